What follows belongs to an exercise in optimizing a design on an open flow for small area, a short achievable clock period and few clock cycles; a production flow would make more cautious choices.
The RTL was checked by simulation tests, not by an equivalence proof against the original design.
The runs stand in the order in which they began. Some may have run side by side, so a run need not build on the results above it, and the first need not be the original design.
The series may have gaps, and a smaller design here may also do less where the tests do not look.

**run.sh**
```bash
#!/bin/bash
# synth_recipe.tcl (not shown) runs the flow's synth.tcl, then flattens the netlist and writes it again
# the make line also repeats each setting of config.mk as NAME=value (left out here)
make -C /OpenROAD-flow-scripts/flow DESIGN_CONFIG=/design/flow/config.mk WORK_HOME=/design/flow/orfs CLKGATE_MAP_FILE= SYNTH_SCRIPT=/design/flow/synth_recipe.tcl finish
```
**config.mk**
```make
export PLATFORM = sky130hd
export DESIGN_NAME = EC_TOP
export DESIGN_NICKNAME = EC_TOP
export VERILOG_FILES = /design/flow/design.v
export SDC_FILE = /design/flow/constraint.sdc
export NUM_CORES = 4
export LEC_CHECK = 0
export CAP_MARGIN = 20
export CORE_MARGIN = 2
export CORE_UTILIZATION = 30
export SLEW_MARGIN = 20
```
**constraint.sdc**
```tcl
create_clock -name core_clock -period 160.0 [get_ports {clk}]
set_input_delay 32.0000 -clock core_clock [delete_from_list [all_inputs] [get_ports {clk}]]
set_output_delay 32.0000 -clock core_clock [all_outputs]
set_load 0.01 [all_outputs]
```
**design.v**
```verilog
module INV_IP #(parameter IP_WIDTH = 6) (
    IN_1, IN_2,
    OUT_INV
);
input  [IP_WIDTH-1:0] IN_1, IN_2;
output signed [IP_WIDTH-1:0] OUT_INV;
reg [IP_WIDTH-1:0] a[IP_WIDTH+2:0];
reg [IP_WIDTH-1:0] b[IP_WIDTH+2:0];
reg [IP_WIDTH-1:0] q[IP_WIDTH+2:0];
reg [IP_WIDTH-1:0] mo[IP_WIDTH+2:0];
reg signed [IP_WIDTH-1:0] d[IP_WIDTH+2:0];
reg signed [IP_WIDTH-1:0] s[IP_WIDTH+2:0];
reg signed [IP_WIDTH-1:0] t[IP_WIDTH+2:0];
genvar i;
generate
    for(i=0;i<IP_WIDTH+3;i=i+1)begin:loop_mo
        always@(*)begin
          if(i==0)begin
            if(IN_1>IN_2)begin
                a[0] = IN_1;
                b[0] = IN_2;
            end
            else begin
                a[0] = IN_2;
                b[0] = IN_1;
            end
            q[0] = a[0]/b[0];
            mo[0] = a[0]%b[0];
          end
          else if(mo[i-1]!=0) begin
            a[i] = b[i-1];
            b[i] = mo[i-1];
            q[i] = a[i]/b[i];
            mo[i] = a[i]%b[i];
          end
          else begin
            a[i] = 1;
            b[i] = 0;
            q[i] = 0;
            mo[i] = 0;
          end
        end
    end
endgenerate
genvar j;
generate
    for(j=0;j<IP_WIDTH+3;j=j+1)begin:cal
        always@(*)begin
            if(b[IP_WIDTH+2-j]==0)begin
                d[j] = 1;
                s[j] = 1;
                t[j] = 0;
            end
            else if(j==0)begin
                d[j] = 1;
                s[j] = 1;
                t[j] = 0;
            end
            else  begin
                d[j] = d[(j==0)?0:j-1];
                s[j] = t[(j==0)?0:j-1];
                t[j] = s[(j==0)?0:j-1]-q[IP_WIDTH+2-j]*t[(j==0)?0:j-1];
            end
        end
    end
endgenerate
assign OUT_INV =(t[IP_WIDTH+2]>0)? t[IP_WIDTH+2]:t[IP_WIDTH+2]+a[0];
endmodule
module EC_TOP(
    clk, rst_n, in_valid,
    in_Px, in_Py, in_Qx, in_Qy, in_prime, in_a,
    out_valid, out_Rx, out_Ry
);
input clk, rst_n, in_valid;
input [6-1:0] in_Px, in_Py, in_Qx, in_Qy, in_prime, in_a;
output reg out_valid;
output reg [6-1:0] out_Rx, out_Ry;
parameter IDLE = 3'b0;
parameter IN_DATA = 3'b1;
parameter CAL1 = 3'b010;
parameter CAL2 = 3'b011;
parameter CAL3 = 3'b100;
parameter CAL4 = 3'b101;
parameter OUT = 3'b110;
reg [2:0] current_state,next_state;
reg [5:0] Px,Py,Qx,Qy;
reg [5:0] npx,npy,nqx,nqy,nrx;
reg [5:0] pr,a;
reg [5:0] in1,in2;
wire [5:0] wout;
reg [20:0] fup;
reg [20:0] s;
reg  [7:0] Rx,Ry;
reg [10:0] bin1;
always@(posedge clk or negedge rst_n)begin
    if(!rst_n) current_state<=IDLE;
    else current_state<=next_state;
end
always@(*)begin
    case(current_state)
    IDLE:begin
        if(in_valid) next_state = IN_DATA;
        else next_state = IDLE;
    end
    IN_DATA:begin
      if(!in_valid)  next_state = CAL1;
      else next_state = IN_DATA;
    end
    CAL1:begin
        next_state = CAL2;
    end
    CAL2:begin
        next_state = CAL3;
    end
    CAL3:begin
        next_state = CAL4;
    end
    CAL4:begin
        next_state = OUT;
    end
    OUT:begin
        next_state = IDLE;
    end
    default:next_state = IDLE;
    endcase
end
always@(posedge clk or negedge rst_n)begin
    if(!rst_n)begin
        Px<=0;
        Py<=0;
        Qx<=0;
        Qy<=0;
        pr<=0;
        a<=0;
    end
    else if(in_valid)begin
        Px<=in_Px;
        Py<=in_Py;
        Qx<=in_Qx;
        Qy<=in_Qy;
        pr<=in_prime;
        a<=in_a;
    end
end
always@(*)begin
    npx = pr-Px;
    npy = pr-Py;
    nqx = pr-Qx;
    nqy = pr-Qy;
    nrx = pr-Rx;
end
always@(*)begin
    if((Px==Qx)&&(Py==Qy)) begin
        bin1 = (2*Py)%pr;
        in1=bin1;
        in2=pr;
    end
    else begin
        bin1 = (Qx+npx)%pr;
        in1=bin1;
        in2 = pr;
    end
end
INV_IP #(.IP_WIDTH(6)) I_INV_IP ( .IN_1(in1), .IN_2(in2), .OUT_INV(wout));
always @(posedge clk or negedge rst_n) begin
    if(!rst_n)begin
        fup<=0;
    end
    else if(current_state==CAL1)begin
        if((Px==Qx)&&(Py==Qy)) begin
            fup<=(3*Px*Px+a)%pr;
        end
        else begin
            fup<=(Qy+npy)%pr;
        end
    end
end
always @(posedge clk or negedge rst_n) begin
    if(!rst_n)begin
        s<=0;
    end
    else if(current_state==CAL2)begin
            s<=(fup*wout)%pr;
    end
end
always @(posedge clk or negedge rst_n) begin
    if(!rst_n)begin
        Rx<=0;
    end
    else if(current_state==CAL3)begin
            Rx<=((s*s)+npx+nqx)%pr;
    end
end
always @(posedge clk or negedge rst_n) begin
    if(!rst_n)begin
        Ry<=0;
    end
    else if(current_state==CAL4)begin
        Ry<=(s*(Px+nrx)+npy)%pr;
    end
end
always@(posedge clk or negedge rst_n)begin
    if(!rst_n)begin
        out_valid<=0;
        out_Rx<=0;
        out_Ry<=0;
    end
    else if(current_state==OUT)begin
        out_valid<=1;
        out_Rx<=Rx;
        out_Ry<=Ry;
    end
    else begin
        out_valid<=0;
        out_Rx<=0;
        out_Ry<=0;
    end
end
endmodule
```
==> impl_results.md, run 1 <==
* Outcome: no timing/DRC/antenna violations
* EDFF count, synth at 0
* Sum of overflow across all layers after global routing at 0
* Crit-path slowest cell: or4b_1
* Average via count per standard cell at between 5 and 6
* GRT Util Overall at about 17%
* Number of buffers added by the clock tree synthesis step at 9
* Final setup viols at 0
* Category of the worst setup path launch point: flip-flop
* Largest fanout of any net on the critical path at 26
* Final hold viol count at 0
* Path type of the worst min-delay path: reg -> reg
* Proportion of synthesized flip-flops having asynchronous set or reset at between 90% and 100%
* Ys flop type: dfrtp_1
* Arrival time of data at the critical path endpoint at 148.88 ns
* Family with the most delay on the worst path: compound AO/OA/AOI/OAI gates
* Max Freq at 0.00673 GHz
* Routability Congestion at a little over 0.9
* Detail Placement HPWL at 188 mm
* Wirelength, routed at 229 mm
* Final standard cell utilization of the core at 32.2%
* # diodes at 0
* # fillers at 27600
* Max-cap violations at 0
* Placement Rows at 186
* Critical Path Sink Type: flip-flop
* Most frequent cell after synthesis: ha_1
* Number of global-route vias before repair at just over 70000
* Leading post-synthesis cells by cell area: ha_1 (17%), fa_1 (9.6%), xnor2_1 (5.3%)
* Clock slew at the register clock pins of the worst setup and hold paths at 0.09 ns
* Worst path bufs/invs at between 40 and 50
* Top post-synthesis cells by count: ha_1 (1068), nand2_1 (916), nor2_1 (819)
* Area growth from synthesis to layout at 6.80%
* Max-slew headroom at 6.38%
* Hold path start: Ry[5]
* Levels on crit path at 706
* Critical path start-end classification: reg -> reg
* CP required at between 150 and 200 ns
* Fin nets at 11800
* Final period util at 92.8%
* Post-CTS Hold Fix Bufs at 0
* Capturing element of the worst setup path: s[0]
* Part of the Yosys area used for sequential elements at 3.43%
* Max H-tree Level at 3
* Final sum of negative setup slack at 0 ns
* Clock insertion delay at the later pin of the skew report at a little over 0.4 ns
* CTS Sinks at 106
* Routed WL per cell at ~17 um
* Initial Utilization at 30.1%
* WHS Path Cells at 2
* Clock period minus worst slack at approximately 150 ns
* Library cell appearing most often on the critical path: ha_1
* Iteration count of the initial detailed-routing pass at 6
* Clk root buf: clkbuf_16
* Antenna violations before repair at 4
* Yosys warning count at 9
* Count of different cell masters after synthesis at around 170
* Worst path max stage delay at ~0.7 ns
* DRC Markers at 0
* First-pass GRT wire length at 374 mm
* Die height at 512 um
* Max Buffers Root-to-Sink at 2
* Startpoint of the most critical setup path: pr[0]
* Biggest registers after layout: fup x21, s x21
* Final number of max-transition violations at 0
* Minimum setup slack among reg-to-reg paths at between 10 and 15 ns
* Slew at the pin with the worst max-slew slack at 1.39 ns
* Mapped Area at 0.0773 sq mm
* Post-synth top area share at between 10% and 20%
* Number of top-level design ports at 52
* Total area of sequential cells at ~0.0027 sq mm
* Routed Antenna Nets at 0
* CTS tree: yes
* Synth Register Bits at 106
* Worst r2r path cells at 706
* Number of I/O port buffers at 51
* Crit Reg-Reg Endpoint: s[0]
* Core box area at 0.257 sq mm
* Maximum number of pins on one net before global-route repair at 60
* Die Wd at 512 um
* WHS Endpoint: Ry[5]
* Reg2Reg Launch Point: pr[0]
* Cell taking the most area after synthesis: ha_1
* First-iteration detailed-routing DRC count at 4889
* Multi-input gate area in the final layout at 0.0710 sq mm
* Synth Area per Inst at 7.47 sq um
* Post-route clock skew at around 0.020 ns
* Vias after detailed routing at 74800
* Fraction of final layout cells with drive strength greater than 1 at 7.66%
* Overall die area at 0.262 sq mm
* Synthesized netlist cell count at ~10000
routing by layer:
layer,routed length (um),up-vias,GRT usage (%)
met5,18,-,0
met4,4520,2,3.20
li1,-,37600,-
met1,110000,35300,23.6
met2,105000,1677,28.5
met3,9000,245,0.965
per-stage QoR:
| step | hold slack [ns] | area [sq um] | std cells | setup slack [ns] |
|---|---|---|---|---|
| 6_report | 0.485 | 82600 | 13700 | 11.45 |
| 5_1_grt | 0.506 | 82600 | 13700 | -0.454 |
| 4_1_cts | 0.492 | 81800 | 13600 | 1.64 |
| 3_5_place_dp | 0.470 | 81500 | 13600 | 2.17 |
| 3_3_place_gp | 0.462 | 81500 | 13600 | 5.18 |
| 2_1_floorplan | 0.442 | 77400 | 10400 | 20.60 |
layout by cell type (no fill, tap or decap), types with 30 or more instances in the layout:
cell type / synthesis / final
o21a_1: 434 / 433
o21ai_1: 110 / 116
nand2_1: 916 / 910
nand2b_1: 146 / 143
nor4_1: 69 / 64
a211o_1: 31 / 30
xor2_1: 226 / 225
nand3_1: 198 / 197
nor2_1: 819 / 815
mux2i_1: 119 / 116
nor3_1: 551 / 546
o21bai_1: 83 / 83
xnor2_1: 464 / 463
a21oi_1: 605 / 587
dfrtp_1: 106 / 104
a21o_1: 210 / 206
or4_1: 33 / 33
or2_2: 88 / 88
mux2_2: 150 / 150
ha_1: 1068 / 1068
and4_1: 32 / 32
a31oi_1: 104 / 100
a211oi_1: 91 / 87
fa_1: 372 / 372
o31ai_1: 191 / 190
inv_1: 766 / 759
o21ai_0: 427 / 415
nor2b_1: 129 / 121
a21boi_0: 32 / 32
or3_1: 107 / 105
nand4_1: 113 / 113
o211ai_1: 59 / 59
and3_1: 110 / 109
and2_1: 305 / 303
clkdlybuf4s50_1: 0 / 49
buf_4: 47 / 114
cell type report:
class,count,share of cell area (%)
Multi-Input combinational cell,9216,86.0
Sequential cell,106,3.22
Clock inverter,5,0.0560
Timing Repair Buffer,166,1.68
Inverter,786,3.61
Tap cell,3384,5.13
Clock buffer,11,0.306
what timing repair did:
item	CTS	global route
gates resized for setup	0	137
endpoints found under the setup margin	0	21
hold endpoints to repair	0	0
setup buffers	0	27
logic make-up after synthesis:
logic type | Yosys count | synth area share [%]
AND/OR/NAND/NOR | 3887 | 26.1
AO/OA/AOI/OAI | 2870 | 25.6
adder cells (fa/ha/maj) | 1452 | 27.1
buffers and inverters | 1050 | 5.65
XOR/XNOR | 698 | 8.02
multiplexers | 287 | 4.05
flip-flops | 106 | 3.43
other | 1 | 0.00485
Testbench counts, summed over its fixed seeds: cycles 11,208.
Power of run 1 is not shown: the default activity estimate is doubtful for this run.
==> run 2, diff against run 1 <==
==> design.v (replaced) <==
module EC_TOP(
    clk, rst_n, in_valid,
    in_Px, in_Py, in_Qx, in_Qy, in_prime, in_a,
    out_valid, out_Rx, out_Ry
);
input clk, rst_n, in_valid;
input [5:0] in_Px, in_Py, in_Qx, in_Qy, in_prime, in_a;
output reg out_valid;
output reg [5:0] out_Rx, out_Ry;
wire [5:0] p = in_prime;
wire [5:0] Px = in_Px, Py = in_Py, Qx = in_Qx, Qy = in_Qy, a = in_a;
function [5:0] modred;
    input [13:0] x;
    input [5:0]  p;
    input integer rows;
    reg [14:0] r;
    integer k;
    begin
        r = {1'b0, x};
        for (k = 7; k >= 0; k = k - 1)
            if (k < rows && r[k +: 7] >= {1'b0, p})
                r[k +: 7] = r[k +: 7] - {1'b0, p};
        modred = r[5:0];
    end
endfunction
function [5:0] modsub;
    input [5:0] x, y, p;
    reg [6:0] d;
    begin
        d = {1'b0, x} - {1'b0, y};
        if (d[6]) d = d + {1'b0, p};
        modsub = d[5:0];
    end
endfunction
function [5:0] half;
    input [5:0] x, p;
    reg [6:0] t;
    begin
        t = x[0] ? {1'b0, x} + {1'b0, p} : {1'b0, x};
        half = t[6:1];
    end
endfunction
wire dbl = (Px == Qx);
wire [11:0] px2  = Px * Px;
wire [5:0]  px2m = modred({2'b0, px2}, p, 6);
wire [7:0]  n3   = {2'b0, px2m} + {1'b0, px2m, 1'b0} + {2'b0, a};
wire [5:0]  numd = modred({6'b0, n3}, p, 2);
wire [5:0]  numa = modsub(Qy, Py, p);
wire [6:0]  py2  = {Py, 1'b0};
wire [5:0]  dend = (py2 >= {1'b0, p}) ? py2 - {1'b0, p} : py2[5:0];
wire [5:0]  dena = modsub(Qx, Px, p);
wire [5:0]  num  = dbl ? numd : numa;
wire [5:0]  den  = dbl ? dend : dena;
function [5:0] bound;
    input [5:0] x;
    input integer m;
    integer b;
    begin
        for (b = 0; b < 6; b = b + 1)
            bound[b] = (m >= (1 << b)) ? x[b] : 1'b0;
    end
endfunction
function [5:0] halfsub;
    input [5:0] xa, xb, p;
    reg [6:0] d;
    reg [7:0] t;
    begin
        d = {1'b0, xa} - {1'b0, xb};
        t = {d[6], d} + (d[0] ? {2'b0, p} : d[6] ? {1'b0, p, 1'b0} : 8'd0);
        halfsub = t[6:1];
    end
endfunction
reg [5:0] u, v, x1, x2, xa, xb;
reg [6:0] du;
reg swap;
integer i;
always @(*) begin
    u = den; v = p; x1 = num; x2 = 6'd0;
    for (i = 0; i < 10; i = i + 1) begin
        u = bound(u, (i == 0) ? 60 : (i < 7) ? 30 : (i == 7) ? 15 : (i == 8) ? 7 : 3);
        v = bound(v, (i < 6) ? 61 : (i == 6) ? 29 : (i == 7) ? 9 : (i == 8) ? 5 : 3);
        du = {1'b0, u} - {1'b0, v};
        swap = u[0] & du[6];
        xa = swap ? x2 : x1;
        xb = u[0] ? (swap ? x1 : x2) : 6'd0;
        if (swap) begin
            x2 = x1;
            v = u;
        end
        x1 = halfsub(xa, xb, p);
        u = !u[0] ? u >> 1 : swap ? (~du[5:0] + 6'd1) >> 1 : du[6:1];
    end
end
wire [5:0] s = x2;
wire [11:0] s2  = s * s;
wire [6:0]  cx  = {p, 1'b0} - {1'b0, Px} - {1'b0, Qx};
wire [5:0]  Rx  = modred({2'b0, s2} + {7'b0, cx}, p, 6);
wire [6:0]  e   = {1'b0, Px} + {1'b0, p} - {1'b0, Rx};
wire [12:0] se  = s * e;
wire [5:0]  Ry  = modred({1'b0, se} + {8'b0, p} - {8'b0, Py}, p, 7);
always @(posedge clk or negedge rst_n) begin
    if (!rst_n) begin
        out_valid <= 1'b0;
        out_Rx <= 6'd0;
        out_Ry <= 6'd0;
    end else begin
        out_valid <= in_valid;
        out_Rx <= in_valid ? Rx : 6'd0;
        out_Ry <= in_valid ? Ry : 6'd0;
    end
end
endmodule
==> run 2 against run 1 <==
Die area shrank 71%. Global-route usage is 1.2 points lower. Largest cell class unchanged. Worst setup slack better by 34 ns. Still clean on timing, DRC and antenna. Clock-buffer cell count decreased by 7. Critical path depth down 312. Hold slack improved by 32 ns. Core utilization increased by 0.36 points. Synthesized cell count is 72% lower.
==> impl_results.md, run 2 <==
* Outcome: no timing/DRC/antenna violations
* Maximum number of pins on one net before global-route repair at 40
* Post-CTS Setup Repair Bufs at 0
* Fraction of final layout cells with drive strength greater than 1 at between 6 and 7%
* Final period util at 71.5%
* Number of top-level design ports at 52
* Number of global-route vias before repair at slightly below 20000
* Critical Path Sink Type: flip-flop
* Average via count per standard cell at around 5
* Most frequent cells in the layout: ha_1 (409), inv_1 (326), a21oi_1 (233)
* Number of buffers added by the clock tree synthesis step at 3
* CTS tree: yes
* Slew at the pin with the worst max-slew slack at 0.934 ns
* Max Buffers Root-to-Sink at 2
* Iteration count of the initial detailed-routing pass at 7
* Quantity of gates resized following cts at 0
* Max-cap violations at 0
* CP required at 160.10 ns
* Clk root buf: clkbuf_16
* Wirelength, routed at 59.8 mm
* Post-CTS Hold Fix Bufs at 0
* Arrival time of data at the critical path endpoint at between 100 and 150 ns
* First-pass GRT wire length at 98.2 mm
* Initial Utilization at 30.2%
* Mapped Area at 0.0220 sq mm
* Count of different cell masters after synthesis at ~110
* Routed WL per cell at 15.6 um
* Proportion of synthesized flip-flops having asynchronous set or reset at 100%
* Synthesized netlist cell count at 2861
* Library cell appearing most often on the critical path: a21o_1
* Leading post-synthesis cells by cell area: ha_1 (23%), fa_1 (10%), xnor2_1 (6.8%)
* Area growth from synthesis to layout at 7.60%
* GRT Util Overall at 15.6%
* Synth Register Bits at 13
* Crit-path slowest cell: nor3_1
* Path type of the worst min-delay path: in -> async
* Overall die area at 0.0756 sq mm
* Biggest registers after layout: out_Rx x6, out_Ry x6, out_valid x1
* EDFF count, synth at 0
* DRC Markers at 0
* Category of the worst setup path launch point: input pin
* CTS Sinks at 13
* Ys flop type: dfrtp_1
* Antenna violations before repair at 2
* Die height at 275 um
* Fin nets at 3440
* Part of the Yosys area used for sequential elements at 1.48%
* Yosys warning count at 1
* Final sum of negative setup slack at 0 ns
* Max-slew headroom at 37.7%
* Placement Rows at 99
* Critical path start-end classification: in -> reg
* Vias after detailed routing at 19600
* Worst path max stage delay at between 0.6 and 0.7 ns
* Post-synth top area share at 23.2%
* Setup repair after global routing missed its margin: false
* Most common library cell in the layout ignoring fill and taps: ha_1
* Die Wd at 275 um
* Most frequent cell after synthesis: ha_1
* Max Freq at 0.00874 GHz
* Cell taking the most area after synthesis: ha_1
* Routability Congestion at 0.884
* Synth Area per Inst at 7.70 sq um
* Final setup viols at 0
* Clock slew at the register clock pins of the worst setup and hold paths at approximately 0.040 ns
* Largest fanout of any net on the critical path at 14
* Final number of max-transition violations at 0
* Final hold viol count at 0
* Clock period minus worst slack at 114.38 ns
* Core box area at 0.0728 sq mm
* # diodes at 0
* Routed Antenna Nets at 0
* Top post-synthesis cells by count: ha_1 (409), inv_1 (330), a21oi_1 (233)
* # fillers at about 7800
* Sum of overflow across all layers after global routing at 0
* Number of I/O port buffers at between 50 and 60
* Max H-tree Level at 1
* Detail Placement HPWL at 49.0 mm
* First-iteration detailed-routing DRC count at 1051
## run 2: cell type report
| class | count | area (sq um) | share of cell area [%] |
|---|---|---|---|
| Sequential cell | 13 | 325 | 1.37 |
| Inverter | 338 | 1270 | 5.36 |
| Timing Repair Buffer | 71 | 651 | 2.75 |
| Tap cell | 959 | 1200 | 5.06 |
| Clock buffer | 4 | 78.8 | 0.333 |
| Multi-Input combinational cell | 2451 | 20200 | 85.1 |
## run 2: path summary, 6_finish.rpt
kind	from	endpoint	depth (start not counted)
setup / recovery	in_Px[4]	out_Ry[5]	394
hold / removal	rst_n	out_Rx[3]	1
max in group asynchronous	rst_n	out_Ry[1]	1
min in group core_clock	in_valid	out_valid	1
## run 2: through the flow
| stage | hold WS [ns] | worst slack [ns] | instances | area (sq um) | utilization, % |
|---|---|---|---|---|---|
| floorplan | 31.70 | 53.79 | 2861 | 22000 | - |
| global placement | 32.40 | 46.73 | 3832 | 23600 | 32.4 |
| detailed placement | 32.41 | 45.73 | 3832 | 23600 | 32.4 |
| CTS | 32.15 | 45.68 | 3836 | 23700 | 32.5 |
| global route | 32.19 | 38.46 | 3836 | 23700 | 32.5 |
| finish | 32.13 | 45.62 | 3836 | 23700 | 32.5 |
## run 2: cell families (layout without fill, tap and decap cells)
| kind of cell | count (synthesis) | count (layout) | share of synthesized area (%) |
|---|---|---|---|
| AOI/OAI and AO/OA | 786 | 786 | 23.4 |
| xor gates and xnor gates | 270 | 270 | 10.7 |
| adders and majority gates | 524 | 524 | 33.6 |
| buffers and inverters | 397 | 413 | 6.96 |
| DFF | 13 | 13 | 1.48 |
| muxes | 174 | 174 | 8.40 |
| and+or+nand+nor | 697 | 697 | 15.4 |
## run 2: metal layers
layer | global-route usage, % | routed length [um]
met5 | 0 | 32
met4 | 2.23 | 813
met3 | 0.820 | 1760
met2 | 27.8 | 28000
met1 | 21.2 | 29200
## run 2: critical path: cells and delay by family
family / cells / cell delay, ns
AND/OR/NAND/NOR: 74 / 13.29
XOR/XNOR: 16 / 2.85
AO/OA/AOI/OAI: 188 / 36.02
buffers and inverters: 38 / 3.79
multiplexers: 21 / 7.29
adder cells (fa/ha/maj): 57 / 19.11
Testbench counts for the RTL of run 2, summed over its fixed seeds: cycles 1,608.
Power of run 2 is left out: the tool's default activity adds up to more than one toggle a clock period on the data nets, which glitch-free logic cannot reach.
==> run 3, diff against run 2 <==
==> flow/run.sh (new file) <==
#!/bin/bash
# Own layout flow: the standard ORFS flow, with a different synthesis mapping:
#  - ripple-carry adders (no Kogge-Stone extra map, no full-adder cell extraction),
#  - abc technology mapping with flow/abc.script (area-oriented map with a delay target).
# Registers, their names and everything after synthesis are as in the standard flow.
set -euo pipefail
W=$(pwd)
mkdir -p "$W/mysynth"
python3 - "$FLOW_HOME/scripts/synth.tcl" "$W/mysynth/synth.tcl" "$W/flow/abc.script" <<'PY'
import sys
src, dst, abc = sys.argv[1:]
s = open(src).read()
old = "  log_cmd abc {*}$abc_args\n"
assert s.count(old) == 1
s = s.replace(old, "  set abc_args [lreplace $abc_args 1 1 %s]\n%s" % (abc, old))
open(dst, "w").write(s)
PY
bash standard.sh SYNTH_SCRIPT="$W/flow/my_synth.tcl" MY_SYNTH_TCL="$W/mysynth/synth.tcl" \
    SYNTH_OPERATIONS_ARGS=-nofsm ADDER_MAP_FILE= finish > "$W/flow_make.log" 2>&1
==> flow/abc.script (new file) <==
strash
dch
map -D 70000 -B 0.9
topo
stime -c
buffer -c
upsize -c -D 70000
dnsize -c -D 70000
==> flow/my_synth.tcl (new file) <==
# The standard flow's synthesis wrapper (synth_recipe.tcl), sourcing a copy of ORFS's synth.tcl
# whose abc call uses flow/abc.script (see run.sh).
proc synth {args} { yosys synth -nofsm -noshare {*}$args }
source $::env(MY_SYNTH_TCL)
# left out here: clear keep_hierarchy, flatten, clean up, hide names made inside functions, write 1_2_yosys.v
==> standard.sh (new file) <==
#!/bin/bash
# synth_recipe.tcl (not shown) runs the flow's synth.tcl, then flattens the netlist and writes it again
# the make line also repeats each setting of config.mk as NAME=value (left out here)
make -C /OpenROAD-flow-scripts/flow DESIGN_CONFIG=/design/flow/config.mk WORK_HOME=/design/flow/orfs CLKGATE_MAP_FILE= SYNTH_SCRIPT=/design/flow/synth_recipe.tcl "${@:-finish}"
removed: run.sh
==> run 3 against run 2 <==
Still clean. Area after synthesis shrank 6.3%. Hold slack gained 0.0019 ns. Design area shrank 6.8%. Worst setup slack gained 31 ns. First-iteration DRC count grew 98%. Global-route usage grew 2.8 points. Fmax grew 38%. Critical path type unchanged. Critical endpoint is now out_Ry[1].
==> impl_results.md, run 3 <==
* First-iteration detailed-routing DRC count at just over 2000
* DRC Markers at 0
* Max-cap violations at 0
* Number of I/O port buffers at between 50 and 60
* Slew at the pin with the worst max-slew slack at 0.899 ns
* Routability Congestion at around 0.95
* Top post-synthesis cells by count: nand2_1 (2083), nand3_1 (747), inv_1 (607)
* Average via count per standard cell at just under 5
* Global-route met3 utilization at 1.47%
* Number of top-level design ports at 52
* Overall die area at 0.0709 sq mm
* CTS Sinks at 13
* Max Buffers Root-to-Sink at 2
* Compound-cell area share of the yosys netlist at 10.5%
* Synth Area per Inst at roughly 4.5 sq um
* Post-CTS Setup Repair Bufs at 0
* # diodes at 0
* CP required at 160.17 ns
* Maximum number of pins on one net before global-route repair at 50
* Largest fanout of any net on the critical path at 21
* Cell taking the most area after synthesis: nand2_1
* Count of different cell masters after synthesis at 36
* Vias after detailed routing at 27300
* Antenna violations before repair at 0
* Outcome: no timing/DRC/antenna violations
* Biggest registers after layout: out_Rx x6, out_Ry x6, out_valid x1
* Die Wd at ~270 um
* Final sum of negative setup slack at 0 ns
* Final number of max-transition violations at 0
* Busiest layer in global routing: met2
* Most frequent cells in the layout: nand2_1 (2083), nand3_1 (747), inv_1 (603)
* Post-synth top area share at 37.9%
* Library cell appearing most often on the critical path: nand2_1
* Sum of overflow across all layers after global routing at 0
* Critical Path Sink Type: flip-flop
* Mapped Area at 0.0206 sq mm
* Post-route cell area at about 0.022 sq mm
* Ys flop type: dfrtp_1
* Most frequent cell after synthesis: nand2_1
* Number of global-route vias before repair at 24000
* Core box area at between 0.06 and 0.07 sq mm
* Final setup viols at 0
* Fraction of final layout cells with drive strength greater than 1 at 2.04%
* Proportion of synthesized flip-flops having asynchronous set or reset at 100%
* Main combinational cell family by area after synthesis: simple AND/OR/NAND/NOR gates
* Max Freq at 0.0121 GHz
* Clock slew at the register clock pins of the worst setup and hold paths at 0.04 ns
* Die height at 266 um
* Yosys warning count at 1
* Routed WL per cell at around 12 um
* Family with the most delay on the worst path: simple AND/OR/NAND/NOR gates
* Max-slew headroom at 39.4%
* Area growth from synthesis to layout at 7.01%
* Synthesized netlist cell count at 4632
* CTS tree: yes
* Multiplexer share of the synthesized area at 0.103%
* Placement Rows at 96
* Fraction of met1 tracks used by global routing at around 25%
* Iteration count of the initial detailed-routing pass at 6
* Initial Utilization at 30.2%
* Quantity of gates resized following cts at 0
* Worst path bufs/invs at 35
* Routed Antenna Nets at 0
* Wirelength, routed at 66.9 mm
* Part of the Yosys area used for sequential elements at 1.58%
* Total cell area at the placement stage at between 0.02 and 0.025 sq mm
* First-pass GRT wire length at 112 mm
* Adder-Cell Fraction of Synth Area at 0%
* Clk root buf: clkbuf_16
* Post-CTS Hold Fix Bufs at 0
* GRT Util Overall at around 18%
* Leading post-synthesis cells by cell area: nand2_1 (38%), nand3_1 (18%), inv_1 (11%)
* Path type of the worst min-delay path: in -> async
* Max H-tree Level at 1
* Setup repair after global routing missed its margin: false
* Detail Placement HPWL at 52.9 mm
* Final period util at 51.9%
* Crit-path slowest cell: clkdlybuf4s50_1
* EDFF count, synth at 0
* GR Layer Usage met2 at 32.3%
* Most common library cell in the layout ignoring fill and taps: nand2_1
* Parity-gate share of the synthesized area counting xor and xnor cells at approximately 7.2%
* Critical path start-end classification: in -> reg
* Startpoint of the most critical setup path: in_Px[2]
* Final hold viol count at 0
* Category of the worst setup path launch point: input pin
* Synth Register Bits at 13
* Number of buffers added by the clock tree synthesis step at 3
* Synthesized-area fraction occupied by and/or/nand/nor cells at 67.7%
* Clock period minus worst slack at 82.97 ns
* Fin nets at 4648
* Worst path max stage delay at 0.77 ns
* Arrival time of data at the critical path endpoint at 83.14 ns
-- run 3: layer usage --
metal / wire length, um / up-vias
li1: - / 14600
met1: 31000 / 11800
met2: 30200 / 787
met3: 4210 / 110
met4: 1390 / 0
met5: 0 / -
-- run 3: worst paths after layout --
check / end / slack [ns] / depth (start not counted)
setup / recovery: out_Ry[1] / 77.03 / 388
hold / removal: out_Ry[4] / 32.14 / 1
max in group asynchronous: out_Rx[0] / 127.48 / 1
min in group core_clock: out_valid / 32.37 / 1
-- run 3: cell type report --
class                   count  area, sq um
clock buffers               4         78.8
fillers                  7906        46300
inverters                 615         2310
multi-input cells        3905        17600
flip-flops and latches     13          325
well taps                 882         1100
repair buffers             71          636
-- run 3: cell families after synthesis --
kind of cell	Yosys count
xor gates and xnor gates	167
DFF	13
muxes	2
buffers and inverters	714
AOI/OAI and AO/OA	388
and+or+nand+nor	3348
-- run 3: metrics by stage --
step / utilization [%] / worst slack [ns] / std cells / hold WS [ns]
floorplan: - / 86.94 / 4632 / 31.70
global placement: 32.2 / 78.58 / 5486 / 32.41
detailed placement: 32.2 / 77.62 / 5486 / 32.41
CTS: 32.3 / 77.74 / 5490 / 32.16
global route: 32.3 / 68.75 / 5490 / 32.19
finish: 32.3 / 77.03 / 5490 / 32.14
Power of run 3 is left out for the same reason.
==> run 4, diff against run 3 <==
==> design.v (replaced) <==
module EC_TOP(
    clk, rst_n, in_valid,
    in_Px, in_Py, in_Qx, in_Qy, in_prime, in_a,
    out_valid, out_Rx, out_Ry
);
input clk, rst_n, in_valid;
input [5:0] in_Px, in_Py, in_Qx, in_Qy, in_prime, in_a;
output reg out_valid;
output [5:0] out_Rx, out_Ry;
localparam CUT = 7;
function [5:0] modred;
    input [13:0] x;
    input [5:0]  p;
    input integer rows;
    reg [14:0] r;
    reg [7:0] t;
    integer k;
    begin
        r = {1'b0, x};
        for (k = 7; k >= 0; k = k - 1)
            if (k < rows) begin
                t = {1'b0, r[k +: 7]} - {2'b0, p};
                if (!t[7]) r[k +: 7] = t[6:0];
            end
        modred = r[5:0];
    end
endfunction
function [5:0] modsub;
    input [5:0] x, y, p;
    reg [6:0] d;
    begin
        d = {1'b0, x} - {1'b0, y};
        if (d[6]) d = d + {1'b0, p};
        modsub = d[5:0];
    end
endfunction
function [11:0] square;
    input [5:0] x;
    integer i, j;
    reg [11:0] acc;
    begin
        acc = 12'd0;
        for (i = 0; i < 6; i = i + 1) begin
            acc = acc + ({11'd0, x[i]} << (2 * i));
            for (j = i + 1; j < 6; j = j + 1)
                acc = acc + ({11'd0, x[i] & x[j]} << (i + j + 1));
        end
        square = acc;
    end
endfunction
function [5:0] bound;
    input [5:0] x;
    input integer m;
    integer b;
    begin
        for (b = 0; b < 6; b = b + 1)
            bound[b] = (m >= (1 << b)) ? x[b] : 1'b0;
    end
endfunction
function [5:0] halfsub;
    input [5:0] xa, xb, p;
    reg [6:0] d;
    reg [7:0] t;
    begin
        d = {1'b0, xa} - {1'b0, xb};
        t = {d[6], d} + (d[0] ? {2'b0, p} : d[6] ? {1'b0, p, 1'b0} : 8'd0);
        halfsub = t[6:1];
    end
endfunction
function integer umax;
    input integer i;
    umax = (i == 0) ? 60 : (i < 7) ? 30 : (i == 7) ? 15 : (i == 8) ? 7 : 3;
endfunction
function integer vmax;
    input integer i;
    vmax = (i < 6) ? 61 : (i == 6) ? 29 : (i == 7) ? 9 : (i == 8) ? 5 : 3;
endfunction
wire [5:0] p = in_prime;
wire [5:0] Px = in_Px, Py = in_Py, Qx = in_Qx, Qy = in_Qy, a = in_a;
wire dbl = (Px == Qx);
wire [11:0] px2  = square(Px);
wire [5:0]  px2m = modred({2'b0, px2}, p, 6);
wire [7:0]  n3   = {2'b0, px2m} + {1'b0, px2m, 1'b0} + {2'b0, a};
wire [5:0]  numd = modred({6'b0, n3}, p, 2);
wire [5:0]  numa = modsub(Qy, Py, p);
wire [6:0]  py2  = {Py, 1'b0};
wire [7:0]  pyd  = {1'b0, py2} - {2'b0, p};
wire [5:0]  dend = pyd[7] ? py2[5:0] : pyd[5:0];
wire [5:0]  dena = modsub(Qx, Px, p);
wire [5:0]  num  = dbl ? numd : numa;
wire [5:0]  den  = dbl ? dend : dena;
function [23:0] step;
    input integer i;
    input [23:0] st;
    input [5:0] p;
    reg [5:0] u, v, x1, x2, xa, xb;
    reg [6:0] du, dv;
    reg swap;
    begin
        u = bound(st[23:18], umax(i));
        v = bound(st[17:12], vmax(i));
        x1 = st[11:6];
        x2 = st[5:0];
        du = {1'b0, u} - {1'b0, v};
        dv = {1'b0, v} - {1'b0, u};
        swap = u[0] & du[6];
        xa = swap ? x2 : x1;
        xb = u[0] ? (swap ? x1 : x2) : 6'd0;
        if (swap) begin
            x2 = x1;
            v = u;
        end
        x1 = halfsub(xa, xb, p);
        u = !u[0] ? u >> 1 : swap ? dv[6:1] : du[6:1];
        step = {u, v, x1, x2};
    end
endfunction
reg [23:0] sta;
integer ia;
always @(*) begin
    sta = {den, p, num, 6'd0};
    for (ia = 0; ia < CUT; ia = ia + 1)
        sta = step(ia, sta, p);
end
reg [23:0] st_r;
reg [5:0] p_r, px_r, py_r;
reg [6:0] cx_r;
always @(posedge clk) begin
    st_r <= sta;
    p_r  <= p;
    px_r <= Px;
    py_r <= Py;
    cx_r <= {p, 1'b0} - {1'b0, Px} - {1'b0, Qx};
end
always @(posedge clk or negedge rst_n) begin
    if (!rst_n) out_valid <= 1'b0;
    else        out_valid <= in_valid;
end
reg [23:0] stb;
integer ib;
always @(*) begin
    stb = st_r;
    for (ib = CUT; ib < 10; ib = ib + 1)
        stb = step(ib, stb, p_r);
end
wire [5:0] s = stb[5:0];
wire [11:0] s2  = square(s);
wire [5:0]  Rx  = modred({2'b0, s2} + {7'b0, cx_r}, p_r, 6);
wire [6:0]  e   = {1'b0, px_r} + {1'b0, p_r} - {1'b0, Rx};
wire [12:0] se  = s * e;
wire [5:0]  Ry  = modred({1'b0, se} + {8'b0, p_r} - {8'b0, py_r}, p_r, 7);
assign out_Rx = out_valid ? Rx : 6'd0;
assign out_Ry = out_valid ? Ry : 6'd0;
endmodule
==> flow/abc.script (replaced) <==
strash
balance
rewrite
refactor
balance
rewrite
rewrite -z
balance
refactor -z
rewrite -z
balance
ifraig
scorr
dc2
dretime
strash
dch -f
map -D 30000 -B 0.9
topo
stime -c
buffer -c
upsize -c -D 30000
dnsize -c -D 30000
--- a/config.mk
+++ b/config.mk
@@ -8,4 +8,4 @@
 export CAP_MARGIN = 20
 export CORE_MARGIN = 2
-export CORE_UTILIZATION = 30
+export CORE_UTILIZATION = 55
 export SLEW_MARGIN = 20
==> run 4 against run 3 <==
Die area fell by 48%. Design area fell by 7.8%. Global-route usage rose by 12 points. Fmax rose by 36%. Core utilization rose by 27 points. Hold slack got worse by 0.30 ns. Worst setup slack improved by 22 ns. Critical endpoint is now out_Ry[0]. Largest cell class unchanged.
==> impl_results.md, run 4 <==
* Final hold viol count at 0
* Maximum number of pins on one net before global-route repair at 35
* Clk root buf: clkbuf_16
* Number of cells in the finished layout apart from fillers at 4605
* Most common library cell in the layout ignoring fill and taps: nand2_1
* First-pass GRT wire length at 93.6 mm
* Part of the Yosys area used for sequential elements at 4.81%
* # fillers at 3936
* Placement Rows at 68
* Overall die area at 0.0365 sq mm
* Post-CTS Setup Repair Bufs at 0
* GRT Util Overall at 30.4%
* Number of I/O port buffers at 51
* Critical path start-end classification: reg -> out
* Number of instances in the placed design at 4597
* Largest fanout of any net on the critical path at 30
* Most frequent cells in the layout: nand2_1 (1811), nand3_1 (637), inv_1 (556)
* Routed WL per cell at roughly 12 um
* Max Freq at 0.0164 GHz
* Number of global-route vias before repair at 20400
* CTS Sinks at 46
* Arrival time of data at the critical path endpoint at 28.97 ns
* Slew at the pin with the worst max-slew slack at 0.908 ns
* Synth Register Bits at 46
* Detail Placement HPWL at 43.9 mm
* Area growth from synthesis to layout at 5.64%
* Quantity of gates resized following cts at 0
* Sum of overflow across all layers after global routing at 0
* Biggest registers after layout: st_r x20, cx_r x7
* Vias after detailed routing at 24100
* Library cell appearing most often on the critical path: nand2_1
* Die Wd at 191 um
* Number of flip-flops in the largest register at 20
* Routability Congestion at 0.925
* CP required at 128.00 ns
* # diodes at 0
* Core box area at 0.0345 sq mm
* Post-synth top area share at 35.3%
* EDFF count, synth at 0
* Wirelength, routed at 55.9 mm
* Initial Utilization at 55.8%
* Leading post-synthesis cells by cell area: nand2_1 (35%), nand3_1 (17%), inv_1 (11%)
* Setup repair after global routing missed its margin: false
* Most frequent cell after synthesis: nand2_1
* Iteration count of the initial detailed-routing pass at 5
* Max-cap violations at 0
* Ys flop type: dfxtp_1
* Fin nets at roughly 4200
* Worst slack after detailed placement at 99.74 ns
* DRC Markers at 0
* Average via count per standard cell at 5.24
* Proportion of synthesized flip-flops having asynchronous set or reset at 2.17%
* Final setup viols at 0
* Number of top-level design ports at 52
* Path type of the worst min-delay path: in -> async
* Clock slew at the register clock pins of the worst setup and hold paths at 0.07 ns
* Yosys warning count at 1
* Post-CTS Hold Fix Bufs at 0
* Worst path max stage delay at about 0.63 ns
* Antenna violations before repair at 0
* Die height at 191 um
* Routed wl met3 at 2.64 mm
* Wire length on met2 at 24.9 mm
* Routed Antenna Nets at 0
* Clock period minus worst slack at 60.97 ns
* First-iteration detailed-routing DRC count at approximately 1400
* Top metal layer carrying routed signals: met4
* Max-slew headroom at between 30% and 40%
* Number of buffers added by the clock tree synthesis step at 5
* Cell taking the most area after synthesis: nand2_1
* Final sum of negative setup slack at 0 ns
* Final number of max-transition violations at 0
* Fraction of final layout cells with drive strength greater than 1 at 2.72%
* CTS tree: yes
* Top post-synthesis cells by count: nand2_1 (1811), nand3_1 (637), inv_1 (556)
* Largest register by flop count: st_r
* Mapped Area at between 0.015 and 0.02 sq mm
* Final period util at 38.1%
* Synthesized netlist cell count at 4157
* Category of the worst setup path launch point: flip-flop
* Synth Area per Inst at 4.64 sq um
* Metal1 wirelength at 26.6 mm
* Critical Path Sink Type: primary output
* Max Buffers Root-to-Sink at 2
* Count of different cell masters after synthesis at 36
* Crit-path slowest cell: dfxtp_1
* Least setup slack across all paths after layout at 99.03 ns
* Max H-tree Level at 2
* Worst hold-check slack at 31.83 ns
* Outcome: no timing/DRC/antenna violations
## run 4: cell types whose count changed after synthesis, sizes merged, moves of 12 or more
cell,change
inv,-51
nor2,-124
a21oi,-14
o211ai,-17
a31oi,+16
nand2,-272
or2,+15
dfxtp,+45
dfrtp,-12
xnor2,+15
o21ai,+60
nand3,-110
## run 4: kinds of logic (layout without fill, tap and decap cells)
logic type / after synthesis / after routing / share of synthesized area [%]
flip-flops: 46 / 46 / 4.81
buffers and inverters: 656 / 649 / 12.8
AO/OA/AOI/OAI: 448 / 448 / 12.8
XOR/XNOR: 172 / 172 / 7.82
AND/OR/NAND/NOR: 2830 / 2830 / 61.6
adder cells (fa/ha/maj): 5 / 5 / 0.260
## run 4: per-stage QoR
stage | instance area, sq um | util (%)
after global routing | 20400 | 58.9
after global placement | 20200 | 58.5
after CTS | 20400 | 58.9
after floorplan | 19300 | -
final | 20400 | 58.9
after detailed placement | 20200 | 58.5
## run 4: area by class of cell
class,instances,area (sq um),area share (%)
multi-input cells,3455,15900,78.0
repair buffers,78,713,3.50
flip-flops and latches,46,926,4.55
clock inverters,3,21.3,0.104
well taps,455,569,2.80
inverters,563,2110,10.4
clock buffers,5,125,0.615
## run 4: final timing paths
check / depth (start not counted) / slack, ns / from / endpoint
min in group core_clock: 1 / 32.14 / in_valid / out_valid
setup / recovery: 224 / 99.03 / st_r[18] / out_Ry[0]
hold / removal: 1 / 31.83 / rst_n / out_valid
max in group asynchronous: 1 / 128.07 / rst_n / out_valid
## run 4: critical path, delay by kind of cell, from the launching register on
kind | cells | cell delay (ns)
AOI/OAI and AO/OA | 13 | 3.58
buffers and inverters | 17 | 1.77
xor gates and xnor gates | 1 | 0.13
and+or+nand+nor | 193 | 22.50
DFF | 1 | 0.63
## run 4: per-layer routing
metal | track usage [%] | up-vias
li1 | - | 13200
met1 | 39.9 | 10300
met2 | 53.0 | 513
met3 | 1.34 | 101
met4 | 10.2 | 0
met5 | 0 | -
Testbench counts for the RTL of run 4, summed over its fixed seeds: cycles 1,608.
Power of run 4 is left out for the same reason.
==> run 5, diff against run 4 <==
--- a/design.v
+++ b/design.v
@@ -147,7 +147,7 @@
 wire [11:0] s2  = square(s);
 wire [5:0]  Rx  = modred({2'b0, s2} + {7'b0, cx_r}, p_r, 6);
-wire [6:0]  e   = {1'b0, px_r} + {1'b0, p_r} - {1'b0, Rx};
-wire [12:0] se  = s * e;
-wire [5:0]  Ry  = modred({1'b0, se} + {8'b0, p_r} - {8'b0, py_r}, p_r, 7);
+wire [5:0]  e   = modsub(px_r, Rx, p_r);
+wire [11:0] se  = s * e;
+wire [5:0]  Ry  = modred({2'b0, se} + {8'b0, p_r} - {8'b0, py_r}, p_r, 6);
 assign out_Rx = out_valid ? Rx : 6'd0;
 assign out_Ry = out_valid ? Ry : 6'd0;
==> run.sh (new file) <==
#!/bin/bash
# synth_recipe.tcl (not shown) runs the flow's synth.tcl, then flattens the netlist and writes it again
# the make line also repeats each setting of config.mk as NAME=value (left out here)
make -C /OpenROAD-flow-scripts/flow DESIGN_CONFIG=/design/flow/config.mk WORK_HOME=/design/flow/orfs CLKGATE_MAP_FILE= SYNTH_SCRIPT=/design/flow/synth_recipe.tcl finish
--- a/config.mk
+++ b/config.mk
@@ -6,4 +6,5 @@
 export NUM_CORES = 4
 export LEC_CHECK = 0
+export ABC_AREA = 1
 export CAP_MARGIN = 20
 export CORE_MARGIN = 2
removed: flow/run.sh
removed: flow/abc.script
removed: flow/my_synth.tcl
removed: standard.sh
==> run 5 against run 4 <==
Via count fell by 12%. Die area rose by 15%. Synthesized cell count fell by 18%. First-iteration DRC count fell by 22%. Area after synthesis rose by 15%. Sequential share of layout area fell by 0.58 points. Cell count fell by 14%. Largest cell class unchanged. Fmax fell by 12%. Sequential cell count did not move. Clock-buffer cell count did not move. Critical path type unchanged.
==> impl_results.md, run 5 <==
* Outcome: no timing/DRC/antenna violations
* CTS Sinks at 46
* Synthesized netlist cell count at 3399
* Final hold viol count at 0
* Most frequent cell after synthesis: nand2_1
* Yosys warning count at 1
* Clk root buf: clkbuf_16
* Quantity of gates resized following cts at 0
* Die Wd at between 200 and 250 um
* Number of buffers added by the clock tree synthesis step at 5
* Fin nets at 3971
* Wirelength, routed at 57.0 mm
* Crit-path slowest cell: clkdlybuf4s50_1
* Max H-tree Level at 2
* Number of global-route vias before repair at 20400
* Post-CTS Setup Repair Bufs at 0
* Leading post-synthesis cells by cell area: ha_1 (23%), nand2_1 (13%), fa_1 (9.8%)
* Largest register by flop count: st_r
* Detail Placement HPWL at about 47 mm
* Mapped Area at 0.0222 sq mm
* First-iteration detailed-routing DRC count at 1125
* Average via count per standard cell at 5.38
* Cell taking the most area after synthesis: ha_1
* Sum of overflow across all layers after global routing at 0
* Clock period minus worst slack at 69.68 ns
* First-pass GRT wire length at 95.0 mm
* Worst path max stage delay at roughly 0.61 ns
* Critical Path Sink Type: primary output
* Number of I/O port buffers at 51
* Final sum of negative setup slack at 0 ns
* Overall die area at 0.0420 sq mm
* Placement Rows at 73
* Core box area at 0.0398 sq mm
* Number of top-level design ports at 52
* Max-slew headroom at 35.2%
* Top post-synthesis cells by count: nand2_1 (794), inv_1 (556), ha_1 (410)
* Proportion of synthesized flip-flops having asynchronous set or reset at roughly 2.2%
* Vias after detailed routing at 21200
* Arrival time of data at the critical path endpoint at 37.68 ns
* Final number of max-transition violations at 0
* Fraction of final layout cells with drive strength greater than 1 at 5.68%
* Max-cap violations at 0
* Category of the worst setup path launch point: flip-flop
* Largest fanout of any net on the critical path at 21
* Routed WL per cell at around 14 um
* Count of different cell masters after synthesis at 60
* Routability Congestion at 0.933
* Post-synth top area share at a little under a quarter
* Final setup viols at 0
* # diodes at 0
* Initial Utilization at 55.8%
* Synth Area per Inst at 6.53 sq um
* Number of flip-flops in the largest register at 20
* DRC Markers at 0
* Part of the Yosys area used for sequential elements at 4.17%
* Most common library cell in the layout ignoring fill and taps: nand2_1
* Maximum number of pins on one net before global-route repair at 35
* Biggest registers after layout: st_r x20, cx_r x7
* Routed Antenna Nets at 0
* CTS tree: yes
* Antenna violations before repair at 0
* Max Freq at approximately 0.014 GHz
* GRT Util Overall at 27.3%
* Clock slew at the register clock pins of the worst setup and hold paths at 0.06 ns
* Max Buffers Root-to-Sink at 2
* Critical path start-end classification: reg -> out
* Synth Register Bits at 46
* Iteration count of the initial detailed-routing pass at 5
* EDFF count, synth at 0
* Area growth from synthesis to layout at 5.06%
* Ys flop type: dfxtp_1
* Post-CTS Hold Fix Bufs at 0
* Setup repair after global routing missed its margin: false
* Die height at around 200 um
* Path type of the worst min-delay path: in -> async
* Final period util at 43.5%
* Slew at the pin with the worst max-slew slack at 0.962 ns
* Most frequent cells in the layout: nand2_1 (794), inv_1 (556), ha_1 (410)
* CP required at ~130 ns
==> run 5: cell types whose count changed in the layout (fill, tap and decap cells not counted), sizes merged, moves of 17 or more <==
cell    delta
a21oi    +163
a31oi     -21
fa       +109
ha       +410
inv       +38
nand2    -973
nand3    -430
nand3b    -28
nand4     -21
nor2      -49
o21bai    +17
o22ai     +29
or2       -39
xor2      +35
==> run 5: layer usage <==
| metal | wire length, um | GRT usage, % |
|---|---|---|
| met1 | 25800 | 34.2 |
| met2 | 27500 | 49.7 |
| met3 | 1850 | 1.10 |
| met4 | 1850 | 9.71 |
| met5 | 0 | 0 |
==> run 5: kinds of logic (layout without fill, tap and decap cells) <==
| family | Yosys count | after routing | synth area share (%) |
|---|---|---|---|
| flops | 46 | 46 | 4.17 |
| fa+ha+maj | 519 | 519 | 32.9 |
| simple gates | 1289 | 1289 | 25.5 |
| buf+inv | 661 | 676 | 11.6 |
| xor+xnor | 221 | 221 | 8.71 |
| mux | 8 | 8 | 0.372 |
| compound gates | 655 | 655 | 16.7 |
==> run 5: metrics by stage <==
| stage | hold slack [ns] | utilization, % | std cells | worst slack [ns] | cell area [sq um] |
|---|---|---|---|---|---|
| after floorplan | 31.70 | - | 3399 | 95.58 | 22200 |
| after global placement | 32.15 | 58.2 | 3931 | 92.11 | 23200 |
| after detailed placement | 32.15 | 58.2 | 3931 | 90.85 | 23200 |
| after CTS | 31.84 | 58.6 | 3939 | 90.45 | 23300 |
| after global routing | 31.84 | 58.6 | 3939 | 86.35 | 23300 |
| final | 31.84 | 58.6 | 3939 | 90.32 | 23300 |
==> run 5: worst max-delay path: cells and delay by family, from the launching register on <==
family,cells,cell delay (ns)
AO/OA/AOI/OAI,71,11.97
XOR/XNOR,6,1.34
adder cells (fa/ha/maj),30,11.01
buffers and inverters,39,3.62
flip-flops,1,0.38
AND/OR/NAND/NOR,80,8.97
==> run 5: cell type report <==
type / count / area [sq um]
tap: 525 / 657
multi-input combinational: 2692 / 18700
sequential: 46 / 926
timing repair buffer: 69 / 646
clock inverter: 3 / 23.8
clock buffer: 5 / 125
fill: 3986 / 16500
inverter: 599 / 2260
==> run 5: path summary, 6_finish.rpt <==
| path | from | end | cells past startpoint |
|---|---|---|---|
| worst max-delay path | st_r[18] | out_Ry[0] | 226 |
| worst min-delay path | rst_n | out_valid | 1 |
| max in group asynchronous | rst_n | out_valid | 1 |
| min in group core_clock | in_valid | out_valid | 1 |
Testbench counts for the RTL of run 5, summed over its fixed seeds: cycles 1,608.
Power of run 5 is left out for the same reason.
==> run 6, diff against run 5 <==
==> flow/run.sh (new file) <==
#!/bin/bash
# Own layout flow: the standard ORFS flow, with a different synthesis mapping:
#  - no full-adder cell extraction (adders stay plain gates for abc),
#  - abc technology mapping with flow/abc.script (area-oriented map with a delay target).
# Registers, their names and everything after synthesis are as in the standard flow.
set -euo pipefail
W=$(pwd)
mkdir -p "$W/mysynth"
python3 - "$FLOW_HOME/scripts/synth.tcl" "$W/mysynth/synth.tcl" "$W/flow/abc.script" <<'PY'
import sys
src, dst, abc = sys.argv[1:]
s = open(src).read()
old = "  log_cmd abc {*}$abc_args\n"
assert s.count(old) == 1
s = s.replace(old, "  set abc_args [lreplace $abc_args 1 1 %s]\n%s" % (abc, old))
open(dst, "w").write(s)
PY
bash standard.sh SYNTH_SCRIPT="$W/flow/my_synth.tcl" MY_SYNTH_TCL="$W/mysynth/synth.tcl" \
    ADDER_MAP_FILE= finish > "$W/flow_make.log" 2>&1
==> flow/abc.script (new file) <==
strash
ifraig
scorr
dc2
dretime
strash
dch -f
map -D 30000 -B 0.9
strash
dch -f
map -D 30000 -B 0.9
topo
stime -c
buffer -c
upsize -c -D 30000
dnsize -c -D 30000
==> flow/my_synth.tcl (new file) <==
# The standard flow's synthesis wrapper (synth_recipe.tcl), sourcing a copy of ORFS's synth.tcl
# whose abc call uses flow/abc.script (see run.sh).
proc synth {args} { yosys synth -nofsm -noshare {*}$args }
source $::env(MY_SYNTH_TCL)
# left out here: clear keep_hierarchy, flatten, clean up, hide names made inside functions, write 1_2_yosys.v
==> standard.sh (new file) <==
#!/bin/bash
# synth_recipe.tcl (not shown) runs the flow's synth.tcl, then flattens the netlist and writes it again
# the make line also repeats each setting of config.mk as NAME=value (left out here)
make -C /OpenROAD-flow-scripts/flow DESIGN_CONFIG=/design/flow/config.mk WORK_HOME=/design/flow/orfs CLKGATE_MAP_FILE= SYNTH_SCRIPT=/design/flow/synth_recipe.tcl "${@:-finish}"
--- a/config.mk
+++ b/config.mk
@@ -6,7 +6,6 @@
 export NUM_CORES = 4
 export LEC_CHECK = 0
-export ABC_AREA = 1
 export CAP_MARGIN = 20
 export CORE_MARGIN = 2
-export CORE_UTILIZATION = 55
+export CORE_UTILIZATION = 70
 export SLEW_MARGIN = 20
removed: run.sh
==> run 6 against run 5 <==
Via count grew 16%. Die area shrank 32%. Still clean. Global-route usage grew 9.5 points. Routed wire length shrank 5.4%. Non-clock buffer count grew 5. Largest cell class unchanged.
==> impl_results.md, run 6 <==
* Outcome: no timing/DRC/antenna violations
* Post-CTS Setup Repair Bufs at 0
* Max-slew headroom at 44.3%
* Synthesized netlist cell count at just over 4000
* Final hold viol count at 0
* Critical path start-end classification: reg -> out
* Placement Rows at 60
* Post-synth top area share at 36.6%
* Final standard cell utilization of the core at 74.4%
* Most common library cell in the layout ignoring fill and taps: nand2_1
* Maximum number of pins on one net before global-route repair at 42
* Iteration count of the initial detailed-routing pass at 6
* First-iteration detailed-routing DRC count at 2066
* Final sum of negative setup slack at 0 ns
* Core box area at 0.0268 sq mm
* Die height at about 170 um
* Count of different cell masters after synthesis at 42
* Die Wd at 169 um
* Wirelength, routed at 53.9 mm
* Max-cap violations at 0
* Vias after detailed routing at ~25000
* CTS tree: yes
* Number of buffers added by the clock tree synthesis step at 5
* Worst path max stage delay at a little over 0.6 ns
* Routed Antenna Nets at 0
* Path type of the worst min-delay path: in -> async
* Mapped Area at 0.0190 sq mm
* Max Freq at 0.0167 GHz
* Number of flip-flops in the largest register at 20
* Average via count per standard cell at 5.49
* Antenna violations before repair at 0
* # fillers at approximately 2700
* Synth Register Bits at between 40 and 50
* Number of I/O port buffers at 51
* Initial Utilization at 70.9%
* Arrival time of data at the critical path endpoint at 28.02 ns
* Detail Placement HPWL at 41.8 mm
* Area growth from synthesis to layout at 4.96%
* Yosys warning count at 1
* Total cell area at the placement stage at ~0.020 sq mm
* GRT Util Overall at 36.7%
* Number of global-route vias before repair at ~20000
* Ys flop type: dfxtp_1
* Clk root buf: clkbuf_16
* Proportion of synthesized flip-flops having asynchronous set or reset at 2.17%
* Max Buffers Root-to-Sink at 2
* Quantity of gates resized following cts at 0
* Final setup viols at 0
* Most frequent cell after synthesis: nand2_1
* Fin nets at 4175
* Sum of overflow across all layers after global routing at 0
* Max H-tree Level at 2
* CP required at 128.00 ns
* Cell taking the most area after synthesis: nand2_1
* Fraction of final layout cells with drive strength greater than 1 at under 10%
* Clock period minus worst slack at 60.02 ns
* Most frequent cells in the layout: nand2_1 (1852), inv_1 (581), nand3_1 (577)
* Setup repair after global routing missed its margin: false
* Biggest registers after layout: st_r x20, cx_r x7
* Largest fanout of any net on the critical path at 25
* Largest register by flop count: st_r
* Overall die area at 0.0285 sq mm
* Number of cells in the finished layout apart from fillers at 4478
* Number of instances in the placed design at 4470
* Final number of max-transition violations at 0
* Synth Area per Inst at 4.59 sq um
* Leading post-synthesis cells by cell area: nand2_1 (37%), nand3_1 (15%), inv_1 (11%)
* Post-route cell area at 0.0199 sq mm
* DRC Markers at 0
* # diodes at 0
* Routability Congestion at a little under 1
* Final period util at a little under two fifths
* Part of the Yosys area used for sequential elements at 4.87%
* Number of top-level design ports at 52
* First-pass GRT wire length at approximately 90 mm
* Library cell appearing most often on the critical path: nand2_1
* CTS Sinks at 46
* Critical Path Sink Type: primary output
* Routed WL per cell at 12.0 um
* Category of the worst setup path launch point: flip-flop
* Clock slew at the register clock pins of the worst setup and hold paths at 0.07 ns
* Top post-synthesis cells by count: nand2_1 (1852), inv_1 (581), nand3_1 (577)
* Post-CTS Hold Fix Bufs at 0
* Slew at the pin with the worst max-slew slack at 0.832 ns
* EDFF count, synth at 0
* Crit-path slowest cell: dfxtp_1
==> run 6: cell count changes after synthesis, moves of 35 or more <==
cell | before | now
fa_1 | 109 | 0
clkbuf_1 | 35 | 73
a21oi_1 | 246 | 79
nand2_1 | 794 | 1852
nand3_1 | 187 | 577
nor2_1 | 167 | 279
ha_1 | 410 | 0
xnor2_1 | 94 | 59
==> run 6: routing by layer <==
| layer | track usage, % | vias up | part of all wire, % |
|---|---|---|---|
| met5 | 0 | - | 0 |
| met4 | 12.6 | 0 | 3.4 |
| met3 | 2.27 | 152 | 7.5 |
| met2 | 64.6 | 880 | 45 |
| met1 | 47.7 | 10500 | 44 |
| li1 | - | 13000 | - |
==> run 6: layout make-up <==
type | count | area, sq um | share of cell area (%)
Timing Repair Buffer | 74 | 683 | 3.43
Sequential cell | 46 | 926 | 4.64
Clock inverter | 2 | 37.5 | 0.188
Clock buffer | 6 | 129 | 0.646
Inverter | 586 | 2200 | 11.0
Tap cell | 341 | 427 | 2.14
Multi-Input combinational cell | 3423 | 15500 | 77.9
==> run 6: worst paths after layout <==
kind / depth (start not counted) / startpoint / to / slack, ns
min in group core_clock: 1 / in_valid / out_valid / 32.14
worst max-delay path: 213 / st_r[18] / out_Ry[0] / 99.98
worst min-delay path: 1 / rst_n / out_valid / 31.84
max in group asynchronous: 1 / rst_n / out_valid / 128.06
==> run 6: metrics by stage <==
stage	setup WS, ns	hold slack [ns]
2_1_floorplan	106.30	31.70
5_1_grt	95.60	31.86
6_report	99.98	31.84
4_1_cts	100.46	31.85
3_5_place_dp	100.92	32.16
3_3_place_gp	101.24	32.15
==> run 6: logic make-up after synthesis <==
family	after synthesis	synth area share, %
muxes	1	0.0527
DFF	46	4.87
xor gates and xnor gates	181	8.34
buffers and inverters	675	13.3
AOI/OAI and AO/OA	397	11.5
and+or+nand+nor	2843	61.8
adders and majority gates	1	0.0527
==> run 6: worst max-delay path: cells and delay by family (launching register included) <==
| family | cells | cell delay, ns |
|---|---|---|
| and+or+nand+nor | 192 | 22.76 |
| buffers and inverters | 13 | 2.38 |
| AOI/OAI and AO/OA | 8 | 1.86 |
| DFF | 1 | 0.62 |
Power of run 6 is left out for the same reason.
==> run 7, diff against run 6 <==
==> run.sh (new file) <==
#!/bin/bash
# synth_recipe.tcl (not shown) runs the flow's synth.tcl, then flattens the netlist and writes it again
# the make line also repeats each setting of config.mk as NAME=value (left out here)
make -C /OpenROAD-flow-scripts/flow DESIGN_CONFIG=/design/flow/config.mk WORK_HOME=/design/flow/orfs CLKGATE_MAP_FILE= SYNTH_SCRIPT=/design/flow/synth_recipe.tcl finish
--- a/config.mk
+++ b/config.mk
@@ -6,4 +6,5 @@
 export NUM_CORES = 4
 export LEC_CHECK = 0
+export ABC_AREA = 1
 export CAP_MARGIN = 20
 export CORE_MARGIN = 2
removed: flow/run.sh
removed: flow/abc.script
removed: flow/my_synth.tcl
removed: standard.sh
==> run 7 against run 6 <==
Still clean on timing, DRC and antenna. Synthesized cell count decreased by 18%. Design area increased by 16%. Worst setup slack got worse by 9.9 ns. Sequential share of layout area decreased by 0.65 points. Core utilization decreased by 0.46 points. Critical path depth increased by 10.
==> impl_results.md, run 7 <==
* Part of the Yosys area used for sequential elements at 4.17%
* Most common library cell in the layout ignoring fill and taps: nand2_1
* Outcome: no timing/DRC/antenna violations
* Adder-Cell Fraction of Synth Area at 32.9%
* Detail Placement HPWL at 46.5 mm
* Sum of overflow across all layers after global routing at 0
* Number of top-level design ports at 52
* Compound-cell area share of the yosys netlist at 16.7%
* Biggest registers after layout: st_r x20, cx_r x7
* Number of I/O port buffers at slightly above 50
* CTS tree: yes
* Critical path start-end classification: reg -> out
* Clock slew at the register clock pins of the worst setup and hold paths at roughly 0.060 ns
* Area growth from synthesis to layout at 4.52%
* Post-CTS Hold Fix Bufs at 0
* # diodes at 0
* Die Wd at 182 um
* Count of different cell masters after synthesis at 60
* Core box area at 0.0314 sq mm
* Cell taking the most area after synthesis: ha_1
* Proportion of synthesized flip-flops having asynchronous set or reset at between 2 and 2.5%
* DRC Markers at 0
* Most frequent cell after synthesis: nand2_1
* Number of flip-flops in the largest register at 20
* First-iteration detailed-routing DRC count at 1389
* Leading post-synthesis cells by cell area: ha_1 (23%), nand2_1 (13%), fa_1 (9.8%)
* Crit-path slowest cell: clkdlybuf4s50_1
* Number of instances in the placed design at 3810
* Die height at 182 um
* Synth Area per Inst at 6.53 sq um
* Routed WL per cell at between 10 and 15 um
* Post-synth top area share at 23.1%
* Largest register by flop count: st_r
* GRT Util Overall at 34.4%
* Maximum number of pins on one net before global-route repair at 35
* Critical Path Sink Type: primary output
* Multiplexer share of the synthesized area at 0.372%
* Max-slew headroom at between 40% and 50%
* First-pass GRT wire length at 96.2 mm
* Placement Rows at 65
* Clk root buf: clkbuf_16
* Startpoint of the most critical setup path: st_r[18]
* Max H-tree Level at 2
* Parity-gate share of the synthesized area counting xor and xnor cells at ~8.7%
* Most frequent cells in the layout: nand2_1 (794), inv_1 (556), ha_1 (410)
* Synthesized-area fraction occupied by and/or/nand/nor cells at about a quarter
* Max Buffers Root-to-Sink at 2
* Yosys warning count at 1
* Routed Antenna Nets at 0
* Capturing element of the worst setup path: out_Ry[4]
* Library cell appearing most often on the critical path: a21oi_1
* CTS Sinks at 46
* Max Freq at 0.0143 GHz
* Mapped Area at between 0.02 and 0.025 sq mm
* Path type of the worst min-delay path: in -> async
* Average via count per standard cell at about 5.7
* Iteration count of the initial detailed-routing pass at 6
* Final hold viol count at 0
* EDFF count, synth at 0
* Largest fanout of any net on the critical path at 21
* Number of global-route vias before repair at 21100
* Worst path max stage delay at approximately 0.61 ns
* Routability Congestion at about 0.96
* Final setup viols at 0
* Post-CTS Setup Repair Bufs at 0
* Fraction of final layout cells with drive strength greater than 1 at 5.71%
* Final number of max-transition violations at 0
* CP required at 128.00 ns
* Final sum of negative setup slack at 0 ns
* Clock period minus worst slack at 69.93 ns
* Setup repair after global routing missed its margin: false
* Initial Utilization at 70.8%
* Number of buffers added by the clock tree synthesis step at 5
* Max-cap violations at 0
* Vias after detailed routing at 21700
* Main combinational cell family by area after synthesis: adder cells
* Quantity of gates resized following cts at 0
* Number of cells in the finished layout apart from fillers at 3818
* Synth Register Bits at 46
* Ys flop type: dfxtp_1
* Antenna violations before repair at 0
* Wirelength, routed at approximately 56 mm
* Slew at the pin with the worst max-slew slack at 0.861 ns
* Arrival time of data at the critical path endpoint at 37.93 ns
* Top post-synthesis cells by count: nand2_1 (794), inv_1 (556), ha_1 (410)
* Overall die area at between 0.03 and 0.04 sq mm
* Fin nets at 3973
* Final period util at 43.7%
* Synthesized netlist cell count at roughly 3400
* Category of the worst setup path launch point: flip-flop
-- run 7: cell types whose count changed after synthesis, moves of 25 or more --
cell	change
clkbuf_1	-38
inv_2	+33
nand2_1	-1058
xnor2_1	+35
nand3_1	-390
nor2_1	-112
o22ai_1	+25
nand2_2	+32
a21oi_1	+167
ha_1	+410
o21ai_1	+29
inv_1	-25
fa_1	+109
-- run 7: worst max-delay path: cells and delay by family (launching register included) --
kind	cells	cell delay [ns]
AO/OA/AOI/OAI	71	12.41
XOR/XNOR	6	1.36
adder cells (fa/ha/maj)	30	11.01
buffers and inverters	37	3.53
flip-flops	1	0.38
AND/OR/NAND/NOR	79	8.86
-- run 7: layout make-up --
| cell class | count | area, sq um |
|---|---|---|
| clock buffer | 6 | 129 |
| clock inverter | 2 | 37.5 |
| fill | 2653 | 8180 |
| inverter | 599 | 2260 |
| multi-input combinational | 2692 | 18700 |
| sequential | 46 | 926 |
| tap | 402 | 503 |
| timing repair buffer | 71 | 661 |
-- run 7: metrics by stage --
step                      area [sq um]  hold WS, ns  setup slack, ns  utilization, %
after floorplan                  22200        31.70            95.58               -
after global placement           23000        32.15            92.55            73.4
after detailed placement         23000        32.17            90.79            73.4
after CTS                        23200        31.85            90.38            73.9
after global routing             23200        31.85            86.53            73.9
final                            23200        31.85            90.07            73.9
-- run 7: worst min-delay path by stage --
stage	startpoint	end	slack [ns]
global placement	rst_n	out_valid	32.15
finish	rst_n	out_valid	31.85
global route	rst_n	out_valid	31.85
detailed placement	rst_n	out_valid	32.17
CTS	rst_n	out_valid	31.85
floorplan	rst_n	out_valid	31.70
-- run 7: per-layer routing --
metal	vias up	track usage, %	wire length [um]
met3	152	1.68	3250
met5	-	0	0
met2	675	61.9	26600
met4	0	13.4	2140
li1	11000	-	-
met1	9869	43.3	24300
-- run 7: cell families (layout without fill, tap and decap cells) --
| family | Yosys count | after routing |
|---|---|---|
| AOI/OAI and AO/OA | 655 | 655 |
| buffers and inverters | 661 | 678 |
| muxes | 8 | 8 |
| adders and majority gates | 519 | 519 |
| DFF | 46 | 46 |
| xor gates and xnor gates | 221 | 221 |
| and+or+nand+nor | 1289 | 1289 |
Power of run 7 is left out for the same reason.
==> run 8, diff against run 7 <==
--- a/design.v
+++ b/design.v
@@ -8,5 +8,5 @@
 output reg out_valid;
 output [5:0] out_Rx, out_Ry;
-localparam CUT = 7;
+localparam CUT = 8;
 function [5:0] modred;
     input [13:0] x;
@@ -79,6 +79,8 @@
 wire [5:0] Px = in_Px, Py = in_Py, Qx = in_Qx, Qy = in_Qy, a = in_a;
 wire dbl = (Px == Qx);
-wire [11:0] px2  = square(Px);
-wire [5:0]  px2m = modred({2'b0, px2}, p, 6);
+wire [6:0]  pmx  = {1'b0, p} - {1'b0, Px};
+wire [5:0]  h    = (pmx[5:0] < Px) ? pmx[5:0] : Px;
+wire [11:0] h2   = square(h);
+wire [5:0]  px2m = modred({2'b0, h2}, p, 4);
 wire [7:0]  n3   = {2'b0, px2m} + {1'b0, px2m, 1'b0} + {2'b0, a};
 wire [5:0]  numd = modred({6'b0, n3}, p, 2);
--- a/config.mk
+++ b/config.mk
@@ -9,4 +9,4 @@
 export CAP_MARGIN = 20
 export CORE_MARGIN = 2
-export CORE_UTILIZATION = 70
+export CORE_UTILIZATION = 55
 export SLEW_MARGIN = 20
==> run 8 against run 7 <==
Routed wire length down 1.4%. Non-clock buffer count increased by 2. Clock-buffer cell count is 1 lower. Via count is 7.0% lower. Core utilization shrank 16 points. Worst setup slack improved by 2.0 ns. First-iteration DRC count down 25%. Sequential cell count is 2 lower. Synthesized cell count shrank 4.8%. Design area fell by 3.3%. Hold slack lost 0.034 ns. Area after synthesis decreased by 4.1%. Critical endpoint is now st_r[11]. Highest routed layer unchanged.
==> impl_results.md, run 8 <==
* Outcome: no timing/DRC/antenna violations
* Initial Utilization at 55.4%
* Ys flop type: dfxtp_1
* Crit-path slowest cell: o21ai_0
* Clk root buf: clkbuf_16
* Overall die area at between 0.04 and 0.05 sq mm
* Sum of overflow across all layers after global routing at 0
* Least setup slack across all paths after layout at 92.09 ns
* Placement Rows at slightly above 70
* First-iteration detailed-routing DRC count at approximately 1000
* Part of the Yosys area used for sequential elements at 4.16%
* Core box area at 0.0385 sq mm
* Max Buffers Root-to-Sink at 2
* Final setup viols at 0
* Path type of the worst min-delay path: in -> async
* Post-CTS Setup Repair Bufs at 0
* Synthesized netlist cell count at between 3000 and 4000
* Slew at the pin with the worst max-slew slack at 0.848 ns
* Clock slew at the register clock pins of the worst setup and hold paths at 0.07 ns
* Number of global-route vias before repair at a little under 20000
* CTS Sinks at 44
* Cell taking the most area after synthesis: ha_1
* Most frequent cell after synthesis: nand2_1
* Final sum of negative setup slack at 0 ns
* Post-CTS Hold Fix Bufs at 0
* Top post-synthesis cells by count: nand2_1 (689), inv_1 (518), ha_1 (408)
* CP required at 160.20 ns
* Wirelength, routed at 55.5 mm
* Vias after detailed routing at 20200
* Die Wd at 201 um
* Die height at roughly 200 um
* Biggest registers after layout: st_r x18, cx_r x7
* Max H-tree Level at 2
* Iteration count of the initial detailed-routing pass at 5
* Routed Antenna Nets at 0
* Leading post-synthesis cells by cell area: ha_1 (24%), nand2_1 (12%), fa_1 (10%)
* Most common library cell in the layout ignoring fill and taps: nand2_1
* Detail Placement HPWL at between 40 and 50 mm
* Synth Area per Inst at 6.58 sq um
* # diodes at 0
* Final hold viol count at 0
* Worst slack after detailed placement at 92.19 ns
* EDFF count, synth at 0
* Final period util at 42.4%
* Main combinational cell family by area after synthesis: adder cells
* Number of I/O port buffers at 51
* Quantity of gates resized following cts at 0
* Synthesized-area fraction occupied by and/or/nand/nor cells at 23.5%
* Clock period minus worst slack at 67.91 ns
* Setup repair after global routing missed its margin: false
* Critical path start-end classification: in -> reg
* Number of top-level design ports at 52
* Maximum number of pins on one net before global-route repair at 36
* Library cell appearing most often on the critical path: nand2_1
* Max-cap violations at 0
* Yosys warning count at 1
* Parity-gate share of the synthesized area counting xor and xnor cells at 8.88%
* Final number of max-transition violations at 0
* Most frequent cells in the layout: nand2_1 (689), inv_1 (518), ha_1 (408)
* Largest register by flop count: st_r
* Average via count per standard cell at 5.35
* Category of the worst setup path launch point: input pin
* Routability Congestion at 0.893
* Adder-Cell Fraction of Synth Area at 34.2%
* DRC Markers at 0
* Proportion of synthesized flip-flops having asynchronous set or reset at ~2.3%
* Critical Path Sink Type: flip-flop
* Fin nets at ~3800
* Antenna violations before repair at 0
* Compound-cell area share of the yosys netlist at between 15 and 20%
* Largest fanout of any net on the critical path at 21
* CTS tree: yes
* Count of different cell masters after synthesis at 63
* Arrival time of data at the critical path endpoint at 68.11 ns
* Synth Register Bits at 44
* Max Freq at approximately 0.015 GHz
* GRT Util Overall at between 20% and 30%
* Worst path max stage delay at 0.53 ns
* Max-slew headroom at between 40% and 50%
* Capturing element of the worst setup path: st_r[11]
* Number of flip-flops in the largest register at 18
* Final standard cell utilization of the core at 58.3%
* Fraction of final layout cells with drive strength greater than 1 at 4.33%
* Startpoint of the most critical setup path: in_prime[1]
* Multiplexer share of the synthesized area at 0.288%
* Area growth from synthesis to layout at 5.38%
* # fillers at 3824
* Mapped Area at 0.0213 sq mm
* Routed WL per cell at 14.7 um
* Number of buffers added by the clock tree synthesis step at 5
* First-pass GRT wire length at 93.3 mm
* Post-synth top area share at 24.0%
run 8: changes by cell type after synthesis, moves of 7 or more:
cell | before | now
nand2_1 | 794 | 689
inv_1 | 556 | 518
o21ai_0 | 226 | 258
nor2_1 | 167 | 190
nand3_1 | 187 | 166
nand2_2 | 32 | 16
xor2_1 | 127 | 114
o22ai_1 | 35 | 25
inv_2 | 33 | 25
o21ai_2 | 9 | 1
or2_2 | 32 | 24
xnor2_1 | 94 | 102
a211oi_1 | 3 | 10
o21ai_1 | 31 | 38
run 8: logic make-up (layout without fill, tap and decap cells):
group | after synthesis | after routing
simple gates | 1160 | 1160
compound gates | 679 | 679
buf+inv | 615 | 634
fa+ha+maj | 517 | 517
xor+xnor | 216 | 216
flops | 44 | 44
mux | 6 | 6
run 8: critical path: cells and delay by family:
kind,cells,cell delay (ns)
AO/OA/AOI/OAI,62,11.60
XOR/XNOR,11,1.81
adder cells (fa/ha/maj),31,11.76
buffers and inverters,24,2.62
multiplexers,1,0.38
AND/OR/NAND/NOR,70,7.82
run 8: per-stage QoR:
stage | hold WS [ns] | instance area, sq um | cells
after floorplan | 31.70 | 21300 | 3237
after global placement | 32.15 | 22300 | 3766
after detailed placement | 32.16 | 22300 | 3766
after CTS | 31.82 | 22400 | 3774
after global routing | 31.83 | 22400 | 3774
final | 31.82 | 22400 | 3774
run 8: how the worst min path moves through the flow:
stage,startpoint,to,slack (ns),cells after the start
6_report,rst_n,out_valid,31.82,1
5_1_grt,rst_n,out_valid,31.83,1
4_1_cts,rst_n,out_valid,31.82,1
3_5_place_dp,rst_n,out_valid,32.16,1
3_3_place_gp,rst_n,out_valid,32.15,1
2_1_floorplan,rst_n,out_valid,31.70,0
run 8: metal layers:
| layer | part of all wire, % | GRT usage [%] | vias to the layer above |
|---|---|---|---|
| met2 | 48 | 50.2 | 319 |
| met4 | 1.8 | 5.82 | 0 |
| met1 | 47 | 36.4 | 9228 |
| li1 | - | - | 10600 |
| met5 | 0 | 0 | - |
| met3 | 3.3 | 1.43 | 58 |
run 8: cell type report:
cell class | count | area [sq um] | share of cell area [%]
Clock inverter | 3 | 18.8 | 0.0836
Multi-Input combinational cell | 2578 | 18000 | 80.2
Tap cell | 518 | 648 | 2.89
Clock buffer | 5 | 125 | 0.558
Timing Repair Buffer | 73 | 676 | 3.01
Sequential cell | 44 | 886 | 3.95
Inverter | 553 | 2080 | 9.28
Testbench counts for the RTL of run 8, summed over its fixed seeds: cycles 1,608.
Power of run 8 is left out for the same reason.
==> run 9, diff against run 8 <==
==> flow/run.sh (new file) <==
#!/bin/bash
# Own layout flow: the standard ORFS flow, with a different synthesis mapping:
#  - no full-adder cell extraction (adders stay plain gates for abc),
#  - abc technology mapping with flow/abc.script (area-oriented map with a delay target).
# Registers, their names and everything after synthesis are as in the standard flow.
set -euo pipefail
W=$(pwd)
mkdir -p "$W/mysynth"
python3 - "$FLOW_HOME/scripts/synth.tcl" "$W/mysynth/synth.tcl" "$W/flow/abc.script" <<'PY'
import sys
src, dst, abc = sys.argv[1:]
s = open(src).read()
old = "  log_cmd abc {*}$abc_args\n"
assert s.count(old) == 1
s = s.replace(old, "  set abc_args [lreplace $abc_args 1 1 %s]\n%s" % (abc, old))
open(dst, "w").write(s)
PY
bash standard.sh SYNTH_SCRIPT="$W/flow/my_synth.tcl" MY_SYNTH_TCL="$W/mysynth/synth.tcl" \
    ADDER_MAP_FILE= finish > "$W/flow_make.log" 2>&1
==> flow/abc.script (new file) <==
strash
ifraig
scorr
dc2
dretime
strash
dch -f
map -D 30000 -B 0.9
strash
dch -f
map -D 30000 -B 0.9
topo
stime -c
buffer -c
upsize -c -D 30000
dnsize -c -D 30000
==> flow/my_synth.tcl (new file) <==
# The standard flow's synthesis wrapper (synth_recipe.tcl), sourcing a copy of ORFS's synth.tcl
# whose abc call uses flow/abc.script (see run.sh).
proc synth {args} { yosys synth -nofsm -noshare {*}$args }
source $::env(MY_SYNTH_TCL)
# left out here: clear keep_hierarchy, flatten, clean up, hide names made inside functions, write 1_2_yosys.v
==> standard.sh (new file) <==
#!/bin/bash
# synth_recipe.tcl (not shown) runs the flow's synth.tcl, then flattens the netlist and writes it again
# the make line also repeats each setting of config.mk as NAME=value (left out here)
make -C /OpenROAD-flow-scripts/flow DESIGN_CONFIG=/design/flow/config.mk WORK_HOME=/design/flow/orfs CLKGATE_MAP_FILE= SYNTH_SCRIPT=/design/flow/synth_recipe.tcl "${@:-finish}"
--- a/config.mk
+++ b/config.mk
@@ -6,5 +6,4 @@
 export NUM_CORES = 4
 export LEC_CHECK = 0
-export ABC_AREA = 1
 export CAP_MARGIN = 20
 export CORE_MARGIN = 2
removed: run.sh
==> run 9 against run 8 <==
Still clean on timing, DRC and antenna. Synthesized cell count increased by 25%. Sequential share of layout area grew 0.54 points. Worst setup slack better by 9.1 ns. First-iteration DRC count up 62%. Critical path depth grew 38. Fmax is 16% higher. Clock-buffer cell count rose by 1. Core utilization rose by 0.62 points. Global-route usage up 2.9 points. Non-clock buffer count unchanged. Highest routed layer unchanged.
==> impl_results.md, run 9 <==
* Mapped Area at 0.0187 sq mm
* Worst slack after detailed placement at around 100 ns
* Max-slew headroom at between 40 and 50%
* Number of I/O port buffers at 51
* Critical Path Sink Type: flip-flop
* Routability Congestion at 0.925
* Clock slew at the register clock pins of the worst setup and hold paths at about 0.07 ns
* Part of the Yosys area used for sequential elements at 4.75%
* Outcome: no timing/DRC/antenna violations
* Average via count per standard cell at 5.21
* Capturing element of the worst setup path: st_r[11]
* Fraction of final layout cells with drive strength greater than 1 at 2.22%
* Max Buffers Root-to-Sink at 2
* Core box area at 0.0334 sq mm
* Busiest layer in global routing: met2
* Overall die area at 0.0354 sq mm
* Crit-path slowest cell: a21boi_1
* Critical path start-end classification: in -> reg
* Antenna violations before repair at 0
* Least setup slack across all paths after layout at around 100 ns
* Max-cap violations at 0
* Most common library cell in the layout ignoring fill and taps: nand2_1
* Post-synth top area share at 36.9%
* Biggest registers after layout: st_r x18, cx_r x7
* Max Freq at 0.0170 GHz
* Synth Area per Inst at 4.60 sq um
* Cell taking the most area after synthesis: nand2_1
* Sum of overflow across all layers after global routing at 0
* Largest fanout of any net on the critical path at 36
* First-iteration detailed-routing DRC count at between 1500 and 2000
* Path type of the worst min-delay path: in -> async
* DRC Markers at 0
* Number of buffers added by the clock tree synthesis step at 5
* Most frequent cells in the layout: nand2_1 (1833), nand3_1 (572), inv_1 (532)
* Clk root buf: clkbuf_16
* Initial Utilization at roughly 56%
* CTS Sinks at between 40 and 50
* Clock period minus worst slack at 58.76 ns
* Slew at the pin with the worst max-slew slack at between 0.7 and 0.8 ns
* Category of the worst setup path launch point: input pin
* EDFF count, synth at 0
* Yosys warning count at 1
* Ys flop type: dfxtp_1
* Quantity of gates resized following cts at 0
* Library cell appearing most often on the critical path: nand2_1
* Largest register by flop count: st_r
* Post-route cell area at 0.0197 sq mm
* Placement Rows at 67
* Final period util at about 37%
* GRT Util Overall at 30.6%
* Routed WL per cell at approximately 12 um
* Worst path max stage delay at approximately 0.49 ns
* Worst hold-check slack at 31.82 ns
* Wirelength, routed at 55.2 mm
* Number of global-route vias before repair at 19700
* # diodes at 0
* Vias after detailed routing at 23500
* Synth Register Bits at 44
* Final hold viol count at 0
* Count of different cell masters after synthesis at 39
* Die height at around 190 um
* CTS tree: yes
* Area growth from synthesis to layout at 5.70%
* Leading post-synthesis cells by cell area: nand2_1 (37%), nand3_1 (15%), inv_1 (11%)
* Synthesized netlist cell count at 4056
* Post-CTS Hold Fix Bufs at 0
* Final sum of negative setup slack at 0 ns
* Setup repair after global routing missed its margin: false
* Number of top-level design ports at 52
* Final setup viols at 0
* Top post-synthesis cells by count: nand2_1 (1833), nand3_1 (572), inv_1 (532)
* Routed Antenna Nets at 0
* Fraction of met1 tracks used by global routing at between 40% and 50%
* Most frequent cell after synthesis: nand2_1
* Iteration count of the initial detailed-routing pass at 6
* Arrival time of data at the critical path endpoint at 58.97 ns
* Number of flip-flops in the largest register at 18
* Final number of max-transition violations at 0
* CP required at 160.21 ns
* Post-CTS Setup Repair Bufs at 0
* Total cell area at the placement stage at 0.0196 sq mm
* Die Wd at approximately 190 um
* Maximum number of pins on one net before global-route repair at 41
* GR Layer Usage met2 at a little over half
* Max H-tree Level at 2
* Global-route met3 utilization at 1.71%
* Startpoint of the most critical setup path: in_prime[0]
* Proportion of synthesized flip-flops having asynchronous set or reset at 2.27%
* Fin nets at between 4000 and 5000
* Detail Placement HPWL at approximately 43 mm
* First-pass GRT wire length at 92.3 mm
run 9: per-layer routing:
layer / up-vias / share of wire, %
li1: 12800 / -
met1: 10000 / 48
met2: 588 / 44
met3: 63 / 5.9
met4: 0 / 1.5
met5: - / 0
run 9: layout make-up:
class	count	area (sq um)
Sequential cell	44	886
Tap cell	448	561
Clock inverter	2	15.0
Timing Repair Buffer	73	676
Multi-Input combinational cell	3378	15400
Clock buffer	6	139
Inverter	547	2050
Fill cell	3794	13700
run 9: how the worst min path moves through the flow:
stage	slack, ns	cells past startpoint	startpoint	end
floorplan	31.70	0	rst_n	out_valid
global placement	32.15	1	rst_n	out_valid
detailed placement	32.15	1	rst_n	out_valid
CTS	31.82	1	rst_n	out_valid
global route	31.82	1	rst_n	out_valid
finish	31.82	1	rst_n	out_valid
run 9: per-stage QoR:
stage | utilization, % | cells
6_report | 59.0 | 4498
5_1_grt | 59.0 | 4498
4_1_cts | 59.0 | 4498
3_5_place_dp | 58.5 | 4490
3_3_place_gp | 58.5 | 4490
2_1_floorplan | - | 4056
run 9: worst max-delay path: cells and delay by family:
family | cells | cell delay [ns]
and+or+nand+nor | 206 | 20.63
AOI/OAI and AO/OA | 15 | 4.04
buffers and inverters | 14 | 1.78
xor gates and xnor gates | 2 | 0.42
run 9: kinds of logic after synthesis:
| family | share of synthesized area, % |
|---|---|
| buf+inv | 12.8 |
| xor+xnor | 8.78 |
| compound gates | 11.7 |
| flops | 4.75 |
| simple gates | 61.8 |
| fa+ha+maj | 0.161 |
Power of run 9 is left out for the same reason.
==> run 10: too many edits to list; what changed since run 9 <==
design.v: 156 -> 4303 lines; modules unchanged: 0
  EC_TOP: edited, 156 -> 4138 lines, shown in part
  g_a21boi: new, 5 lines
  g_a21o: new, 5 lines
  g_a21oi: new, 5 lines
  g_a221o: new, 5 lines
  g_a221oi: new, 5 lines
  g_a22o: new, 5 lines
  g_a22oi: new, 5 lines
  g_a31oi: new, 5 lines
  g_a32oi: new, 5 lines
  g_and2: new, 5 lines
  g_clkinv: new, 5 lines
  g_inv: new, 5 lines
  g_maj3: new, 5 lines
  g_nand2: new, 5 lines
  g_nand3: new, 5 lines
  g_nand3b: new, 5 lines
  g_nand4: new, 5 lines
  g_nor2: new, 5 lines
  g_nor3: new, 5 lines
  g_nor4: new, 5 lines
  g_o211ai: new, 5 lines
  g_o21a: new, 5 lines
  g_o21ai: new, 5 lines
  g_o21bai: new, 5 lines
  g_o221a: new, 5 lines
  g_o221ai: new, 5 lines
  g_o22ai: new, 5 lines
  g_o311ai: new, 5 lines
  g_o31ai: new, 5 lines
  and 4 more new or edited modules, 4 of them shown
==> module EC_TOP as of run 10, first 13 of 4138 lines <==
module EC_TOP(clk, rst_n, in_valid, in_Px, in_Py, in_Qx, in_Qy, in_prime, in_a, out_valid, out_Rx, out_Ry);
input  clk;
input  rst_n;
input  in_valid;
input [5:0] in_Px;
input [5:0] in_Py;
input [5:0] in_Qx;
input [5:0] in_Qy;
input [5:0] in_prime;
input [5:0] in_a;
output  out_valid;
output [5:0] out_Rx;
output [5:0] out_Ry;
==> module g_a21boi as of run 10 <==
module g_a21boi(A1, A2, B1_N, Y);
input A1, A2, B1_N;
output Y;
assign Y = (~A1&B1_N) | (~A2&B1_N);
endmodule
==> module g_a21o as of run 10 <==
module g_a21o(A1, A2, B1, X);
input A1, A2, B1;
output X;
assign X = (A1&A2) | (B1);
endmodule
==> module g_a21oi as of run 10 <==
module g_a21oi(A1, A2, B1, Y);
input A1, A2, B1;
output Y;
assign Y = (~A1&~B1) | (~A2&~B1);
endmodule
==> module g_a221o as of run 10 <==
module g_a221o(A1, A2, B1, B2, C1, X);
input A1, A2, B1, B2, C1;
output X;
assign X = (B1&B2) | (A1&A2) | (C1);
endmodule
==> module g_a221oi as of run 10 <==
module g_a221oi(A1, A2, B1, B2, C1, Y);
input A1, A2, B1, B2, C1;
output Y;
assign Y = (~A1&~B1&~C1) | (~A1&~B2&~C1) | (~A2&~B1&~C1) | (~A2&~B2&~C1);
endmodule
==> module g_a22o as of run 10 <==
module g_a22o(A1, A2, B1, B2, X);
input A1, A2, B1, B2;
output X;
assign X = (B1&B2) | (A1&A2);
endmodule
==> module g_a22oi as of run 10 <==
module g_a22oi(A1, A2, B1, B2, Y);
input A1, A2, B1, B2;
output Y;
assign Y = (~A1&~B1) | (~A1&~B2) | (~A2&~B1) | (~A2&~B2);
endmodule
==> module g_a31oi as of run 10 <==
module g_a31oi(A1, A2, A3, B1, Y);
input A1, A2, A3, B1;
output Y;
assign Y = (~A1&~B1) | (~A2&~B1) | (~A3&~B1);
endmodule
==> module g_a32oi as of run 10 <==
module g_a32oi(A1, A2, A3, B1, B2, Y);
input A1, A2, A3, B1, B2;
output Y;
assign Y = (~A1&~B1) | (~A1&~B2) | (~A2&~B1) | (~A3&~B1) | (~A2&~B2) | (~A3&~B2);
endmodule
==> module g_and2 as of run 10 <==
module g_and2(A, B, X);
input A, B;
output X;
assign X = (A&B);
endmodule
==> module g_clkinv as of run 10 <==
module g_clkinv(A, Y);
input A;
output Y;
assign Y = (~A);
endmodule
==> module g_inv as of run 10 <==
module g_inv(A, Y);
input A;
output Y;
assign Y = (~A);
endmodule
==> module g_maj3 as of run 10 <==
module g_maj3(A, B, C, X);
input A, B, C;
output X;
assign X = (A&B) | (A&C) | (B&C);
endmodule
==> module g_nand2 as of run 10 <==
module g_nand2(A, B, Y);
input A, B;
output Y;
assign Y = (~A) | (~B);
endmodule
==> module g_nand3 as of run 10 <==
module g_nand3(A, B, C, Y);
input A, B, C;
output Y;
assign Y = (~A) | (~B) | (~C);
endmodule
==> module g_nand3b as of run 10 <==
module g_nand3b(A_N, B, C, Y);
input A_N, B, C;
output Y;
assign Y = (A_N) | (~B) | (~C);
endmodule
==> module g_nand4 as of run 10 <==
module g_nand4(A, B, C, D, Y);
input A, B, C, D;
output Y;
assign Y = (~A) | (~B) | (~C) | (~D);
endmodule
==> module g_nor2 as of run 10 <==
module g_nor2(A, B, Y);
input A, B;
output Y;
assign Y = (~A&~B);
endmodule
==> module g_nor3 as of run 10 <==
module g_nor3(A, B, C, Y);
input A, B, C;
output Y;
assign Y = (~A&~B&~C);
endmodule
==> module g_nor4 as of run 10 <==
module g_nor4(A, B, C, D, Y);
input A, B, C, D;
output Y;
assign Y = (~A&~B&~C&~D);
endmodule
==> module g_o211ai as of run 10 <==
module g_o211ai(A1, A2, B1, C1, Y);
input A1, A2, B1, C1;
output Y;
assign Y = (~A1&~A2) | (~B1) | (~C1);
endmodule
==> module g_o21a as of run 10 <==
module g_o21a(A1, A2, B1, X);
input A1, A2, B1;
output X;
assign X = (A1&B1) | (A2&B1);
endmodule
==> module g_o21ai as of run 10 <==
module g_o21ai(A1, A2, B1, Y);
input A1, A2, B1;
output Y;
assign Y = (~A1&~A2) | (~B1);
endmodule
==> module g_o21bai as of run 10 <==
module g_o21bai(A1, A2, B1_N, Y);
input A1, A2, B1_N;
output Y;
assign Y = (~A1&~A2) | (B1_N);
endmodule
==> module g_o221a as of run 10 <==
module g_o221a(A1, A2, B1, B2, C1, X);
input A1, A2, B1, B2, C1;
output X;
assign X = (A1&B1&C1) | (A2&B1&C1) | (A1&B2&C1) | (A2&B2&C1);
endmodule
==> module g_o221ai as of run 10 <==
module g_o221ai(A1, A2, B1, B2, C1, Y);
input A1, A2, B1, B2, C1;
output Y;
assign Y = (~B1&~B2) | (~A1&~A2) | (~C1);
endmodule
==> module g_o22ai as of run 10 <==
module g_o22ai(A1, A2, B1, B2, Y);
input A1, A2, B1, B2;
output Y;
assign Y = (~B1&~B2) | (~A1&~A2);
endmodule
==> module g_o311ai as of run 10 <==
module g_o311ai(A1, A2, A3, B1, C1, Y);
input A1, A2, A3, B1, C1;
output Y;
assign Y = (~A1&~A2&~A3) | (~B1) | (~C1);
endmodule
==> module g_o31ai as of run 10 <==
module g_o31ai(A1, A2, A3, B1, Y);
input A1, A2, A3, B1;
output Y;
assign Y = (~A1&~A2&~A3) | (~B1);
endmodule
==> module g_o41ai as of run 10 <==
module g_o41ai(A1, A2, A3, A4, B1, Y);
input A1, A2, A3, A4, B1;
output Y;
assign Y = (~A1&~A2&~A3&~A4) | (~B1);
endmodule
==> module g_or2 as of run 10 <==
module g_or2(A, B, X);
input A, B;
output X;
assign X = (A) | (B);
endmodule
==> module g_xnor2 as of run 10 <==
module g_xnor2(A, B, Y);
input A, B;
output Y;
assign Y = (~A&~B) | (A&B);
endmodule
==> module g_xor2 as of run 10 <==
module g_xor2(A, B, X);
input A, B;
output X;
assign X = (A&~B) | (~A&B);
endmodule
removed: flow/run.sh
removed: flow/abc.script
removed: flow/my_synth.tcl
removed: standard.sh
==> run.sh (new file) <==
#!/bin/bash
# synth_recipe.tcl (not shown) runs the flow's synth.tcl, then flattens the netlist and writes it again
# the make line also repeats each setting of config.mk as NAME=value (left out here)
make -C /OpenROAD-flow-scripts/flow DESIGN_CONFIG=/design/flow/config.mk WORK_HOME=/design/flow/orfs CLKGATE_MAP_FILE= SYNTH_SCRIPT=/design/flow/synth_recipe.tcl finish
--- a/config.mk
+++ b/config.mk
@@ -10,2 +10,4 @@
 export CORE_UTILIZATION = 55
 export SLEW_MARGIN = 20
+export SYNTH_HIERARCHICAL = 1
+export SYNTH_MINIMUM_KEEP_SIZE = 0
==> run 10 against run 9 <==
Still clean on timing, DRC and antenna. Sequential share of layout area fell by 0.12 points. Sequential cell count did not move. Worst setup slack got worse by 1.1 ns. Clock-buffer cell count did not move. Routed wire length rose by 2.2%. Core utilization rose by 1.3 points. Hold slack improved by 0.0074 ns. Cell count barely moved. Critical path type is now reg -> out.
==> impl_results.md, run 10 <==
* Outcome: no timing/DRC/antenna violations
* Number of global-route vias before repair at 20400
* Clk root buf: clkbuf_16
* Core box area at 0.0336 sq mm
* Post-CTS Setup Repair Bufs at 0
* Most frequent cell after synthesis: nand2_1
* EDFF count, synth at 0
* Average via count per standard cell at 5.20
* Least setup slack across all paths after layout at 100.19 ns
* Routed WL per cell at 12.5 um
* Worst hold-check slack at 31.83 ns
* Area growth from synthesis to layout at 7.46%
* Library cell appearing most often on the critical path: nand2_1
* First-pass GRT wire length at between 90 and 100 mm
* Slew at the pin with the worst max-slew slack at around 1.0 ns
* Max-slew headroom at 29.9%
* Fin nets at ~4100
* Clock period minus worst slack at 59.82 ns
* Final setup viols at 0
* Top post-synthesis cells by count: nand2_1 (1833), nand3_1 (572), inv_1 (547)
* Leading post-synthesis cells by cell area: nand2_1 (37%), nand3_1 (15%), inv_1 (11%)
* Worst slack after detailed placement at 100.88 ns
* Proportion of synthesized flip-flops having asynchronous set or reset at 2.27%
* Path type of the worst min-delay path: in -> async
* Cell taking the most area after synthesis: nand2_1
* Initial Utilization at 56.1%
* Synthesized netlist cell count at 3969
* Worst path bufs/invs at 11
* Final hold viol count at 0
* Synth Area per Inst at 4.75 sq um
* Setup repair after global routing missed its margin: false
* CTS tree: yes
* Critical Path Sink Type: primary output
* Number of buffers added by the clock tree synthesis step at 5
* Final sum of negative setup slack at 0 ns
* Critical path start-end classification: reg -> out
* Post-synth top area share at 36.5%
* Clock slew at the register clock pins of the worst setup and hold paths at 0.07 ns
* Largest register by flop count: st_r
* Overall die area at 0.0358 sq mm
* Family with the most delay on the worst path: simple AND/OR/NAND/NOR gates
* Number of flip-flops in the largest register at 18
* Placement Rows at 67
* Biggest registers after layout: st_r x18, cx_r x7
* Number of I/O port buffers at 51
* Arrival time of data at the critical path endpoint at 27.81 ns
* Max H-tree Level at 2
* Synth Register Bits at 44
* Most frequent cells in the layout: nand2_1 (1833), nand3_1 (572), inv_1 (547)
* Crit-path slowest cell: clkdlybuf4s50_1
* Final period util at between 30% and 40%
* Die Wd at between 150 and 200 um
* Antenna violations before repair at 3
* Routability Congestion at 0.917
* Fraction of final layout cells with drive strength greater than 1 at under 10%
* GRT Util Overall at 31.4%
* Largest fanout of any net on the critical path at 20
* Yosys warning count at 7
* Vias after detailed routing at roughly 23000
* Die height at 189 um
* Routed Antenna Nets at 0
* Worst path max stage delay at 0.53 ns
* Iteration count of the initial detailed-routing pass at 5
* Wirelength, routed at approximately 56 mm
* Part of the Yosys area used for sequential elements at 4.70%
* Quantity of gates resized following cts at 0
* Count of different cell masters after synthesis at 34
* Sum of overflow across all layers after global routing at 0
* Most common library cell in the layout ignoring fill and taps: nand2_1
* Maximum number of pins on one net before global-route repair at 41
* Max-cap violations at 0
* Number of top-level design ports at 52
* CP required at 128.00 ns
* CTS Sinks at 44
* Max Buffers Root-to-Sink at 2
* Max Freq at 0.0167 GHz
* First-iteration detailed-routing DRC count at 1585
* Final standard cell utilization of the core at about 60%
* Category of the worst setup path launch point: flip-flop
* DRC Markers at 0
* Final number of max-transition violations at 0
* Post-CTS Hold Fix Bufs at 0
* Detail Placement HPWL at 44.3 mm
* Mapped Area at 0.0188 sq mm
* Ys flop type: dfxtp_1
## run 10: changes by cell type in the layout (fill, tap and decap cells not counted), moves of 59 or more
cell | previous run | this run
a21oi_1 | 71 | 0
or2_2 | 59 | 0
a21oi_2 | 0 | 71
or2_1 | 0 | 59
o21ai_1 | 3 | 225
o21ai_0 | 222 | 0
## run 10: area by class of cell
| type | count | area [sq um] |
|---|---|---|
| antenna | 2 | 5.00 |
| fill | 3651 | 13400 |
| clock inverter | 2 | 38.8 |
| clock buffer | 6 | 139 |
| tap | 448 | 561 |
| multi-input combinational | 3378 | 15900 |
| sequential | 44 | 886 |
| inverter | 547 | 2050 |
| timing repair buffer | 72 | 663 |
## run 10: worst paths after layout
path                             end  startpoint  slack (ns)  cells past startpoint
min in group core_clock    out_valid    in_valid       32.13                      1
max                        out_Ry[3]    st_r[18]      100.19                    199
min                        out_valid       rst_n       31.83                      1
max in group asynchronous  out_valid       rst_n      128.07                      1
## run 10: metrics by stage
step,instance area (sq um),instances
final,20200,4499
after global routing,20200,4499
after CTS,20200,4497
after detailed placement,20100,4489
after global placement,20100,4489
after floorplan,18800,3969
## run 10: Yosys stat by module, one instance, submodules excluded, a selection
module    copies in the design  flops+latches
g_a21oi                     71              0
g_a32oi                      2              0
g_nor3                      10              0
g_or2                       59              0
g_a21boi                     8              0
g_o22ai                     14              0
## run 10: cell families after synthesis
group,share of synthesized area [%]
xor+xnor,8.69
fa+ha+maj,0.179
flops,4.70
compound gates,14.0
buf+inv,10.9
simple gates,61.5
## run 10: per-layer routing
metal,up-vias,GRT usage (%),wire [um]
met5,-,0,0
met4,0,11.7,1900
met3,109,2.48,2920
met2,569,53.0,24600
met1,9935,41.5,27000
li1,12800,-,-
Testbench counts for the RTL of run 10, summed over its fixed seeds: cycles 1,608.
Power of run 10 is left out for the same reason.
==> run 11, diff against run 10 <==
--- a/config.mk
+++ b/config.mk
@@ -8,5 +8,6 @@
 export CAP_MARGIN = 20
 export CORE_MARGIN = 2
-export CORE_UTILIZATION = 55
+export CORE_UTILIZATION = 65
+export PLACE_DENSITY = 0.8
 export SLEW_MARGIN = 20
 export SYNTH_HIERARCHICAL = 1
==> run 11 against run 10 <==
Still clean. Via count is 1.6% higher. Global-route usage is 3.3 points higher. Area after synthesis stayed put. Synthesized cell count stayed put. Largest cell class unchanged.
==> impl_results.md, run 11 <==
* Detail Placement HPWL at 42.2 mm
* Max-cap violations at 0
* Max Buffers Root-to-Sink at 2
* Category of the worst setup path launch point: flip-flop
* Final setup viols at 0
* Largest fanout of any net on the critical path at 20
* Area growth from synthesis to layout at 6.85%
* Final sum of negative setup slack at 0 ns
* Final hold viol count at 0
* Vias after detailed routing at 23800
* Multi-input gate area in the final layout at 0.0159 sq mm
* Worst path max stage delay at 0.53 ns
* Post-CTS Hold Fix Bufs at 0
* Routed WL per cell at 12.2 um
* Largest register by flop count: st_r
* Iteration count of the initial detailed-routing pass at 6
* Leading post-synthesis cells by cell area: nand2_1 (37%), nand3_1 (15%), inv_1 (11%)
* Most frequent cells in the layout: nand2_1 (1833), nand3_1 (572), inv_1 (547)
* Proportion of synthesized flip-flops having asynchronous set or reset at 2.27%
* Clk root buf: clkbuf_16
* Setup repair after global routing missed its margin: false
* Number of flip-flops in the largest register at 18
* Antenna violations before repair at 0
* CP required at about 130 ns
* Mapped Area at 0.0188 sq mm
* Post-CTS Setup Repair Bufs at 0
* First-iteration detailed-routing DRC count at 1829
* Die height at 174 um
* Maximum number of pins on one net before global-route repair at 41
* Fin nets at between 4000 and 5000
* Synth Register Bits at 44
* Wirelength, routed at 54.1 mm
* Final period util at between 30% and 40%
* Arrival time of data at the critical path endpoint at roughly 28 ns
* Post-synth top area share at 36.5%
* GRT Util Overall at 34.7%
* Top post-synthesis cells by count: nand2_1 (1833), nand3_1 (572), inv_1 (547)
* Path type of the worst min-delay path: in -> async
* Average via count per standard cell at 5.37
* Most common library cell in the layout ignoring fill and taps: nand2_1
* Quantity of gates resized following cts at 0
* Part of the Yosys area used for sequential elements at 4.70%
* Overall die area at 0.0304 sq mm
* Max H-tree Level at 2
* Synthesized netlist cell count at 3969
* Biggest registers after layout: st_r x18, cx_r x7
* Die Wd at roughly 170 um
* CTS tree: yes
* EDFF count, synth at 0
* Outcome: no timing/DRC/antenna violations
* Placement Rows at 62
* Routability Congestion at approximately 0.96
* Sum of overflow across all layers after global routing at 0
* Synth Area per Inst at roughly 4.7 sq um
* Critical path start-end classification: reg -> out
* # diodes at 0
* Core box area at between 0.02 and 0.03 sq mm
* Initial Utilization at between 60% and 70%
* DRC Markers at 0
* Count of different cell masters after synthesis at 34
* Crit-path slowest cell: clkdlybuf4s50_1
* Clock slew at the register clock pins of the worst setup and hold paths at 0.07 ns
* Number of I/O port buffers at 51
* Cell taking the most area after synthesis: nand2_1
* Number of global-route vias before repair at about 20000
* Library cell appearing most often on the critical path: nand2_1
* Critical Path Sink Type: primary output
* Final number of max-transition violations at 0
* Most frequent cell after synthesis: nand2_1
* Startpoint of the most critical setup path: st_r[18]
* Yosys warning count at 7
* # fillers at 2910
* CTS Sinks at 44
* Fraction of final layout cells with drive strength greater than 1 at 3.71%
* Ys flop type: dfxtp_1
* Number of buffers added by the clock tree synthesis step at 5
* Max Freq at about 0.017 GHz
* First-pass GRT wire length at 90.8 mm
* Slew at the pin with the worst max-slew slack at 0.997 ns
* Number of top-level design ports at between 50 and 60
* Routed Antenna Nets at 0
* Max-slew headroom at 33.1%
* Total area of sequential cells at 886 sq um
* Clock period minus worst slack at 60.01 ns
## run 11: changes by cell type in the layout (fill, tap and decap cells not counted), sizes merged
cell / before / now
buf: 22 / 20
diode: 2 / 0
inv: 547 / 549
bufinv: 1 / 0
clkbuf: 6 / 5
clkdlybuf4s50: 50 / 51
clkinv: 1 / 0
clkinvlp: 0 / 1
## run 11: metrics by stage
step / utilization [%] / hold slack [ns] / std cells / instance area [sq um] / worst slack [ns]
floorplan: - / 31.70 / 3969 / 18800 / 104.79
global placement: 69.8 / 32.15 / 4424 / 20000 / 101.06
detailed placement: 69.8 / 32.16 / 4424 / 20000 / 100.79
CTS: 70.3 / 31.84 / 4432 / 20100 / 100.36
global route: 70.3 / 31.84 / 4432 / 20100 / 96.19
finish: 70.3 / 31.84 / 4432 / 20100 / 99.99
## run 11: critical path, delay by kind of cell (launching register included)
family,cells,cell delay [ns]
DFF,1,0.50
xor gates and xnor gates,6,1.14
and+or+nand+nor,168,21.54
AOI/OAI and AO/OA,14,2.52
adders and majority gates,1,0.35
buffers and inverters,10,1.52
## run 11: path summary, 6_finish.rpt
| path | to | slack (ns) |
|---|---|---|
| worst max-delay path | out_Ry[3] | 99.99 |
| worst min-delay path | out_valid | 31.84 |
| max in group asynchronous | out_valid | 128.05 |
| min in group core_clock | out_valid | 32.16 |
## run 11: cells by family after synthesis
| logic type | after synthesis | share of synthesized area, % |
|---|---|---|
| adders and majority gates | 3 | 0.179 |
| xor gates and xnor gates | 187 | 8.69 |
| and+or+nand+nor | 2794 | 61.5 |
| DFF | 44 | 4.70 |
| buffers and inverters | 547 | 10.9 |
| AOI/OAI and AO/OA | 394 | 14.0 |
## run 11: cell type report
cell class / count / area share (%)
Multi-Input combinational cell: 3378 / 79.0
Inverter: 547 / 10.2
Sequential cell: 44 / 4.40
Timing Repair Buffer: 71 / 3.28
Tap cell: 384 / 2.39
Clock buffer: 5 / 0.621
Clock inverter: 3 / 0.124
## run 11: layer usage
| layer | routed length (um) | vias up | GRT usage, % |
|---|---|---|---|
| met5 | 0 | - | 0 |
| met3 | 3710 | 123 | 2.01 |
| met1 | 24300 | 10200 | 45.5 |
| met2 | 24400 | 710 | 60.3 |
| li1 | - | 12800 | - |
| met4 | 1680 | 0 | 11.9 |
## run 11: Yosys stat by module, one instance, submodules excluded, a selection
module	copies in the design	flops+latches	area, sq um
g_a22o	2	0	8.76
g_a31oi	23	0	6.26
g_a32oi	2	0	8.76
g_inv	532	0	3.75
g_nand3	572	0	5.00
g_o211ai	19	0	12.5
g_o221a	1	0	11.3
g_o221ai	3	0	15.0
g_o22ai	14	0	6.26
g_o31ai	3	0	12.5
g_o41ai	1	0	16.3
g_or2	59	0	6.26
Power of run 11 is left out for the same reason.
--- run 12: outline of the changes from run 11 ---
design.v: 4303 -> 3916 lines; modules unchanged: 27
  EC_TOP: edited, 4138 -> 3756 lines, shown in part
  g_a211oi: new, 5 lines
  g_a31o: new, 5 lines
  g_a32o: new, 5 lines
  g_or3: new, 5 lines
  g_xnor3: new, 5 lines
  removed: g_a221o, g_a221oi, g_maj3, g_nor4, g_o221a, g_o41ai
==> module EC_TOP as of run 12, first 13 of 3756 lines <==
module EC_TOP(clk, rst_n, in_valid, in_Px, in_Py, in_Qx, in_Qy, in_prime, in_a, out_valid, out_Rx, out_Ry);
input  clk;
input  rst_n;
input  in_valid;
input [5:0] in_Px;
input [5:0] in_Py;
input [5:0] in_Qx;
input [5:0] in_Qy;
input [5:0] in_prime;
input [5:0] in_a;
output  out_valid;
output [5:0] out_Rx;
output [5:0] out_Ry;
==> module g_a211oi as of run 12 <==
module g_a211oi(A1, A2, B1, C1, Y);
input A1, A2, B1, C1;
output Y;
assign Y = (~A1&~B1&~C1) | (~A2&~B1&~C1);
endmodule
==> module g_a31o as of run 12 <==
module g_a31o(A1, A2, A3, B1, X);
input A1, A2, A3, B1;
output X;
assign X = (A1&A2&A3) | (B1);
endmodule
==> module g_a32o as of run 12 <==
module g_a32o(A1, A2, A3, B1, B2, X);
input A1, A2, A3, B1, B2;
output X;
assign X = (A1&A2&A3) | (B1&B2);
endmodule
==> module g_or3 as of run 12 <==
module g_or3(A, B, C, X);
input A, B, C;
output X;
assign X = (A) | (B) | (C);
endmodule
==> module g_xnor3 as of run 12 <==
module g_xnor3(A, B, C, X);
input A, B, C;
output X;
assign X = (~A&~B&~C) | (A&B&~C) | (A&~B&C) | (~A&B&C);
endmodule
--- a/config.mk
+++ b/config.mk
@@ -8,6 +8,5 @@
 export CAP_MARGIN = 20
 export CORE_MARGIN = 2
-export CORE_UTILIZATION = 65
-export PLACE_DENSITY = 0.8
+export CORE_UTILIZATION = 55
 export SLEW_MARGIN = 20
 export SYNTH_HIERARCHICAL = 1
==> run 12 against run 11 <==
Design area is 7.1% lower. Synthesized cell count fell by 9.2%. Fmax up 0.80%. Critical endpoint is now st_r[11].
==> impl_results.md, run 12 <==
* EDFF count, synth at 0
* Post-CTS Hold Fix Bufs at 0
* Multiplexer share of the synthesized area at 0%
* Critical Path Sink Type: flip-flop
* Routed wl met3 at 3.21 mm
* Iteration count of the initial detailed-routing pass at 6
* Largest fanout of any net on the critical path at 26
* Multi-input gate area in the final layout at 0.0147 sq mm
* Biggest registers after layout: st_r x18, cx_r x7
* Area growth from synthesis to layout at 7.55%
* Die Wd at 182 um
* Quantity of gates resized following cts at 0
* Routed Antenna Nets at 0
* Maximum number of pins on one net before global-route repair at 39
* Routability Congestion at 0.958
* Post-synth top area share at 34.3%
* First-pass GRT wire length at 91.2 mm
* Sum of overflow across all layers after global routing at 0
* Main combinational cell family by area after synthesis: simple AND/OR/NAND/NOR gates
* Mapped Area at 0.0174 sq mm
* Cell taking the most area after synthesis: nand2_1
* # diodes at 0
* Compound-cell area share of the yosys netlist at between 10 and 15%
* Max-slew headroom at 37.8%
* Parity-gate share of the synthesized area counting xor and xnor cells at 9.70%
* Synth Area per Inst at 4.83 sq um
* Fin nets at 3718
* Fraction of final layout cells with drive strength greater than 1 at 3.53%
* CP required at 160.21 ns
* GRT Util Overall at 32.4%
* Path type of the worst min-delay path: in -> async
* Max Freq at roughly 0.017 GHz
* Leading post-synthesis cells by cell area: nand2_1 (34%), nand3_1 (17%), inv_1 (10%)
* Wire length on met2 at between 20 and 30 mm
* Worst slack after detailed placement at 100.59 ns
* Clk root buf: clkbuf_16
* Least setup slack across all paths after layout at between 100 and 150 ns
* Number of I/O port buffers at 51
* Top metal layer carrying routed signals: met4
* Placement Rows at 65
* Setup repair after global routing missed its margin: false
* Vias after detailed routing at between 20000 and 25000
* Number of flip-flops in the largest register at 18
* Crit-path slowest cell: clkdlybuf4s50_1
* Family with the most delay on the worst path: simple AND/OR/NAND/NOR gates
* Proportion of synthesized flip-flops having asynchronous set or reset at 2.27%
* Antenna violations before repair at 3
* Critical path start-end classification: in -> reg
* Worst path bufs/invs at 9
* Count of different cell masters after synthesis at 33
* Detail Placement HPWL at about 43 mm
* Synthesized-area fraction occupied by and/or/nand/nor cells at 62.0%
* Final hold viol count at 0
* Number of global-route vias before repair at 20100
* Outcome: no timing/DRC/antenna violations
* Library cell appearing most often on the critical path: nand2_1
* Top post-synthesis cells by count: nand2_1 (1589), nand3_1 (585), inv_1 (485)
* Most common library cell in the layout ignoring fill and taps: nand2_1
* Number of buffers added by the clock tree synthesis step at 5
* Core box area at 0.0313 sq mm
* Wirelength, routed at 53.7 mm
* Average via count per standard cell at 5.47
* Levels on crit path at 223
* Worst path max stage delay at about 0.45 ns
* Max-cap violations at 0
* Adder-Cell Fraction of Synth Area at 0%
* Category of the worst setup path launch point: input pin
* Max Buffers Root-to-Sink at 2
* Synth Register Bits at 44
* Final number of max-transition violations at 0
* Total area of sequential cells at 886 sq um
* CTS tree: yes
* Clock period minus worst slack at 59.54 ns
* Ys flop type: dfxtp_1
* Final sum of negative setup slack at 0 ns
* Most frequent cells in the layout: nand2_1 (1589), nand3_1 (585), inv_1 (485)
* Overall die area at 0.0331 sq mm
* CTS Sinks at 44
* Arrival time of data at the critical path endpoint at 59.74 ns
* Final setup viols at 0
* Yosys warning count at 7
* Final period util at 37.2%
* # fillers at 3344
* Metal1 wirelength at 24.0 mm
* Synthesized netlist cell count at 3602
* First-iteration detailed-routing DRC count at ~1800
* DRC Markers at 0
* Number of top-level design ports at 52
* Initial Utilization at 55.5%
* Die height at 182 um
* Startpoint of the most critical setup path: in_prime[1]
* Max H-tree Level at 2
* Clock slew at the register clock pins of the worst setup and hold paths at 0.07 ns
* Routed WL per cell at 13.2 um
* Part of the Yosys area used for sequential elements at 5.09%
* Most frequent cell after synthesis: nand2_1
* Slew at the pin with the worst max-slew slack at 0.929 ns
* Post-CTS Setup Repair Bufs at 0
* Largest register by flop count: st_r
-- run 12: cell types whose count changed after synthesis, moves of 7 or more --
cell      previous run  this run
a21oi_2             71        64
nand3_1            572       585
nand3b_1            24        35
inv_1              547       485
nor2_1             263       222
o21ai_1            225       189
nand2_1           1833      1589
a31oi_1             23         6
nand4_1             30        49
-- run 12: stage by stage --
step | hold WS, ns | instance area [sq um] | cells | utilization (%)
after global placement | 32.15 | 18500 | 4074 | 59.2
after floorplan | 31.70 | 17400 | 3602 | -
after detailed placement | 32.15 | 18500 | 4074 | 59.2
after CTS | 31.82 | 18700 | 4082 | 59.7
final | 31.83 | 18700 | 4082 | 59.7
after global routing | 31.83 | 18700 | 4082 | 59.7
-- run 12: logic make-up after synthesis --
family | Yosys count
AOI/OAI and AO/OA | 330
xor gates and xnor gates | 191
buffers and inverters | 485
DFF | 44
and+or+nand+nor | 2552
-- run 12: Yosys stat by module, one instance, submodules excluded, excerpt --
module / area, sq um / cells inside / flip-flops and latches / times used
g_nand4: 6.26 / 1 / 0 / 49
g_o21ai: 5.00 / 1 / 0 / 189
g_clkinv: 3.75 / 1 / 0 / 8
g_o311ai: 8.76 / 1 / 0 / 2
g_a21o: 7.51 / 1 / 0 / 7
g_nand2: 3.75 / 1 / 0 / 1589
g_nand3b: 7.51 / 1 / 0 / 35
g_or3: 6.26 / 1 / 0 / 1
-- run 12: final cells by class --
class	count	share of cell area, %
multi-input combinational	3073	78.5
inverter	485	9.73
sequential	44	4.74
timing repair buffer	70	3.49
tap	402	2.69
clock buffer	6	0.743
clock inverter	2	0.0803
-- run 12: path summary, 6_finish.rpt --
kind	endpoint	slack, ns
setup / recovery	st_r[11]	100.47
hold / removal	out_valid	31.83
max in group asynchronous	out_valid	128.08
min in group core_clock	out_valid	32.13
-- run 12: per-layer routing --
layer,vias up,track usage (%)
met5,-,0
met4,0,9.89
met3,92,1.97
met2,651,58.2
met1,9882,41.5
li1,11700,-
Testbench counts for the RTL of run 12, summed over its fixed seeds: cycles 1,608.
Power of run 12 is left out for the same reason.
==> run 13, diff against run 12 <==
==> design.v: back to that of run 8 <==
==> flow/run.sh (new file) <==
#!/bin/bash
# Own layout flow: the standard ORFS flow, with a different synthesis mapping:
#  - no full-adder cell extraction (adders stay plain gates for abc),
#  - abc with flow/abc.script: &deepsyn restructuring, then an area-oriented map with a delay target.
# Registers, their names and everything after synthesis are as in the standard flow.
set -euo pipefail
W=$(pwd)
mkdir -p "$W/mysynth"
python3 - "$FLOW_HOME/scripts/synth.tcl" "$W/mysynth/synth.tcl" "$W/flow/abc.script" <<'PY'
import sys
src, dst, abc = sys.argv[1:]
s = open(src).read()
old = "  log_cmd abc {*}$abc_args\n"
assert s.count(old) == 1
s = s.replace(old, "  set abc_args [lreplace $abc_args 1 1 %s]\n%s" % (abc, old))
open(dst, "w").write(s)
PY
bash standard.sh SYNTH_SCRIPT="$W/flow/my_synth.tcl" MY_SYNTH_TCL="$W/mysynth/synth.tcl" \
    ADDER_MAP_FILE= finish > "$W/flow_make.log" 2>&1
==> flow/abc.script (new file) <==
strash
ifraig
scorr
dc2
dretime
strash
&get -n
&deepsyn -T 120
&put
dch -f
map -D 30000 -B 0.9
strash
dch -f
map -D 30000 -B 0.9
topo
stime -c
buffer -c
upsize -c -D 30000
dnsize -c -D 30000
==> flow/my_synth.tcl (new file) <==
# The standard flow's synthesis wrapper (synth_recipe.tcl), sourcing a copy of ORFS's synth.tcl
# whose abc call uses flow/abc.script (see run.sh).
proc synth {args} { yosys synth -nofsm -noshare {*}$args }
source $::env(MY_SYNTH_TCL)
# left out here: clear keep_hierarchy, flatten, clean up, hide names made inside functions, write 1_2_yosys.v
==> standard.sh (new file) <==
#!/bin/bash
# synth_recipe.tcl (not shown) runs the flow's synth.tcl, then flattens the netlist and writes it again
# the make line also repeats each setting of config.mk as NAME=value (left out here)
make -C /OpenROAD-flow-scripts/flow DESIGN_CONFIG=/design/flow/config.mk WORK_HOME=/design/flow/orfs CLKGATE_MAP_FILE= SYNTH_SCRIPT=/design/flow/synth_recipe.tcl "${@:-finish}"
--- a/config.mk
+++ b/config.mk
@@ -10,4 +10,2 @@
 export CORE_UTILIZATION = 55
 export SLEW_MARGIN = 20
-export SYNTH_HIERARCHICAL = 1
-export SYNTH_MINIMUM_KEEP_SIZE = 0
removed: run.sh
==> run 13 against run 12 <==
Cell count hardly changed. Sequential cell count is the same. Synthesized cell count up 2.0%. Non-clock buffer count grew 2. Design area fell by 2.2%. Fmax rose by 1.9%. Hold slack got worse by 0.0068 ns. Core utilization shrank 0.22 points. Area after synthesis down 0.88%. Global-route usage down 0.62 points. Critical path type unchanged. Largest cell class unchanged.
==> impl_results.md, run 13 <==
* Wirelength, routed at 53.5 mm
* Die height at 181 um
* Clock period minus worst slack at roughly 58 ns
* Max Freq at 0.0171 GHz
* Final sum of negative setup slack at 0 ns
* Leading post-synthesis cells by cell area: nand2_1 (35%), nand3_1 (17%), inv_1 (10%)
* Number of top-level design ports at between 50 and 60
* Biggest registers after layout: st_r x18, cx_r x7
* Number of global-route vias before repair at 19400
* Worst hold-check slack at 31.82 ns
* Clk root buf: clkbuf_16
* Initial Utilization at 56.1%
* Critical Path Sink Type: flip-flop
* Fin nets at 3720
* CTS Sinks at 44
* Final number of max-transition violations at 0
* Quantity of gates resized following cts at 0
* Max Buffers Root-to-Sink at 2
* Fraction of final layout cells with drive strength greater than 1 at 2.34%
* Ys flop type: dfxtp_1
* Synth Area per Inst at approximately 4.7 sq um
* Number of buffers added by the clock tree synthesis step at 5
* Arrival time of data at the critical path endpoint at 58.63 ns
* Iteration count of the initial detailed-routing pass at 8
* Overall die area at 0.0328 sq mm
* Placement Rows at 64
* Count of different cell masters after synthesis at 38
* DRC Markers at 0
* Post-synth top area share at 34.6%
* CTS tree: yes
* Critical path start-end classification: in -> reg
* Multi-input gate area in the final layout at roughly 0.014 sq mm
* Setup repair after global routing missed its margin: false
* CP required at approximately 160 ns
* Most frequent cell after synthesis: nand2_1
* Post-CTS Setup Repair Bufs at 0
* First-iteration detailed-routing DRC count at about 1600
* Area growth from synthesis to layout at 6.18%
* Vias after detailed routing at 22200
* Detail Placement HPWL at 42.7 mm
* Synth Register Bits at 44
* Max-cap violations at 0
* First-pass GRT wire length at 88.3 mm
* Path type of the worst min-delay path: in -> async
* Final setup viols at 0
* Synthesized netlist cell count at 3674
* Cell taking the most area after synthesis: nand2_1
* Mapped Area at 0.0172 sq mm
* # diodes at 0
* Routed WL per cell at 13.1 um
* Average via count per standard cell at 5.45
* Yosys warning count at 1
* Outcome: no timing/DRC/antenna violations
* GRT Util Overall at 31.8%
* Most common library cell in the layout ignoring fill and taps: nand2_1
* Max-slew headroom at 46.0%
* Antenna violations before repair at 0
* Final standard cell utilization of the core at 59.5%
* Max H-tree Level at 2
* Final hold viol count at 0
* Largest register by flop count: st_r
* Die Wd at 181 um
* Part of the Yosys area used for sequential elements at 5.14%
* Clock slew at the register clock pins of the worst setup and hold paths at 0.08 ns
* Number of I/O port buffers at 51
* Largest fanout of any net on the critical path at 29
* Library cell appearing most often on the critical path: nand2_1
* Final period util at 36.5%
* Proportion of synthesized flip-flops having asynchronous set or reset at 2.27%
* Post-CTS Hold Fix Bufs at 0
* Number of flip-flops in the largest register at 18
* Routability Congestion at 0.917
* Crit-path slowest cell: clkinv_1
* EDFF count, synth at 0
* Routed Antenna Nets at 0
* # fillers at 3333
* Most frequent cells in the layout: nand2_1 (1589), nand3_1 (585), inv_1 (477)
* Top post-synthesis cells by count: nand2_1 (1589), nand3_1 (585), inv_1 (477)
* Sum of overflow across all layers after global routing at 0
* Total area of sequential cells at 886 sq um
* Slew at the pin with the worst max-slew slack at 0.807 ns
* Maximum number of pins on one net before global-route repair at 39
* Core box area at 0.0307 sq mm
* Category of the worst setup path launch point: input pin
* Worst path max stage delay at 0.77 ns
## run 13: cells by family (layout without fill, tap and decap cells)
kind of cell           count (synthesis)  in the layout  synth area share (%)
AND/OR/NAND/NOR                     2552           2552                  62.3
buffers and inverters                557            565                  12.1
AO/OA/AOI/OAI                        330            330                  10.7
XOR/XNOR                             191            191                  9.79
flip-flops                            44             44                  5.14
## run 13: area by class of cell
cell class / instances / area share [%]
clock inverters: 3 / 0.253
inverters: 485 / 9.95
multi-input cells: 3073 / 77.9
flip-flops and latches: 44 / 4.84
well taps: 396 / 2.71
repair buffers: 72 / 3.65
clock buffers: 5 / 0.684
## run 13: per-layer routing
layer	up-vias	track usage (%)	share of wire, %
met1	9756	39.9	44
met4	0	10.4	3.1
met5	-	0	0
met2	656	57.6	47
met3	120	2.24	5.8
li1	11700	-	-
## run 13: how the worst max path moves through the flow
stage / start / endpoint / slack, ns / cells after the start
global route: in_prime[3] / st_r[11] / 97.76 / 219
floorplan: in_prime[3] / st_r[11] / 107.02 / 213
CTS: in_prime[3] / st_r[11] / 102.15 / 220
detailed placement: in_prime[3] / st_r[11] / 101.93 / 220
finish: in_prime[3] / st_r[11] / 101.56 / 211
global placement: in_prime[3] / st_r[11] / 103.03 / 212
## run 13: worst max-delay path: cells and delay by family
family | cells | cell delay, ns
compound gates | 7 | 1.87
xor+xnor | 3 | 0.68
buf+inv | 9 | 2.05
simple gates | 192 | 22.00
## run 13: per-stage QoR
| stage | std cells | setup slack, ns | area (sq um) |
|---|---|---|---|
| 6_report | 4078 | 101.56 | 18300 |
| 2_1_floorplan | 3674 | 107.02 | 17200 |
| 3_3_place_gp | 4070 | 103.03 | 18100 |
| 3_5_place_dp | 4070 | 101.93 | 18100 |
| 5_1_grt | 4078 | 97.76 | 18300 |
| 4_1_cts | 4078 | 102.15 | 18300 |
Testbench counts for the RTL of run 13, summed over its fixed seeds: cycles 1,608.
Power of run 13 is left out for the same reason.
==> run 14, diff against run 13 <==
--- a/design.v
+++ b/design.v
@@ -147,6 +147,8 @@
 end
 wire [5:0] s = stb[5:0];
-wire [11:0] s2  = square(s);
-wire [5:0]  Rx  = modred({2'b0, s2} + {7'b0, cx_r}, p_r, 6);
+wire [6:0]  pms = {1'b0, p_r} - {1'b0, s};
+wire [5:0]  g   = (pms[5:0] < s) ? pms[5:0] : s;
+wire [11:0] s2  = square(g);
+wire [5:0]  Rx  = modred({2'b0, s2} + {7'b0, cx_r}, p_r, 5);
 wire [5:0]  e   = modsub(px_r, Rx, p_r);
 wire [11:0] se  = s * e;
==> run 14 against run 13 <==
Area after synthesis down 0.24%. Critical path depth up 6. Hold slack better by 0.0047 ns. Cell count down 0.64%. Clock-buffer cell count up 2. Largest cell class unchanged. Critical path type unchanged. Critical endpoint unchanged. Non-clock buffer count up 3. Core utilization up 0.070 points. Fmax up 0.76%. Global-route usage down 0.12 points.
==> impl_results.md, run 14 <==
* Outcome: no timing/DRC/antenna violations
* CP required at 160.20 ns
* CTS Sinks at 44
* Routability Congestion at a little under 1
* Max-cap violations at 0
* Final sum of negative setup slack at 0 ns
* Mapped Area at 0.0172 sq mm
* Final number of max-transition violations at 0
* Library cell appearing most often on the critical path: nand2_1
* Number of global-route vias before repair at just under 20000
* First-pass GRT wire length at 88.6 mm
* Post-synth top area share at 34.9%
* Critical path start-end classification: in -> reg
* Count of different cell masters after synthesis at 43
* Sum of overflow across all layers after global routing at 0
* Synthesized netlist cell count at between 3000 and 4000
* Antenna violations before repair at 0
* Synth Register Bits at 44
* Iteration count of the initial detailed-routing pass at 6
* Max Buffers Root-to-Sink at 2
* Path type of the worst min-delay path: in -> async
* Setup repair after global routing missed its margin: false
* Clock slew at the register clock pins of the worst setup and hold paths at 0.07 ns
* Die Wd at 181 um
* Post-CTS Setup Repair Bufs at 0
* Category of the worst setup path launch point: input pin
* Crit-path slowest cell: clkinv_1
* Worst path max stage delay at 0.54 ns
* Post-route cell area at 0.0183 sq mm
* Wirelength, routed at 53.1 mm
* Ys flop type: dfxtp_1
* Max Freq at 0.0172 GHz
* Core box area at between 0.03 and 0.04 sq mm
* First-iteration detailed-routing DRC count at 1559
* Yosys warning count at 1
* Most common library cell in the layout ignoring fill and taps: nand2_1
* Synth Area per Inst at 4.72 sq um
* Die height at 181 um
* Detail Placement HPWL at about 42 mm
* Quantity of gates resized following cts at 0
* DRC Markers at 0
* # diodes at 0
* Proportion of synthesized flip-flops having asynchronous set or reset at 2.27%
* Clk root buf: clkbuf_16
* Number of instances in the placed design at 4044
* Average via count per standard cell at around 5.5
* Number of I/O port buffers at 51
* Vias after detailed routing at 22100
* Overall die area at 0.0327 sq mm
* Arrival time of data at the critical path endpoint at 58.20 ns
* Post-CTS Hold Fix Bufs at 0
* Routed WL per cell at 13.1 um
* Most frequent cell after synthesis: nand2_1
* CTS tree: yes
* Top post-synthesis cells by count: nand2_1 (1597), nand3_1 (548), inv_1 (492)
* Fraction of final layout cells with drive strength greater than 1 at under 10%
* Cell taking the most area after synthesis: nand2_1
* Largest fanout of any net on the critical path at 27
* Routed Antenna Nets at 0
* Final period util at 36.3%
* Final hold viol count at 0
* Initial Utilization at 56.1%
* Slew at the pin with the worst max-slew slack at between 0.9 and 1 ns
* Biggest registers after layout: st_r x18, cx_r x7
* Most frequent cells in the layout: nand2_1 (1597), nand3_1 (548), inv_1 (492)
* Max H-tree Level at 2
* Clock period minus worst slack at 58.00 ns
* Total cell area at the placement stage at roughly 0.018 sq mm
* Part of the Yosys area used for sequential elements at between 5 and 6%
* Fin nets at 3694
* Maximum number of pins on one net before global-route repair at 41
* Critical Path Sink Type: flip-flop
* Number of buffers added by the clock tree synthesis step at 5
* Max-slew headroom at 34.0%
* Number of flip-flops in the largest register at 18
* Placement Rows at 64
* Largest register by flop count: st_r
* Leading post-synthesis cells by cell area: nand2_1 (35%), nand3_1 (16%), inv_1 (11%)
* GRT Util Overall at 31.7%
* Number of cells in the finished layout apart from fillers at 4052
* Final setup viols at 0
* Area growth from synthesis to layout at 6.28%
* EDFF count, synth at 0
* Number of top-level design ports at 52
[run 14: cell count changes after synthesis, moves of 6 or more]
cell      change
or2_2        -14
nor2_1       -26
inv_1        +15
nand2_1       +8
nand3b_1      +6
o21ai_0      -22
nand3_1      -37
o22ai_1      +14
xor2_1       +12
[run 14: kinds of logic (layout without fill, tap and decap cells)]
group,Yosys count,after routing,synth area share [%]
AOI/OAI and AO/OA,331,331,11.0
xor gates and xnor gates,204,204,10.5
and+or+nand+nor,2494,2494,60.9
adders and majority gates,1,1,0.0582
DFF,44,44,5.15
muxes,1,1,0.0582
buffers and inverters,569,581,12.4
[run 14: final cells by class]
class,count,area [sq um]
multi-input cells,3031,14200
fillers,3278,12400
inverters,498,1870
flip-flops and latches,44,886
repair buffers,75,686
well taps,396,495
clock buffers,7,143
clock inverters,1,7.51
[run 14: through the flow]
stage / utilization (%) / worst slack (ns) / hold slack, ns
after global routing: 59.6 / 97.74 / 31.83
after global placement: 59.1 / 102.87 / 32.15
after detailed placement: 59.1 / 102.08 / 32.15
after floorplan: - / 107.37 / 31.70
after CTS: 59.6 / 102.31 / 31.82
final: 59.6 / 102.00 / 31.82
[run 14: layer usage]
metal  vias up  GRT usage (%)  wire length [um]  share of wire [%]
met5         -              0                 0                  0
met4         0           10.5              1540                2.9
met3       109           2.38              3280                6.2
met2       617           57.3             25200                 47
met1      9758           39.5             23100                 43
li1      11600              -                 -                  -
[run 14: final timing paths]
path                             start   endpoint  slack, ns  depth (start not counted)
setup / recovery           in_prime[1]   st_r[11]     102.00                        217
min in group core_clock       in_valid  out_valid      32.12                          1
hold / removal                   rst_n  out_valid      31.82                          1
max in group asynchronous        rst_n  out_valid     128.08                          1
[run 14: critical path, delay by kind of cell]
kind | cells | cell delay, ns
AND/OR/NAND/NOR | 200 | 22.33
AO/OA/AOI/OAI | 6 | 1.44
buffers and inverters | 8 | 1.64
XOR/XNOR | 3 | 0.72
Testbench counts for the RTL of run 14, summed over its fixed seeds: cycles 1,608.
Power of run 14 is left out for the same reason.
==> run 15, diff against run 14 <==
--- a/design.v
+++ b/design.v
@@ -147,8 +147,6 @@
 end
 wire [5:0] s = stb[5:0];
-wire [6:0]  pms = {1'b0, p_r} - {1'b0, s};
-wire [5:0]  g   = (pms[5:0] < s) ? pms[5:0] : s;
-wire [11:0] s2  = square(g);
-wire [5:0]  Rx  = modred({2'b0, s2} + {7'b0, cx_r}, p_r, 5);
+wire [11:0] s2  = square(s);
+wire [5:0]  Rx  = modred({2'b0, s2} + {7'b0, cx_r}, p_r, 6);
 wire [5:0]  e   = modsub(px_r, Rx, p_r);
 wire [11:0] se  = s * e;
==> flow/abc.script (replaced) <==
strash
ifraig
scorr
dc2
dretime
strash
&get -n
&deepsyn -T 120
&put
dch -f
map -D 40000 -B 0.9
strash
dch -f
map -D 40000 -B 0.9
topo
stime -c
buffer -c
upsize -c -D 40000
dnsize -c -D 40000
==> run 15 against run 14 <==
Routed wire length fell by 2.0%. Highest routed layer is now met5. Core utilization fell by 0.45 points. Design area fell by 1.3%. Worst setup slack got worse by 0.035 ns. Area after synthesis fell by 0.94%. Clock-buffer cell count fell by 2. Critical path type unchanged. Largest cell class unchanged. Hold slack improved by 0.0082 ns. Synthesized cell count fell by 1.3%. Global-route usage fell by 0.54 points.
==> impl_results.md, run 15 <==
* Max Buffers Root-to-Sink at 2
* Max-cap violations at 0
* Maximum number of pins on one net before global-route repair at 39
* Critical path start-end classification: in -> reg
* Routed Antenna Nets at 0
* Post-route cell area at approximately 0.018 sq mm
* Library cell appearing most often on the critical path: nand2_1
* Post-CTS Hold Fix Bufs at 0
* Average via count per standard cell at about 5.5
* Initial Utilization at a little under three fifths
* First-pass GRT wire length at 86.4 mm
* Final setup viols at 0
* Critical Path Sink Type: flip-flop
* Largest register by flop count: st_r
* Number of flip-flops in the largest register at 18
* Arrival time of data at the critical path endpoint at 58.24 ns
* Least setup slack across all paths after layout at a little over 100 ns
* Worst path max stage delay at 0.51 ns
* Mapped Area at 0.0170 sq mm
* Proportion of synthesized flip-flops having asynchronous set or reset at 2.27%
* Clock period minus worst slack at 58.04 ns
* Detail Placement HPWL at a little over 40 mm
* Final hold viol count at 0
* Fraction of final layout cells with drive strength greater than 1 at under 10%
* Quantity of gates resized following cts at 0
* Count of different cell masters after synthesis at 38
* First-iteration detailed-routing DRC count at 1408
* Number of global-route vias before repair at 19100
* Die Wd at 180 um
* Core box area at 0.0305 sq mm
* Worst path bufs/invs at 6
* Number of top-level design ports at 52
* Most frequent cells in the layout: nand2_1 (1527), nand3_1 (541), inv_1 (474)
* Clock slew at the register clock pins of the worst setup and hold paths at 0.06 ns
* Multi-input gate area in the final layout at 0.0141 sq mm
* Sum of overflow across all layers after global routing at 0
* Worst slack after detailed placement at ~100 ns
* Number of I/O port buffers at just over 50
* Area growth from synthesis to layout at 5.93%
* Post-synth top area share at approximately a third
* Post-CTS Setup Repair Bufs at 0
* CTS Sinks at 44
* Final sum of negative setup slack at 0 ns
* Total cell area at the placement stage at about 0.018 sq mm
* Synth Register Bits at 44
* CP required at 160.20 ns
* Routed WL per cell at 13.0 um
* Largest fanout of any net on the critical path at 28
* # fillers at 3276
* Vias after detailed routing at 21900
* Top post-synthesis cells by count: nand2_1 (1527), nand3_1 (541), inv_1 (474)
* Leading post-synthesis cells by cell area: nand2_1 (34%), nand3_1 (16%), inv_1 (10%)
* Wirelength, routed at 52.0 mm
* # diodes at 0
* Max-slew headroom at approximately two fifths
* Antenna violations before repair at 1
* Die height at 180 um
* Cell taking the most area after synthesis: nand2_1
* Yosys warning count at 1
* Category of the worst setup path launch point: input pin
* Placement Rows at 64
* Slew at the pin with the worst max-slew slack at 0.909 ns
* Max Freq at 0.0172 GHz
* CTS tree: yes
* DRC Markers at 0
* Fin nets at 3638
* Biggest registers after layout: st_r x18, cx_r x7
* Part of the Yosys area used for sequential elements at 5.20%
* Path type of the worst min-delay path: in -> async
* Number of cells in the finished layout apart from fillers at 3996
* Outcome: no timing/DRC/antenna violations
* Final number of max-transition violations at 0
* EDFF count, synth at 0
* Setup repair after global routing missed its margin: false
* Most common library cell in the layout ignoring fill and taps: nand2_1
* Synth Area per Inst at 4.74 sq um
* Family with the most delay on the worst path: simple AND/OR/NAND/NOR gates
* Crit-path slowest cell: o21ai_0
* Max H-tree Level at 2
* Most frequent cell after synthesis: nand2_1
* Clk root buf: clkbuf_16
* Synthesized netlist cell count at roughly 3600
* Total area of sequential cells at between 800 and 900 sq um
* Iteration count of the initial detailed-routing pass at 6
* Routability Congestion at 0.946
* Ys flop type: dfxtp_1
* Final period util at a little over a third
* GRT Util Overall at between 30% and 40%
* Number of instances in the placed design at approximately 4000
* Number of buffers added by the clock tree synthesis step at 5
* Overall die area at 0.0324 sq mm
run 15: area by class of cell:
cell class / count / area share, %
sequential: 44 / 4.91
clock buffer: 5 / 0.693
tap: 396 / 2.75
inverter: 482 / 10.0
clock inverter: 3 / 0.104
timing repair buffer: 70 / 3.59
multi-input combinational: 2996 / 77.9
run 15: final timing paths:
path / start / slack [ns] / endpoint / depth (start not counted)
min in group core_clock: in_valid / 32.14 / out_valid / 1
worst min-delay path: rst_n / 31.83 / out_valid / 1
worst max-delay path: in_prime[1] / 101.97 / st_r[11] / 211
max in group asynchronous: rst_n / 128.07 / out_valid / 1
run 15: routing by layer:
layer,track usage [%],vias up,share of wire [%]
li1,-,11500,-
met1,39.4,9718,44
met2,56.1,584,48
met3,2.11,108,5.4
met4,9.85,2,2.8
met5,0,-,0.025
run 15: per-stage QoR:
stage                     hold WS (ns)  utilization (%)
final                            31.83             59.1
after global placement           32.15             58.7
after CTS                        31.83             59.1
after floorplan                  31.70                -
after global routing             31.82             59.1
after detailed placement         32.15             58.7
run 15: kinds of logic (layout without fill, tap and decap cells):
family	count (synthesis)	after routing	share of synthesized area, %
buffers and inverters	556	560	12.3
and+or+nand+nor	2432	2432	60.1
xor gates and xnor gates	203	203	10.5
AOI/OAI and AO/OA	361	361	11.9
DFF	44	44	5.20
Testbench counts for the RTL of run 15, summed over its fixed seeds: cycles 1,608.
Power of run 15 is left out for the same reason.
## Run 16: large edit since run 15, in outline
design.v: 156 -> 3838 lines; modules unchanged: 0
  EC_TOP: edited, 156 -> 3678 lines, shown in part
  g_a211oi: new, 5 lines
  g_a21boi: new, 5 lines
  g_a21o: new, 5 lines
  g_a21oi: new, 5 lines
  g_a22o: new, 5 lines
  g_a22oi: new, 5 lines
  g_a31o: new, 5 lines
  g_a31oi: new, 5 lines
  g_a32o: new, 5 lines
  g_a32oi: new, 5 lines
  g_and2: new, 5 lines
  g_clkinv: new, 5 lines
  g_inv: new, 5 lines
  g_nand2: new, 5 lines
  g_nand3: new, 5 lines
  g_nand3b: new, 5 lines
  g_nand4: new, 5 lines
  g_nor2: new, 5 lines
  g_nor3: new, 5 lines
  g_o211ai: new, 5 lines
  g_o21a: new, 5 lines
  g_o21ai: new, 5 lines
  g_o21bai: new, 5 lines
  g_o221ai: new, 5 lines
  g_o22ai: new, 5 lines
  g_o311ai: new, 5 lines
  g_o31ai: new, 5 lines
  g_or2: new, 5 lines
  g_or3: new, 5 lines
  and 3 more new or edited modules, 3 of them shown
==> module EC_TOP as of run 16, first 13 of 3678 lines <==
module EC_TOP(clk, rst_n, in_valid, in_Px, in_Py, in_Qx, in_Qy, in_prime, in_a, out_valid, out_Rx, out_Ry);
input  clk;
input  rst_n;
input  in_valid;
input [5:0] in_Px;
input [5:0] in_Py;
input [5:0] in_Qx;
input [5:0] in_Qy;
input [5:0] in_prime;
input [5:0] in_a;
output  out_valid;
output [5:0] out_Rx;
output [5:0] out_Ry;
==> module g_a211oi as of run 16 <==
module g_a211oi(A1, A2, B1, C1, Y);
input A1, A2, B1, C1;
output Y;
assign Y = (~A1&~B1&~C1) | (~A2&~B1&~C1);
endmodule
==> module g_a21boi as of run 16 <==
module g_a21boi(A1, A2, B1_N, Y);
input A1, A2, B1_N;
output Y;
assign Y = (~A1&B1_N) | (~A2&B1_N);
endmodule
==> module g_a21o as of run 16 <==
module g_a21o(A1, A2, B1, X);
input A1, A2, B1;
output X;
assign X = (A1&A2) | (B1);
endmodule
==> module g_a21oi as of run 16 <==
module g_a21oi(A1, A2, B1, Y);
input A1, A2, B1;
output Y;
assign Y = (~A1&~B1) | (~A2&~B1);
endmodule
==> module g_a22o as of run 16 <==
module g_a22o(A1, A2, B1, B2, X);
input A1, A2, B1, B2;
output X;
assign X = (B1&B2) | (A1&A2);
endmodule
==> module g_a22oi as of run 16 <==
module g_a22oi(A1, A2, B1, B2, Y);
input A1, A2, B1, B2;
output Y;
assign Y = (~A1&~B1) | (~A1&~B2) | (~A2&~B1) | (~A2&~B2);
endmodule
==> module g_a31o as of run 16 <==
module g_a31o(A1, A2, A3, B1, X);
input A1, A2, A3, B1;
output X;
assign X = (A1&A2&A3) | (B1);
endmodule
==> module g_a31oi as of run 16 <==
module g_a31oi(A1, A2, A3, B1, Y);
input A1, A2, A3, B1;
output Y;
assign Y = (~A1&~B1) | (~A2&~B1) | (~A3&~B1);
endmodule
==> module g_a32o as of run 16 <==
module g_a32o(A1, A2, A3, B1, B2, X);
input A1, A2, A3, B1, B2;
output X;
assign X = (A1&A2&A3) | (B1&B2);
endmodule
==> module g_a32oi as of run 16 <==
module g_a32oi(A1, A2, A3, B1, B2, Y);
input A1, A2, A3, B1, B2;
output Y;
assign Y = (~A1&~B1) | (~A1&~B2) | (~A2&~B1) | (~A3&~B1) | (~A2&~B2) | (~A3&~B2);
endmodule
==> module g_and2 as of run 16 <==
module g_and2(A, B, X);
input A, B;
output X;
assign X = (A&B);
endmodule
==> module g_clkinv as of run 16 <==
module g_clkinv(A, Y);
input A;
output Y;
assign Y = (~A);
endmodule
==> module g_inv as of run 16 <==
module g_inv(A, Y);
input A;
output Y;
assign Y = (~A);
endmodule
==> module g_nand2 as of run 16 <==
module g_nand2(A, B, Y);
input A, B;
output Y;
assign Y = (~A) | (~B);
endmodule
==> module g_nand3 as of run 16 <==
module g_nand3(A, B, C, Y);
input A, B, C;
output Y;
assign Y = (~A) | (~B) | (~C);
endmodule
==> module g_nand3b as of run 16 <==
module g_nand3b(A_N, B, C, Y);
input A_N, B, C;
output Y;
assign Y = (A_N) | (~B) | (~C);
endmodule
==> module g_nand4 as of run 16 <==
module g_nand4(A, B, C, D, Y);
input A, B, C, D;
output Y;
assign Y = (~A) | (~B) | (~C) | (~D);
endmodule
==> module g_nor2 as of run 16 <==
module g_nor2(A, B, Y);
input A, B;
output Y;
assign Y = (~A&~B);
endmodule
==> module g_nor3 as of run 16 <==
module g_nor3(A, B, C, Y);
input A, B, C;
output Y;
assign Y = (~A&~B&~C);
endmodule
==> module g_o211ai as of run 16 <==
module g_o211ai(A1, A2, B1, C1, Y);
input A1, A2, B1, C1;
output Y;
assign Y = (~A1&~A2) | (~B1) | (~C1);
endmodule
==> module g_o21a as of run 16 <==
module g_o21a(A1, A2, B1, X);
input A1, A2, B1;
output X;
assign X = (A1&B1) | (A2&B1);
endmodule
==> module g_o21ai as of run 16 <==
module g_o21ai(A1, A2, B1, Y);
input A1, A2, B1;
output Y;
assign Y = (~A1&~A2) | (~B1);
endmodule
==> module g_o21bai as of run 16 <==
module g_o21bai(A1, A2, B1_N, Y);
input A1, A2, B1_N;
output Y;
assign Y = (~A1&~A2) | (B1_N);
endmodule
==> module g_o221ai as of run 16 <==
module g_o221ai(A1, A2, B1, B2, C1, Y);
input A1, A2, B1, B2, C1;
output Y;
assign Y = (~B1&~B2) | (~A1&~A2) | (~C1);
endmodule
==> module g_o22ai as of run 16 <==
module g_o22ai(A1, A2, B1, B2, Y);
input A1, A2, B1, B2;
output Y;
assign Y = (~B1&~B2) | (~A1&~A2);
endmodule
==> module g_o311ai as of run 16 <==
module g_o311ai(A1, A2, A3, B1, C1, Y);
input A1, A2, A3, B1, C1;
output Y;
assign Y = (~A1&~A2&~A3) | (~B1) | (~C1);
endmodule
==> module g_o31ai as of run 16 <==
module g_o31ai(A1, A2, A3, B1, Y);
input A1, A2, A3, B1;
output Y;
assign Y = (~A1&~A2&~A3) | (~B1);
endmodule
==> module g_or2 as of run 16 <==
module g_or2(A, B, X);
input A, B;
output X;
assign X = (A) | (B);
endmodule
==> module g_or3 as of run 16 <==
module g_or3(A, B, C, X);
input A, B, C;
output X;
assign X = (A) | (B) | (C);
endmodule
==> module g_xnor2 as of run 16 <==
module g_xnor2(A, B, Y);
input A, B;
output Y;
assign Y = (~A&~B) | (A&B);
endmodule
==> module g_xnor3 as of run 16 <==
module g_xnor3(A, B, C, X);
input A, B, C;
output X;
assign X = (~A&~B&~C) | (A&B&~C) | (A&~B&C) | (~A&B&C);
endmodule
==> module g_xor2 as of run 16 <==
module g_xor2(A, B, X);
input A, B;
output X;
assign X = (A&~B) | (~A&B);
endmodule
removed: flow/run.sh
removed: flow/abc.script
removed: flow/my_synth.tcl
removed: standard.sh
==> run.sh (new file) <==
#!/bin/bash
# synth_recipe.tcl (not shown) runs the flow's synth.tcl, then flattens the netlist and writes it again
# the make line also repeats each setting of config.mk as NAME=value (left out here)
make -C /OpenROAD-flow-scripts/flow DESIGN_CONFIG=/design/flow/config.mk WORK_HOME=/design/flow/orfs CLKGATE_MAP_FILE= SYNTH_SCRIPT=/design/flow/synth_recipe.tcl finish
--- a/config.mk
+++ b/config.mk
@@ -10,2 +10,4 @@
 export CORE_UTILIZATION = 55
 export SLEW_MARGIN = 20
+export SYNTH_HIERARCHICAL = 1
+export SYNTH_MINIMUM_KEEP_SIZE = 0
==> run 16 against run 15 <==
Critical endpoint unchanged. Via count up 0.76%. Design area up 2.6%. Largest cell class unchanged. Critical path depth is 2 higher.
==> impl_results.md, run 16 <==
* Part of the Yosys area used for sequential elements at 5.15%
* Detail Placement HPWL at between 40 and 50 mm
* Placement Rows at 64
* Vias after detailed routing at between 20000 and 25000
* Antenna violations before repair at 0
* First-iteration detailed-routing DRC count at 1573
* Slew at the pin with the worst max-slew slack at 1.03 ns
* Post-synth top area share at 33.3%
* Number of top-level design ports at 52
* Fin nets at around 3600
* Core box area at 0.0307 sq mm
* Least setup slack across all paths after layout at just over 100 ns
* Category of the worst setup path launch point: input pin
* Arrival time of data at the critical path endpoint at slightly below 60 ns
* Synth Register Bits at 44
* Mapped Area at 0.0172 sq mm
* Number of buffers added by the clock tree synthesis step at 5
* Final number of max-transition violations at 0
* Post-CTS Setup Repair Bufs at 0
* CTS Sinks at 44
* Setup repair after global routing missed its margin: false
* Routability Congestion at 0.931
* Top metal layer carrying routed signals: met4
* Initial Utilization at 56.1%
* Crit-path slowest cell: clkdlybuf4s50_1
* Number of I/O port buffers at 51
* Routed WL per cell at 13.6 um
* Number of flip-flops in the largest register at 18
* Path type of the worst min-delay path: in -> async
* Wirelength, routed at 54.2 mm
* Biggest registers after layout: st_r x18, cx_r x7
* CP required at 160.20 ns
* Yosys warning count at 7
* Multiplexer share of the synthesized area at 0%
* Most frequent cells in the layout: nand2_1 (1527), nand3_1 (541), inv_1 (482)
* Largest fanout of any net on the critical path at 10
* Critical Path Sink Type: flip-flop
* Worst hold-check slack at around 32 ns
* Number of cells in the finished layout apart from fillers at 3998
* Final sum of negative setup slack at 0 ns
* Synthesized-area fraction occupied by and/or/nand/nor cells at 59.8%
* Largest register by flop count: st_r
* Max Buffers Root-to-Sink at 2
* Post-CTS Hold Fix Bufs at 0
* Clk root buf: clkbuf_16
* Library cell appearing most often on the critical path: nand2_1
* # fillers at 3215
* Maximum number of pins on one net before global-route repair at 39
* Max H-tree Level at 2
* Clock slew at the register clock pins of the worst setup and hold paths at ~0.07 ns
* Die height at around 180 um
* Routed Antenna Nets at 0
* Synthesized netlist cell count at 3522
* Most frequent cell after synthesis: nand2_1
* Parity-gate share of the synthesized area counting xor and xnor cells at 10.4%
* Routed wl met3 at around 3.2 mm
* Final setup viols at 0
* Count of different cell masters after synthesis at 33
* Proportion of synthesized flip-flops having asynchronous set or reset at under 10%
* Max-cap violations at 0
* DRC Markers at 0
* Area growth from synthesis to layout at 7.60%
* Metal1 wirelength at 24.2 mm
* Max Freq at 0.0169 GHz
* Final hold viol count at 0
* Clock period minus worst slack at 59.27 ns
* Leading post-synthesis cells by cell area: nand2_1 (33%), nand3_1 (16%), inv_1 (11%)
* Average via count per standard cell at 5.52
* Ys flop type: dfxtp_1
* Main combinational cell family by area after synthesis: simple AND/OR/NAND/NOR gates
* Fraction of final layout cells with drive strength greater than 1 at 3.72%
* Critical path start-end classification: in -> reg
* EDFF count, synth at 0
* First-pass GRT wire length at 91.4 mm
* Number of global-route vias before repair at 20000
* Adder-Cell Fraction of Synth Area at 0%
* Outcome: no timing/DRC/antenna violations
* Max-slew headroom at 31.1%
* Most common library cell in the layout ignoring fill and taps: nand2_1
* Final period util at 37.0%
* GRT Util Overall at roughly 33%
* Quantity of gates resized following cts at 0
* Compound-cell area share of the yosys netlist at 14.1%
* Cell taking the most area after synthesis: nand2_1
* Synth Area per Inst at a little under 5 sq um
* Overall die area at ~0.033 sq mm
* Die Wd at around 180 um
* Worst slack after detailed placement at 100.85 ns
* Wire length on met2 at roughly 25 mm
* Number of instances in the placed design at 3989
* Iteration count of the initial detailed-routing pass at 8
* CTS tree: yes
* Sum of overflow across all layers after global routing at 0
* Worst path max stage delay at 0.64 ns
* Top post-synthesis cells by count: nand2_1 (1527), nand3_1 (541), inv_1 (482)
==> run 16: per-module statistics from Yosys, one instance, submodules excluded, excerpt <==
| module | copies in the design | area (sq um) |
|---|---|---|
| g_a21boi | 5 | 11.3 |
| g_a21o | 6 | 7.51 |
| g_a21oi | 61 | 8.76 |
| g_a22o | 11 | 8.76 |
| g_a22oi | 2 | 12.5 |
| g_a31oi | 8 | 6.26 |
| g_clkinv | 8 | 3.75 |
| g_inv | 474 | 3.75 |
| g_o22ai | 26 | 6.26 |
| g_xor2 | 133 | 8.76 |
==> run 16: area by class of cell <==
class	count	area (sq um)	share of cell area (%)
clock inverter	2	15.0	0.0811
multi-input combinational	2996	14500	78.4
inverter	482	1810	9.77
sequential	44	886	4.79
clock buffer	6	139	0.750
timing repair buffer	71	656	3.54
antenna	1	2.50	0.0135
tap	396	495	2.68
==> run 16: worst max path at each step <==
stage	from	end	depth (start not counted)
6_report	in_prime[1]	st_r[11]	213
5_1_grt	in_prime[1]	st_r[11]	217
4_1_cts	in_prime[1]	st_r[11]	214
3_5_place_dp	in_prime[1]	st_r[11]	214
3_3_place_gp	in_prime[1]	st_r[11]	208
2_1_floorplan	st_r[13]	out_Ry[0]	210
==> run 16: per-stage QoR <==
stage	area, sq um	util (%)
finish	18500	60.4
global route	18500	60.3
CTS	18500	60.3
detailed placement	18400	59.8
global placement	18400	59.8
floorplan	17200	-
==> run 16: critical path: cells and delay by family <==
family / cells / cell delay (ns)
AOI/OAI and AO/OA: 7 / 1.24
xor gates and xnor gates: 9 / 2.51
buffers and inverters: 8 / 1.88
and+or+nand+nor: 189 / 21.76
==> run 16: metal layers <==
metal	global-route usage (%)	vias to the layer above
li1	-	11500
met1	42.2	9785
met2	57.8	667
met3	1.75	113
met4	10.4	0
met5	0	-
==> run 16: kinds of logic after synthesis <==
kind of cell / count (synthesis)
flops: 44
buf+inv: 482
xor+xnor: 203
compound gates: 361
simple gates: 2432
Testbench counts for the RTL of run 16, summed over its fixed seeds: cycles 1,608.
Power of run 16 is left out for the same reason.
==> run 17, diff against run 16 <==
==> design.v: back to that of run 8 <==
==> flow/run.sh (new file) <==
#!/bin/bash
# Own layout flow: the standard ORFS flow, with a different synthesis mapping:
#  - no full-adder cell extraction (adders stay plain gates for abc),
#  - abc with flow/abc.script: &deepsyn restructuring, then an area-oriented map with a delay target.
#  - every input and output port still gets a buffer, but a sky130_fd_sc_hd__buf_2
#    instead of the delay buffer buffer_ports picks by default.
# Registers, their names and everything else are as in the standard flow.
set -euo pipefail
W=$(pwd)
mkdir -p "$W/mysynth"
python3 - "$FLOW_HOME/scripts/synth.tcl" "$W/mysynth/synth.tcl" "$W/flow/abc.script" <<'PY'
import sys
src, dst, abc = sys.argv[1:]
s = open(src).read()
old = "  log_cmd abc {*}$abc_args\n"
assert s.count(old) == 1
s = s.replace(old, "  set abc_args [lreplace $abc_args 1 1 %s]\n%s" % (abc, old))
open(dst, "w").write(s)
PY
bash standard.sh SYNTH_SCRIPT="$W/flow/my_synth.tcl" MY_SYNTH_TCL="$W/mysynth/synth.tcl" \
    ADDER_MAP_FILE= BUFFER_PORTS_ARGS="-buffer_cell sky130_fd_sc_hd__buf_2" finish > "$W/flow_make.log" 2>&1
==> flow/abc.script (new file) <==
strash
ifraig
scorr
dc2
dretime
strash
&get -n
&deepsyn -T 120
&put
dch -f
map -D 40000 -B 0.9
strash
dch -f
map -D 40000 -B 0.9
topo
stime -c
buffer -c
upsize -c -D 40000
dnsize -c -D 40000
==> flow/my_synth.tcl (new file) <==
# The standard flow's synthesis wrapper (synth_recipe.tcl), sourcing a copy of ORFS's synth.tcl
# whose abc call uses flow/abc.script (see run.sh).
proc synth {args} { yosys synth -nofsm -noshare {*}$args }
source $::env(MY_SYNTH_TCL)
# left out here: clear keep_hierarchy, flatten, clean up, hide names made inside functions, write 1_2_yosys.v
==> standard.sh (new file) <==
#!/bin/bash
# synth_recipe.tcl (not shown) runs the flow's synth.tcl, then flattens the netlist and writes it again
# the make line also repeats each setting of config.mk as NAME=value (left out here)
make -C /OpenROAD-flow-scripts/flow DESIGN_CONFIG=/design/flow/config.mk WORK_HOME=/design/flow/orfs CLKGATE_MAP_FILE= SYNTH_SCRIPT=/design/flow/synth_recipe.tcl "${@:-finish}"
--- a/config.mk
+++ b/config.mk
@@ -10,4 +10,2 @@
 export CORE_UTILIZATION = 55
 export SLEW_MARGIN = 20
-export SYNTH_HIERARCHICAL = 1
-export SYNTH_MINIMUM_KEEP_SIZE = 0
removed: run.sh
==> run 17 against run 16 <==
Die area fell by 0.96%. Hold slack worse by 0.37 ns. Global-route usage shrank 1.4 points. Via count fell by 0.60%. Core utilization shrank 2.0 points. Synthesized cell count grew 2.1%. First-iteration DRC count down 9.0%. Still clean. Clock-buffer cell count is 1 higher. Area after synthesis down 0.98%. Critical endpoint unchanged.
==> impl_results.md, run 17 <==
* Overall die area at 0.0324 sq mm
* Ys flop type: dfxtp_1
* Crit-path slowest cell: clkinv_1
* Post-CTS Setup Repair Bufs at 0
* Proportion of synthesized flip-flops having asynchronous set or reset at 2.27%
* CP required at 160.19 ns
* Routability Congestion at 0.939
* Post-CTS Hold Fix Bufs at 0
* Mapped Area at 0.0170 sq mm
* Critical Path Sink Type: flip-flop
* Post-synth top area share at 33.6%
* Clk root buf: clkbuf_16
* Number of I/O port buffers at approximately 50
* Setup repair after global routing missed its margin: false
* Most common library cell in the layout ignoring fill and taps: nand2_1
* Top post-synthesis cells by count: nand2_1 (1527), nand3_1 (541), inv_1 (474)
* Number of flip-flops in the largest register at 18
* Wirelength, routed at 52.3 mm
* Category of the worst setup path launch point: input pin
* EDFF count, synth at 0
* Final number of max-transition violations at 0
* Most frequent cells in the layout: nand2_1 (1527), nand3_1 (541), inv_1 (474)
* Number of global-route vias before repair at 19300
* Final sum of negative setup slack at 0 ns
* Critical path start-end classification: in -> reg
* Final period util at a little over a third
* Number of cells in the finished layout apart from fillers at 3997
* Fraction of final layout cells with drive strength greater than 1 at 3.31%
* Synthesized netlist cell count at 3596
* Cell taking the most area after synthesis: nand2_1
* Number of buffers added by the clock tree synthesis step at 5
* Iteration count of the initial detailed-routing pass at 8
* Count of different cell masters after synthesis at 38
* Library cell appearing most often on the critical path: nand2_1
* Most frequent cell after synthesis: nand2_1
* # fillers at 3280
* Path type of the worst min-delay path: in -> async
* Slew at the pin with the worst max-slew slack at ~0.94 ns
* Max Buffers Root-to-Sink at 2
* First-iteration detailed-routing DRC count at between 1000 and 1500
* Max H-tree Level at 2
* Sum of overflow across all layers after global routing at 0
* CTS tree: yes
* Initial Utilization at 55.8%
* CTS Sinks at 44
* Yosys warning count at 1
* Antenna violations before repair at 3
* First-pass GRT wire length at 87.1 mm
* Clock period minus worst slack at approximately 58 ns
* Number of instances in the placed design at 3986
* Max-slew headroom at 37.2%
* Synth Register Bits at 44
* Final hold viol count at 0
* Largest fanout of any net on the critical path at 38
* Outcome: no timing/DRC/antenna violations
* Final standard cell utilization of the core at 58.3%
* Quantity of gates resized following cts at 0
* GRT Util Overall at a little under a third
* Part of the Yosys area used for sequential elements at 5.20%
* Detail Placement HPWL at 41.6 mm
* Largest register by flop count: st_r
* Arrival time of data at the critical path endpoint at 58.43 ns
* Core box area at 0.0305 sq mm
* Max Freq at 0.0172 GHz
* Leading post-synthesis cells by cell area: nand2_1 (34%), nand3_1 (16%), inv_1 (10%)
* Clock slew at the register clock pins of the worst setup and hold paths at 0.06 ns
* Average via count per standard cell at 5.49
* Routed WL per cell at 13.1 um
* Placement Rows at 64
* Die height at 180 um
* Number of top-level design ports at 52
* Max-cap violations at 0
* Biggest registers after layout: st_r x18, cx_r x7
* Maximum number of pins on one net before global-route repair at 39
* Fin nets at 3636
* Synth Area per Inst at 4.74 sq um
* Vias after detailed routing at 21900
* Die Wd at approximately 180 um
* DRC Markers at 0
* Final setup viols at 0
* Area growth from synthesis to layout at 4.45%
* Routed Antenna Nets at 0
* Worst path max stage delay at 0.75 ns
==> run 17: per-layer routing <==
layer	part of all wire, %	track usage [%]	up-vias
li1	-	-	11500
met1	44	39.2	9686
met2	47	56.5	661
met3	6.1	2.33	99
met4	2.7	9.85	0
met5	0	0	-
==> run 17: worst max-delay path: cells and delay by family <==
family | cells | cell delay (ns)
AOI/OAI and AO/OA | 10 | 2.44
buffers and inverters | 6 | 1.66
xor gates and xnor gates | 8 | 2.17
and+or+nand+nor | 183 | 20.07
==> run 17: final timing paths <==
path                        startpoint  slack [ns]         to  depth (start not counted)
worst max-delay path       in_prime[0]      101.76   st_r[11]                        207
worst min-delay path             rst_n       31.47  out_valid                          1
max in group asynchronous        rst_n      128.45  out_valid                          1
min in group core_clock       in_valid       31.81  out_valid                          1
==> run 17: logic make-up (layout without fill, tap and decap cells) <==
| family | after synthesis | after routing | synth area share (%) |
|---|---|---|---|
| compound gates | 361 | 361 | 11.9 |
| flops | 44 | 44 | 5.20 |
| buf+inv | 556 | 558 | 12.3 |
| xor+xnor | 203 | 203 | 10.5 |
| simple gates | 2432 | 2432 | 60.1 |
| other cells | 0 | 3 | 0 |
==> run 17: final cells by class <==
| type | count | area [sq um] | share of cell area [%] |
|---|---|---|---|
| Multi-Input combinational cell | 2996 | 14100 | 79.0 |
| Inverter | 482 | 1810 | 10.2 |
| Sequential cell | 44 | 886 | 4.98 |
| Tap cell | 396 | 495 | 2.78 |
| Timing Repair Buffer | 68 | 383 | 2.15 |
| Clock buffer | 7 | 143 | 0.802 |
| Clock inverter | 1 | 7.51 | 0.0422 |
| Antenna cell | 3 | 7.51 | 0.0422 |
==> run 17: per-stage QoR <==
step | area (sq um) | setup WS, ns | hold slack (ns)
floorplan | 17000 | 107.33 | 31.70
global placement | 17600 | 103.07 | 31.77
detailed placement | 17600 | 102.02 | 31.78
CTS | 17800 | 102.29 | 31.46
global route | 17800 | 97.79 | 31.46
finish | 17800 | 101.76 | 31.47
Testbench counts for the RTL of run 17, summed over its fixed seeds: cycles 1,608.
Power of run 17 is left out for the same reason.
==> run 18, diff against run 17 <==
--- a/design.v
+++ b/design.v
@@ -147,6 +147,8 @@
 end
 wire [5:0] s = stb[5:0];
-wire [11:0] s2  = square(s);
-wire [5:0]  Rx  = modred({2'b0, s2} + {7'b0, cx_r}, p_r, 6);
+wire [6:0]  pms = {1'b0, p_r} - {1'b0, s};
+wire [5:0]  g   = (pms[5:0] < s) ? pms[5:0] : s;
+wire [11:0] s2  = square(g);
+wire [5:0]  Rx  = modred({2'b0, s2} + {7'b0, cx_r}, p_r, 5);
 wire [5:0]  e   = modsub(px_r, Rx, p_r);
 wire [11:0] se  = s * e;
==> run 18 against run 17 <==
Design area up 0.15%. Core utilization increased by 0.086 points. Clock-buffer cell count unchanged.
==> impl_results.md, run 18 <==
* First-pass GRT wire length at 86.2 mm
* Startpoint of the most critical setup path: in_prime[1]
* Synth Area per Inst at 4.73 sq um
* Sum of overflow across all layers after global routing at 0
* First-iteration detailed-routing DRC count at 1644
* Die Wd at 180 um
* Top post-synthesis cells by count: nand2_1 (1560), nand3_1 (500), inv_1 (484)
* Number of global-route vias before repair at 19200
* Detail Placement HPWL at 41.1 mm
* Synthesized netlist cell count at 3588
* Worst path max stage delay at 0.60 ns
* Max-cap violations at 0
* Most common library cell in the layout ignoring fill and taps: nand2_1
* Average via count per standard cell at between 5 and 6
* Category of the worst setup path launch point: input pin
* Antenna violations before repair at 1
* CTS tree: yes
* Wirelength, routed at between 50 and 60 mm
* Setup repair after global routing missed its margin: false
* CP required at between 150 and 200 ns
* Quantity of gates resized following cts at 0
* Post-CTS Hold Fix Bufs at 0
* Mapped Area at 0.0170 sq mm
* Max-slew headroom at 37.3%
* Post-CTS Setup Repair Bufs at 0
* Max Freq at approximately 0.017 GHz
* Path type of the worst min-delay path: in -> async
* Final period util at between 30% and 40%
* Number of top-level design ports at 52
* Routed WL per cell at roughly 13 um
* Arrival time of data at the critical path endpoint at 58.18 ns
* Final sum of negative setup slack at 0 ns
* GRT Util Overall at 31.0%
* Core box area at 0.0305 sq mm
* CTS Sinks at 44
* Max H-tree Level at 2
* Maximum number of pins on one net before global-route repair at 37
* Worst path bufs/invs at 10
* Biggest registers after layout: st_r x18, cx_r x7
* Clock period minus worst slack at a little under 60 ns
* Area growth from synthesis to layout at 5.01%
* Vias after detailed routing at 21700
* Clock slew at the register clock pins of the worst setup and hold paths at approximately 0.070 ns
* Post-synth top area share at about a third
* Max Buffers Root-to-Sink at 2
* Number of buffers added by the clock tree synthesis step at 5
* Routed Antenna Nets at 0
* Most frequent cell after synthesis: nand2_1
* Routability Congestion at about 0.94
* Final number of max-transition violations at 0
* Count of different cell masters after synthesis at 42
* EDFF count, synth at 0
* Overall die area at 0.0323 sq mm
* DRC Markers at 0
* Number of I/O port buffers at 51
* Most frequent cells in the layout: nand2_1 (1560), nand3_1 (500), inv_1 (484)
* Critical Path Sink Type: flip-flop
* Family with the most delay on the worst path: simple AND/OR/NAND/NOR gates
* Largest register by flop count: st_r
* Crit-path slowest cell: buf_2
* Final setup viols at 0
* Initial Utilization at around 56%
* Slew at the pin with the worst max-slew slack at 0.932 ns
* Part of the Yosys area used for sequential elements at 5.22%
* Fin nets at around 3600
* Iteration count of the initial detailed-routing pass at 6
* Synth Register Bits at 44
* Clk root buf: clkbuf_16
* Proportion of synthesized flip-flops having asynchronous set or reset at 2.27%
* Library cell appearing most often on the critical path: nand2_1
* Placement Rows at 64
* Largest fanout of any net on the critical path at 29
* Ys flop type: dfxtp_1
* Fraction of final layout cells with drive strength greater than 1 at under 10%
* Leading post-synthesis cells by cell area: nand2_1 (35%), nand3_1 (15%), inv_1 (11%)
* Final hold viol count at 0
* Outcome: no timing/DRC/antenna violations
* Critical path start-end classification: in -> reg
* Number of flip-flops in the largest register at 18
* Die height at about 180 um
* Yosys warning count at 1
* Cell taking the most area after synthesis: nand2_1
## run 18: changes by cell type after synthesis, sizes merged, moves of 6 or more
cell,change
inv,+11
nand2,+33
nand3,-41
o21ai,-20
o22ai,+6
xor2,+8
## run 18: area by class of cell
type	instances	area [sq um]
Clock inverter	1	7.51
Antenna cell	1	2.50
Multi-Input combinational cell	2985	14000
Clock buffer	7	143
Tap cell	396	495
Timing Repair Buffer	76	443
Sequential cell	44	886
Inverter	493	1850
Fill cell	3307	12700
## run 18: path summary, 6_finish.rpt
| kind | end | slack, ns | cells after the start |
|---|---|---|---|
| setup / recovery | st_r[11] | 102.02 | 219 |
| hold / removal | out_valid | 31.45 | 1 |
| max in group asynchronous | out_valid | 128.47 | 1 |
| min in group core_clock | out_valid | 31.79 | 1 |
## run 18: kinds of logic (layout without fill, tap and decap cells)
group           Yosys count  count (layout)  synth area share (%)
simple gates           2425            2425                  59.8
buf+inv                 559             577                  12.4
compound gates          352             352                  11.8
xor+xnor                207             207                  10.8
flops                    44              44                  5.22
fa+ha+maj                 1               1                0.0590
other cells               0               1                     0
## run 18: per-stage QoR
step	instances	area (sq um)	worst slack, ns	util, %	hold WS (ns)
global placement	3994	17700	102.66	57.9	31.77
global route	4002	17800	97.63	58.4	31.44
detailed placement	3994	17700	102.12	57.9	31.78
CTS	4002	17800	102.37	58.4	31.44
floorplan	3588	17000	106.86	-	31.70
finish	4003	17800	102.02	58.4	31.45
## run 18: routing by layer
layer | global-route usage, % | routed length, um | vias up
met1 | 40.3 | 23200 | 9565
met3 | 3.10 | 3550 | 90
met4 | 9.37 | 1230 | 0
li1 | - | - | 11400
met2 | 54.0 | 23700 | 603
met5 | 0 | 0 | -
Testbench counts for the RTL of run 18, summed over its fixed seeds: cycles 1,608.
Power of run 18 is left out for the same reason.
==> run 19, diff against run 18 <==
--- a/design.v
+++ b/design.v
@@ -147,8 +147,6 @@
 end
 wire [5:0] s = stb[5:0];
-wire [6:0]  pms = {1'b0, p_r} - {1'b0, s};
-wire [5:0]  g   = (pms[5:0] < s) ? pms[5:0] : s;
-wire [11:0] s2  = square(g);
-wire [5:0]  Rx  = modred({2'b0, s2} + {7'b0, cx_r}, p_r, 5);
+wire [11:0] s2  = square(s);
+wire [5:0]  Rx  = modred({2'b0, s2} + {7'b0, cx_r}, p_r, 6);
 wire [5:0]  e   = modsub(px_r, Rx, p_r);
 wire [11:0] se  = s * e;
--- a/flow/run.sh
+++ b/flow/run.sh
@@ -3,5 +3,5 @@
 #  - no full-adder cell extraction (adders stay plain gates for abc),
 #  - abc with flow/abc.script: &deepsyn restructuring, then an area-oriented map with a delay target.
-#  - every input and output port still gets a buffer, but a sky130_fd_sc_hd__buf_2
+#  - every input and output port still gets a buffer, but a sky130_fd_sc_hd__buf_1
 #    instead of the delay buffer buffer_ports picks by default.
 # Registers, their names and everything else are as in the standard flow.
@@ -19,3 +19,3 @@
 PY
 bash standard.sh SYNTH_SCRIPT="$W/flow/my_synth.tcl" MY_SYNTH_TCL="$W/mysynth/synth.tcl" \
-    ADDER_MAP_FILE= BUFFER_PORTS_ARGS="-buffer_cell sky130_fd_sc_hd__buf_2" finish > "$W/flow_make.log" 2>&1
+    ADDER_MAP_FILE= BUFFER_PORTS_ARGS="-buffer_cell sky130_fd_sc_hd__buf_1" finish > "$W/flow_make.log" 2>&1
==> run 19 against run 18 <==
Die area is 0.37% higher. Routed wire length is 0.68% higher. Area after synthesis grew 0.38%. Hold slack worse by 0.0036 ns. Highest routed layer is now met5.
==> impl_results.md, run 19 <==
* Outcome: no timing/DRC/antenna violations
* Worst path max stage delay at 0.80 ns
* Die height at 180 um
* Yosys warning count at 1
* Final number of max-transition violations at 0
* Routed WL per cell at 13.0 um
* Number of cells in the finished layout apart from fillers at between 4000 and 5000
* Clk root buf: clkbuf_16
* Initial Utilization at 55.8%
* Leading post-synthesis cells by cell area: nand2_1 (34%), nand3_1 (16%), inv_1 (10%)
* Post-CTS Hold Fix Bufs at 0
* Biggest registers after layout: st_r x18, cx_r x7
* Placement Rows at 64
* Average via count per standard cell at 5.44
* Final sum of negative setup slack at 0 ns
* Fraction of final layout cells with drive strength greater than 1 at 2.03%
* Maximum number of pins on one net before global-route repair at 39
* Quantity of gates resized following cts at 0
* Synth Register Bits at 44
* Sum of overflow across all layers after global routing at 0
* Library cell appearing most often on the critical path: nand2_1
* Number of top-level design ports at 52
* Critical path start-end classification: in -> reg
* Overall die area at 0.0324 sq mm
* Arrival time of data at the critical path endpoint at 58.46 ns
* Post-synth top area share at 33.6%
* Post-CTS Setup Repair Bufs at 0
* Ys flop type: dfxtp_1
* CP required at 160.20 ns
* Final hold viol count at 0
* Number of I/O port buffers at 51
* Clock period minus worst slack at 58.26 ns
* Iteration count of the initial detailed-routing pass at 6
* Mapped Area at between 0.015 and 0.02 sq mm
* Number of instances in the placed design at 3989
* DRC Markers at 0
* Part of the Yosys area used for sequential elements at under 10%
* Most frequent cells in the layout: nand2_1 (1527), nand3_1 (541), inv_1 (474)
* Routed Antenna Nets at 0
* Max H-tree Level at 2
* Count of different cell masters after synthesis at 38
* Antenna violations before repair at 7
* Post-route cell area at 0.0177 sq mm
* Category of the worst setup path launch point: input pin
* Family with the most delay on the worst path: simple AND/OR/NAND/NOR gates
* Number of global-route vias before repair at ~19000
* Most frequent cell after synthesis: nand2_1
* Fin nets at 3639
* Vias after detailed routing at 21800
* Synthesized netlist cell count at 3596
* Most common library cell in the layout ignoring fill and taps: nand2_1
* Proportion of synthesized flip-flops having asynchronous set or reset at 2.27%
* Worst path bufs/invs at 5
* Top post-synthesis cells by count: nand2_1 (1527), nand3_1 (541), inv_1 (474)
* Critical Path Sink Type: flip-flop
* Multi-input gate area in the final layout at 0.0141 sq mm
* Max Freq at 0.0172 GHz
* Routability Congestion at 0.938
* First-iteration detailed-routing DRC count at between 1000 and 1500
* Worst hold-check slack at 31.45 ns
* Area growth from synthesis to layout at 4.19%
* Path type of the worst min-delay path: in -> async
* Number of buffers added by the clock tree synthesis step at 5
* Core box area at about 0.03 sq mm
* Setup repair after global routing missed its margin: false
* Largest fanout of any net on the critical path at 38
* Wirelength, routed at 52.0 mm
* Number of flip-flops in the largest register at 18
* Total cell area at the placement stage at 0.0176 sq mm
* Clock slew at the register clock pins of the worst setup and hold paths at 0.06 ns
* Max-slew headroom at between 30 and 40%
* GRT Util Overall at 31.2%
* Cell taking the most area after synthesis: nand2_1
* Max-cap violations at 0
* Detail Placement HPWL at 41.3 mm
* CTS Sinks at 44
* Final period util at 36.4%
* Largest register by flop count: st_r
* # fillers at 3318
* Synth Area per Inst at 4.74 sq um
* Crit-path slowest cell: clkinv_1
* EDFF count, synth at 0
* CTS tree: yes
* First-pass GRT wire length at roughly 86 mm
* Die Wd at 180 um
* Slew at the pin with the worst max-slew slack at 0.941 ns
* Final setup viols at 0
* Max Buffers Root-to-Sink at 2
* Total area of sequential cells at about 890 sq um
==> run 19: cell families (layout without fill, tap and decap cells) <==
logic type | after synthesis | after routing | share of synthesized area [%]
xor+xnor | 203 | 203 | 10.5
compound gates | 361 | 361 | 11.9
other cells | 0 | 4 | 0
simple gates | 2432 | 2432 | 60.1
buf+inv | 556 | 561 | 12.3
flops | 44 | 44 | 5.20
==> run 19: metal layers <==
layer	routed length [um]	vias to the layer above	part of all wire, %	GRT usage (%)
met5	41	-	0.079	0
met4	1960	6	3.8	12.5
met3	2770	138	5.3	3.18
met2	24300	536	47	55.3
met1	23000	9605	44	38.5
li1	-	11500	-	-
==> run 19: how the worst max path moves through the flow <==
stage / from / end / slack, ns / depth (start not counted)
after floorplan: in_prime[0] / st_r[11] / 107.33 / 207
after global placement: in_prime[0] / st_r[11] / 102.86 / 212
after detailed placement: in_prime[0] / st_r[11] / 101.87 / 208
after CTS: in_prime[0] / st_r[11] / 102.09 / 211
after global routing: in_prime[0] / st_r[11] / 97.59 / 212
final: in_prime[0] / st_r[11] / 101.74 / 211
==> run 19: area by class of cell <==
type	count	area share (%)
antenna	4	0.0564
multi-input combinational	2996	79.2
tap	396	2.79
clock inverter	3	0.106
sequential	44	4.99
timing repair buffer	71	1.93
inverter	482	10.2
clock buffer	5	0.705
==> run 19: through the flow <==
| stage | setup slack, ns | util (%) |
|---|---|---|
| final | 101.74 | 58.2 |
| after global routing | 97.59 | 58.1 |
| after CTS | 102.09 | 58.1 |
| after detailed placement | 101.87 | 57.7 |
| after global placement | 102.86 | 57.7 |
| after floorplan | 107.33 | - |
Testbench counts for the RTL of run 19, summed over its fixed seeds: cycles 1,608.
Power of run 19 is left out for the same reason.
==> run 20, diff against run 19 <==
--- a/design.v
+++ b/design.v
@@ -147,6 +147,8 @@
 end
 wire [5:0] s = stb[5:0];
-wire [11:0] s2  = square(s);
-wire [5:0]  Rx  = modred({2'b0, s2} + {7'b0, cx_r}, p_r, 6);
+wire [6:0]  pms = {1'b0, p_r} - {1'b0, s};
+wire [5:0]  g   = (pms[5:0] < s) ? pms[5:0] : s;
+wire [11:0] s2  = square(g);
+wire [5:0]  Rx  = modred({2'b0, s2} + {7'b0, cx_r}, p_r, 5);
 wire [5:0]  e   = modsub(px_r, Rx, p_r);
 wire [11:0] se  = s * e;
--- a/flow/run.sh
+++ b/flow/run.sh
@@ -3,5 +3,5 @@
 #  - no full-adder cell extraction (adders stay plain gates for abc),
 #  - abc with flow/abc.script: &deepsyn restructuring, then an area-oriented map with a delay target.
-#  - every input and output port still gets a buffer, but a sky130_fd_sc_hd__buf_1
+#  - every input and output port still gets a buffer, but a sky130_fd_sc_hd__buf_2
 #    instead of the delay buffer buffer_ports picks by default.
 # Registers, their names and everything else are as in the standard flow.
@@ -19,3 +19,3 @@
 PY
 bash standard.sh SYNTH_SCRIPT="$W/flow/my_synth.tcl" MY_SYNTH_TCL="$W/mysynth/synth.tcl" \
-    ADDER_MAP_FILE= BUFFER_PORTS_ARGS="-buffer_cell sky130_fd_sc_hd__buf_1" finish > "$W/flow_make.log" 2>&1
+    ADDER_MAP_FILE= BUFFER_PORTS_ARGS="-buffer_cell sky130_fd_sc_hd__buf_2" finish > "$W/flow_make.log" 2>&1
==> flow/abc.script (replaced) <==
strash
ifraig
scorr
dc2
dretime
strash
&get -n
&deepsyn -T 120
&put
dch -f
map -D 47000 -B 0.9
strash
dch -f
map -D 47000 -B 0.9
topo
stime -c
buffer -c
upsize -c -D 47000
dnsize -c -D 47000
==> run 20 against run 19 <==
Via count down 9.0%. Synthesized cell count fell by 8.9%. Hold slack improved by 0.0085 ns. Design area down 4.2%. Worst setup slack got worse by 3.5 ns. Die area down 5.0%. Non-clock buffer count increased by 2. Sequential share of layout area rose by 0.22 points.
==> impl_results.md, run 20 <==
* Routed WL per cell at 13.0 um
* Wirelength, routed at about 48 mm
* Number of instances in the placed design at 3667
* Post-route cell area at 0.0170 sq mm
* Final sum of negative setup slack at 0 ns
* Fin nets at 3330
* Max H-tree Level at 2
* Average via count per standard cell at between 5 and 6
* Yosys warning count at 1
* Outcome: no timing/DRC/antenna violations
* Top post-synthesis cells by count: nand2_1 (1277), inv_1 (424), nand3_1 (311)
* Core box area at 0.0289 sq mm
* Number of flip-flops in the largest register at 18
* Mapped Area at 0.0162 sq mm
* Slew at the pin with the worst max-slew slack at about 1 ns
* Quantity of gates resized following cts at 0
* Worst path bufs/invs at 14
* Category of the worst setup path launch point: input pin
* Max Freq at 0.0162 GHz
* Setup repair after global routing missed its margin: false
* Die height at 175 um
* Largest fanout of any net on the critical path at 28
* Final setup viols at 0
* Detail Placement HPWL at 38.5 mm
* Fraction of final layout cells with drive strength greater than 1 at 4.86%
* Iteration count of the initial detailed-routing pass at 6
* Part of the Yosys area used for sequential elements at 5.48%
* Post-synth top area share at 29.6%
* Total cell area at the placement stage at roughly 0.017 sq mm
* Initial Utilization at a little under three fifths
* Number of top-level design ports at 52
* Synth Register Bits at 44
* Antenna violations before repair at 0
* First-pass GRT wire length at slightly below 80 mm
* Critical Path Sink Type: flip-flop
* EDFF count, synth at 0
* Clock slew at the register clock pins of the worst setup and hold paths at 0.07 ns
* DRC Markers at 0
* Count of different cell masters after synthesis at 42
* Most frequent cell after synthesis: nand2_1
* Overall die area at 0.0308 sq mm
* # diodes at 0
* Max-slew headroom at 34.3%
* Max-cap violations at 0
* Maximum number of pins on one net before global-route repair at 29
* CTS tree: yes
* Least setup slack across all paths after layout at 98.26 ns
* Synthesized netlist cell count at 3275
* Vias after detailed routing at 19800
* Die Wd at 175 um
* Critical path start-end classification: in -> reg
* Arrival time of data at the critical path endpoint at around 62 ns
* Area growth from synthesis to layout at 5.19%
* CTS Sinks at 44
* Library cell appearing most often on the critical path: nand2_1
* Cell taking the most area after synthesis: nand2_1
* Clock period minus worst slack at 61.74 ns
* Worst slack after detailed placement at 98.40 ns
* First-iteration detailed-routing DRC count at between 1000 and 1500
* Max Buffers Root-to-Sink at 2
* Proportion of synthesized flip-flops having asynchronous set or reset at 2.27%
* Biggest registers after layout: st_r x18, cx_r x7
* Sum of overflow across all layers after global routing at 0
* GRT Util Overall at 30.5%
* Post-CTS Setup Repair Bufs at 0
* Final hold viol count at 0
* CP required at around 160 ns
* Ys flop type: dfxtp_1
* Clk root buf: clkbuf_16
* Number of global-route vias before repair at 17500
* Most frequent cells in the layout: nand2_1 (1277), inv_1 (424), nand3_1 (311)
* Number of buffers added by the clock tree synthesis step at 5
* Worst path max stage delay at 0.76 ns
* Family with the most delay on the worst path: simple AND/OR/NAND/NOR gates
* Routability Congestion at 0.962
* Synth Area per Inst at between 4 and 5 sq um
* Most common library cell in the layout ignoring fill and taps: nand2_1
* Final period util at 38.6%
* Routed Antenna Nets at 0
* Leading post-synthesis cells by cell area: nand2_1 (30%), xor2_1 (10%), inv_1 (9.8%)
* Largest register by flop count: st_r
* Post-CTS Hold Fix Bufs at 0
* Crit-path slowest cell: clkinv_1
* Final number of max-transition violations at 0
* Placement Rows at 62
* Path type of the worst min-delay path: in -> async
* Number of cells in the finished layout apart from fillers at 3676
* Number of I/O port buffers at 51
[run 20: final timing paths]
| kind | endpoint | depth (start not counted) | from | slack, ns |
|---|---|---|---|---|
| worst min-delay path | out_valid | 1 | rst_n | 31.46 |
| max in group asynchronous | out_valid | 1 | rst_n | 128.46 |
| worst max-delay path | st_r[11] | 238 | in_prime[0] | 98.26 |
| min in group core_clock | out_valid | 1 | in_valid | 31.81 |
[run 20: cell type report]
cell class,instances,area [sq um]
multi-input cells,2738,13400
fillers,3094,11900
inverters,429,1610
flip-flops and latches,44,886
well taps,384,480
repair buffers,73,420
clock buffers,5,125
clock inverters,3,46.3
[run 20: logic make-up after synthesis]
| kind of cell | synth area share, % |
|---|---|
| AO/OA/AOI/OAI | 15.4 |
| XOR/XNOR | 15.1 |
| adder cells (fa/ha/maj) | 0.310 |
| buffers and inverters | 11.4 |
| flip-flops | 5.48 |
| AND/OR/NAND/NOR | 52.2 |
[run 20: stage by stage]
step                      hold slack, ns  util, %
final                              31.46     58.9
after global routing               31.45     58.9
after CTS                          31.45     58.9
after detailed placement           31.78     58.3
after global placement             31.77     58.3
after floorplan                    31.70        -
[run 20: layer usage]
layer,part of all wire (%),global-route usage [%],wire [um]
met5,0,0,0
met4,3.3,12.2,1600
met3,5.3,1.67,2560
met2,47,54.8,22600
met1,44,37.9,21200
Testbench counts for the RTL of run 20, summed over its fixed seeds: cycles 1,608.
Power of run 20 is left out for the same reason.

## re-timing with driven ports
No port has a modelled driver above. Below, the same layouts with a new extraction and two added sets of constraints. Step 1 sets driving cells, clkbuf_16 on the clock port and buf_2 on the other inputs (assumed; they add their load-dependent delay and slew). Step 2 adds t to the input delays and takes it off the output delays; t is the mean of the earliest and latest rising clock arrival at the registers after step 1. Input paths then give back, and output paths get back, about the clock's delay inside the block. Three values: ideal ports, drivers, drivers and shift; two values: the first two.
run | t, ns | setup WS [ns] | worst setup path after step 2 | latest minus earliest clock arrival (ns) | worst register clock-pin slew, ns
run 1 | 0.453 | 11.453 / 11.453 / 11.453 | register to register | 0.021 / 0.021 | 0.09 / 0.09
run 2 | 0.260 | 45.620 / 45.607 / 45.348 | input to register | 0.001 / 0.001 | 0.04 / 0.04
run 3 | 0.263 | 77.032 / 77.030 / 76.767 | input to register | 0.002 / 0.002 | 0.04 / 0.04
run 4 | 0.344 | 99.027 / 98.982 / 99.326 | register to output | 0.012 / 0.012 | 0.07 / 0.07
run 5 | 0.332 | 90.322 / 90.278 / 90.609 | register to output | 0.013 / 0.013 | 0.07 / 0.07
run 6 | 0.328 | 99.977 / 99.938 / 100.266 | register to output | 0.013 / 0.013 | 0.07 / 0.07
run 7 | 0.327 | 90.073 / 90.033 / 90.360 | register to output | 0.007 / 0.007 | 0.06 / 0.06
run 8 | 0.351 | 92.091 / 92.114 / 91.762 | input to register | 0.015 / 0.015 | 0.07 / 0.07
run 9 | 0.352 | 101.240 / 101.263 / 100.910 | input to register | 0.011 / 0.011 | 0.07 / 0.07
run 10 | 0.353 | 100.185 / 100.137 / 100.490 | register to output | 0.006 / 0.006 | 0.07 / 0.07
run 11 | 0.343 | 99.987 / 99.945 / 100.287 | register to output | 0.014 / 0.013 | 0.07 / 0.07
run 12 | 0.352 | 100.465 / 100.489 / 100.137 | input to register | 0.008 / 0.009 | 0.07 / 0.07
run 13 | 0.346 | 101.557 / 101.575 / 101.229 | input to register | 0.017 / 0.016 | 0.08 / 0.08
run 14 | 0.347 | 102.000 / 102.022 / 101.675 | input to register | 0.010 / 0.011 | 0.07 / 0.07
run 15 | 0.348 | 101.965 / 101.985 / 101.636 | input to register | 0.009 / 0.009 | 0.07 / 0.07
run 16 | 0.345 | 100.730 / 100.744 / 100.399 | input to register | 0.007 / 0.007 | 0.07 / 0.07
run 17 | 0.333 | 101.756 / 101.780 / 101.448 | input to register | 0.005 / 0.005 | 0.06 / 0.06
run 18 | 0.346 | 102.016 / 102.037 / 101.691 | input to register | 0.012 / 0.012 | 0.07 / 0.07
run 19 | 0.340 | 101.737 / 101.758 / 101.418 | input to register | 0.013 / 0.014 | 0.07 / 0.07
run 20 | 0.347 | 98.261 / 98.286 / 97.939 | input to register | 0.009 / 0.010 | 0.07 / 0.07
After both steps every run listed still meets setup and hold. For run 16, which loses most, drivers alone change the setup slack by +0.014 ns; drivers and shift together by -0.331 ns.
